Source: an optimization exercise on an open RTL-to-GDS flow (aim: small area and a short achievable clock period). Production flows keep margins and buffers that such runs may drop. Where RTL was checked, it was by simulation tests only, not by an equivalence proof against the original. Runs are listed by start time; runs that overlapped did not see each other's results, and the first one shown may already differ from the original design. The series may have gaps, and a smaller design here may also do less where the tests do not look. Only the layout flow was run in runs 2, 3, 7, 8, 17, 22, 24 and 25; the RTL was not checked for function there. No driver is modelled on the clock port, so clock power and skew are understated where the tree is cut down; a real chip needs a root buffer or a tree.

==> flow/design.v <==
`timescale 1ns/1ps
module sync_fifo #(
    parameter WIDTH = 32,
    parameter DEPTH = 8
)(
    input wire clk,
    input wire rst,
    input wire wr_en,
    input wire rd_en,
    input wire [WIDTH-1:0] din,
    output reg [WIDTH-1:0] dout,
    output reg full,
    output reg empty
);
    reg [WIDTH-1:0] mem [0:DEPTH-1];
    reg [$clog2(DEPTH)-1:0] wptr, rptr;
    reg [$clog2(DEPTH):0] count;
    always @(posedge clk or posedge rst) begin
        if (rst) begin
            wptr  <= 0;
            rptr  <= 0;
            count <= 0;
            full  <= 0;
            empty <= 1;
            dout  <= 0;
        end else begin
            if (rd_en && !empty) begin
                dout <= mem[rptr];
                rptr <= (rptr + 1) % DEPTH;
            end
            if (wr_en && !full) begin
                mem[wptr] <= din;
                wptr <= (wptr + 1) % DEPTH;
            end
            case ({wr_en && !full, rd_en && !empty})
                2'b10: count <= count + 1;    
                2'b01: count <= count - 1;    
                default: count <= count;      
            endcase
            full  <= (count == DEPTH-1) && (wr_en && !full) && !(rd_en && !empty)
                   ? 1'b1 : (count == DEPTH) && !(rd_en && !empty) ? 1'b1 : 1'b0;
            empty <= (count == 1) && (rd_en && !empty) && !(wr_en && !full)
                   ? 1'b1 : (count == 0) && !(wr_en && !full) ? 1'b1 : 1'b0;
        end
    end
endmodule
==> flow/run.sh <==
#!/bin/bash
# synth_recipe.tcl (not shown) runs the flow's synth.tcl, then flattens the netlist and writes it again
# the make line also repeats each setting of config.mk as NAME=value (left out here)
make -C /OpenROAD-flow-scripts/flow DESIGN_CONFIG=/design/flow/config.mk WORK_HOME=/design/flow/orfs CLKGATE_MAP_FILE= SYNTH_SCRIPT=/design/flow/synth_recipe.tcl finish
==> flow/config.mk <==
export PLATFORM = sky130hd
export DESIGN_NAME = sync_fifo
export DESIGN_NICKNAME = sync_fifo
export VERILOG_FILES = /design/flow/design.v
export SDC_FILE = /design/flow/constraint.sdc
export NUM_CORES = 4
export LEC_CHECK = 0
export CAP_MARGIN = 20
export CORE_MARGIN = 2
export CORE_UTILIZATION = 40
export SLEW_MARGIN = 20
==> flow/constraint.sdc <==
create_clock -name core_clock -period 3.0 [get_ports {clk}]
set_input_delay 0.6000 -clock core_clock [delete_from_list [all_inputs] [get_ports {clk}]]
set_output_delay 0.6000 -clock core_clock [all_outputs]
set_load 0.01 [all_outputs]
==> run notes, run 1 <==
status complete, no violations; Die H 175 um; Post-Route Setup TNS 0 ns; CP Buf/Inv Count 2; GR Overflow Total 0; layout net count 805; most frequent cells after synthesis edfxtp_1, dfrtp_1, nand2_1, o21ai_0; count of flip-flops with a built-in enable after synthesis 256; #FFs+latches synth 300; Die Wd 175 um; slowest CP cell dfrtp_2; YS warnings 2; Layout area overhead 19.5%; cell depth of the worst hold path 1; largest stage delay on the critical path 0.74 ns; Pre-antenna DRT Iters 5; largest net degree at the start of global routing 38; WP data arrival 2.85 ns; fin crit share 0.806; GP Congestion 0.736; worst min path class flop to flop; Synth cell types 40; core area 0.0288 sq mm; vias in the first global route 6632; synth top area cells edfxtp_1, dfrtp_1, a221oi_2; DRC 0; final hold violations 0; worst-case clock buffer depth 3; RSZ-0062 raised after global routing false; placed insts 1104; initial antenna violation count 0; clk slew on worst S/H paths 0.06 ns; FF-to-FF End dout[20]$_DFFE_PP0P_; DPL Wire Length 14000 um; Hold Buf Count CTS 0; Hold Crit Start count[2]$_DFFE_PP0P_; Worst-Skew Late Latency 0.55 ns; ant diodes 0; final setup margin 0.582 ns; Avg WL per Cell 21.5 um; crit-path max FO 19; io pins 70; H-tree depth 1; DIE AREA 0.0307 sq mm; Critical Path Start Type flop; area leader, netlist edfxtp_1; row count 62; Slew Limit Fails 0; pre-CTS setup slack 0.526 ns; CP Cell Sequence inv_2 -> ha_1 -> nor4_2 -> nand2_2 -> buf_12 -> o21a_1 -> a22o_1; Data required, critical path 3.44 ns; GRT Total Usage 0.163; routed vias 6270; post-CTS resize count 0; ANT nets after route 0; Initial DRC Count 451; top-count cell post-synth edfxtp_1; Post-Syn Instances 671; Worst setup EP type flop; r2r startpoint rptr[2]$_DFFE_PP0P_; Top delay family on crit path flip-flops; Fin Clk Skew 0.0108 ns; Max Cap Violations 0; Least-Margin Pin Slew 0.683 ns; ys async rst share 0.147; sequential area share after synthesis 0.750; CTS sink count 300; layout cells sized above 1 0.183; first-pass GRT wire length 38500 um; Avg Inst Size Synth 17.5 sq um; FMAX 414 MHz; TritonCTS Buffers 30; Crit Path Category flop to flop; Finished Layout Cells 1160; PortBufs 69; Synth Flop Type edfxtp_1; fin crit period 2.42 ns; max_slew headroom 0.545; CTS Root Cell clkbuf_16; CTS tree built; Via density 5.41; Total Wirelength 24900 um; worst hold endpoint empty$_DFF_PP1_; post-synth top area share 0.656; # setup viols final 0; post-CTS setup buffers 0; FF-to-FF setup slack 0.58 ns; Mapped Area 0.0117 sq mm; starting density of the core 0.407; R2R depth 7
[cell type report]
cell class / instances / area [sq um]
well taps: 384 / 480
multi-input cells: 314 / 2650
clock buffers: 39 / 866
flip-flops and latches: 300 / 8790
repair buffers: 94 / 978
fillers: 2352 / 14800
clock inverters: 17 / 196
inverters: 12 / 45.0
[flip-flops by register name, summed over array words and instances (netlist names)]
name and cells:
count 4, dout 32, empty 1, full 1, mem 256, rptr 3, wptr 3
[metrics by stage]
| step | hold WS [ns] | util | instance area [sq um] |
|---|---|---|---|
| 3_5_place_dp | 0.420 | 0.450 | 12900 |
| 6_report | 0.432 | 0.487 | 14000 |
| 5_1_grt | 0.446 | 0.487 | 14000 |
| 2_1_floorplan | 0.396 | - | 11700 |
| 3_3_place_gp | 0.410 | 0.450 | 12900 |
| 4_1_cts | 0.429 | 0.487 | 14000 |
[cell families after synthesis]
group,synth area share
compound gates,0.140
buf+inv,0.0249
flops,0.750
xor+xnor,0.00448
simple gates,0.0235
fa+ha+maj,0.0181
mux,0.0396
[how the worst max path moves through the flow]
stage / from / endpoint / slack [ns] / cells after the start
global placement: wr_en / count[3]$_DFFE_PP0P_ / 0.52 / 6
finish: rptr[2]$_DFFE_PP0P_ / dout[20]$_DFFE_PP0P_ / 0.58 / 7
global route: rptr[2]$_DFFE_PP0P_ / dout[20]$_DFFE_PP0P_ / 0.41 / 7
CTS: rptr[2]$_DFFE_PP0P_ / dout[20]$_DFFE_PP0P_ / 0.57 / 7
detailed placement: wr_en / mem[6][5]$_DFFE_PP_ / 0.53 / 5
floorplan: wr_en / mem[4][0]$_DFFE_PP_ / 0.74 / 4
[placed cells by master, fill, tap and decap left out, types with 5 or more instances in the layout]
cell type	instances
a221oi_1	8
a221oi_2	25
a22o_1	32
a22oi_1	32
and2_1	5
buf_12	8
buf_4	17
clkbuf_16	31
clkbuf_8	6
clkdlybuf4s50_1	69
clkinv_2	7
dfrtp_1	42
edfxtp_1	256
ha_1	16
inv_1	10
mux2_2	7
mux2_4	25
nand2_1	37
o211a_1	31
o21ai_0	36
o21ai_1	30
xnor2_1	5
[per-layer routing]
layer | GRT usage | vias up | routed length, um
li1 | - | 2836 | -
met1 | 0.213 | 3227 | 10700
met2 | 0.281 | 171 | 12300
met3 | 0.0250 | 36 | 1380
met4 | 0.0486 | 0 | 495
met5 | 0 | - | 0
Power of run 1 is not shown: the default activity estimate is doubtful for this run.
==> run 2, diff against run 1 <==
==> flow/design.v (replaced) <==
`timescale 1ns/1ps
module sync_fifo #(
    parameter WIDTH = 32,
    parameter DEPTH = 8
)(
    input wire clk,
    input wire rst,
    input wire wr_en,
    input wire rd_en,
    input wire [WIDTH-1:0] din,
    output reg [WIDTH-1:0] dout,
    output reg full,
    output reg empty
);
    reg [WIDTH-1:0] mem [0:7];
    reg [2:0] wptr, rptr;
    reg full_i, empty_i;
    wire wr_acc = wr_en & ~full_i;
    wire rd_acc = rd_en & ~empty_i;
    wire [2:0] wptr_inc = wptr + 3'd1;
    wire [2:0] rptr_inc = rptr + 3'd1;
    wire [7:0] wen, rs;
    sync_fifo_dec8 u_wdec (.en(~full_i), .a(wptr), .y(wen));
    sync_fifo_dec8 u_rdec (.en(rd_acc), .a(rptr), .y(rs));
    wire [8:0] sel = {~rd_acc, rs};
    wire [WIDTH-1:0] rdata;
    genvar b, w;
    generate
        for (b = 0; b < WIDTH; b = b + 1) begin : g_rd
            sync_fifo_rdbit u_rd (
                .sel(sel),
                .d({dout[b], mem[7][b], mem[6][b], mem[5][b], mem[4][b],
                    mem[3][b], mem[2][b], mem[1][b], mem[0][b]}),
                .y(rdata[b])
            );
        end
        for (w = 0; w < 8; w = w + 1) begin : g_wr
            always @(posedge clk) begin
                if (wen[w])
                    mem[w] <= din;
            end
        end
    endgenerate
    always @(posedge clk or posedge rst) begin
        if (rst) begin
            wptr    <= 3'd0;
            rptr    <= 3'd0;
            full_i  <= 1'b0;
            empty_i <= 1'b1;
            full    <= 1'b0;
            empty   <= 1'b1;
            dout    <= {WIDTH{1'b0}};
        end else begin
            dout <= rdata;
            if (wr_acc) wptr <= wptr_inc;
            if (rd_acc) rptr <= rptr_inc;
            full_i  <= (full_i & ~rd_acc) | (wr_acc & ~rd_acc & (wptr_inc == rptr));
            empty_i <= (empty_i & ~wr_acc) | (rd_acc & ~wr_acc & (rptr_inc == wptr));
            full    <= ~rd_acc & (full_i | (wr_acc & (wptr_inc == rptr)));
            empty   <= ~wr_acc & (empty_i | (rd_acc & (rptr_inc == wptr)));
        end
    end
endmodule
module sync_fifo_dec8 (
    input wire en,
    input wire [2:0] a,
    output wire [7:0] y
);
    assign y = {7'd0, en} << a;
endmodule
module sync_fifo_rdbit (
    input wire [8:0] sel,
    input wire [8:0] d,
    output wire y
);
    wire [2:0] n;
    sync_fifo_aoi222 u_a (.s(sel[2:0]), .d(d[2:0]), .y(n[0]));
    sync_fifo_aoi222 u_b (.s(sel[5:3]), .d(d[5:3]), .y(n[1]));
    sync_fifo_aoi222 u_c (.s(sel[8:6]), .d(d[8:6]), .y(n[2]));
    sync_fifo_nand3 u_n (.a(n), .y(y));
endmodule
module sync_fifo_aoi222 (
    input wire [2:0] s,
    input wire [2:0] d,
    output wire y
);
    assign y = ~|(s & d);
endmodule
module sync_fifo_nand3 (
    input wire [2:0] a,
    output wire y
);
    assign y = ~&a;
endmodule
==> flow/flow/run.sh (new file) <==
#!/bin/bash
# Own layout flow: the standard ORFS flow (standard synthesis unchanged),
# with the port buffers made as buf_2 cells instead of the default delay
# buffers, and clock tree synthesis without dummy loads.
set -euo pipefail
cd "$(dirname "$0")/.."
bash standard.sh \
  "BUFFER_PORTS_ARGS=-buffer_cell sky130_fd_sc_hd__buf_2" \
  "CTS_ARGS=-sink_clustering_enable -repair_clock_nets -dont_use_dummy_load -sink_clustering_size 30 -sink_clustering_max_diameter 150" \
  finish > make_finish.log 2>&1
==> flow/standard.sh (new file) <==
#!/bin/bash
# synth_recipe.tcl (not shown) runs the flow's synth.tcl, then flattens the netlist and writes it again
# the make line also repeats each setting of config.mk as NAME=value (left out here)
make -C /OpenROAD-flow-scripts/flow DESIGN_CONFIG=/design/flow/config.mk WORK_HOME=/design/flow/orfs CLKGATE_MAP_FILE= SYNTH_SCRIPT=/design/flow/synth_recipe.tcl "${@:-finish}"
--- a/flow/config.mk
+++ b/flow/config.mk
@@ -10,2 +10,3 @@
 export CORE_UTILIZATION = 40
 export SLEW_MARGIN = 20
+export SYNTH_HIERARCHICAL = 1
removed: flow/run.sh
==> run 2 against run 1 <==
Compared with the run above: synthesized cell count is 30% lower; global-route usage is 1.7 points higher; count of clock-buffer cells in the layout is 26 lower; non-clock buffer count down 6; die area down 12%.
==> run notes, run 2 <==
status complete, no violations; Worst setup EP type flop; FMAX 469 MHz; routed vias 5497; Synth Flop Type edfxtp_1; commonest non-fill, non-tap cell in the layout edfxtp_1; Top delay family on crit path simple AND/OR/NAND/NOR gates; largest registers mem x256, dout x32; Post-Syn Instances 472; post-CTS setup buffers 0; Largest register FFs 256; area leader, netlist edfxtp_1; row count 58; Pre-antenna DRT Iters 7; crit-path max FO 21; CTS tree built; YS warnings 8; sequential area share after synthesis 0.851; layout net count 613; slowest CP cell dfstp_2; most frequent cells after synthesis edfxtp_1, a222oi_1, dfrtp_1, nand3_1, xnor2_1; CP Cell Sequence nand2b_4 -> inv_1 -> and4b_2 -> buf_12 -> a222oi_1 -> nand3_1; PortBufs 69; WP data arrival 2.49 ns; Via density 6.08; final hold violations 0; layout cells sized above 1 0.215; worst min path class input port to async pin; Initial DRC Count 932; metal2 WL 11400 um; worst-case clock buffer depth 3; max_slew headroom 0.562; Mapped Area 0.0103 sq mm; CP Buf/Inv Count 2; highest metal used met5; first-pass GRT wire length 35200 um; count of flip-flops with a built-in enable after synthesis 256; # setup viols final 0; ANT nets after route 0; io pins 70; Crit Path Category flop to flop; top-count cell post-synth edfxtp_1; synth top area cells edfxtp_1, dfrtp_1, a222oi_1; Met3 Wirelength 2250 um; post-synth top area share 0.748; DRC 0; Data required, critical path 3.35 ns; Total Wirelength 24000 um; starting density of the core 0.408; core area 0.0252 sq mm; GR Overflow Total 0; CTS sink count 298; largest stage delay on the critical path 0.55 ns; DIE AREA 0.0270 sq mm; Slew Limit Fails 0; clk slew on worst S/H paths 0.11 ns; Hold Buf Count CTS 0; largest net degree at the start of global routing 36; Least-Margin Pin Slew 0.656 ns; Fin Clk Skew 0.0179 ns; #FFs+latches synth 298; vias in the first global route 5529; Die Wd 164 um; met1 wire length 10000 um; CTS Root Cell clkbuf_16; Synth cell types 21; GRT Total Usage 0.180; Layout area overhead 12.5%; Max Cap Violations 0; initial antenna violation count 3; ys async rst share 0.141; Die H 164 um; DPL Wire Length 12000 um; fin crit share 0.711; Avg WL per Cell 26.5 um; Biggest register mem; Avg Inst Size Synth 21.8 sq um; TritonCTS Buffers 13; r2r startpoint empty_i$_DFF_PP1_; Critical Path Start Type flop; Worst-Skew Late Latency 0.49 ns; GP Congestion 0.727; critical path startpoint empty_i$_DFF_PP1_; RSZ-0062 raised after global routing false; H-tree depth 1; fin crit period 2.13 ns; leading cell types in the layout, fill and taps excluded edfxtp_1, a222oi_1, buf_2, dfrtp_1, nand3_1; Post-Route Setup TNS 0 ns; post-CTS resize count 0
==> run 2: changes by cell type after synthesis, moves of 18 or more <==
cell / previous run / this run
o211a_1: 31 / 0
o21ai_1: 30 / 2
mux2_4: 25 / 0
o21ai_0: 36 / 0
a222oi_1: 0 / 96
a22oi_1: 32 / 0
a22o_1: 32 / 0
nand2_1: 37 / 5
clkbuf_1: 21 / 0
buf_2: 18 / 0
nand3_1: 1 / 33
a221oi_2: 25 / 0
==> run 2: metrics by stage <==
step | cell area [sq um] | instances | hold WS [ns] | setup slack, ns | util
final | 11600 | 904 | 0.189 | 0.866 | 0.459
after global routing | 11600 | 903 | 0.206 | 0.762 | 0.459
after CTS | 11600 | 903 | 0.188 | 0.864 | 0.459
after detailed placement | 11200 | 890 | 0.460 | 0.750 | 0.446
after global placement | 11200 | 890 | 0.451 | 0.832 | 0.446
after floorplan | 10300 | 472 | 0.447 | 0.141 | -
==> run 2: worst register-to-register path, delay by kind of cell (launching register included) <==
| kind | cells | cell delay, ns |
|---|---|---|
| buffers and inverters | 2 | 0.36 |
| flip-flops | 1 | 0.55 |
| AO/OA/AOI/OAI | 1 | 0.44 |
| AND/OR/NAND/NOR | 3 | 0.64 |
==> run 2: cells by family after synthesis <==
group / Yosys count / synth area share
DFF: 298 / 0.851
AOI/OAI and AO/OA: 100 / 0.0957
and+or+nand+nor: 58 / 0.0398
xor gates and xnor gates: 10 / 0.00925
buffers and inverters: 3 / 0.00110
adders and majority gates: 2 / 0.00243
muxes: 1 / 0.00110
==> run 2: per-module statistics from Yosys, one instance, submodules excluded, a selection <==
module	times used	flip-flops and latches	cell area [sq um]
sync_fifo_aoi222	96	0	10.0
sync_fifo_nand3	32	0	5.00
sync_fifo	1	298	8960
sync_fifo_dec8	2	0	96.3
==> run 2: layout make-up <==
cell class              count  area, sq um
diodes                      1         2.50
clock buffers              13          325
fillers                  2086        13600
inverters                   3         11.3
multi-input cells         171         1540
flip-flops and latches    298         8740
well taps                 330          413
repair buffers             88          526
==> run 2: worst paths after layout <==
path	slack, ns	to	depth (start not counted)
worst max-delay path	0.87	dout[28]$_DFF_PP0_	6
worst max register to register	0.87	dout[28]$_DFF_PP0_	6
max in group asynchronous	2.10	empty_i$_DFF_PP1_	3
min in group core_clock	0.38	mem[3][4]$_DFFE_PP_	1
worst min-delay path	0.19	dout[27]$_DFF_PP0_	2
worst min register to register	0.48	dout[13]$_DFF_PP0_	2
==> run 2: routing by layer <==
layer / GRT usage / up-vias
li1: - / 2350
met1: 0.262 / 2846
met2: 0.289 / 266
met3: 0.0303 / 31
met4: 0.0339 / 4
met5: 0 / -
Power of run 2 is not shown: the default activity estimate is doubtful for this run.
==> run 3, diff against run 2 <==
--- a/flow/flow/run.sh
+++ b/flow/flow/run.sh
@@ -7,4 +7,4 @@
 bash standard.sh \
   "BUFFER_PORTS_ARGS=-buffer_cell sky130_fd_sc_hd__buf_2" \
-  "CTS_ARGS=-sink_clustering_enable -repair_clock_nets -dont_use_dummy_load -sink_clustering_size 30 -sink_clustering_max_diameter 150" \
+  "CTS_ARGS=-sink_clustering_enable -repair_clock_nets -dont_use_dummy_load" \
   finish > make_finish.log 2>&1
==> run 3 against run 2 <==
Compared with the run above: sequential share of layout area is 2.7 points lower; utilization rose by 1.7 points; via count is 2.0% higher; die area unchanged; synthesized area is the same; first-iteration DRC count fell by 11%; global-route usage increased by 0.11 points; still clean; largest cell class unchanged.
==> run notes, run 3 <==
layout net count 630; Crit Path Category flop to flop; Largest register FFs 256; H-tree depth 1; pre-CTS setup slack 0.750 ns; # setup viols final 0; CTS sink count 298; Finished Layout Cells 921; leading cell types in the layout, fill and taps excluded edfxtp_1, a222oi_1, buf_2, dfrtp_1, nand3_1; sequential area share after synthesis 0.851; synth top area cells edfxtp_1, dfrtp_1, a222oi_1; FMAX 478 MHz; most frequent cells after synthesis edfxtp_1, a222oi_1, dfrtp_1, nand3_1, xnor2_1; final setup margin 0.906 ns; YS warnings 8; Data required, critical path 3.41 ns; Synth Flop Type edfxtp_1; row count 58; status complete, no violations; initial antenna violation count 3; clk slew on worst S/H paths 0.06 ns; layout cells sized above 1 0.237; Hold WS 0.147 ns; Layout area overhead 16.6%; routed vias 5608; Post-Route Setup TNS 0 ns; commonest non-fill, non-tap cell in the layout edfxtp_1; Pre-antenna DRT Iters 6; core area 0.0252 sq mm; Avg WL per Cell 26.4 um; Fin Clk Skew 0.0481 ns; CTS Root Cell clkbuf_16; worst min path class input port to async pin; count of flip-flops with a built-in enable after synthesis 256; fill count 2035; fin crit period 2.09 ns; Max Cap Violations 0; fin crit share 0.698; Biggest register mem; Synth cell types 21; TritonCTS Buffers 30; crit-path max FO 21; worst-case clock buffer depth 3; Worst setup EP type flop; DIE AREA 0.0270 sq mm; final hold violations 0; largest net degree at the start of global routing 36; Avg Inst Size Synth 21.8 sq um; post-CTS setup buffers 0; Slew Limit Fails 0; #FFs+latches synth 298; post-CTS resize count 0; GRT Total Usage 0.181; Critical Path Start Type flop; largest registers mem x256, dout x32; GR Overflow Total 0; Total Wirelength 24300 um; Mapped Area 0.0103 sq mm; DRC 0; Initial DRC Count 829; RSZ-0062 raised after global routing false; post-synth top area share 0.748; starting density of the core 0.408; CTS tree built; Hold Buf Count CTS 0; Die H 164 um; ys async rst share 0.141; WP data arrival 2.51 ns; Worst-Skew Late Latency 0.56 ns; max_slew headroom 0.554; GP Congestion 0.727; ANT nets after route 0; Via density 6.09; placed insts 890; R2R depth 6; first-pass GRT wire length 35400 um; area leader, netlist edfxtp_1; Least-Margin Pin Slew 0.668 ns; io pins 70; vias in the first global route 5661; PortBufs 69; Post-Syn Instances 472; top-count cell post-synth edfxtp_1; Die Wd 164 um; DPL Wire Length 12000 um
## run 3: logic make-up (layout without fill, tap and decap cells)
kind of cell,count (synthesis),after routing,synth area share
muxes,1,1,0.00110
AOI/OAI and AO/OA,100,100,0.0957
adders and majority gates,2,2,0.00243
and+or+nand+nor,58,58,0.0398
buffers and inverters,3,121,0.00110
xor gates and xnor gates,10,10,0.00925
other,0,1,0
DFF,298,298,0.851
## run 3: modules after synthesis (local to each module, per instance), excerpt
module | times used | cells inside
sync_fifo | 1 | 328
sync_fifo_aoi222 | 96 | 1
sync_fifo_nand3 | 32 | 1
sync_fifo_dec8 | 2 | 8
## run 3: cell type report
| cell class | instances | area, sq um | area share |
|---|---|---|---|
| inverters | 3 | 11.3 | 0.000940 |
| well taps | 330 | 413 | 0.0345 |
| clock buffers | 30 | 751 | 0.0626 |
| multi-input cells | 171 | 1540 | 0.129 |
| repair buffers | 88 | 526 | 0.0438 |
| diodes | 1 | 2.50 | 0.000209 |
| flip-flops and latches | 298 | 8740 | 0.729 |
## run 3: critical path: stages, from the launching register on
cell and delay, ns:
dfstp_2 0.53, nand2b_4 0.12, inv_1 0.14, and4b_2 0.40
buf_12 0.23, a222oi_1 0.42, nand3_1 0.13
## run 3: per-layer routing
metal / wire, um / global-route usage / part of all wire
met5: 20 / 0 / 0.00082
met4: 585 / 0.0415 / 0.024
met3: 1910 / 0.0328 / 0.078
met2: 11600 / 0.295 / 0.48
met1: 10200 / 0.255 / 0.42
## run 3: worst paths after layout
kind / slack, ns / start / end
min in group core_clock: 0.31 / din[24] / mem[3][24]$_DFFE_PP_
min: 0.15 / rst / dout[3]$_DFF_PP0_
min reg2reg: 0.46 / mem[1][25]$_DFFE_PP_ / dout[25]$_DFF_PP0_
max reg2reg: 0.91 / empty_i$_DFF_PP1_ / dout[28]$_DFF_PP0_
max: 0.91 / empty_i$_DFF_PP1_ / dout[28]$_DFF_PP0_
max in group asynchronous: 2.10 / rst / empty_i$_DFF_PP1_
## run 3: through the flow
step                      area [sq um]   util
after CTS                        12000  0.476
after detailed placement         11200  0.446
after global placement           11200  0.446
after global routing             12000  0.476
final                            12000  0.476
after floorplan                  10300      -
Power of run 3 is not shown: the default activity estimate is doubtful for this run.
==> run 4, diff against run 3 <==
--- a/flow/design.v
+++ b/flow/design.v
@@ -14,14 +14,14 @@
 );
     reg [WIDTH-1:0] mem [0:7];
-    reg [2:0] wptr, rptr;
-    reg full_i, empty_i;
+    reg [2:0] wptr;
+    reg [7:0] rsel;
+    reg full_i, nempty_i;
     wire wr_acc = wr_en & ~full_i;
-    wire rd_acc = rd_en & ~empty_i;
-    wire [2:0] wptr_inc = wptr + 3'd1;
-    wire [2:0] rptr_inc = rptr + 3'd1;
-    wire [7:0] wen, rs;
+    wire rd_acc = rd_en & nempty_i;
+    wire [7:0] wen;
     sync_fifo_dec8 u_wdec (.en(~full_i), .a(wptr), .y(wen));
-    sync_fifo_dec8 u_rdec (.en(rd_acc), .a(rptr), .y(rs));
-    wire [8:0] sel = {~rd_acc, rs};
+    wire n7 = |(wen & {rsel[0], rsel[7:1]});
+    wire n1 = |(rsel & {wen[0], wen[7:1]});
+    wire [8:0] sel = {~rd_acc, rsel & {8{rd_acc}}};
     wire [WIDTH-1:0] rdata;
     genvar b, w;
@@ -44,19 +44,19 @@
     always @(posedge clk or posedge rst) begin
         if (rst) begin
-            wptr    <= 3'd0;
-            rptr    <= 3'd0;
-            full_i  <= 1'b0;
-            empty_i <= 1'b1;
-            full    <= 1'b0;
-            empty   <= 1'b1;
-            dout    <= {WIDTH{1'b0}};
+            wptr     <= 3'd0;
+            rsel     <= 8'd1;
+            full_i   <= 1'b0;
+            nempty_i <= 1'b0;
+            full     <= 1'b0;
+            empty    <= 1'b1;
+            dout     <= {WIDTH{1'b0}};
         end else begin
             dout <= rdata;
-            if (wr_acc) wptr <= wptr_inc;
-            if (rd_acc) rptr <= rptr_inc;
-            full_i  <= (full_i & ~rd_acc) | (wr_acc & ~rd_acc & (wptr_inc == rptr));
-            empty_i <= (empty_i & ~wr_acc) | (rd_acc & ~wr_acc & (rptr_inc == wptr));
-            full    <= ~rd_acc & (full_i | (wr_acc & (wptr_inc == rptr)));
-            empty   <= ~wr_acc & (empty_i | (rd_acc & (rptr_inc == wptr)));
+            if (wr_acc) wptr <= wptr + 3'd1;
+            if (rd_acc) rsel <= {rsel[6:0], rsel[7]};
+            full_i   <= (full_i & ~rd_acc) | (wr_acc & ~rd_acc & n7);
+            nempty_i <= (nempty_i | wr_acc) & ~(rd_acc & ~wr_acc & n1);
+            full     <= ~rd_acc & (full_i | (wr_acc & n7));
+            empty    <= ~wr_acc & (~nempty_i | (rd_acc & n1));
         end
     end
--- a/flow/flow/run.sh
+++ b/flow/flow/run.sh
@@ -7,4 +7,4 @@
 bash standard.sh \
   "BUFFER_PORTS_ARGS=-buffer_cell sky130_fd_sc_hd__buf_2" \
-  "CTS_ARGS=-sink_clustering_enable -repair_clock_nets -dont_use_dummy_load" \
+  "CTS_ARGS=-sink_clustering_enable -repair_clock_nets -dont_use_dummy_load -sink_clustering_size 30 -sink_clustering_max_diameter 150" \
   finish > make_finish.log 2>&1
==> run 4 against run 3 <==
Compared with the run above: register-to-register slack got worse by 0.09 ns; critical path type unchanged; highest routed layer unchanged; flip-flop and latch count increased by 5; synthesized cell count increased by 2.5%; fmax decreased by 4.0%; die area increased by 1.2%; global-route usage decreased by 0.14 points; via count increased by 0.55%; cell area decreased by 1.6%; wire length decreased by 0.11%; count of clock-buffer cells in the layout decreased by 16; critical path depth decreased by 3; first-iteration DRC count increased by 9.9%.
==> run notes, run 4 <==
Mapped Area 0.0104 sq mm; Total Wirelength 24300 um; DPL Wire Length 14200 um; Critical Path Start Type flop; Post-Route Setup TNS 0 ns; synth top area cells edfxtp_1, dfrtp_1, a222oi_1; layout cells sized above 1 0.213; Avg WL per Cell 26.2 um; Hold Buf Count CTS 0; post-CTS resize count 0; Data required, critical path 3.09 ns; Via density 6.07; CP Buf/Inv Count 2; layout net count 631; Least-Margin Pin Slew 0.943 ns; routed vias 5639; fin crit share 0.727; vias in the first global route 5825; Pre-antenna DRT Iters 5; PortBufs 69; fin crit period 2.18 ns; CP Cell Sequence inv_1 -> and4b_2 -> buf_4; leading cell types in the layout, fill and taps excluded edfxtp_1, a222oi_1, buf_2, dfrtp_1, nand3_1; clk slew on worst S/H paths 0.11 ns; post-CTS setup buffers 0; Worst-Skew Late Latency 0.49 ns; WP data arrival 2.27 ns; Post-Syn Instances 484; sequential area share after synthesis 0.852; CTS sink count 303; CTS Root Cell clkbuf_16; core area 0.0258 sq mm; Avg Inst Size Synth 21.5 sq um; RSZ-0062 raised after global routing false; final hold violations 0; Slew Limit Fails 0; largest stage delay on the critical path 0.70 ns; ANT nets after route 0; io pins 70; # setup viols final 0; Top delay family on crit path simple AND/OR/NAND/NOR gates; starting density of the core 0.404; TritonCTS Buffers 14; post-synth top area share 0.739; H-tree depth 1; count of flip-flops with a built-in enable after synthesis 256; Synth Flop Type edfxtp_1; YS warnings 8; Max Cap Violations 0; Synth cell types 29; #FFs+latches synth 303; slowest CP cell and4b_2; area leader, netlist edfxtp_1; worst-case clock buffer depth 3; GP Congestion 0.750; GR Overflow Total 0; GRT Total Usage 0.179; DIE AREA 0.0273 sq mm; initial antenna violation count 3; Biggest register mem; status complete, no violations; Fin Clk Skew 0.0664 ns; Crit Path Category flop to flop; Largest register FFs 256; ys async rst share 0.155; most frequent cells after synthesis edfxtp_1, a222oi_1, dfrtp_1, nand3_1; Die H 165 um; top-count cell post-synth edfxtp_1; worst min path class input port to async pin; Worst setup EP type flop; Initial DRC Count 911; row count 59; Layout area overhead 13.4%; first-pass GRT wire length 35900 um; FMAX 459 MHz; largest registers mem x256, dout x32, rsel x8; Die Wd 165 um; DRC 0; largest net degree at the start of global routing 48; commonest non-fill, non-tap cell in the layout edfxtp_1; CTS tree built; crit-path max FO 19; max_slew headroom 0.371
-- run 4: cell count changes after synthesis, sizes merged, moves of 2 or more --
cell	change
xnor2	-8
buf	+2
nand2b	-2
a21o	+8
dfrtp	+5
and4b	-3
o22ai	-2
and3	+8
and4bb	-3
a22oi	+8
-- run 4: layer usage --
layer	track usage	part of all wire
met1	0.236	0.40
met2	0.316	0.51
met3	0.0270	0.073
met4	0.0419	0.017
met5	0	0.00053
-- run 4: worst paths after layout --
kind | from | endpoint | slack [ns] | depth (start not counted)
worst min register to register | mem[4][11]$_DFFE_PP_ | dout[11]$_DFF_PP0_ | 0.40 | 2
min in group core_clock | din[11] | mem[6][11]$_DFFE_PP_ | 0.38 | 1
worst max-delay path | full_i$_DFF_PP0_ | mem[6][8]$_DFFE_PP_ | 0.82 | 3
worst min-delay path | rst | dout[12]$_DFF_PP0_ | 0.31 | 3
worst max register to register | full_i$_DFF_PP0_ | mem[6][8]$_DFFE_PP_ | 0.82 | 3
max in group asynchronous | rst | dout[23]$_DFF_PP0_ | 2.17 | 3
-- run 4: final cells by class --
type	count	area (sq um)
fill	2147	14000
sequential	303	8870
timing repair buffer	96	623
multi-input combinational	177	1520
inverter	2	7.51
antenna	2	5.00
clock buffer	14	350
tap	335	419
-- run 4: kinds of logic after synthesis --
family	Yosys count	share of synthesized area
buffers and inverters	4	0.00229
AO/OA/AOI/OAI	116	0.106
AND/OR/NAND/NOR	57	0.0350
flip-flops	303	0.852
adder cells (fa/ha/maj)	1	0.00120
XOR/XNOR	2	0.00168
multiplexers	1	0.00108
-- run 4: per-stage QoR --
stage	util	std cells	area (sq um)	worst slack, ns	hold WS (ns)
6_report	0.458	929	11800	0.820	0.313
5_1_grt	0.457	927	11800	0.721	0.356
4_1_cts	0.457	927	11800	0.806	0.341
3_5_place_dp	0.444	913	11400	0.754	0.458
3_3_place_gp	0.444	913	11400	0.792	0.451
2_1_floorplan	-	484	10400	0.668	0.447
-- run 4: worst min-delay path: cells and delay by family --
family,cells,cell delay (ns)
buffers and inverters,3,0.71
-- run 4: Yosys stat by module (local to each module, per instance), a selection --
module / cells / flops+latches
sync_fifo: 348 / 303
sync_fifo_nand3: 1 / 0
sync_fifo_dec8: 8 / 0
sync_fifo_aoi222: 1 / 0
Power of run 4 is not shown: the default activity estimate is doubtful for this run.
==> run 5, diff against run 4 <==
--- a/flow/config.mk
+++ b/flow/config.mk
@@ -9,4 +9,5 @@
 export CORE_MARGIN = 2
 export CORE_UTILIZATION = 40
+export SETUP_SLACK_MARGIN = 1.4
 export SLEW_MARGIN = 20
 export SYNTH_HIERARCHICAL = 1
==> run 5 against run 4 <==
Compared with the run above: still clean on timing, DRC and antenna; wire length increased by 24%; critical endpoint is now empty; utilization increased by 3.0 points; synthesized area unchanged; count of clock-buffer cells in the layout unchanged; clock skew increased by 0.023 ns; worst hold slack improved by 0.037 ns; critical path depth decreased by 2; global-route usage increased by 2.6 points.
==> run notes, run 5 <==
routed vias 6279; first-pass GRT wire length 40000 um; Initial DRC Count 1148; layout net count 697; Die H 165 um; worst-case clock buffer depth 3; DIE AREA 0.0273 sq mm; largest stage delay on the critical path 0.54 ns; sequential area share after synthesis 0.852; Worst-Skew Late Latency 0.50 ns; worst min path class input port to async pin; layout cells sized above 1 0.313; Worst setup EP type output pin; slowest CP cell dfstp_2; Die Wd 165 um; Avg Inst Size Synth 21.5 sq um; H-tree depth 1; Post-Syn Instances 484; crit-path max FO 1; GRT Total Usage 0.205; largest net degree at the start of global routing 48; initial antenna violation count 3; fin crit share 0.581; FMAX 574 MHz; Worst path depth 1; #FFs+latches synth 303; top-count cell post-synth edfxtp_1; Via density 6.31; Data required, critical path 2.40 ns; CTS Root Cell clkbuf_16; most frequent cells after synthesis edfxtp_1, a222oi_1, dfrtp_1, nand3_1; fill count 2120; Biggest register mem; CTS tree built; post-synth top area share 0.739; Post-Route Setup TNS 0 ns; WP data arrival 1.14 ns; DRC 0; ys async rst share 0.155; Hold Buf Count CTS 0; Hold WS 0.350 ns; row count 59; Mapped Area 0.0104 sq mm; synth top area cells edfxtp_1, dfrtp_1, a222oi_1; core area 0.0258 sq mm; Synth Flop Type edfxtp_1; area leader, netlist edfxtp_1; count of flip-flops with a built-in enable after synthesis 256; final hold violations 0; # setup viols final 0; fin crit period 1.74 ns; leading cell types in the layout, fill and taps excluded edfxtp_1, a222oi_1, buf_2, buf_4, dfrtp_1; starting density of the core 0.404; Total Wirelength 30200 um; GP Congestion 0.708; GR Overflow Total 0; CTS sink count 303; Least-Margin Pin Slew 0.819 ns; Avg WL per Cell 30.4 um; Max Cap Violations 0; Top delay family on crit path flip-flops; YS warnings 8; Pre-antenna DRT Iters 6; Crit Path Category flop to output pin; R2R depth 2; DPL Wire Length 13000 um; Critical Path Start Type flop; vias in the first global route 6230; max_slew headroom 0.454; status complete, no violations; CP Buf/Inv Count 1; Largest register FFs 256; TritonCTS Buffers 14; Slew Limit Fails 0; largest registers mem x256, dout x32, rsel x8; CP Cell Sequence buf_6; Layout area overhead 20.9%; clk slew on worst S/H paths 0.11 ns; PortBufs 69; Synth cell types 29; ANT nets after route 0; Fin Clk Skew 0.0899 ns; RSZ-0062 raised after global routing true; io pins 70; commonest non-fill, non-tap cell in the layout edfxtp_1
run 5: layout make-up:
type                    count  area, sq um  area share
diodes                      2         5.00    0.000398
repair buffers            138         1070      0.0851
inverters                   2         16.3     0.00129
well taps                 335          419      0.0333
flip-flops and latches    303         8870       0.706
clock buffers              14          350      0.0279
multi-input cells         201         1840       0.146
run 5: cell families (layout without fill, tap and decap cells):
kind of cell | after synthesis | in the layout | synth area share
multiplexers | 1 | 1 | 0.00108
adder cells (fa/ha/maj) | 1 | 1 | 0.00120
AND/OR/NAND/NOR | 57 | 81 | 0.0350
other | 0 | 2 | 0
AO/OA/AOI/OAI | 116 | 116 | 0.106
XOR/XNOR | 2 | 2 | 0.00168
buffers and inverters | 4 | 154 | 0.00229
flip-flops | 303 | 303 | 0.852
run 5: metrics by stage:
stage / area, sq um / std cells / utilization / worst slack [ns]
finish: 12600 / 995 / 0.488 / 1.26
global route: 12600 / 993 / 0.488 / 1.23
CTS: 12200 / 964 / 0.473 / 1.24
detailed placement: 11400 / 901 / 0.441 / 0.991
global placement: 11400 / 901 / 0.441 / 1.02
floorplan: 10500 / 484 / - / 0.782
run 5: path summary, 6_finish.rpt:
| kind | startpoint | to | slack, ns |
|---|---|---|---|
| max | empty$_DFF_PP1_ | empty | 1.26 |
| min | rst | dout[13]$_DFF_PP0_ | 0.35 |
| max reg2reg | wptr[0]$_DFFE_PP0P_ | mem[2][0]$_DFFE_PP_ | 1.42 |
| min reg2reg | mem[7][16]$_DFFE_PP_ | dout[16]$_DFF_PP0_ | 0.40 |
| max in group asynchronous | rst | wptr[1]$_DFFE_PP0P_ | 2.09 |
| min in group core_clock | din[9] | mem[6][9]$_DFFE_PP_ | 0.36 |
run 5: metal layers:
layer | global-route usage | up-vias | routed length (um) | part of all wire
met1 | 0.266 | 3219 | 11100 | 0.37
li1 | - | 2604 | - | -
met3 | 0.0350 | 65 | 3390 | 0.11
met4 | 0.0613 | 4 | 967 | 0.032
met2 | 0.355 | 387 | 14700 | 0.49
met5 | 0 | - | 28 | 0.00093
run 5: timing repair:
action                     CTS  global route
resized for setup           25            32
buffers inserted            38            13
cloned                      11            16
pin swaps                   11            23
setup endpoints to repair  299            99
run 5: modules after synthesis (local to each module, per instance), a selection:
module,cells inside,times used
sync_fifo_dec8,8,1
sync_fifo_nand3,1,32
sync_fifo_aoi222,1,96
sync_fifo,348,1
Power of run 5 is not shown: the default activity estimate is doubtful for this run.
==> run 6, diff against run 5 <==
--- a/flow/config.mk
+++ b/flow/config.mk
@@ -9,5 +9,5 @@
 export CORE_MARGIN = 2
 export CORE_UTILIZATION = 40
-export SETUP_SLACK_MARGIN = 1.4
+export SETUP_SLACK_MARGIN = 1.2
 export SLEW_MARGIN = 20
 export SYNTH_HIERARCHICAL = 1
==> run 6 against run 5 <==
Compared with the run above: still clean on timing, DRC and antenna; register-to-register slack got worse by 0.15 ns; wire length fell by 17%; clock skew is 0.027 ns lower; via count fell by 8.5%; global-route usage is 2.0 points lower; critical path depth increased by 1; critical path type is now flop to flop; highest routed layer unchanged.
==> run notes, run 6 <==
ANT nets after route 0; RSZ-0062 raised after global routing true; Data required, critical path 3.18 ns; io pins 70; Initial DRC Count 877; Via density 6.17; worst-case clock buffer depth 3; max_slew headroom 0.690; layout cells sized above 1 0.235; area leader, netlist edfxtp_1; crit-path max FO 17; Pre-antenna DRT Iters 6; worst min path class input port to async pin; first-pass GRT wire length 37200 um; #FFs+latches synth 303; Mapped Area 0.0104 sq mm; Layout area overhead 14.3%; Die H 165 um; GP Congestion 0.712; fin crit period 1.73 ns; Post-Route Setup TNS 0 ns; status complete, no violations; routed vias 5746; Biggest register mem; FMAX 577 MHz; ys async rst share 0.155; ant diodes 0; Total Wirelength 25000 um; Synth Flop Type edfxtp_1; row count 59; starting density of the core 0.404; Critical Path Start Type flop; Fin Clk Skew 0.0628 ns; GR Overflow Total 0; leading cell types in the layout, fill and taps excluded edfxtp_1, a222oi_1, buf_2, dfrtp_1, nand3_1; Post-Syn Instances 484; fill count 2171; Crit Path Category flop to flop; Avg WL per Cell 26.9 um; Worst setup EP type flop; layout net count 635; largest registers mem x256, dout x32, rsel x8; GRT Total Usage 0.186; post-synthesis mux area share 0.00108; DIE AREA 0.0273 sq mm; Synth cell types 29; CTS tree built; # setup viols final 0; initial antenna violation count 1; top-count cell post-synth edfxtp_1; clk slew on worst S/H paths 0.11 ns; largest net degree at the start of global routing 38; adder-cell share of the synthesized area 0.00120; most frequent cells after synthesis edfxtp_1, a222oi_1, dfrtp_1, nand3_1; CTS Root Cell clkbuf_16; Slew Limit Fails 0; Hold WS 0.0765 ns; largest family of logic cells by synthesized area compound AO/OA/AOI/OAI gates; Worst-Skew Late Latency 0.48 ns; sequential area share after synthesis 0.852; final hold violations 0; count of flip-flops with a built-in enable after synthesis 256; YS warnings 8; Max Cap Violations 0; synth top area cells edfxtp_1, dfrtp_1, a222oi_1; commonest non-fill, non-tap cell in the layout edfxtp_1; Avg Inst Size Synth 21.5 sq um; post-synth top area share 0.739; DPL Wire Length 14200 um; XOR/XNOR share of the synthesized area 0.00168; core area 0.0258 sq mm; Die Wd 165 um; vias in the first global route 5939; Synth Area in Simple Gates 0.0350; WP data arrival 1.91 ns; CTS sink count 303; Largest register FFs 256; post-synthesis compound-gate area fraction 0.106; PortBufs 69; DRC 0; Least-Margin Pin Slew 0.465 ns; TritonCTS Buffers 14; H-tree depth 1; fin crit share 0.578
[run 6: logic make-up (layout without fill, tap and decap cells)]
| group | after synthesis | count (layout) |
|---|---|---|
| simple gates | 57 | 57 |
| compound gates | 116 | 116 |
| xor+xnor | 2 | 2 |
| buf+inv | 4 | 116 |
| flops | 303 | 303 |
| mux | 1 | 1 |
| fa+ha+maj | 1 | 1 |
[run 6: layout make-up]
class                           instances  area (sq um)  area share
Multi-Input combinational cell        177          1560       0.131
Clock buffer                           14           350      0.0295
Tap cell                              335           419      0.0353
Timing Repair Buffer                  100           681      0.0573
Inverter                                2          7.51    0.000632
Sequential cell                       303          8870       0.746
[run 6: final timing paths]
kind / startpoint / endpoint / slack, ns / cells past startpoint
worst min register to register: mem[4][20]$_DFFE_PP_ / dout[20]$_DFF_PP0_ / 0.41 / 2
max in group asynchronous: rst / rsel[0]$_DFFE_PP1P_ / 2.30 / 3
worst max-delay path: wptr[2]$_DFFE_PP0P_ / mem[3][24]$_DFFE_PP_ / 1.27 / 2
worst min-delay path: rst / dout[5]$_DFF_PP0_ / 0.08 / 2
min in group core_clock: din[14] / mem[3][14]$_DFFE_PP_ / 0.38 / 1
worst max register to register: wptr[2]$_DFFE_PP0P_ / mem[3][24]$_DFFE_PP_ / 1.27 / 2
[run 6: what timing repair did]
action,in CTS,in global routing
pin swaps,0,1
setup buffers,0,4
resized for setup,11,9
setup endpoints to repair,128,56
hold buffers,0,0
[run 6: per-module statistics from Yosys, one instance, submodules excluded, excerpt]
module / cells inside / times used
sync_fifo_dec8: 8 / 1
sync_fifo_aoi222: 1 / 96
sync_fifo_nand3: 1 / 32
sync_fifo: 348 / 1
[run 6: metal layers]
layer / part of all wire / wire length (um) / global-route usage
met4: 0.019 / 474 / 0.0470
met5: 0.00044 / 11 / 0
met2: 0.48 / 12100 / 0.302
met1: 0.42 / 10400 / 0.267
met3: 0.082 / 2050 / 0.0247
[run 6: worst max-delay path: stages, from the launching register on]
cell     delay [ns]
dfrtp_2        0.50
and4b_4        0.61
buf_4          0.31
[run 6: through the flow]
stage / area [sq um] / utilization / std cells / worst slack (ns)
finish: 11900 / 0.461 / 931 / 1.27
global route: 11900 / 0.461 / 931 / 1.19
CTS: 11800 / 0.459 / 927 / 1.20
detailed placement: 11500 / 0.445 / 913 / 0.806
global placement: 11500 / 0.445 / 913 / 0.830
floorplan: 10400 / - / 484 / 0.782
Power of run 6 is not shown: the default activity estimate is doubtful for this run.
==> run 7, diff against run 6 <==
--- a/flow/design.v
+++ b/flow/design.v
@@ -11,10 +11,11 @@
     output reg [WIDTH-1:0] dout,
     output reg full,
-    output reg empty
+    output wire empty
 );
     reg [WIDTH-1:0] mem [0:7];
     reg [2:0] wptr;
     reg [7:0] rsel;
-    reg full_i, nempty_i;
+    reg full_i, nempty_i, nempty_o;
+    assign empty = ~nempty_o;
     wire wr_acc = wr_en & ~full_i;
     wire rd_acc = rd_en & nempty_i;
@@ -49,5 +50,5 @@
             nempty_i <= 1'b0;
             full     <= 1'b0;
-            empty    <= 1'b1;
+            nempty_o <= 1'b0;
             dout     <= {WIDTH{1'b0}};
         end else begin
@@ -58,5 +59,5 @@
             nempty_i <= (nempty_i | wr_acc) & ~(rd_acc & ~wr_acc & n1);
             full     <= ~rd_acc & (full_i | (wr_acc & n7));
-            empty    <= ~wr_acc & (~nempty_i | (rd_acc & n1));
+            nempty_o <= wr_acc | (nempty_i & ~(rd_acc & n1));
         end
     end
==> run 7 against run 6 <==
Compared with the run above: critical path depth is 1 higher; count of clock-buffer cells in the layout is the same; die area about the same; still clean on timing, DRC and antenna; non-clock buffer count rose by 2.
==> run notes, run 7 <==
largest family of logic cells by synthesized area compound AO/OA/AOI/OAI gates; Met3 Wirelength 1760 um; Top delay family on crit path buffers and inverters; Pre-antenna DRT Iters 7; layout cells sized above 1 0.240; Crit Path Category flop to flop; commonest non-fill, non-tap cell in the layout edfxtp_1; Worst-Skew Late Latency 0.50 ns; XOR/XNOR share of the synthesized area 0.00168; worst-case clock buffer depth 3; DRC 0; Avg Inst Size Synth 21.5 sq um; Hold Buf Count CTS 0; PortBufs 69; GP Congestion 0.744; fill count 2236; Mapped Area 0.0104 sq mm; adder-cell share of the synthesized area 0.00120; Least-Margin Pin Slew 0.629 ns; slowest CP cell dfrtp_1; io pins 70; row count 59; most frequent cells after synthesis edfxtp_1, a222oi_1, dfrtp_1, nand3_1; core area 0.0258 sq mm; post-synthesis mux area share 0.00108; fin crit period 1.74 ns; CP Cell Sequence inv_2 -> and4b_4 -> buf_8; metal2 WL 11800 um; ANT nets after route 0; DIE AREA 0.0273 sq mm; GRT Total Usage 0.175; layout net count 639; first-pass GRT wire length 35300 um; sequential cell area 0.00887 sq mm; final setup margin 1.26 ns; Post-Syn Instances 485; clk slew on worst S/H paths 0.11 ns; Fin Clk Skew 0.0709 ns; Data required, critical path 3.16 ns; Die H 165 um; largest net degree at the start of global routing 34; YS warnings 8; ys async rst share 0.155; worst min path class input port to async pin; Post-Place Cell Area 0.0114 sq mm; status complete, no violations; H-tree depth 1; Max Cap Violations 0; DPL Wire Length 13900 um; starting density of the core 0.403; # setup viols final 0; TritonCTS Buffers 14; Critical Path Start Type flop; leading cell types in the layout, fill and taps excluded edfxtp_1, a222oi_1, buf_2, dfrtp_1, nand3_1; sequential area share after synthesis 0.852; Total Wirelength 24100 um; CP Buf/Inv Count 2; placed insts 915; Synth cell types 27; Via density 6.07; post-synthesis compound-gate area fraction 0.106; initial antenna violation count 2; final hold violations 0; Finished Layout Cells 936; Avg WL per Cell 25.8 um; largest registers mem x256, dout x32, rsel x8; Synth Area in Simple Gates 0.0355; max_slew headroom 0.580; area leader, netlist edfxtp_1; synth top area cells edfxtp_1, dfrtp_1, a222oi_1; design area 0.0119 sq mm; post-synth top area share 0.738; RSZ-0062 raised after global routing false; GR Overflow Total 0; multi-input logic area 0.00158 sq mm; CTS tree built; Die Wd 165 um; CTS Root Cell clkbuf_16; largest stage delay on the critical path 0.46 ns; Biggest register mem; routed vias 5684; pre-CTS setup slack 0.898 ns; crit-path max FO 26; highest metal used met5; Slew Limit Fails 0; vias in the first global route 5678; #FFs+latches synth 303; Worst setup EP type flop; Initial DRC Count 839; top-count cell post-synth edfxtp_1; fin crit share 0.581; CTS sink count 303; Layout area overhead 14.5%; Synth Flop Type edfxtp_1; Largest register FFs 256; FMAX 574 MHz; Post-Route Setup TNS 0 ns; WP data arrival 1.91 ns; met1 wire length 10100 um; count of flip-flops with a built-in enable after synthesis 256
==> run 7: changes by cell type in the layout (fill, tap and decap cells not counted), moves of 2 or more <==
cell and delta:
and3_1 -2, and3_4 +3, buf_4 +5, buf_6 -3
inv_1 +2
==> run 7: per-layer routing <==
layer	up-vias	GRT usage
li1	2429	-
met1	2970	0.234
met2	247	0.301
met3	34	0.0292
met4	4	0.0458
met5	-	0
==> run 7: cell families (layout without fill, tap and decap cells) <==
| kind of cell | Yosys count | in the layout |
|---|---|---|
| xor+xnor | 2 | 2 |
| mux | 1 | 1 |
| flops | 303 | 303 |
| buf+inv | 6 | 120 |
| fa+ha+maj | 1 | 1 |
| compound gates | 116 | 116 |
| other cells | 0 | 1 |
| simple gates | 56 | 57 |
==> run 7: path summary, 6_finish.rpt <==
kind	from	endpoint	slack [ns]	depth (start not counted)
worst max-delay path	full_i$_DFF_PP0_	mem[6][5]$_DFFE_PP_	1.26	3
worst min-delay path	rst	rsel[5]$_DFFE_PP0P_	0.17	2
worst max register to register	full_i$_DFF_PP0_	mem[6][5]$_DFFE_PP_	1.26	3
worst min register to register	mem[7][30]$_DFFE_PP_	dout[30]$_DFF_PP0_	0.40	2
max in group asynchronous	rst	dout[2]$_DFF_PP0_	2.23	3
min in group core_clock	din[7]	mem[6][7]$_DFFE_PP_	0.36	1
==> run 7: area by class of cell <==
type	instances	share of cell area
clock buffers	14	0.0294
flip-flops and latches	303	0.744
diodes	1	0.000210
well taps	335	0.0352
repair buffers	102	0.0570
inverters	4	0.00126
multi-input cells	177	0.133
==> run 7: worst reg2reg max path, stage by stage (launching register included) <==
cell and delay [ns]:
dfrtp_1 0.46, inv_2 0.20, and4b_4 0.41, buf_8 0.32
==> run 7: stage by stage <==
stage	util	hold slack, ns
6_report	0.461	0.165
4_1_cts	0.458	0.191
2_1_floorplan	-	0.447
3_5_place_dp	0.443	0.457
5_1_grt	0.461	0.195
3_3_place_gp	0.443	0.454
==> run 7: what timing repair did <==
action                                 4_1_cts  5_1_grt
pin swaps                                    0        1
setup endpoints to repair                  144       74
gates resized for setup                     12        9
buffers inserted                             0        5
cloned                                       0        1
endpoints found under the hold margin        0        0
==> run 7: per-module statistics from Yosys, one instance, submodules excluded, a selection <==
| module | flip-flops and latches | times used | cells inside | area (sq um) |
|---|---|---|---|---|
| sync_fifo | 303 | 1 | 349 | 9190 |
| sync_fifo_dec8 | 0 | 1 | 8 | 96.3 |
| sync_fifo_aoi222 | 0 | 96 | 1 | 10.0 |
| sync_fifo_nand3 | 0 | 32 | 1 | 5.00 |
Power of run 7 is not shown: the default activity estimate is doubtful for this run.
==> run 8, diff against run 7 <==
==> flow/flow/run.sh (replaced) <==
#!/bin/bash
# Own layout flow: the standard ORFS flow (standard synthesis unchanged),
# with the port buffers made as buf_1 cells instead of the default delay
# buffers, and clock tree synthesis without dummy loads.
set -euo pipefail
cd "$(dirname "$0")/.."
bash standard.sh \
  "BUFFER_PORTS_ARGS=-buffer_cell sky130_fd_sc_hd__buf_1" \
  "CTS_ARGS=-sink_clustering_enable -repair_clock_nets -dont_use_dummy_load -sink_clustering_size 30 -sink_clustering_max_diameter 150" \
  finish > make_finish.log 2>&1
==> run 8 against run 7 <==
Compared with the run above: setup slack lost 0.012 ns; fmax shrank 0.67%; synthesized area stayed put.
==> run notes, run 8 <==
status complete, no violations; multi-input logic area 0.00156 sq mm; sequential cell area 0.00887 sq mm; io pins 70; worst-case clock buffer depth 3; #FFs+latches synth 303; Hold Buf Count CTS 0; RSZ-0062 raised after global routing true; Via density 6.12; PortBufs 69; area leader, netlist edfxtp_1; Pre-antenna DRT Iters 6; CTS sink count 303; Least-Margin Pin Slew 0.636 ns; max_slew headroom 0.576; largest registers mem x256, dout x32, rsel x8; Worst setup EP type flop; commonest non-fill, non-tap cell in the layout edfxtp_1; most frequent cells after synthesis edfxtp_1, a222oi_1, dfrtp_1, nand3_1; largest net degree at the start of global routing 34; Post-Syn Instances 485; starting density of the core 0.403; pre-CTS setup slack 0.774 ns; FF-to-FF End mem[4][1]$_DFFE_PP_; M2 GR Usage 0.313; DRC 0; core area 0.0258 sq mm; Top Usage Layer GRT met2; met1 Track Usage GR 0.240; FF-to-FF setup slack 1.24 ns; Synth cell types 27; Post-Route Setup TNS 0 ns; CTS tree built; DIE AREA 0.0273 sq mm; Critical Path Start Type flop; crit-path max FO 16; fill count 2189; Hold WS 0.155 ns; top-count cell post-synth edfxtp_1; DPL Wire Length 14000 um; layout net count 642; GRT Total Usage 0.179; fin crit period 1.76 ns; FMAX 570 MHz; Mapped Area 0.0104 sq mm; Die H 165 um; # setup viols final 0; GP Congestion 0.758; Max Cap Violations 0; count of flip-flops with a built-in enable after synthesis 256; synth top area cells edfxtp_1, dfrtp_1, a222oi_1; ys async rst share 0.155; R2R depth 2; vias in the first global route 5746; clk slew on worst S/H paths 0.11 ns; Largest register FFs 256; leading cell types in the layout, fill and taps excluded edfxtp_1, a222oi_1, buf_1, dfrtp_1, nand3_1; Avg Inst Size Synth 21.5 sq um; row count 59; final hold violations 0; H-tree depth 1; Total Wirelength 24300 um; Data required, critical path 3.17 ns; final setup margin 1.24 ns; ANT nets after route 0; YS warnings 8; post-synth top area share 0.738; GR Overflow Total 0; CTS Root Cell clkbuf_16; initial antenna violation count 0; Synth Flop Type edfxtp_1; TritonCTS Buffers 14; fin crit share 0.585; ant diodes 0; Worst-Skew Late Latency 0.49 ns; M3 GR Usage 0.0255; WP data arrival 1.92 ns; Slew Limit Fails 0; Fin Clk Skew 0.0652 ns; layout cells sized above 1 0.124; first-pass GRT wire length 35700 um; Crit Path Category flop to flop; Biggest register mem; Avg WL per Cell 25.9 um; Initial DRC Count 774; r2r startpoint wptr[0]$_DFFE_PP0P_; routed vias 5738; sequential area share after synthesis 0.852; worst min path class input port to async pin; Layout area overhead 14.1%; Die Wd 165 um
==> run 8: area by class of cell <==
class                      count  area share
clock buffer                  14      0.0295
multi-input combinational    176       0.132
tap                          335      0.0353
timing repair buffer         106      0.0560
sequential                   303       0.746
inverter                       4     0.00126
==> run 8: worst max path at each step <==
stage | from | endpoint | slack (ns) | cells past startpoint
6_report | wptr[0]$_DFFE_PP0P_ | mem[4][1]$_DFFE_PP_ | 1.24 | 2
5_1_grt | nempty_i$_DFF_PP0_ | dout[4]$_DFF_PP0_ | 1.18 | 4
4_1_cts | full_i$_DFF_PP0_ | mem[6][19]$_DFFE_PP_ | 1.18 | 3
3_5_place_dp | rd_en | dout[24]$_DFF_PP0_ | 0.77 | 5
3_3_place_gp | rd_en | dout[24]$_DFF_PP0_ | 0.82 | 5
2_1_floorplan | wptr[2]$_DFFE_PP0P_ | full$_DFF_PP0_ | 0.78 | 4
==> run 8: repair_timing <==
action                                  CTS  global route
hold endpoints to repair                  0             0
endpoints found under the setup margin  124            89
resized for setup                        10             3
pin swaps                                 0             1
setup buffers                             3            10
==> run 8: kinds of logic (layout without fill, tap and decap cells) <==
group           Yosys count  in the layout  synth area share
simple gates             56             56            0.0355
xor+xnor                  2              2           0.00168
compound gates          116            116             0.106
buf+inv                   6            124           0.00300
flops                   303            303             0.852
mux                       1              1           0.00108
fa+ha+maj                 1              1           0.00120
==> run 8: layer usage <==
metal | up-vias | wire, um
met2 | 236 | 12300
met5 | - | 0
met4 | 0 | 370
met1 | 3034 | 10000
li1 | 2438 | -
met3 | 30 | 1650
==> run 8: worst max-delay path, cell delays in order (launching register included) <==
cell and delay (ns):
dfrtp_1 0.52, and4bb_4 0.56, buf_4 0.35
==> run 8: Yosys stat by module, one instance, submodules excluded, excerpt <==
| module | copies in the design | flops+latches | cells |
|---|---|---|---|
| sync_fifo | 1 | 303 | 349 |
| sync_fifo_aoi222 | 96 | 0 | 1 |
| sync_fifo_dec8 | 1 | 0 | 8 |
| sync_fifo_nand3 | 32 | 0 | 1 |
==> run 8: through the flow <==
step	cells	cell area, sq um	utilization
floorplan	485	10400	-
global placement	911	11400	0.441
detailed placement	911	11400	0.441
CTS	928	11800	0.456
global route	938	11900	0.460
finish	938	11900	0.460
Power of run 8 is not shown: the default activity estimate is doubtful for this run.
==> run 9, diff against run 8 <==
--- a/flow/design.v
+++ b/flow/design.v
@@ -14,5 +14,5 @@
 );
     reg [WIDTH-1:0] mem [0:7];
-    reg [2:0] wptr;
+    reg [7:0] wen;      
     reg [7:0] rsel;
     reg full_i, nempty_i, nempty_o;
@@ -20,8 +20,7 @@
     wire wr_acc = wr_en & ~full_i;
     wire rd_acc = rd_en & nempty_i;
-    wire [7:0] wen;
-    sync_fifo_dec8 u_wdec (.en(~full_i), .a(wptr), .y(wen));
     wire n7 = |(wen & {rsel[0], rsel[7:1]});
     wire n1 = |(rsel & {wen[0], wen[7:1]});
+    wire full_nx = (full_i & ~rd_acc) | (wr_acc & ~rd_acc & n7);
     wire [8:0] sel = {~rd_acc, rsel & {8{rd_acc}}};
     wire [WIDTH-1:0] rdata;
@@ -45,5 +44,5 @@
     always @(posedge clk or posedge rst) begin
         if (rst) begin
-            wptr     <= 3'd0;
+            wen      <= 8'd1;
             rsel     <= 8'd1;
             full_i   <= 1'b0;
@@ -54,7 +53,8 @@
         end else begin
             dout <= rdata;
-            if (wr_acc) wptr <= wptr + 3'd1;
+            wen <= {8{~full_nx}} &
+                   ({8{full_i}} & rsel | (wr_acc ? {wen[6:0], wen[7]} : wen));
             if (rd_acc) rsel <= {rsel[6:0], rsel[7]};
-            full_i   <= (full_i & ~rd_acc) | (wr_acc & ~rd_acc & n7);
+            full_i   <= full_nx;
             nempty_i <= (nempty_i | wr_acc) & ~(rd_acc & ~wr_acc & n1);
             full     <= ~rd_acc & (full_i | (wr_acc & n7));
@@ -62,11 +62,4 @@
         end
     end
-endmodule
-module sync_fifo_dec8 (
-    input wire en,
-    input wire [2:0] a,
-    output wire [7:0] y
-);
-    assign y = {7'd0, en} << a;
 endmodule
 module sync_fifo_rdbit (
==> flow/flow/run.sh (replaced) <==
#!/bin/bash
# Own layout flow: the standard ORFS flow (standard synthesis unchanged),
# with
#  - the port buffers made as buf_1 cells instead of the default delay buffers;
#  - clock tree synthesis without dummy loads, in clusters of up to 30 sinks;
#  - after CTS, the branch level of the clock tree removed (collapse_clock.tcl),
#    so every register sees the root buffer and one leaf buffer.
# make's output goes to make_finish.log; each step's own log is under orfs/logs.
set -euo pipefail
cd "$(dirname "$0")/.."
here=$(pwd)
bash standard.sh \
  "BUFFER_PORTS_ARGS=-buffer_cell sky130_fd_sc_hd__buf_1" \
  "CTS_ARGS=-sink_clustering_enable -repair_clock_nets -dont_use_dummy_load -sink_clustering_size 30 -sink_clustering_max_diameter 150" \
  "POST_CTS_TCL=$here/flow/collapse_clock.tcl" \
  finish > make_finish.log 2>&1
==> flow/flow/collapse_clock.tcl (new file) <==
# POST_CTS hook: collapse the clock tree to two buffer levels. Every clock
# buffer that the root buffer drives and that drives only other clock
# buffers is removed, and its loads are moved onto the root buffer's net.
# All registers keep the same number of buffers (two) between them and the
# clock port, so the tree stays balanced; only the insertion delay drops.
proc my_collapse_clock_tree {} {
  set block [ord::get_db_block]
  set removed 0
  set port [$block findBTerm clk]
  set clknet [$port getNet]
  foreach rit [$clknet getITerms] {
    set root [$rit getInst]
    set rootout ""
    foreach it [$root getITerms] { if {[$it isOutputSignal]} { set rootout [$it getNet] } }
    if {$rootout eq ""} { continue }
    foreach it [$rootout getITerms] {
      set mid [$it getInst]
      if {$mid eq $root} { continue }
      if {![string match "*clkbuf*" [[$mid getMaster] getName]]} { continue }
      set midout ""
      foreach mit [$mid getITerms] { if {[$mit isOutputSignal]} { set midout $mit } }
      if {$midout eq ""} { continue }
      set onet [$midout getNet]
      set all_bufs 1
      foreach lit [$onet getITerms] {
        if {$lit eq $midout} { continue }
        if {![string match "*clkbuf*" [[[$lit getInst] getMaster] getName]]} { set all_bufs 0 }
      }
      if {!$all_bufs} { continue }
      foreach lit [$onet getITerms] {
        if {$lit eq $midout} { continue }
        $lit disconnect
        $lit connect $rootout
      }
      $midout disconnect
      $it disconnect
      odb::dbInst_destroy $mid
      odb::dbNet_destroy $onet
      incr removed
    }
  }
  puts "my_collapse_clock_tree: removed $removed clock buffers"
}
my_collapse_clock_tree
estimate_parasitics -placement
report_clock_latency -clock [all_clocks]
--- a/flow/config.mk
+++ b/flow/config.mk
@@ -8,6 +8,6 @@
 export CAP_MARGIN = 20
 export CORE_MARGIN = 2
-export CORE_UTILIZATION = 40
-export SETUP_SLACK_MARGIN = 1.2
+export CORE_UTILIZATION = 60
+export SETUP_SLACK_MARGIN = 1.3
 export SLEW_MARGIN = 20
 export SYNTH_HIERARCHICAL = 1
==> run 9 against run 8 <==
Compared with the run above: still clean on timing, DRC and antenna; die area shrank 31%; clock skew fell by 0.012 ns; critical path depth up 2; global-route usage rose by 9.6 points; synthesized area increased by 2.2%; utilization rose by 22 points; flip-flop and latch count rose by 5; sequential share of layout area is 1.8 points higher; wire length is 3.2% higher; cell area down 0.75%; cell count shrank 11%; critical path type unchanged.
==> run notes, run 9 <==
fin crit share 0.565; CP Buf/Inv Count 1; # setup viols final 0; vias in the first global route 5945; GRT Total Usage 0.275; Slew Limit Fails 0; slowest CP cell dfrtp_2; post-synth top area share 0.722; ANT nets after route 0; Critical Path Start Type flop; synth top area cells edfxtp_1, dfrtp_1, a222oi_1; Crit Path Category flop to flop; Avg WL per Cell 30.0 um; first-pass GRT wire length 36100 um; initial antenna violation count 0; ant diodes 0; Avg Inst Size Synth 20.7 sq um; commonest non-fill, non-tap cell in the layout edfxtp_1; Synth Flop Type edfxtp_1; CTS sink count 308; final hold violations 0; crit-path max FO 33; largest net degree at the start of global routing 34; FMAX 590 MHz; max_slew headroom 0.557; Top delay family on crit path simple AND/OR/NAND/NOR gates; pre-CTS setup slack 0.551 ns; YS warnings 8; GP Congestion 0.758; GR Overflow Total 0; Die H 137 um; sequential area share after synthesis 0.845; Post-Route Setup TNS 0 ns; layout net count 651; Synth cell types 24; largest stage delay on the critical path 0.46 ns; Top Usage Layer GRT met2; Mapped Area 0.0106 sq mm; Layout area overhead 10.8%; Worst-Skew Late Latency 0.44 ns; layout cells sized above 1 0.103; top-count cell post-synth edfxtp_1; clk slew on worst S/H paths 0.11 ns; M3 GR Usage 0.0673; most frequent cells after synthesis edfxtp_1, a222oi_1, dfrtp_1, nand3_1; CP Cell Sequence buf_4 -> and3_4 -> a222oi_1 -> nand3_1; core area 0.0173 sq mm; starting density of the core 0.615; PortBufs 69; count of flip-flops with a built-in enable after synthesis 256; Data required, critical path 3.30 ns; io pins 70; Final Util 0.682; Pre-antenna DRT Iters 6; Total Wirelength 25100 um; row count 48; DRC 0; Via density 7.20; Initial DRC Count 871; Worst setup EP type flop; routed vias 6031; status complete, no violations; met1 Track Usage GR 0.391; fin crit period 1.70 ns; Hold WS 0.216 ns; Least-Margin Pin Slew 0.665 ns; DIE AREA 0.0188 sq mm; RSZ-0062 raised after global routing true; DPL Wire Length 13200 um; leading cell types in the layout, fill and taps excluded edfxtp_1, a222oi_1, buf_1, dfrtp_1, nand3_1; Largest register FFs 256; #FFs+latches synth 308; Max Cap Violations 0; WP data arrival 2.00 ns; largest registers mem x256, dout x32; Post-Syn Instances 514; worst min path class input port to async pin; ys async rst share 0.169; area leader, netlist edfxtp_1; Die Wd 137 um; M2 GR Usage 0.431; Biggest register mem; final setup margin 1.30 ns; Fin Clk Skew 0.0531 ns
==> run 9: per-layer routing <==
layer  up-vias  share of wire
li1       2508              -
met1      3164           0.40
met2       331           0.49
met3        28          0.094
met4         0          0.014
met5         -              0
==> run 9: cell type report <==
class / count / area, sq um
flip-flops and latches: 308 / 9010
inverters: 4 / 21.3
well taps: 225 / 282
multi-input cells: 194 / 1640
repair buffers: 95 / 537
fillers: 1150 / 5510
clock buffers: 12 / 300
==> run 9: Yosys stat by module, one instance, submodules excluded, a selection <==
module	flip-flops and latches	copies in the design	cells inside	cell area [sq um]
sync_fifo_aoi222	0	96	1	10.0
sync_fifo	308	1	386	9520
sync_fifo_nand3	0	32	1	5.00
==> run 9: kinds of logic after synthesis <==
family	share of synthesized area
flip-flops	0.845
AO/OA/AOI/OAI	0.120
AND/OR/NAND/NOR	0.0288
buffers and inverters	0.00588
==> run 9: worst paths after layout <==
path / start / endpoint / slack, ns / cells past startpoint
setup / recovery: nempty_i$_DFF_PP0_ / dout[25]$_DFF_PP0_ / 1.30 / 4
hold / removal: rst / full$_DFF_PP0_ / 0.22 / 2
setup reg to reg: nempty_i$_DFF_PP0_ / dout[25]$_DFF_PP0_ / 1.30 / 4
hold reg to reg: mem[4][1]$_DFFE_PP_ / dout[1]$_DFF_PP0_ / 0.44 / 2
max in group asynchronous: rst / rsel[6]$_DFFE_PP0P_ / 2.06 / 3
min in group core_clock: mem[4][1]$_DFFE_PP_ / dout[1]$_DFF_PP0_ / 0.44 / 2
==> run 9: stage by stage <==
step           instances  cell area [sq um]
6_report             838              11800
5_1_grt              838              11800
3_5_place_dp         819              11300
3_3_place_gp         819              11300
2_1_floorplan        514              10700
==> run 9: worst reg2reg max path: stages (launching register included) <==
cell and delay, ns:
dfrtp_2 0.46, buf_4 0.17, and3_4 0.35, a222oi_1 0.46, nand3_1 0.13
Power of run 9 is not shown: the default activity estimate is doubtful for this run.
==> run 10, diff against run 9 <==
--- a/flow/design.v
+++ b/flow/design.v
@@ -14,6 +14,8 @@
 );
     reg [WIDTH-1:0] mem [0:7];
-    reg [7:0] wen;      
-    reg [7:0] rsel;
+    reg [7:0] wen_q;    
+    wire [7:0] wen = wen_q ^ 8'd1;
+    reg [7:0] rsel_q;   
+    wire [7:0] rsel = rsel_q ^ 8'd1;
     reg full_i, nempty_i, nempty_o;
     assign empty = ~nempty_o;
@@ -44,6 +46,6 @@
     always @(posedge clk or posedge rst) begin
         if (rst) begin
-            wen      <= 8'd1;
-            rsel     <= 8'd1;
+            wen_q    <= 8'd0;
+            rsel_q   <= 8'd0;
             full_i   <= 1'b0;
             nempty_i <= 1'b0;
@@ -53,7 +55,7 @@
         end else begin
             dout <= rdata;
-            wen <= {8{~full_nx}} &
-                   ({8{full_i}} & rsel | (wr_acc ? {wen[6:0], wen[7]} : wen));
-            if (rd_acc) rsel <= {rsel[6:0], rsel[7]};
+            wen_q <= ({8{~full_nx}} &
+                     ({8{full_i}} & rsel | (wr_acc ? {wen[6:0], wen[7]} : wen))) ^ 8'd1;
+            if (rd_acc) rsel_q <= {rsel[6:0], rsel[7]} ^ 8'd1;
             full_i   <= full_nx;
             nempty_i <= (nempty_i | wr_acc) & ~(rd_acc & ~wr_acc & n1);
--- a/flow/config.mk
+++ b/flow/config.mk
@@ -8,6 +8,6 @@
 export CAP_MARGIN = 20
 export CORE_MARGIN = 2
-export CORE_UTILIZATION = 60
-export SETUP_SLACK_MARGIN = 1.3
+export CORE_UTILIZATION = 40
+export SETUP_SLACK_MARGIN = 1.4
 export SLEW_MARGIN = 20
 export SYNTH_HIERARCHICAL = 1
==> run 10 against run 9 <==
Compared with the run above: clock skew up 0.0028 ns; global-route usage down 7.6 points; wire length up 11%; sequential share of layout area down 4.4 points; count of clock-buffer cells in the layout unchanged; critical path depth down 3; largest cell class unchanged; highest routed layer unchanged.
==> run notes, run 10 <==
Post-Route Setup TNS 0 ns; Largest register FFs 256; # setup viols final 0; area leader, netlist edfxtp_1; Final Util 0.480; core area 0.0261 sq mm; routed vias 6156; RSZ-0062 raised after global routing true; Crit Path Category flop to output pin; Post-Syn Instances 513; DPL Wire Length 14200 um; io pins 70; Max Cap Violations 0; Synth Flop Type edfxtp_1; ys async rst share 0.169; fin crit period 1.63 ns; final hold violations 0; commonest non-fill, non-tap cell in the layout edfxtp_1; GRT Total Usage 0.199; CP Buf/Inv Count 1; clk slew on worst S/H paths 0.11 ns; worst min path class input port to async pin; layout cells sized above 1 0.213; sequential area share after synthesis 0.845; row count 59; slowest CP cell dfrtp_1; Top delay family on crit path flip-flops; Die H 167 um; Worst-Skew Late Latency 0.45 ns; YS warnings 8; crit-path max FO 2; largest registers mem x256, dout x32; status complete, no violations; Least-Margin Pin Slew 0.801 ns; #FFs+latches synth 308; Die Wd 167 um; vias in the first global route 6344; Synth cell types 25; GP Congestion 0.818; max_slew headroom 0.466; largest stage delay on the critical path 0.43 ns; Avg Inst Size Synth 20.7 sq um; fin crit share 0.542; placed insts 933; top-count cell post-synth edfxtp_1; Fin Clk Skew 0.0558 ns; DIE AREA 0.0279 sq mm; WP data arrival 1.03 ns; PortBufs 69; largest net degree at the start of global routing 36; Finished Layout Cells 989; Pre-antenna DRT Iters 8; Slew Limit Fails 0; ant diodes 0; DRC 0; ANT nets after route 0; layout net count 692; Total Wirelength 27900 um; Initial DRC Count 950; synth top area cells edfxtp_1, dfrtp_1, a222oi_1; CP Cell Sequence buf_2; Data required, critical path 2.40 ns; Mapped Area 0.0106 sq mm; GR Overflow Total 0; initial antenna violation count 0; starting density of the core 0.408; count of flip-flops with a built-in enable after synthesis 256; first-pass GRT wire length 40400 um; Via density 6.22; fill count 2173; Layout area overhead 17.6%; CTS sink count 308; Worst setup EP type output pin; Biggest register mem; Avg WL per Cell 28.3 um; FMAX 615 MHz; most frequent cells after synthesis edfxtp_1, a222oi_1, dfrtp_1, nand3_1, a211oi_1; leading cell types in the layout, fill and taps excluded edfxtp_1, a222oi_1, dfrtp_1, buf_4, buf_1; post-synth top area share 0.723; Critical Path Start Type flop
## run 10: cell types whose count changed in the layout (fill, tap and decap cells not counted), moves of 3 or more
| cell | before | now |
|---|---|---|
| clkbuf_2 | 1 | 17 |
| buf_2 | 0 | 12 |
| buf_4 | 18 | 39 |
| buf_1 | 68 | 35 |
| buf_12 | 3 | 9 |
| a211oi_1 | 8 | 12 |
| a211oi_2 | 0 | 3 |
| buf_6 | 1 | 15 |
| a22oi_1 | 5 | 0 |
| a221oi_1 | 8 | 1 |
## run 10: stage by stage
step / hold WS, ns / instance area [sq um] / setup WS, ns
2_1_floorplan: 0.447 / 10700 / 1.26
3_5_place_dp: 0.461 / 11500 / 0.616
3_3_place_gp: 0.449 / 11500 / 0.672
6_report: 0.260 / 12500 / 1.37
5_1_grt: 0.290 / 12500 / 1.34
## run 10: logic make-up (layout without fill, tap and decap cells)
kind of cell           after synthesis  after routing  share of synthesized area
and+or+nand+nor                     53             53                     0.0262
buffers and inverters               12            152                    0.00518
AOI/OAI and AO/OA                  140            141                      0.123
DFF                                308            308                      0.845
## run 10: layout make-up
cell class,count,area (sq um),share of cell area
Clock buffer,12,300,0.0240
Inverter,7,46.3,0.00370
Multi-Input combinational cell,194,1670,0.134
Sequential cell,308,9020,0.721
Tap cell,335,419,0.0335
Timing Repair Buffer,132,1040,0.0834
Timing Repair inverter,1,8.76,0.000700
## run 10: final timing paths
check                                startpoint               endpoint  slack [ns]  cells after the start
setup / recovery             dout[25]$_DFF_PP0_               dout[25]        1.37                      1
hold / removal                              rst      dout[1]$_DFF_PP0_        0.26                      2
setup reg to reg             wen_q[5]$_DFF_PP0_     wen_q[0]$_DFF_PP0_        1.41                      4
hold reg to reg            mem[1][13]$_DFFE_PP_     dout[13]$_DFF_PP0_        0.43                      2
max in group asynchronous                   rst  rsel_q[4]$_DFFE_PP0P_        2.06                      3
min in group core_clock    mem[1][13]$_DFFE_PP_     dout[13]$_DFF_PP0_        0.43                      2
## run 10: Yosys stat by module, one instance, submodules excluded, excerpt
module            times used  flops+latches  cells
sync_fifo_nand3           32              0      1
sync_fifo_aoi222          96              0      1
sync_fifo                  1            308    385
## run 10: metal layers
| metal | up-vias | share of wire | GRT usage |
|---|---|---|---|
| met1 | 3218 | 0.40 | 0.271 |
| li1 | 2592 | - | - |
| met3 | 35 | 0.084 | 0.0385 |
| met5 | - | 0 | 0 |
| met4 | 0 | 0.015 | 0.0607 |
| met2 | 311 | 0.50 | 0.327 |
Power of run 10 is not shown: the default activity estimate is doubtful for this run.
==> run 11, diff against run 10 <==
--- a/flow/config.mk
+++ b/flow/config.mk
@@ -9,5 +9,5 @@
 export CORE_MARGIN = 2
 export CORE_UTILIZATION = 40
-export SETUP_SLACK_MARGIN = 1.4
+export SETUP_SLACK_MARGIN = 1.5
 export SLEW_MARGIN = 20
 export SYNTH_HIERARCHICAL = 1
==> run 11 against run 10 <==
Compared with the run above: worst hold slack got worse by 0.027 ns; setup slack worse by 0.044 ns; still clean on timing, DRC and antenna; die area did not move; via count grew 2.2%; non-clock buffer count up 21; critical endpoint is now dout[12]$_DFF_PP0_.
==> run notes, run 11 <==
Slew Limit Fails 0; routed vias 6291; final hold violations 0; GP Congestion 0.772; Critical Path Start Type flop; vias in the first global route 6373; Initial DRC Count 1091; clk slew on worst S/H paths 0.12 ns; Hold WS 0.232 ns; # setup viols final 0; placed insts 935; Worst setup EP type flop; DPL Wire Length 14000 um; io pins 70; ys async rst share 0.169; sequential area share after synthesis 0.845; Least-Margin Pin Slew 0.794 ns; design area 0.0129 sq mm; fin crit share 0.556; Largest register FFs 256; max_slew headroom 0.471; Die Wd 167 um; core area 0.0261 sq mm; DIE AREA 0.0279 sq mm; leading cell types in the layout, fill and taps excluded edfxtp_1, a222oi_1, buf_4, dfrtp_1, buf_1; Post-Route Setup TNS 0 ns; Synth cell types 25; Layout area overhead 21.2%; Synth Flop Type edfxtp_1; first-pass GRT wire length 40800 um; Fin Clk Skew 0.0628 ns; worst min path class input port to async pin; Total Wirelength 27700 um; sequential cell area 0.00901 sq mm; most frequent cells after synthesis edfxtp_1, a222oi_1, dfrtp_1, nand3_1, a211oi_1; PortBufs 69; row count 59; Crit Path Category flop to flop; ANT nets after route 0; CTS sink count 308; highest metal used met4; YS warnings 8; Met3 Wirelength 3130 um; GRT Total Usage 0.201; status complete, no violations; fill count 2097; Via density 6.22; layout cells sized above 1 0.244; count of flip-flops with a built-in enable after synthesis 256; met1 wire length 11000 um; initial antenna violation count 2; commonest non-fill, non-tap cell in the layout edfxtp_1; largest registers mem x256, dout x32; layout net count 713; top-count cell post-synth edfxtp_1; FMAX 599 MHz; starting density of the core 0.408; GR Overflow Total 0; Finished Layout Cells 1012; DRC 0; Avg WL per Cell 27.4 um; Biggest register mem; Post-Syn Instances 513; WP data arrival 1.98 ns; RSZ-0062 raised after global routing true; multi-input logic area 0.00171 sq mm; largest net degree at the start of global routing 33; crit-path max FO 8; #FFs+latches synth 308; post-synth top area share 0.723; area leader, netlist edfxtp_1; Pre-antenna DRT Iters 7; fin crit period 1.67 ns; Data required, critical path 3.31 ns; Post-Place Cell Area 0.0115 sq mm; Die H 167 um; Worst-Skew Late Latency 0.44 ns; metal2 WL 13000 um; Avg Inst Size Synth 20.7 sq um; Mapped Area 0.0106 sq mm; synth top area cells edfxtp_1, dfrtp_1, a222oi_1; Max Cap Violations 0
[run 11: area by class of cell]
type,count,area share
Sequential cell,308,0.699
Multi-Input combinational cell,194,0.132
Timing Repair Buffer,153,0.108
Tap cell,335,0.0325
Clock buffer,12,0.0233
Inverter,7,0.00359
Timing Repair inverter,1,0.000679
Antenna cell,2,0.000388
[run 11: worst paths after layout]
path                                           start                     to  slack, ns  cells past startpoint
worst max register to register    nempty_i$_DFF_PP0_     dout[12]$_DFF_PP0_       1.33                      6
max in group asynchronous                        rst  rsel_q[5]$_DFFE_PP0P_       2.04                      3
min in group core_clock         mem[7][29]$_DFFE_PP_     dout[29]$_DFF_PP0_       0.48                      2
worst min register to register  mem[7][29]$_DFFE_PP_     dout[29]$_DFF_PP0_       0.48                      2
worst max-delay path              nempty_i$_DFF_PP0_     dout[12]$_DFF_PP0_       1.33                      6
worst min-delay path                             rst     nempty_o$_DFF_PP0_       0.23                      2
[run 11: cells by family after synthesis]
group | count (synthesis) | synth area share
flip-flops | 308 | 0.845
buffers and inverters | 12 | 0.00518
AO/OA/AOI/OAI | 140 | 0.123
AND/OR/NAND/NOR | 53 | 0.0262
[run 11: stage by stage]
stage | setup slack (ns) | util
final | 1.33 | 0.495
after global routing | 1.28 | 0.495
after detailed placement | 0.661 | 0.442
after global placement | 0.698 | 0.442
after floorplan | 1.26 | -
[run 11: layer usage]
layer,vias up,global-route usage
met5,-,0
met4,0,0.0705
met3,43,0.0542
met2,392,0.306
met1,3214,0.282
li1,2642,-
[run 11: worst max-delay path, cell delays in order (launching register included)]
cell and delay, ns:
dfrtp_2 0.43, and2_4 0.20, clkinv_8 0.08, nor2_4 0.44, buf_12 0.21, a222oi_1 0.09, nand3_1 0.08
[run 11: Yosys stat by module (local to each module, per instance), excerpt]
module / flops+latches / cells / copies in the design
sync_fifo: 308 / 385 / 1
sync_fifo_aoi222: 0 / 1 / 96
sync_fifo_nand3: 0 / 1 / 32
Power of run 11 is not shown: the default activity estimate is doubtful for this run.
==> run 12, diff against run 11 <==
--- a/flow/config.mk
+++ b/flow/config.mk
@@ -9,5 +9,5 @@
 export CORE_MARGIN = 2
 export CORE_UTILIZATION = 40
-export SETUP_SLACK_MARGIN = 1.5
+export SETUP_SLACK_MARGIN = 1.33
 export SLEW_MARGIN = 20
 export SYNTH_HIERARCHICAL = 1
==> run 12 against run 11 <==
Compared with the run above: register-to-register slack better by 0.02 ns; count of clock-buffer cells in the layout stayed put; setup slack better by 0.019 ns; critical path type unchanged; critical endpoint is now dout[7]$_DFF_PP0_; largest cell class unchanged.
==> run notes, run 12 <==
R2R depth 5; Initial DRC Count 1068; CP Cell Sequence buf_1 -> and3_1 -> buf_4 -> a222oi_1 -> nand3_1; GR Overflow Total 0; Synth cell types 25; post-synth top area share 0.723; status complete, no violations; GP Congestion 0.811; Avg WL per Cell 26.3 um; DIE AREA 0.0279 sq mm; # setup viols final 0; DPL Wire Length 14100 um; Post-Route Setup TNS 0 ns; fin crit period 1.65 ns; crit-path max FO 15; Crit Path Category flop to flop; fin crit share 0.550; area leader, netlist edfxtp_1; Critical Path Start Type flop; Synth Flop Type edfxtp_1; Mapped Area 0.0106 sq mm; PortBufs 69; Least-Margin Pin Slew 0.785 ns; clk slew on worst S/H paths 0.12 ns; commonest non-fill, non-tap cell in the layout edfxtp_1; M3 GR Usage 0.0387; top-count cell post-synth edfxtp_1; CTS sink count 308; ys async rst share 0.169; Top Usage Layer GRT met2; largest registers mem x256, dout x32; layout cells sized above 1 0.133; Die H 167 um; Max Cap Violations 0; Via density 6.11; ant diodes 0; first-pass GRT wire length 37200 um; starting density of the core 0.408; Total Wirelength 25500 um; Worst setup EP type flop; io pins 70; largest stage delay on the critical path 0.45 ns; #FFs+latches synth 308; Fin Clk Skew 0.0625 ns; most frequent cells after synthesis edfxtp_1, a222oi_1, dfrtp_1, nand3_1, a211oi_1; Largest register FFs 256; sequential area share after synthesis 0.845; vias in the first global route 5928; initial antenna violation count 0; RSZ-0062 raised after global routing true; pre-CTS setup slack 0.508 ns; Biggest register mem; worst min path class input port to async pin; leading cell types in the layout, fill and taps excluded edfxtp_1, a222oi_1, buf_1, dfrtp_1, buf_4; Slew Limit Fails 0; Pre-antenna DRT Iters 8; count of flip-flops with a built-in enable after synthesis 256; M2 GR Usage 0.302; FF-to-FF setup slack 1.35 ns; Post-Syn Instances 513; Worst path depth 5; Data required, critical path 3.25 ns; final setup margin 1.35 ns; FMAX 606 MHz; WP data arrival 1.90 ns; met1 Track Usage GR 0.248; layout net count 675; core area 0.0261 sq mm; GRT Total Usage 0.182; max_slew headroom 0.477; YS warnings 8; CP Buf/Inv Count 2; largest net degree at the start of global routing 31; row count 59; routed vias 5938; final hold violations 0; Die Wd 167 um; synth top area cells edfxtp_1, dfrtp_1, a222oi_1; Avg Inst Size Synth 20.7 sq um; Layout area overhead 13.7%; slowest CP cell dfrtp_2; Top delay family on crit path flip-flops; Worst-Skew Late Latency 0.45 ns; DRC 0; ANT nets after route 0
==> run 12: cell counts after synthesis <==
No cell type changed its count.
==> run 12: cell families after synthesis <==
kind of cell | Yosys count | synth area share
flops | 308 | 0.845
buf+inv | 12 | 0.00518
compound gates | 140 | 0.123
simple gates | 53 | 0.0262
==> run 12: final cells by class <==
class / count / area (sq um)
clock buffer: 12 / 300
fill: 2187 / 14000
inverter: 7 / 46.3
multi-input combinational: 193 / 1610
sequential: 308 / 9010
tap: 335 / 419
timing repair buffer: 116 / 692
timing repair inverter: 1 / 8.76
==> run 12: per-stage QoR <==
step	util	instances	hold slack, ns	instance area (sq um)
after floorplan	-	513	0.447	10700
after global placement	0.441	937	0.449	11500
after detailed placement	0.442	938	0.463	11500
after global routing	0.464	972	0.279	12100
final	0.464	972	0.250	12100
==> run 12: path summary, 6_finish.rpt <==
kind                                       to                start
setup / recovery            dout[7]$_DFF_PP0_   nempty_i$_DFF_PP0_
hold / removal                 full$_DFF_PP0_                  rst
setup reg to reg            dout[7]$_DFF_PP0_   nempty_i$_DFF_PP0_
hold reg to reg             dout[6]$_DFF_PP0_  mem[1][6]$_DFFE_PP_
max in group asynchronous  dout[15]$_DFF_PP0_                  rst
min in group core_clock     dout[6]$_DFF_PP0_  mem[1][6]$_DFFE_PP_
==> run 12: layer usage <==
layer / wire length [um] / part of all wire
met5: 0 / 0
met1: 10400 / 0.41
met3: 2220 / 0.087
met2: 12700 / 0.50
met4: 246 / 0.0096
==> run 12: modules after synthesis, one instance, submodules excluded, a selection <==
module            cells  area, sq um
sync_fifo_nand3       1         5.00
sync_fifo           385         9510
sync_fifo_aoi222      1         10.0
Power of run 12 is not shown: the default activity estimate is doubtful for this run.
==> run 13, diff against run 12 <==
--- a/flow/config.mk
+++ b/flow/config.mk
@@ -9,5 +9,5 @@
 export CORE_MARGIN = 2
 export CORE_UTILIZATION = 40
-export SETUP_SLACK_MARGIN = 1.33
+export SETUP_SLACK_MARGIN = 1.36
 export SLEW_MARGIN = 20
 export SYNTH_HIERARCHICAL = 1
==> run 13 against run 12 <==
Compared with the run above: worst hold slack better by 0.018 ns; count of clock-buffer cells in the layout unchanged; fmax increased by 0.98%; non-clock buffer count up 2; clock skew down 0.0062 ns; register-to-register slack gained 0.03 ns.
==> run notes, run 13 <==
Synth cell types 25; Total Wirelength 27200 um; Final Util 0.471; count of flip-flops with a built-in enable after synthesis 256; RSZ-0062 raised after global routing true; initial antenna violation count 0; fill count 2197; final setup margin 1.37 ns; Worst-Skew Late Latency 0.45 ns; vias in the first global route 6278; Mapped Area 0.0106 sq mm; Largest register FFs 256; fin crit period 1.63 ns; CP Buf/Inv Count 1; FMAX 612 MHz; GR Overflow Total 0; first-pass GRT wire length 39800 um; starting density of the core 0.408; Data required, critical path 2.40 ns; DIE AREA 0.0279 sq mm; largest stage delay on the critical path 0.43 ns; most frequent cells after synthesis edfxtp_1, a222oi_1, dfrtp_1, nand3_1, a211oi_1; area leader, netlist edfxtp_1; row count 59; CTS sink count 308; Fin Clk Skew 0.0564 ns; Die H 167 um; ant diodes 0; WP data arrival 1.03 ns; leading cell types in the layout, fill and taps excluded edfxtp_1, a222oi_1, dfrtp_1, buf_1, nand3_1; GRT Total Usage 0.196; core area 0.0261 sq mm; io pins 70; Slew Limit Fails 0; Post-Syn Instances 513; Avg Inst Size Synth 20.7 sq um; Worst setup EP type output pin; top-count cell post-synth edfxtp_1; ys async rst share 0.169; clk slew on worst S/H paths 0.11 ns; layout net count 678; Initial DRC Count 1006; Top delay family on crit path flip-flops; DRC 0; # setup viols final 0; layout cells sized above 1 0.172; slowest CP cell dfrtp_1; ANT nets after route 0; post-synth top area share 0.723; Synth Flop Type edfxtp_1; Avg WL per Cell 27.9 um; Post-Route Setup TNS 0 ns; Die Wd 167 um; final hold violations 0; GP Congestion 0.818; YS warnings 8; Biggest register mem; synth top area cells edfxtp_1, dfrtp_1, a222oi_1; status complete, no violations; commonest non-fill, non-tap cell in the layout edfxtp_1; Max Cap Violations 0; PortBufs 69; Critical Path Start Type flop; Pre-antenna DRT Iters 6; Via density 6.21; Layout area overhead 15.3%; sequential area share after synthesis 0.845; max_slew headroom 0.437; crit-path max FO 2; largest net degree at the start of global routing 36; #FFs+latches synth 308; CP Cell Sequence buf_2; Crit Path Category flop to output pin; pre-CTS setup slack 0.616 ns; routed vias 6054; fin crit share 0.545; worst min path class input port to async pin; largest registers mem x256, dout x32; DPL Wire Length 14200 um; Least-Margin Pin Slew 0.845 ns
## run 13: cell counts after synthesis
Identical to the previous run, type by type.
## run 13: layout make-up
cell class | instances | area (sq um) | share of cell area
Sequential cell | 308 | 9010 | 0.735
Timing Repair Buffer | 118 | 825 | 0.0672
Inverter | 7 | 42.5 | 0.00347
Tap cell | 335 | 419 | 0.0342
Clock buffer | 12 | 300 | 0.0245
Multi-Input combinational cell | 194 | 1660 | 0.135
Timing Repair inverter | 1 | 8.76 | 0.000714
## run 13: final timing paths
kind / slack, ns / depth (start not counted) / startpoint / to
max: 1.37 / 1 / dout[25]$_DFF_PP0_ / dout[25]
min: 0.27 / 2 / rst / dout[27]$_DFF_PP0_
max reg2reg: 1.38 / 3 / wen_q[6]$_DFF_PP0_ / wen_q[0]$_DFF_PP0_
min reg2reg: 0.43 / 2 / mem[1][13]$_DFFE_PP_ / dout[13]$_DFF_PP0_
max in group asynchronous: 2.05 / 3 / rst / rsel_q[4]$_DFFE_PP0P_
min in group core_clock: 0.43 / 2 / mem[1][13]$_DFFE_PP_ / dout[13]$_DFF_PP0_
## run 13: modules after synthesis, one instance, submodules excluded, a selection
module | copies in the design | cell area [sq um] | flops+latches
sync_fifo | 1 | 9510 | 308
sync_fifo_aoi222 | 96 | 10.0 | 0
sync_fifo_nand3 | 32 | 5.00 | 0
## run 13: stage by stage
stage	cell area, sq um	hold WS, ns	cells
after global placement	11500	0.449	933
final	12300	0.268	975
after detailed placement	11500	0.461	933
after global routing	12300	0.289	975
after floorplan	10700	0.447	513
## run 13: cells by family after synthesis
kind of cell,synth area share
DFF,0.845
and+or+nand+nor,0.0262
buffers and inverters,0.00518
AOI/OAI and AO/OA,0.123
## run 13: per-layer routing
metal  wire length (um)  vias up  GRT usage
met5                  0        -          0
met4                485        0     0.0536
met3               2300       42     0.0378
met2              13700      322      0.329
met1              10700     3128      0.265
li1                   -     2562          -
Power of run 13 is not shown: the default activity estimate is doubtful for this run.
==> run 14, diff against run 13 <==
--- a/flow/design.v
+++ b/flow/design.v
@@ -14,8 +14,6 @@
 );
     reg [WIDTH-1:0] mem [0:7];
-    reg [7:0] wen_q;    
-    wire [7:0] wen = wen_q ^ 8'd1;
-    reg [7:0] rsel_q;   
-    wire [7:0] rsel = rsel_q ^ 8'd1;
+    reg [7:0] wen;      
+    reg [7:0] rsel;
     reg full_i, nempty_i, nempty_o;
     assign empty = ~nempty_o;
@@ -46,6 +44,6 @@
     always @(posedge clk or posedge rst) begin
         if (rst) begin
-            wen_q    <= 8'd0;
-            rsel_q   <= 8'd0;
+            wen      <= 8'd1;
+            rsel     <= 8'd1;
             full_i   <= 1'b0;
             nempty_i <= 1'b0;
@@ -55,7 +53,7 @@
         end else begin
             dout <= rdata;
-            wen_q <= ({8{~full_nx}} &
-                     ({8{full_i}} & rsel | (wr_acc ? {wen[6:0], wen[7]} : wen))) ^ 8'd1;
-            if (rd_acc) rsel_q <= {rsel[6:0], rsel[7]} ^ 8'd1;
+            wen <= {8{~full_nx}} &
+                   ({8{full_i}} & rsel | (wr_acc ? {wen[6:0], wen[7]} : wen));
+            if (rd_acc) rsel <= {rsel[6:0], rsel[7]};
             full_i   <= full_nx;
             nempty_i <= (nempty_i | wr_acc) & ~(rd_acc & ~wr_acc & n1);
--- a/flow/config.mk
+++ b/flow/config.mk
@@ -9,5 +9,5 @@
 export CORE_MARGIN = 2
 export CORE_UTILIZATION = 40
-export SETUP_SLACK_MARGIN = 1.36
+export SETUP_SLACK_MARGIN = 1.3
 export SLEW_MARGIN = 20
 export SYNTH_HIERARCHICAL = 1
==> run 14 against run 13 <==
Compared with the run above: synthesized area is essentially flat; flip-flop and latch count is the same; synthesized cell count grew 0.19%; via count shrank 3.7%; worst hold slack lost 0.028 ns; critical path depth grew 2; non-clock buffer count shrank 29.
==> run notes, run 14 <==
XOR/XNOR share of the synthesized area 0; Post-Route Setup TNS 0 ns; Biggest register mem; FF-to-FF setup slack 1.34 ns; Max Cap Violations 0; Data required, critical path 3.38 ns; DPL Wire Length 13600 um; WP data arrival 2.04 ns; Post-Place Cell Area 0.0115 sq mm; fin crit period 1.66 ns; Mapped Area 0.0106 sq mm; Slew Limit Fails 0; clk slew on worst S/H paths 0.11 ns; most frequent cells after synthesis edfxtp_1, a222oi_1, dfrtp_1, nand3_1; commonest non-fill, non-tap cell in the layout edfxtp_1; ys async rst share 0.169; largest family of logic cells by synthesized area compound AO/OA/AOI/OAI gates; synth top area cells edfxtp_1, dfrtp_1, a222oi_1; max_slew headroom 0.548; Synth Area in Simple Gates 0.0288; Least-Margin Pin Slew 0.677 ns; largest registers mem x256, dout x32; vias in the first global route 5916; Hold WS 0.240 ns; routed vias 5828; #FFs+latches synth 308; Die Wd 167 um; design area 0.0119 sq mm; Synth Flop Type edfxtp_1; GR Overflow Total 0; io pins 70; Post-Syn Instances 514; GP Congestion 0.754; Worst-Skew Late Latency 0.44 ns; Largest register FFs 256; largest net degree at the start of global routing 41; layout net count 645; adder-cell share of the synthesized area 0; Fin Clk Skew 0.0568 ns; starting density of the core 0.408; Avg WL per Cell 26.9 um; ANT nets after route 0; row count 59; worst min path class input port to async pin; DIE AREA 0.0279 sq mm; status complete, no violations; YS warnings 8; Via density 6.19; first-pass GRT wire length 37100 um; Synth cell types 24; core area 0.0261 sq mm; PortBufs 69; Layout area overhead 11.7%; final hold violations 0; Die H 167 um; post-synth top area share 0.722; fill count 2222; initial antenna violation count 1; post-synthesis mux area share 0; FMAX 603 MHz; area leader, netlist edfxtp_1; layout cells sized above 1 0.100; Critical Path Start Type flop; Worst setup EP type flop; GRT Total Usage 0.182; RSZ-0062 raised after global routing true; DRC 0; sequential area share after synthesis 0.845; # setup viols final 0; leading cell types in the layout, fill and taps excluded edfxtp_1, a222oi_1, buf_1, dfrtp_1, nand3_1; Crit Path Category flop to flop; crit-path max FO 33; Total Wirelength 25300 um; count of flip-flops with a built-in enable after synthesis 256; Initial DRC Count 944; Avg Inst Size Synth 20.7 sq um; ant diodes 0; top-count cell post-synth edfxtp_1; post-synthesis compound-gate area fraction 0.120; fin crit share 0.552; CTS sink count 308; Pre-antenna DRT Iters 5
-- run 14: kinds of logic (layout without fill, tap and decap cells) --
| group | count (synthesis) | count (layout) |
|---|---|---|
| AND/OR/NAND/NOR | 55 | 55 |
| flip-flops | 308 | 308 |
| AO/OA/AOI/OAI | 139 | 139 |
| buffers and inverters | 12 | 105 |
-- run 14: path summary, 6_finish.rpt --
check                                      to                  from  cells past startpoint
max                         dout[7]$_DFF_PP0_   rsel[0]$_DFFE_PP1P_                      3
min in group core_clock    dout[25]$_DFF_PP0_  mem[4][25]$_DFFE_PP_                      2
max reg2reg                 dout[7]$_DFF_PP0_   rsel[0]$_DFFE_PP1P_                      3
min                          wen[6]$_DFF_PP0_                   rst                      2
min reg2reg                dout[25]$_DFF_PP0_  mem[4][25]$_DFFE_PP_                      2
max in group asynchronous  dout[24]$_DFF_PP0_                   rst                      3
-- run 14: routing by layer --
metal | share of wire | track usage | vias to the layer above
met5 | 0.00043 | 0 | -
met4 | 0.018 | 0.0525 | 2
met3 | 0.084 | 0.0409 | 36
met2 | 0.50 | 0.307 | 266
met1 | 0.40 | 0.237 | 3024
li1 | - | - | 2500
-- run 14: per-module statistics from Yosys, one instance, submodules excluded, a selection --
module	flip-flops and latches	cells
sync_fifo_nand3	0	1
sync_fifo_aoi222	0	1
sync_fifo	308	386
-- run 14: critical path: stages, from the launching register on --
cell,delay [ns]
dfstp_2,0.61
and3_4,0.58
a222oi_1,0.26
nand3_1,0.13
-- run 14: final cells by class --
cell class / instances / area, sq um / area share
multi-input combinational: 194 / 1650 / 0.139
sequential: 308 / 9020 / 0.759
inverter: 4 / 23.8 / 0.00200
timing repair buffer: 89 / 469 / 0.0395
tap: 335 / 419 / 0.0353
clock buffer: 12 / 300 / 0.0253
-- run 14: through the flow --
step           instances  setup WS [ns]   util
2_1_floorplan        514           1.31      -
3_3_place_gp         926          0.640  0.440
3_5_place_dp         926          0.509  0.440
5_1_grt              942           1.28  0.456
6_report             942           1.34  0.456
Power of run 14 is not shown: the default activity estimate is doubtful for this run.
==> run 15, diff against run 14 <==
--- a/flow/design.v
+++ b/flow/design.v
@@ -14,6 +14,8 @@
 );
     reg [WIDTH-1:0] mem [0:7];
-    reg [7:0] wen;      
-    reg [7:0] rsel;
+    reg [7:0] wen_q;    
+    wire [7:0] wen = wen_q ^ 8'd1;
+    reg [7:0] rsel_q;   
+    wire [7:0] rsel = rsel_q ^ 8'd1;
     reg full_i, nempty_i, nempty_o;
     assign empty = ~nempty_o;
@@ -44,6 +46,6 @@
     always @(posedge clk or posedge rst) begin
         if (rst) begin
-            wen      <= 8'd1;
-            rsel     <= 8'd1;
+            wen_q    <= 8'd0;
+            rsel_q   <= 8'd0;
             full_i   <= 1'b0;
             nempty_i <= 1'b0;
@@ -53,7 +55,7 @@
         end else begin
             dout <= rdata;
-            wen <= {8{~full_nx}} &
-                   ({8{full_i}} & rsel | (wr_acc ? {wen[6:0], wen[7]} : wen));
-            if (rd_acc) rsel <= {rsel[6:0], rsel[7]};
+            wen_q <= ({8{~full_nx}} &
+                     ({8{full_i}} & rsel | (wr_acc ? {wen[6:0], wen[7]} : wen))) ^ 8'd1;
+            if (rd_acc) rsel_q <= {rsel[6:0], rsel[7]} ^ 8'd1;
             full_i   <= full_nx;
             nempty_i <= (nempty_i | wr_acc) & ~(rd_acc & ~wr_acc & n1);
--- a/flow/flow/run.sh
+++ b/flow/flow/run.sh
@@ -5,5 +5,6 @@
 #  - clock tree synthesis without dummy loads, in clusters of up to 30 sinks;
 #  - after CTS, the branch level of the clock tree removed (collapse_clock.tcl),
-#    so every register sees the root buffer and one leaf buffer.
+#    so every register sees the root buffer and one leaf buffer; the CTS
+#    step's timing repair then runs on the collapsed tree.
 # make's output goes to make_finish.log; each step's own log is under orfs/logs.
 set -euo pipefail
@@ -14,3 +15,4 @@
   "CTS_ARGS=-sink_clustering_enable -repair_clock_nets -dont_use_dummy_load -sink_clustering_size 30 -sink_clustering_max_diameter 150" \
   "POST_CTS_TCL=$here/flow/collapse_clock.tcl" \
+  "SKIP_CTS_REPAIR_TIMING=1" \
   finish > make_finish.log 2>&1
--- a/flow/flow/collapse_clock.tcl
+++ b/flow/flow/collapse_clock.tcl
@@ -1,3 +1,3 @@
-# POST_CTS hook: collapse the clock tree to two buffer levels. Every clock
+# POST_CTS hook (with SKIP_CTS_REPAIR_TIMING=1): collapse the clock tree to two buffer levels. Every clock
 # buffer that the root buffer drives and that drives only other clock
 # buffers is removed, and its loads are moved onto the root buffer's net.
@@ -45,2 +45,11 @@
 estimate_parasitics -placement
 report_clock_latency -clock [all_clocks]
+
+# The CTS step's own timing repair is skipped (SKIP_CTS_REPAIR_TIMING=1) so
+# that it runs here, on the collapsed tree, as cts.tcl would run it.
+repair_timing_helper
+set result [catch { detailed_placement } msg]
+if { $result != 0 } {
+  error "Detailed placement failed after the clock tree collapse: $msg"
+}
+check_placement -verbose
--- a/flow/config.mk
+++ b/flow/config.mk
@@ -9,5 +9,5 @@
 export CORE_MARGIN = 2
 export CORE_UTILIZATION = 40
-export SETUP_SLACK_MARGIN = 1.3
+export SETUP_SLACK_MARGIN = 1.33
 export SLEW_MARGIN = 20
 export SYNTH_HIERARCHICAL = 1
==> run 15 against run 14 <==
Compared with the run above: count of clock-buffer cells in the layout unchanged; critical path type is now flop to output pin; synthesized cell count fell by 0.19%; cell area up 1.5%; die area barely moved; register-to-register slack better by 0.05 ns; fmax up 1.8%; wire length is 1.7% higher; flip-flop and latch count unchanged.
==> run notes, run 15 <==
fill count 2190; ys async rst share 0.169; Slew Limit Fails 0; Synth Flop Type edfxtp_1; # setup viols final 0; initial antenna violation count 0; commonest non-fill, non-tap cell in the layout edfxtp_1; Total Wirelength 25800 um; Die Wd 167 um; Mapped Area 0.0106 sq mm; area leader, netlist edfxtp_1; Worst setup EP type output pin; Worst path depth 1; starting density of the core 0.408; clk slew on worst S/H paths 0.12 ns; largest net degree at the start of global routing 31; routed vias 5954; Initial DRC Count 1092; CTS sink count 308; FMAX 615 MHz; CP Cell Sequence buf_1; ANT nets after route 0; Critical Path Start Type flop; Post-Syn Instances 513; Biggest register mem; Avg Inst Size Synth 20.7 sq um; ant diodes 0; DIE AREA 0.0279 sq mm; DRC 0; Synth cell types 25; final hold violations 0; worst min path class input port to async pin; layout cells sized above 1 0.122; status complete, no violations; most frequent cells after synthesis edfxtp_1, a222oi_1, dfrtp_1, nand3_1, a211oi_1; layout net count 671; RSZ-0062 raised after global routing true; final setup margin 1.37 ns; top-count cell post-synth edfxtp_1; crit-path max FO 2; largest registers mem x256, dout x32; GR Overflow Total 0; WP data arrival 1.03 ns; Top delay family on crit path flip-flops; YS warnings 8; row count 59; first-pass GRT wire length 37100 um; post-synth top area share 0.723; DPL Wire Length 14100 um; slowest CP cell dfrtp_1; Max Cap Violations 0; Layout area overhead 13.4%; Fin Clk Skew 0.0615 ns; Data required, critical path 2.40 ns; vias in the first global route 5888; io pins 70; Worst-Skew Late Latency 0.45 ns; pre-CTS setup slack 0.508 ns; Least-Margin Pin Slew 0.791 ns; Crit Path Category flop to output pin; fin crit share 0.542; synth top area cells edfxtp_1, dfrtp_1, a222oi_1; leading cell types in the layout, fill and taps excluded edfxtp_1, a222oi_1, buf_1, dfrtp_1, nand3_1; Pre-antenna DRT Iters 8; Die H 167 um; Largest register FFs 256; fin crit period 1.63 ns; GP Congestion 0.811; #FFs+latches synth 308; largest stage delay on the critical path 0.42 ns; core area 0.0261 sq mm; Post-Route Setup TNS 0 ns; Via density 6.15; PortBufs 69; count of flip-flops with a built-in enable after synthesis 256; Avg WL per Cell 26.6 um; CP Buf/Inv Count 1; R2R depth 5; sequential area share after synthesis 0.845; max_slew headroom 0.472; GRT Total Usage 0.182
## run 15: logic make-up (layout without fill, tap and decap cells)
family                 after synthesis  in the layout  synth area share
AND/OR/NAND/NOR                     53             53            0.0262
AO/OA/AOI/OAI                      140            140             0.123
buffers and inverters               12            132           0.00518
flip-flops                         308            308             0.845
## run 15: stage by stage
| stage | std cells | hold WS (ns) | cell area, sq um | util |
|---|---|---|---|---|
| 6_report | 968 | 0.255 | 12100 | 0.463 |
| 5_1_grt | 968 | 0.279 | 12100 | 0.463 |
| 3_5_place_dp | 938 | 0.463 | 11500 | 0.442 |
| 3_3_place_gp | 937 | 0.449 | 11500 | 0.441 |
| 2_1_floorplan | 513 | 0.447 | 10700 | - |
## run 15: routing by layer
metal  wire [um]  up-vias  GRT usage
met5           0        -          0
met2       12700      274      0.299
met4         274        0     0.0435
li1            -     2547          -
met3        1960       22     0.0380
met1       10800     3111      0.250
## run 15: cell type report
class | count | area [sq um] | share of cell area
timing repair inverter | 1 | 8.76 | 0.000726
sequential | 308 | 9010 | 0.747
clock buffer | 12 | 300 | 0.0249
tap | 335 | 419 | 0.0348
multi-input combinational | 193 | 1610 | 0.133
inverter | 7 | 46.3 | 0.00384
timing repair buffer | 112 | 668 | 0.0554
## run 15: path summary, 6_finish.rpt
| path | from | endpoint | slack [ns] |
|---|---|---|---|
| max | dout[23]$_DFF_PP0_ | dout[23] | 1.37 |
| min | rst | nempty_o$_DFF_PP0_ | 0.25 |
| max reg2reg | nempty_i$_DFF_PP0_ | dout[7]$_DFF_PP0_ | 1.39 |
| min reg2reg | mem[1][6]$_DFFE_PP_ | dout[6]$_DFF_PP0_ | 0.44 |
| max in group asynchronous | rst | dout[4]$_DFF_PP0_ | 2.01 |
| min in group core_clock | mem[1][6]$_DFFE_PP_ | dout[6]$_DFF_PP0_ | 0.44 |
## run 15: modules after synthesis, one instance, submodules excluded, excerpt
module,flops+latches,area (sq um),cells inside
sync_fifo_nand3,0,5.00,1
sync_fifo_aoi222,0,10.0,1
sync_fifo,308,9510,385
Power of run 15 is not shown: the default activity estimate is doubtful for this run.
==> run 16, diff against run 15 <==
--- a/flow/config.mk
+++ b/flow/config.mk
@@ -8,5 +8,5 @@
 export CAP_MARGIN = 20
 export CORE_MARGIN = 2
-export CORE_UTILIZATION = 40
+export CORE_UTILIZATION = 55
 export SETUP_SLACK_MARGIN = 1.33
 export SLEW_MARGIN = 20
==> run 16 against run 15 <==
Compared with the run above: still clean on timing, DRC and antenna; sequential share of layout area decreased by 0.41 points; count of clock-buffer cells in the layout unchanged; synthesized area unchanged; worst hold slack lost 0.15 ns; non-clock buffer count up 5; critical endpoint is now dout[4]$_DFF_PP0_; highest routed layer unchanged.
==> run notes, run 16 <==
status complete, no violations; Data required, critical path 3.31 ns; Critical Path Start Type flop; Slew Limit Fails 0; Synth Flop Type edfxtp_1; GP Congestion 0.835; row count 50; max_slew headroom 0.456; initial antenna violation count 0; RSZ-0062 raised after global routing true; Fin Clk Skew 0.0608 ns; CP Cell Sequence buf_6 -> and3_4 -> clkbuf_16 -> a222oi_1 -> nand3_1; Least-Margin Pin Slew 0.816 ns; WP data arrival 1.97 ns; Biggest register mem; sequential area share after synthesis 0.845; Max Cap Violations 0; io pins 70; ys async rst share 0.169; FMAX 601 MHz; post-synth top area share 0.723; YS warnings 8; Worst-Skew Late Latency 0.44 ns; Initial DRC Count 916; Synth cell types 25; Via density 6.69; core area 0.0188 sq mm; fill count 1330; Pre-antenna DRT Iters 6; ant diodes 0; commonest non-fill, non-tap cell in the layout edfxtp_1; synth top area cells edfxtp_1, dfrtp_1, a222oi_1; layout cells sized above 1 0.130; routed vias 6018; Layout area overhead 14.0%; top-count cell post-synth edfxtp_1; clk slew on worst S/H paths 0.11 ns; Post-Route Setup TNS 0 ns; Post-Syn Instances 513; Total Wirelength 25400 um; DIE AREA 0.0205 sq mm; DPL Wire Length 13500 um; DRC 0; fin crit period 1.66 ns; largest registers mem x256, dout x32; largest net degree at the start of global routing 44; #FFs+latches synth 308; area leader, netlist edfxtp_1; GR Overflow Total 0; Largest register FFs 256; Crit Path Category flop to flop; layout net count 677; count of flip-flops with a built-in enable after synthesis 256; # setup viols final 0; largest stage delay on the critical path 0.46 ns; Avg Inst Size Synth 20.7 sq um; vias in the first global route 5811; worst min path class input port to async pin; Mapped Area 0.0106 sq mm; most frequent cells after synthesis edfxtp_1, a222oi_1, dfrtp_1, nand3_1, a211oi_1; fin crit share 0.554; slowest CP cell dfrtp_2; crit-path max FO 11; final hold violations 0; starting density of the core 0.565; leading cell types in the layout, fill and taps excluded edfxtp_1, a222oi_1, buf_1, dfrtp_1, nand3_1; multi-input logic area 0.00163 sq mm; Avg WL per Cell 28.3 um; Die Wd 143 um; first-pass GRT wire length 36400 um; ANT nets after route 0; CTS sink count 308; Die H 143 um; PortBufs 69; Worst setup EP type flop; GRT Total Usage 0.254; sequential cell area 0.00901 sq mm
-- run 16: modules after synthesis (local to each module, per instance), a selection --
module            cells  area, sq um
sync_fifo           385         9510
sync_fifo_aoi222      1         10.0
sync_fifo_nand3       1         5.00
-- run 16: kinds of logic after synthesis --
logic type,count (synthesis),share of synthesized area
AOI/OAI and AO/OA,140,0.123
buffers and inverters,12,0.00518
DFF,308,0.845
and+or+nand+nor,53,0.0262
-- run 16: cell type report --
type                       count  share of cell area
tap                          260              0.0268
timing repair inverter         1            0.000516
inverter                       7             0.00382
clock buffer                  12              0.0248
sequential                   308               0.743
multi-input combinational    194               0.134
timing repair buffer         117              0.0667
-- run 16: stage by stage --
step	instances	hold slack, ns	util	instance area (sq um)	setup slack, ns
after floorplan	513	0.447	-	10700	1.26
after global placement	860	0.451	0.608	11400	0.542
after detailed placement	860	0.463	0.608	11400	0.407
after global routing	899	0.114	0.644	12100	1.26
final	899	0.107	0.644	12100	1.34
-- run 16: path summary, 6_finish.rpt --
kind	endpoint	cells after the start	from	slack, ns
min in group core_clock	dout[12]$_DFF_PP0_	2	mem[7][12]$_DFFE_PP_	0.42
setup / recovery	dout[4]$_DFF_PP0_	5	nempty_i$_DFF_PP0_	1.34
hold reg to reg	dout[12]$_DFF_PP0_	2	mem[7][12]$_DFFE_PP_	0.42
max in group asynchronous	wen_q[5]$_DFF_PP0_	3	rst	2.31
setup reg to reg	dout[4]$_DFF_PP0_	5	nempty_i$_DFF_PP0_	1.34
hold / removal	dout[12]$_DFF_PP0_	2	rst	0.11
-- run 16: routing by layer --
metal  GRT usage  vias to the layer above  part of all wire
li1            -                     2565                 -
met1       0.361                     3121              0.41
met2       0.409                      308              0.49
met3      0.0402                       24             0.084
met4      0.0803                        0             0.014
met5           0                        -                 0
-- run 16: critical path: cells and delay by family, from the launching register on --
| family | cells | cell delay, ns |
|---|---|---|
| compound gates | 1 | 0.38 |
| flops | 1 | 0.46 |
| buf+inv | 2 | 0.35 |
| simple gates | 2 | 0.34 |
Power of run 16 is not shown: the default activity estimate is doubtful for this run.
==> run 17, diff against run 16 <==
--- a/flow/design.v
+++ b/flow/design.v
@@ -14,16 +14,18 @@
 );
     reg [WIDTH-1:0] mem [0:7];
-    reg [7:0] wen_q;    
-    wire [7:0] wen = wen_q ^ 8'd1;
-    reg [7:0] rsel_q;   
-    wire [7:0] rsel = rsel_q ^ 8'd1;
+    reg [3:0] wj, rj;             
     reg full_i, nempty_i, nempty_o;
     assign empty = ~nempty_o;
     wire wr_acc = wr_en & ~full_i;
     wire rd_acc = rd_en & nempty_i;
-    wire n7 = |(wen & {rsel[0], rsel[7:1]});
-    wire n1 = |(rsel & {wen[0], wen[7:1]});
-    wire full_nx = (full_i & ~rd_acc) | (wr_acc & ~rd_acc & n7);
-    wire [8:0] sel = {~rd_acc, rsel & {8{rd_acc}}};
+    wire [3:0] wj_inc = {wj[2:0], ~wj[3]};
+    wire [3:0] rj_inc = {rj[2:0], ~rj[3]};
+    wire n7 = (wj_inc == rj);
+    wire n1 = (rj_inc == wj);
+    wire [7:0] wdec, rdec;
+    sync_fifo_jdec u_wdec (.j(wj), .y(wdec));
+    sync_fifo_jdec u_rdec (.j(rj), .y(rdec));
+    wire [7:0] wen = wdec & {8{~full_i}};
+    wire [8:0] sel = {~rd_acc, rdec & {8{rd_acc}}};
     wire [WIDTH-1:0] rdata;
     genvar b, w;
@@ -46,6 +48,6 @@
     always @(posedge clk or posedge rst) begin
         if (rst) begin
-            wen_q    <= 8'd0;
-            rsel_q   <= 8'd0;
+            wj       <= 4'd0;
+            rj       <= 4'd0;
             full_i   <= 1'b0;
             nempty_i <= 1'b0;
@@ -55,8 +57,7 @@
         end else begin
             dout <= rdata;
-            wen_q <= ({8{~full_nx}} &
-                     ({8{full_i}} & rsel | (wr_acc ? {wen[6:0], wen[7]} : wen))) ^ 8'd1;
-            if (rd_acc) rsel_q <= {rsel[6:0], rsel[7]} ^ 8'd1;
-            full_i   <= full_nx;
+            if (wr_acc) wj <= wj_inc;
+            if (rd_acc) rj <= rj_inc;
+            full_i   <= (full_i & ~rd_acc) | (wr_acc & ~rd_acc & n7);
             nempty_i <= (nempty_i | wr_acc) & ~(rd_acc & ~wr_acc & n1);
             full     <= ~rd_acc & (full_i | (wr_acc & n7));
@@ -64,4 +65,17 @@
         end
     end
+endmodule
+module sync_fifo_jdec (
+    input wire [3:0] j,
+    output wire [7:0] y
+);
+    assign y[0] = ~j[3] & ~j[0];
+    assign y[1] =  j[0] & ~j[1];
+    assign y[2] =  j[1] & ~j[2];
+    assign y[3] =  j[2] & ~j[3];
+    assign y[4] =  j[3] &  j[0];
+    assign y[5] = ~j[0] &  j[1];
+    assign y[6] = ~j[1] &  j[2];
+    assign y[7] = ~j[2] &  j[3];
 endmodule
 module sync_fifo_rdbit (
--- a/flow/config.mk
+++ b/flow/config.mk
@@ -8,5 +8,5 @@
 export CAP_MARGIN = 20
 export CORE_MARGIN = 2
-export CORE_UTILIZATION = 55
+export CORE_UTILIZATION = 40
 export SETUP_SLACK_MARGIN = 1.33
 export SLEW_MARGIN = 20
==> run 17 against run 16 <==
Compared with the run above: still clean on timing, DRC and antenna; clock skew decreased by 0.049 ns; cell area increased by 0.17%; largest cell class unchanged; register-to-register slack got worse by 0.12 ns; synthesized area decreased by 2.2%.
==> run notes, run 17 <==
GRT Total Usage 0.194; Initial DRC Count 1067; WP data arrival 1.84 ns; largest stage delay on the critical path 0.61 ns; slowest CP cell and2b_1; largest registers mem x256, dout x32; Synth Flop Type edfxtp_1; ant diodes 0; row count 59; count of flip-flops with a built-in enable after synthesis 256; top-count cell post-synth edfxtp_1; final hold violations 0; Biggest register mem; # setup viols final 0; vias in the first global route 5723; Least-Margin Pin Slew 0.739 ns; Worst setup EP type flop; Avg Inst Size Synth 21.1 sq um; GR Overflow Total 0; final setup margin 1.22 ns; worst min path class input port to async pin; fin crit share 0.593; DIE AREA 0.0273 sq mm; Critical Path Start Type flop; PortBufs 69; Data required, critical path 3.06 ns; Post-Route Setup TNS 0 ns; crit-path max FO 10; core area 0.0258 sq mm; FMAX 562 MHz; DPL Wire Length 12900 um; CP Cell Sequence nor2b_1 -> and2b_1; Via density 6.13; io pins 70; most frequent cells after synthesis edfxtp_1, a222oi_1, dfrtp_1, nand3_1; sequential area share after synthesis 0.845; Mapped Area 0.0104 sq mm; commonest non-fill, non-tap cell in the layout edfxtp_1; clk slew on worst S/H paths 0.11 ns; largest net degree at the start of global routing 45; Pre-antenna DRT Iters 7; Avg WL per Cell 29.0 um; fin crit period 1.78 ns; #FFs+latches synth 300; first-pass GRT wire length 37100 um; routed vias 5927; Largest register FFs 256; YS warnings 8; GP Congestion 0.706; CTS sink count 300; leading cell types in the layout, fill and taps excluded edfxtp_1, a222oi_1, buf_1, dfrtp_1, nand3_1; pre-CTS setup slack 0.810 ns; DRC 0; max_slew headroom 0.507; post-synth top area share 0.739; Worst-Skew Late Latency 0.42 ns; Layout area overhead 16.7%; status complete, no violations; Hold WS 0.344 ns; area leader, netlist edfxtp_1; ANT nets after route 0; Post-Syn Instances 492; Crit Path Category flop to flop; Die Wd 165 um; layout net count 670; synth top area cells edfxtp_1, dfrtp_1, a222oi_1; Max Cap Violations 0; layout cells sized above 1 0.180; Die H 165 um; Fin Clk Skew 0.0122 ns; Slew Limit Fails 0; starting density of the core 0.404; RSZ-0062 raised after global routing true; ys async rst share 0.147; Total Wirelength 28100 um; Synth cell types 25; initial antenna violation count 1
[run 17: changes by cell type in the layout (fill, tap and decap cells not counted), sizes merged, moves of 3 or more]
cell	change
a21o	-9
xnor2	+4
mux2	+6
xor2	+4
dfrtp	-8
and3	+7
inv	-3
and2b	+15
o21ai	-7
a211oi	-15
[run 17: cells by family (layout without fill, tap and decap cells)]
kind of cell	after synthesis	in the layout	share of synthesized area
multiplexers	6	6	0.00758
AO/OA/AOI/OAI	102	102	0.0967
buffers and inverters	4	134	0.00216
AND/OR/NAND/NOR	72	82	0.0421
flip-flops	300	300	0.845
XOR/XNOR	8	8	0.00673
[run 17: metal layers]
metal / vias up / global-route usage / wire, um
met5: - / 0 / 16
met4: 2 / 0.0577 / 308
met3: 21 / 0.0492 / 3330
met2: 359 / 0.310 / 13300
met1: 3053 / 0.263 / 11100
li1: 2492 / - / -
[run 17: worst paths after layout]
check	startpoint	end	slack [ns]	cells after the start
max in group asynchronous	rst	nempty_i$_DFF_PP0_	2.11	3
min in group core_clock	wr_en	full_i$_DFF_PP0_	0.44	3
worst max-delay path	wj[1]$_DFFE_PP0P_	mem[5][5]$_DFFE_PP_	1.22	2
worst min register to register	mem[4][18]$_DFFE_PP_	dout[18]$_DFF_PP0_	0.48	2
worst max register to register	wj[1]$_DFFE_PP0P_	mem[5][5]$_DFFE_PP_	1.22	2
worst min-delay path	rst	dout[0]$_DFF_PP0_	0.34	3
[run 17: worst max-delay path, delay by kind of cell, from the launching register on]
| family | cells | cell delay (ns) |
|---|---|---|
| AND/OR/NAND/NOR | 2 | 0.90 |
| flip-flops | 1 | 0.52 |
[run 17: modules after synthesis (local to each module, per instance), excerpt]
module / cells / flops+latches
sync_fifo_jdec: 8 / 0
sync_fifo_nand3: 1 / 0
sync_fifo: 348 / 300
sync_fifo_aoi222: 1 / 0
[run 17: area by class of cell]
cell class | count | area (sq um)
inverter | 2 | 7.51
fill | 2153 | 13600
tap | 335 | 419
multi-input combinational | 198 | 1750
sequential | 300 | 8800
timing repair buffer | 121 | 888
clock buffer | 11 | 275
[run 17: stage by stage]
stage | cells | util | cell area (sq um)
final | 967 | 0.471 | 12100
after global routing | 967 | 0.471 | 12100
after detailed placement | 913 | 0.436 | 11200
after global placement | 913 | 0.436 | 11200
after floorplan | 492 | - | 10400
Power of run 17 is not shown: the default activity estimate is doubtful for this run.
==> run 18, diff against run 17 <==
--- a/flow/design.v
+++ b/flow/design.v
@@ -14,18 +14,16 @@
 );
     reg [WIDTH-1:0] mem [0:7];
-    reg [3:0] wj, rj;             
+    reg [7:0] wen_q;    
+    wire [7:0] wen = wen_q ^ 8'd1;
+    reg [7:0] rsel_q;   
+    wire [7:0] rsel = rsel_q ^ 8'd1;
     reg full_i, nempty_i, nempty_o;
     assign empty = ~nempty_o;
     wire wr_acc = wr_en & ~full_i;
     wire rd_acc = rd_en & nempty_i;
-    wire [3:0] wj_inc = {wj[2:0], ~wj[3]};
-    wire [3:0] rj_inc = {rj[2:0], ~rj[3]};
-    wire n7 = (wj_inc == rj);
-    wire n1 = (rj_inc == wj);
-    wire [7:0] wdec, rdec;
-    sync_fifo_jdec u_wdec (.j(wj), .y(wdec));
-    sync_fifo_jdec u_rdec (.j(rj), .y(rdec));
-    wire [7:0] wen = wdec & {8{~full_i}};
-    wire [8:0] sel = {~rd_acc, rdec & {8{rd_acc}}};
+    wire n7 = |(wen & {rsel[0], rsel[7:1]});
+    wire n1 = |(rsel & {wen[0], wen[7:1]});
+    wire full_nx = (full_i & ~rd_acc) | (wr_acc & ~rd_acc & n7);
+    wire [8:0] sel = {~rd_acc, rsel & {8{rd_acc}}};
     wire [WIDTH-1:0] rdata;
     genvar b, w;
@@ -48,6 +46,6 @@
     always @(posedge clk or posedge rst) begin
         if (rst) begin
-            wj       <= 4'd0;
-            rj       <= 4'd0;
+            wen_q    <= 8'd0;
+            rsel_q   <= 8'd0;
             full_i   <= 1'b0;
             nempty_i <= 1'b0;
@@ -57,7 +55,8 @@
         end else begin
             dout <= rdata;
-            if (wr_acc) wj <= wj_inc;
-            if (rd_acc) rj <= rj_inc;
-            full_i   <= (full_i & ~rd_acc) | (wr_acc & ~rd_acc & n7);
+            wen_q <= ({8{~full_nx}} &
+                     ({8{full_i}} & rsel | (wr_acc ? {wen[6:0], wen[7]} : wen))) ^ 8'd1;
+            if (rd_acc) rsel_q <= {rsel[6:0], rsel[7]} ^ 8'd1;
+            full_i   <= full_nx;
             nempty_i <= (nempty_i | wr_acc) & ~(rd_acc & ~wr_acc & n1);
             full     <= ~rd_acc & (full_i | (wr_acc & n7));
@@ -65,17 +64,4 @@
         end
     end
-endmodule
-module sync_fifo_jdec (
-    input wire [3:0] j,
-    output wire [7:0] y
-);
-    assign y[0] = ~j[3] & ~j[0];
-    assign y[1] =  j[0] & ~j[1];
-    assign y[2] =  j[1] & ~j[2];
-    assign y[3] =  j[2] & ~j[3];
-    assign y[4] =  j[3] &  j[0];
-    assign y[5] = ~j[0] &  j[1];
-    assign y[6] = ~j[1] &  j[2];
-    assign y[7] = ~j[2] &  j[3];
 endmodule
 module sync_fifo_rdbit (
--- a/flow/config.mk
+++ b/flow/config.mk
@@ -9,5 +9,6 @@
 export CORE_MARGIN = 2
 export CORE_UTILIZATION = 40
-export SETUP_SLACK_MARGIN = 1.33
+export SETUP_SLACK_MARGIN = 1.36
 export SLEW_MARGIN = 20
 export SYNTH_HIERARCHICAL = 1
+export TNS_END_PERCENT = 0
==> run 18 against run 17 <==
Compared with the run above: still clean on timing, DRC and antenna; global-route usage decreased by 0.52 points; wire length decreased by 6.7%; sequential share of layout area increased by 1.9 points; via count increased by 2.1%; utilization decreased by 0.73 points; non-clock buffer count decreased by 5; cell count increased by 0.41%; fmax increased by 7.9%; first-iteration DRC count increased by 0.28%; synthesized cell count increased by 4.3%.
==> run notes, run 18 <==
Die H 167 um; DRC 0; sequential area share after synthesis 0.845; row count 59; vias in the first global route 6113; largest registers mem x256, dout x32; Layout area overhead 13.7%; Data required, critical path 3.30 ns; Mapped Area 0.0106 sq mm; worst min path class input port to async pin; Fin Clk Skew 0.0627 ns; DPL Wire Length 14900 um; post-synthesis compound-gate area fraction 0.123; layout net count 674; Worst-Skew Late Latency 0.44 ns; sequential cell area 0.00899 sq mm; WP data arrival 1.95 ns; pre-CTS setup slack 0.694 ns; DIE AREA 0.0279 sq mm; post-synthesis mux area share 0; crit-path max FO 13; area leader, netlist edfxtp_1; Largest register FFs 256; fin crit share 0.550; ANT nets after route 0; clk slew on worst S/H paths 0.11 ns; CTS sink count 308; max_slew headroom 0.575; Slew Limit Fails 0; Max Cap Violations 0; layout cells sized above 1 0.126; Die Wd 167 um; Synth Area in Simple Gates 0.0262; Final Util 0.464; GRT Total Usage 0.188; adder-cell share of the synthesized area 0; Avg WL per Cell 27.0 um; post-synth top area share 0.723; most frequent cells after synthesis edfxtp_1, a222oi_1, dfrtp_1, nand3_1, a211oi_1; Pre-antenna DRT Iters 6; Via density 6.23; final setup margin 1.35 ns; core area 0.0261 sq mm; Crit Path Category flop to flop; Initial DRC Count 1070; Biggest register mem; GP Congestion 0.856; ys async rst share 0.169; starting density of the core 0.408; initial antenna violation count 1; GR Overflow Total 0; Critical Path Start Type flop; RSZ-0062 raised after global routing true; final hold violations 0; synth top area cells edfxtp_1, dfrtp_1, a222oi_1; Synth Flop Type edfxtp_1; PortBufs 69; fin crit period 1.65 ns; FMAX 606 MHz; largest net degree at the start of global routing 37; multi-input logic area 0.00164 sq mm; Avg Inst Size Synth 20.7 sq um; io pins 70; # setup viols final 0; top-count cell post-synth edfxtp_1; Least-Margin Pin Slew 0.638 ns; largest family of logic cells by synthesized area compound AO/OA/AOI/OAI gates; XOR/XNOR share of the synthesized area 0; Worst setup EP type flop; Post-Syn Instances 513; Total Wirelength 26200 um; #FFs+latches synth 308; first-pass GRT wire length 38500 um; count of flip-flops with a built-in enable after synthesis 256; leading cell types in the layout, fill and taps excluded edfxtp_1, a222oi_1, buf_1, dfrtp_1, buf_4; routed vias 6049; status complete, no violations; commonest non-fill, non-tap cell in the layout edfxtp_1; fill count 2164; ant diodes 0; Post-Route Setup TNS 0 ns; Synth cell types 25; YS warnings 8
[run 18: cell count changes after synthesis, sizes merged, moves of 4 or more]
cell / change
o21ai: +7
and2b: -12
xor2: -4
xnor2: -4
inv: +4
a211oi: +15
a21o: +9
dfrtp: +8
mux2: -6
[run 18: worst max-delay path, stage by stage (launching register included)]
cell      delay, ns
dfrtp_2        0.48
buf_6          0.15
and3_4         0.18
buf_4          0.21
a222oi_1       0.34
nand3_1        0.14
[run 18: per-module statistics from Yosys, one instance, submodules excluded, excerpt]
module | times used | cells inside | area [sq um] | flip-flops and latches
sync_fifo_aoi222 | 96 | 1 | 10.0 | 0
sync_fifo_nand3 | 32 | 1 | 5.00 | 0
sync_fifo | 1 | 385 | 9510 | 308
[run 18: layer usage]
metal  wire [um]  GRT usage
met5          16          0
met4         371     0.0495
met3        2320     0.0442
met2       13200      0.315
met1       10300      0.250
[run 18: area by class of cell]
type	count	share of cell area
Clock buffer	12	0.0248
Inverter	7	0.00290
Multi-Input combinational cell	193	0.135
Sequential cell	308	0.744
Tap cell	335	0.0347
Timing Repair Buffer	116	0.0586
[run 18: worst paths after layout]
check / start / to / slack, ns / depth (start not counted)
max: nempty_i$_DFF_PP0_ / dout[17]$_DFF_PP0_ / 1.35 / 5
min: rst / dout[28]$_DFF_PP0_ / 0.21 / 2
max reg2reg: nempty_i$_DFF_PP0_ / dout[17]$_DFF_PP0_ / 1.35 / 5
min reg2reg: mem[4][19]$_DFFE_PP_ / dout[19]$_DFF_PP0_ / 0.41 / 2
max in group asynchronous: rst / wen_q[7]$_DFF_PP0_ / 2.08 / 3
min in group core_clock: mem[4][19]$_DFFE_PP_ / dout[19]$_DFF_PP0_ / 0.41 / 2
[run 18: stage by stage]
stage / area (sq um) / instances / hold slack [ns]
2_1_floorplan: 10600 / 513 / 0.447
3_3_place_gp: 11600 / 944 / 0.453
3_5_place_dp: 11600 / 944 / 0.463
5_1_grt: 12100 / 971 / 0.237
6_report: 12100 / 971 / 0.211
[run 18: cells by family (layout without fill, tap and decap cells)]
group,Yosys count,count (layout)
AOI/OAI and AO/OA,140,140
buffers and inverters,12,135
and+or+nand+nor,53,53
DFF,308,308
Power of run 18 is not shown: the default activity estimate is doubtful for this run.
==> run 19, diff against run 18 <==
--- a/flow/config.mk
+++ b/flow/config.mk
@@ -12,3 +12,3 @@
 export SLEW_MARGIN = 20
 export SYNTH_HIERARCHICAL = 1
-export TNS_END_PERCENT = 0
+export TNS_END_PERCENT = 25
==> run 19 against run 18 <==
Compared with the run above: critical path type is now flop to output pin; via count is 0.23% higher; still clean on timing, DRC and antenna; global-route usage up 0.32 points; highest routed layer is now met4; critical path depth shrank 4.
==> run notes, run 19 <==
Fin Clk Skew 0.0588 ns; Die H 167 um; Crit Path Category flop to output pin; fin crit share 0.548; Largest register FFs 256; sequential area share after synthesis 0.845; post-synth top area share 0.723; layout net count 674; row count 59; WP data arrival 1.04 ns; Worst-Skew Late Latency 0.44 ns; layout cells sized above 1 0.134; Synth cell types 25; ANT nets after route 0; largest net degree at the start of global routing 37; most frequent cells after synthesis edfxtp_1, a222oi_1, dfrtp_1, nand3_1, a211oi_1; Data required, critical path 2.40 ns; Via density 6.24; largest registers mem x256, dout x32; first-pass GRT wire length 39100 um; Total Wirelength 26800 um; vias in the first global route 6106; io pins 70; DRC 0; Initial DRC Count 1027; GP Congestion 0.822; count of flip-flops with a built-in enable after synthesis 256; fin crit period 1.64 ns; RSZ-0062 raised after global routing true; DIE AREA 0.0279 sq mm; Die Wd 167 um; leading cell types in the layout, fill and taps excluded edfxtp_1, a222oi_1, buf_1, dfrtp_1, nand3_1; Post-Route Setup TNS 0 ns; initial antenna violation count 0; # setup viols final 0; core area 0.0261 sq mm; Synth Flop Type edfxtp_1; top-count cell post-synth edfxtp_1; #FFs+latches synth 308; Worst setup EP type output pin; ys async rst share 0.169; area leader, netlist edfxtp_1; routed vias 6063; Layout area overhead 15.3%; Biggest register mem; final hold violations 0; PortBufs 69; FMAX 608 MHz; Top delay family on crit path flip-flops; status complete, no violations; commonest non-fill, non-tap cell in the layout edfxtp_1; worst min path class input port to async pin; Least-Margin Pin Slew 0.891 ns; Avg WL per Cell 27.6 um; Mapped Area 0.0106 sq mm; clk slew on worst S/H paths 0.11 ns; DPL Wire Length 14000 um; Pre-antenna DRT Iters 9; Critical Path Start Type flop; GRT Total Usage 0.192; ant diodes 0; Avg Inst Size Synth 20.7 sq um; CP Cell Sequence buf_1; max_slew headroom 0.405; synth top area cells edfxtp_1, dfrtp_1, a222oi_1; Post-Syn Instances 513; starting density of the core 0.408; slowest CP cell dfrtp_1; CP Buf/Inv Count 1; Slew Limit Fails 0; CTS sink count 308; largest stage delay on the critical path 0.43 ns; GR Overflow Total 0; crit-path max FO 2; Max Cap Violations 0; YS warnings 8
run 19: worst paths after layout:
kind                                 startpoint                  to  slack (ns)  cells past startpoint
min                                         rst  dout[19]$_DFF_PP0_        0.31                      2
min reg2reg                mem[7][12]$_DFFE_PP_  dout[12]$_DFF_PP0_        0.43                      2
max reg2reg                  nempty_i$_DFF_PP0_   dout[7]$_DFF_PP0_        1.40                      5
min in group core_clock    mem[7][12]$_DFFE_PP_  dout[12]$_DFF_PP0_        0.43                      2
max                          dout[29]$_DFF_PP0_            dout[29]        1.36                      1
max in group asynchronous                   rst   dout[5]$_DFF_PP0_        1.99                      3
run 19: cells by family after synthesis:
family          share of synthesized area
flops                               0.845
compound gates                      0.123
simple gates                       0.0262
buf+inv                           0.00518
run 19: per-stage QoR:
stage,area (sq um),hold slack [ns],utilization,setup slack [ns],instances
after floorplan,10700,0.447,-,1.12,513
after global placement,11500,0.450,0.442,0.649,933
after detailed placement,11500,0.460,0.442,0.584,933
after global routing,12300,0.382,0.471,1.32,971
final,12300,0.313,0.471,1.36,971
run 19: metal layers:
metal,up-vias,global-route usage,wire [um]
li1,2550,-,-
met1,3148,0.263,11000
met2,329,0.310,13000
met3,36,0.0402,2360
met4,0,0.0581,519
met5,-,0,0
run 19: final cells by class:
cell class	count	area, sq um
tap	335	419
clock buffer	12	300
fill	2192	13800
timing repair inverter	2	32.5
inverter	7	60.1
multi-input combinational	193	1650
timing repair buffer	114	801
sequential	308	9000
run 19: modules after synthesis (local to each module, per instance), excerpt:
module | cell area [sq um] | cells | times used
sync_fifo_nand3 | 5.00 | 1 | 32
sync_fifo_aoi222 | 10.0 | 1 | 96
sync_fifo | 9510 | 385 | 1
Power of run 19 is not shown: the default activity estimate is doubtful for this run.
==> run 20, diff against run 19 <==
--- a/flow/config.mk
+++ b/flow/config.mk
@@ -9,6 +9,6 @@
 export CORE_MARGIN = 2
 export CORE_UTILIZATION = 40
-export SETUP_SLACK_MARGIN = 1.36
+export PLACE_DENSITY = 0.85
+export SETUP_SLACK_MARGIN = 1.33
 export SLEW_MARGIN = 20
 export SYNTH_HIERARCHICAL = 1
-export TNS_END_PERCENT = 25
==> run 20 against run 19 <==
Compared with the run above: register-to-register slack got worse by 0.10 ns; largest cell class unchanged; synthesized area is the same; first-iteration DRC count grew 18%; worst hold slack got worse by 0.26 ns; die area did not move; still clean on timing, DRC and antenna; non-clock buffer count did not move; critical path depth rose by 2; fmax decreased by 3.2%; sequential share of layout area rose by 0.48 points; cell area is 0.57% lower; utilization is 0.27 points lower; count of clock-buffer cells in the layout unchanged.
==> run notes, run 20 <==
status complete, no violations; WP data arrival 2.03 ns; vias in the first global route 6091; Synth Area in Simple Gates 0.0262; Final Util 0.468; Top delay family on crit path compound AO/OA/AOI/OAI gates; worst min path class input port to async pin; Crit Path Category flop to flop; layout net count 674; GRT Total Usage 0.178; # setup viols final 0; post-synthesis mux area share 0; final hold violations 0; Worst-Skew Late Latency 0.43 ns; sequential area share after synthesis 0.845; Max Cap Violations 0; DIE AREA 0.0279 sq mm; DPL Wire Length 14000 um; area leader, netlist edfxtp_1; Data required, critical path 3.33 ns; fin crit period 1.70 ns; PortBufs 69; first-pass GRT wire length 36900 um; synth top area cells edfxtp_1, dfrtp_1, a222oi_1; largest registers mem x256, dout x32; Pre-antenna DRT Iters 6; largest stage delay on the critical path 0.67 ns; post-synthesis compound-gate area fraction 0.123; ANT nets after route 0; initial antenna violation count 2; routed vias 6144; Mapped Area 0.0106 sq mm; CP Cell Sequence a221oi_4 -> a31oi_4 -> a211o_1; Layout area overhead 14.7%; GR Overflow Total 0; io pins 70; core area 0.0261 sq mm; Post-Syn Instances 513; max_slew headroom 0.543; YS warnings 8; CP Buf/Inv Count 0; Initial DRC Count 1213; leading cell types in the layout, fill and taps excluded edfxtp_1, a222oi_1, buf_1, dfrtp_1, nand3_1; ys async rst share 0.169; row count 59; CTS sink count 308; largest net degree at the start of global routing 34; Critical Path Start Type flop; XOR/XNOR share of the synthesized area 0; adder-cell share of the synthesized area 0; Biggest register mem; slowest CP cell dfrtp_4; count of flip-flops with a built-in enable after synthesis 256; FMAX 588 MHz; largest family of logic cells by synthesized area compound AO/OA/AOI/OAI gates; DRC 0; layout cells sized above 1 0.127; fin crit share 0.567; top-count cell post-synth edfxtp_1; #FFs+latches synth 308; starting density of the core 0.408; commonest non-fill, non-tap cell in the layout edfxtp_1; Total Wirelength 26400 um; Synth cell types 25; Post-Route Setup TNS 0 ns; Synth Flop Type edfxtp_1; Via density 6.32; post-synth top area share 0.723; most frequent cells after synthesis edfxtp_1, a222oi_1, dfrtp_1, nand3_1, a211oi_1; GP Congestion 0.814; Worst setup EP type flop; Slew Limit Fails 0; clk slew on worst S/H paths 0.11 ns; Least-Margin Pin Slew 0.686 ns; Die H 167 um; Avg Inst Size Synth 20.7 sq um; Largest register FFs 256; Avg WL per Cell 27.2 um; Fin Clk Skew 0.0559 ns; RSZ-0062 raised after global routing true; Die Wd 167 um; crit-path max FO 20
[run 20: cell count changes in the layout (fill, tap and decap cells not counted), sizes merged]
cell,delta
buf,-2
clkbuf,+2
clkinv,-1
clkinvlp,+1
diode,+1
[run 20: metrics by stage]
| step | setup WS (ns) | hold WS [ns] | cells | area [sq um] |
|---|---|---|---|---|
| 6_report | 1.30 | 0.0514 | 972 | 12200 |
| 5_1_grt | 1.24 | 0.0547 | 972 | 12200 |
| 3_5_place_dp | 0.350 | 0.461 | 936 | 11500 |
| 3_3_place_gp | 0.531 | 0.451 | 936 | 11500 |
| 2_1_floorplan | 1.26 | 0.447 | 513 | 10700 |
[run 20: cell type report]
class | instances | area, sq um
Clock buffer | 12 | 300
Multi-Input combinational cell | 193 | 1620
Fill cell | 2099 | 13900
Timing Repair Buffer | 114 | 778
Tap cell | 335 | 419
Inverter | 7 | 46.3
Antenna cell | 1 | 2.50
Timing Repair inverter | 2 | 13.8
Sequential cell | 308 | 9010
[run 20: modules after synthesis (local to each module, per instance), a selection]
module | cells | times used | flip-flops and latches | cell area [sq um]
sync_fifo | 385 | 1 | 308 | 9510
sync_fifo_aoi222 | 1 | 96 | 0 | 10.0
sync_fifo_nand3 | 1 | 32 | 0 | 5.00
[run 20: final timing paths]
check,from,end,slack [ns],cells after the start
max,wen_q[1]$_DFF_PP0_,wen_q[0]$_DFF_PP0_,1.30,3
min,rst,nempty_o$_DFF_PP0_,0.05,2
max reg2reg,wen_q[1]$_DFF_PP0_,wen_q[0]$_DFF_PP0_,1.30,3
min reg2reg,mem[4][4]$_DFFE_PP_,dout[4]$_DFF_PP0_,0.43,2
max in group asynchronous,rst,wen_q[6]$_DFF_PP0_,2.32,3
min in group core_clock,mem[4][4]$_DFFE_PP_,dout[4]$_DFF_PP0_,0.43,2
[run 20: layer usage]
metal,up-vias,wire [um],global-route usage
met2,470,13200,0.295
met5,-,13,0
met1,3046,9230,0.221
li1,2555,-,-
met3,71,3300,0.0473
met4,2,739,0.0742
[run 20: logic make-up after synthesis]
group	Yosys count
flip-flops	308
AO/OA/AOI/OAI	140
AND/OR/NAND/NOR	53
buffers and inverters	12
Power of run 20 is not shown: the default activity estimate is doubtful for this run.
==> run 21, diff against run 20 <==
--- a/flow/config.mk
+++ b/flow/config.mk
@@ -9,5 +9,5 @@
 export CORE_MARGIN = 2
 export CORE_UTILIZATION = 40
-export PLACE_DENSITY = 0.85
+export PLACE_DENSITY = 0.45
 export SETUP_SLACK_MARGIN = 1.33
 export SLEW_MARGIN = 20
==> run 21 against run 20 <==
Compared with the run above: critical path type unchanged; setup slack improved by 0.077 ns; fmax up 4.8%; cell count is 0.41% lower; critical path depth up 3; utilization down 0.053 points; synthesized area unchanged; still clean; synthesized cell count did not move.
==> run notes, run 21 <==
r2r startpoint nempty_i$_DFF_PP0_; R2R depth 6; DIE AREA 0.0279 sq mm; layout cells sized above 1 0.125; io pins 70; layout net count 670; max_slew headroom 0.557; FMAX 616 MHz; leading cell types in the layout, fill and taps excluded edfxtp_1, a222oi_1, buf_1, dfrtp_1, nand3_1; row count 59; FF-to-FF End dout[28]$_DFF_PP0_; Pre-antenna DRT Iters 6; count of flip-flops with a built-in enable after synthesis 256; RSZ-0062 raised after global routing true; GR Overflow Total 0; multi-input logic area 0.00163 sq mm; ys async rst share 0.169; top-count cell post-synth edfxtp_1; Die Wd 167 um; Layout area overhead 14.5%; Least-Margin Pin Slew 0.665 ns; fin crit share 0.541; synth top area cells edfxtp_1, dfrtp_1, a222oi_1; PortBufs 69; Slew Limit Fails 0; Avg WL per Cell 28.1 um; status complete, no violations; Post-Place Cell Area 0.0116 sq mm; routed vias 5915; GP Congestion 0.725; largest stage delay on the critical path 0.47 ns; CTS sink count 308; fin crit period 1.62 ns; Die H 167 um; Max Cap Violations 0; Synth Flop Type edfxtp_1; Post-Syn Instances 513; #FFs+latches synth 308; sequential cell area 0.00901 sq mm; Worst-Skew Late Latency 0.44 ns; final hold violations 0; post-synth top area share 0.723; Synth cell types 25; first-pass GRT wire length 40000 um; ANT nets after route 0; Biggest register mem; Post-Route Setup TNS 0 ns; Initial DRC Count 788; Via density 6.11; Top delay family on crit path flip-flops; starting density of the core 0.408; worst min path class input port to async pin; Avg Inst Size Synth 20.7 sq um; Total Wirelength 27200 um; vias in the first global route 6053; DRC 0; CP Buf/Inv Count 2; # setup viols final 0; CP Cell Sequence and2_4 -> clkinv_8 -> nor2_4 -> buf_12 -> a222oi_1 -> nand3_1; area leader, netlist edfxtp_1; largest registers mem x256, dout x32; YS warnings 8; slowest CP cell dfrtp_2; fill count 2218; commonest non-fill, non-tap cell in the layout edfxtp_1; FF-to-FF setup slack 1.38 ns; clk slew on worst S/H paths 0.11 ns; Worst setup EP type flop; DPL Wire Length 14700 um; largest net degree at the start of global routing 36; crit-path max FO 9; initial antenna violation count 1; sequential area share after synthesis 0.845; design area 0.0122 sq mm; WP data arrival 1.92 ns; Critical Path Start Type flop; pre-CTS setup slack 0.521 ns; Mapped Area 0.0106 sq mm; Fin Clk Skew 0.0538 ns; final setup margin 1.38 ns; Largest register FFs 256; Data required, critical path 3.30 ns; GRT Total Usage 0.200; most frequent cells after synthesis edfxtp_1, a222oi_1, dfrtp_1, nand3_1, a211oi_1; core area 0.0261 sq mm; Crit Path Category flop to flop
## run 21: logic make-up (layout without fill, tap and decap cells)
logic type	count (synthesis)	count (layout)	share of synthesized area
DFF	308	308	0.845
AOI/OAI and AO/OA	140	140	0.123
and+or+nand+nor	53	53	0.0262
buffers and inverters	12	131	0.00518
other	0	1	0
## run 21: metal layers
layer	GRT usage	wire length, um
met5	0	0
met4	0.0603	420
met3	0.0444	1780
met2	0.329	13500
met1	0.267	11500
## run 21: Yosys stat by module, one instance, submodules excluded, a selection
module | copies in the design | flops+latches | cells | cell area [sq um]
sync_fifo | 1 | 308 | 385 | 9510
sync_fifo_aoi222 | 96 | 0 | 1 | 10.0
sync_fifo_nand3 | 32 | 0 | 1 | 5.00
## run 21: per-stage QoR
step / hold WS [ns] / util / std cells
after floorplan: 0.447 / - / 513
after global placement: 0.455 / 0.443 / 938
after detailed placement: 0.459 / 0.443 / 938
after global routing: 0.188 / 0.467 / 967
final: 0.167 / 0.467 / 968
## run 21: cell type report
| type | instances | area share |
|---|---|---|
| Inverter | 7 | 0.00349 |
| Clock buffer | 12 | 0.0247 |
| Sequential cell | 308 | 0.740 |
| Timing Repair inverter | 1 | 0.000719 |
| Multi-Input combinational cell | 193 | 0.134 |
| Tap cell | 335 | 0.0344 |
| Antenna cell | 1 | 0.000205 |
| Timing Repair Buffer | 111 | 0.0629 |
## run 21: worst max path at each step
stage | startpoint | slack (ns) | end | depth (start not counted)
floorplan | wen_q[0]$_DFF_PP0_ | 1.26 | wen_q[1]$_DFF_PP0_ | 4
global placement | rd_en | 0.60 | dout[4]$_DFF_PP0_ | 6
detailed placement | rd_en | 0.52 | dout[4]$_DFF_PP0_ | 6
global route | nempty_i$_DFF_PP0_ | 1.29 | dout[1]$_DFF_PP0_ | 6
finish | nempty_i$_DFF_PP0_ | 1.38 | dout[28]$_DFF_PP0_ | 6
Power of run 21 is not shown: the default activity estimate is doubtful for this run.
==> run 22, diff against run 21 <==
--- a/flow/design.v
+++ b/flow/design.v
@@ -16,6 +16,7 @@
     reg [7:0] wen_q;    
     wire [7:0] wen = wen_q ^ 8'd1;
-    reg [7:0] rsel_q;   
-    wire [7:0] rsel = rsel_q ^ 8'd1;
+    reg [3:0] rj;       
+    wire [7:0] rsel;    
+    sync_fifo_jdec u_rdec (.j(rj), .y(rsel));
     reg full_i, nempty_i, nempty_o;
     assign empty = ~nempty_o;
@@ -47,5 +48,5 @@
         if (rst) begin
             wen_q    <= 8'd0;
-            rsel_q   <= 8'd0;
+            rj       <= 4'd0;
             full_i   <= 1'b0;
             nempty_i <= 1'b0;
@@ -57,5 +58,5 @@
             wen_q <= ({8{~full_nx}} &
                      ({8{full_i}} & rsel | (wr_acc ? {wen[6:0], wen[7]} : wen))) ^ 8'd1;
-            if (rd_acc) rsel_q <= {rsel[6:0], rsel[7]} ^ 8'd1;
+            if (rd_acc) rj <= {rj[2:0], ~rj[3]};
             full_i   <= full_nx;
             nempty_i <= (nempty_i | wr_acc) & ~(rd_acc & ~wr_acc & n1);
@@ -64,4 +65,17 @@
         end
     end
+endmodule
+module sync_fifo_jdec (
+    input wire [3:0] j,
+    output wire [7:0] y
+);
+    assign y[0] = ~j[3] & ~j[0];
+    assign y[1] =  j[0] & ~j[1];
+    assign y[2] =  j[1] & ~j[2];
+    assign y[3] =  j[2] & ~j[3];
+    assign y[4] =  j[3] &  j[0];
+    assign y[5] = ~j[0] &  j[1];
+    assign y[6] = ~j[1] &  j[2];
+    assign y[7] = ~j[2] &  j[3];
 endmodule
 module sync_fifo_rdbit (
--- a/flow/config.mk
+++ b/flow/config.mk
@@ -9,5 +9,4 @@
 export CORE_MARGIN = 2
 export CORE_UTILIZATION = 40
-export PLACE_DENSITY = 0.45
 export SETUP_SLACK_MARGIN = 1.33
 export SLEW_MARGIN = 20
==> run 22 against run 21 <==
Compared with the run above: synthesized cell count up 0.97%; global-route usage fell by 0.84 points; die area fell by 0.77%; via count rose by 2.4%; flip-flop and latch count down 4; cell area shrank 0.52%; synthesized area is 0.79% lower; cell count grew 0.31%; utilization shrank 0.11 points; clock skew up 0.016 ns; register-to-register slack got worse by 0.13 ns; largest cell class unchanged.
==> run notes, run 22 <==
crit-path max FO 10; Avg WL per Cell 28.3 um; GP Congestion 0.832; CP Cell Sequence and2b_2 -> a22o_1 -> a221oi_2 -> a311oi_4 -> buf_12 -> a211o_1; commonest non-fill, non-tap cell in the layout edfxtp_1; layout cells sized above 1 0.145; # setup viols final 0; Worst-Skew Late Latency 0.44 ns; Avg Inst Size Synth 20.4 sq um; top-count cell post-synth edfxtp_1; Largest register FFs 256; ys async rst share 0.158; DRC 0; Mapped Area 0.0106 sq mm; YS warnings 8; Synth Flop Type edfxtp_1; WP data arrival 2.09 ns; clk slew on worst S/H paths 0.11 ns; synth top area cells edfxtp_1, dfrtp_1, a222oi_1; Total Wirelength 27400 um; starting density of the core 0.406; FMAX 571 MHz; layout net count 673; post-synth top area share 0.729; initial antenna violation count 2; Initial DRC Count 1215; GR Overflow Total 0; r2r startpoint rj[2]$_DFFE_PP0P_; most frequent cells after synthesis edfxtp_1, a222oi_1, dfrtp_1, nand3_1, a211oi_1; Die Wd 166 um; fin crit share 0.584; slowest CP cell dfrtp_1; largest stage delay on the critical path 0.44 ns; #FFs+latches synth 304; Layout area overhead 14.8%; vias in the first global route 6162; pre-CTS setup slack 0.338 ns; Post-Syn Instances 518; leading cell types in the layout, fill and taps excluded edfxtp_1, a222oi_1, buf_1, dfrtp_1, nand3_1; Post-Route Setup TNS 0 ns; R2R depth 6; status complete, no violations; final hold violations 0; RSZ-0062 raised after global routing true; Max Cap Violations 0; io pins 70; worst min path class input port to async pin; Crit Path Category flop to flop; Met3 Wirelength 2640 um; FF-to-FF setup slack 1.25 ns; Least-Margin Pin Slew 0.794 ns; first-pass GRT wire length 38700 um; ANT nets after route 0; highest metal used met5; final setup margin 1.25 ns; Worst setup EP type flop; area leader, netlist edfxtp_1; FF-to-FF End wen_q[0]$_DFF_PP0_; Fin Clk Skew 0.0694 ns; Biggest register mem; Synth cell types 24; max_slew headroom 0.470; CTS sink count 304; largest net degree at the start of global routing 40; DPL Wire Length 13300 um; Die H 166 um; Pre-antenna DRT Iters 7; Critical Path Start Type flop; PortBufs 69; count of flip-flops with a built-in enable after synthesis 256; routed vias 6056; largest registers mem x256, dout x32, wen_q x8; DIE AREA 0.0277 sq mm; GRT Total Usage 0.191; metal2 WL 13100 um; met1 wire length 11300 um; core area 0.0260 sq mm; fin crit period 1.75 ns; Slew Limit Fails 0; Via density 6.24; row count 59; Data required, critical path 3.34 ns; sequential area share after synthesis 0.843
==> run 22: modules after synthesis (local to each module, per instance), excerpt <==
module,flip-flops and latches,times used
sync_fifo_aoi222,0,96
sync_fifo_nand3,0,32
sync_fifo,304,1
sync_fifo_jdec,0,1
==> run 22: cell type report <==
class	count	area (sq um)
repair buffers	104	661
fillers	2179	13900
flip-flops and latches	304	8910
diodes	1	2.50
inverters	6	42.5
multi-input cells	209	1780
clock buffers	12	300
well taps	335	419
==> run 22: worst max path at each step <==
stage / to / slack [ns] / from / cells past startpoint
3_3_place_gp: dout[16]$_DFF_PP0_ / 0.48 / rd_en / 5
6_report: wen_q[0]$_DFF_PP0_ / 1.25 / rj[2]$_DFFE_PP0P_ / 6
2_1_floorplan: wen_q[0]$_DFF_PP0_ / 1.29 / wen_q[0]$_DFF_PP0_ / 4
3_5_place_dp: dout[12]$_DFF_PP0_ / 0.34 / rd_en / 5
5_1_grt: wen_q[0]$_DFF_PP0_ / 1.19 / rj[2]$_DFFE_PP0P_ / 6
==> run 22: cell families after synthesis <==
| group | share of synthesized area |
|---|---|
| AOI/OAI and AO/OA | 0.119 |
| DFF | 0.843 |
| buffers and inverters | 0.00427 |
| and+or+nand+nor | 0.0345 |
==> run 22: metrics by stage <==
stage,instance area [sq um],utilization,std cells,hold slack (ns)
after global routing,12100,0.466,970,0.298
after detailed placement,11400,0.439,930,0.461
after global placement,11400,0.439,930,0.454
after floorplan,10600,-,518,0.447
final,12100,0.466,971,0.266
==> run 22: critical path: cells and delay by family (launching register included) <==
| kind | cells | cell delay (ns) |
|---|---|---|
| compound gates | 4 | 0.80 |
| flops | 1 | 0.44 |
| simple gates | 1 | 0.25 |
| buf+inv | 1 | 0.17 |
==> run 22: layer usage <==
| layer | vias to the layer above | GRT usage |
|---|---|---|
| li1 | 2566 | - |
| met1 | 3163 | 0.268 |
| met2 | 296 | 0.306 |
| met3 | 29 | 0.0448 |
| met4 | 2 | 0.0442 |
| met5 | - | 0 |
Power of run 22 is not shown: the default activity estimate is doubtful for this run.
==> run 23, diff against run 22 <==
--- a/flow/design.v
+++ b/flow/design.v
@@ -16,7 +16,6 @@
     reg [7:0] wen_q;    
     wire [7:0] wen = wen_q ^ 8'd1;
-    reg [3:0] rj;       
-    wire [7:0] rsel;    
-    sync_fifo_jdec u_rdec (.j(rj), .y(rsel));
+    reg [7:0] rsel_q;   
+    wire [7:0] rsel = rsel_q ^ 8'd1;
     reg full_i, nempty_i, nempty_o;
     assign empty = ~nempty_o;
@@ -48,5 +47,5 @@
         if (rst) begin
             wen_q    <= 8'd0;
-            rj       <= 4'd0;
+            rsel_q   <= 8'd0;
             full_i   <= 1'b0;
             nempty_i <= 1'b0;
@@ -58,5 +57,5 @@
             wen_q <= ({8{~full_nx}} &
                      ({8{full_i}} & rsel | (wr_acc ? {wen[6:0], wen[7]} : wen))) ^ 8'd1;
-            if (rd_acc) rj <= {rj[2:0], ~rj[3]};
+            if (rd_acc) rsel_q <= {rsel[6:0], rsel[7]} ^ 8'd1;
             full_i   <= full_nx;
             nempty_i <= (nempty_i | wr_acc) & ~(rd_acc & ~wr_acc & n1);
@@ -65,17 +64,4 @@
         end
     end
-endmodule
-module sync_fifo_jdec (
-    input wire [3:0] j,
-    output wire [7:0] y
-);
-    assign y[0] = ~j[3] & ~j[0];
-    assign y[1] =  j[0] & ~j[1];
-    assign y[2] =  j[1] & ~j[2];
-    assign y[3] =  j[2] & ~j[3];
-    assign y[4] =  j[3] &  j[0];
-    assign y[5] = ~j[0] &  j[1];
-    assign y[6] = ~j[1] &  j[2];
-    assign y[7] = ~j[2] &  j[3];
 endmodule
 module sync_fifo_rdbit (
--- a/flow/flow/run.sh
+++ b/flow/flow/run.sh
@@ -6,5 +6,7 @@
 #  - after CTS, the branch level of the clock tree removed (collapse_clock.tcl),
 #    so every register sees the root buffer and one leaf buffer; the CTS
-#    step's timing repair then runs on the collapsed tree.
+#    step's timing repair then runs on the collapsed tree;
+#  - at floorplan, synthesis buffers removed instead of a timing repair on
+#    the unplaced netlist.
 # make's output goes to make_finish.log; each step's own log is under orfs/logs.
 set -euo pipefail
@@ -16,3 +18,4 @@
   "POST_CTS_TCL=$here/flow/collapse_clock.tcl" \
   "SKIP_CTS_REPAIR_TIMING=1" \
+  "REMOVE_ABC_BUFFERS=1" \
   finish > make_finish.log 2>&1
==> run 23 against run 22 <==
Compared with the run above: non-clock buffer count up 2; first-iteration DRC count down 12%; synthesized cell count fell by 0.97%; utilization fell by 0.39 points; flip-flop and latch count is 4 higher; count of clock-buffer cells in the layout did not move.
==> run notes, run 23 <==
status complete, no violations; ys async rst share 0.169; ant diodes 0; Least-Margin Pin Slew 0.818 ns; CP Buf/Inv Count 1; Worst setup EP type output pin; Mapped Area 0.0106 sq mm; DPL Wire Length 14600 um; ANT nets after route 0; Largest register FFs 256; Layout area overhead 13.3%; Synth Flop Type edfxtp_1; max_slew headroom 0.455; Synth cell types 25; initial antenna violation count 0; Via density 6.13; FMAX 611 MHz; row count 59; multi-input logic area 0.00165 sq mm; top-count cell post-synth edfxtp_1; area leader, netlist edfxtp_1; core area 0.0261 sq mm; io pins 70; GP Congestion 0.781; GR Overflow Total 0; Die Wd 167 um; Worst path depth 1; post-synth top area share 0.723; Max Cap Violations 0; Pre-antenna DRT Iters 8; DRC 0; largest net degree at the start of global routing 37; fin crit period 1.64 ns; starting density of the core 0.408; fill count 2190; Avg WL per Cell 26.6 um; fin crit share 0.546; most frequent cells after synthesis edfxtp_1, a222oi_1, dfrtp_1, nand3_1, a211oi_1; CTS sink count 308; WP data arrival 1.04 ns; Biggest register mem; Initial DRC Count 1075; GRT Total Usage 0.186; leading cell types in the layout, fill and taps excluded edfxtp_1, a222oi_1, buf_1, dfrtp_1, nand3_1; sequential area share after synthesis 0.845; Crit Path Category flop to output pin; Die H 167 um; vias in the first global route 5989; Critical Path Start Type flop; DIE AREA 0.0279 sq mm; # setup viols final 0; Top delay family on crit path flip-flops; Total Wirelength 25600 um; first-pass GRT wire length 37900 um; clk slew on worst S/H paths 0.11 ns; #FFs+latches synth 308; YS warnings 8; Data required, critical path 2.40 ns; Post-Syn Instances 513; slowest CP cell dfrtp_1; Hold WS 0.187 ns; largest registers mem x256, dout x32; Post-Route Setup TNS 0 ns; commonest non-fill, non-tap cell in the layout edfxtp_1; layout cells sized above 1 0.116; RSZ-0062 raised after global routing true; Worst-Skew Late Latency 0.44 ns; Avg Inst Size Synth 20.7 sq um; R2R depth 3; Slew Limit Fails 0; worst min path class input port to async pin; layout net count 665; sequential cell area 0.00900 sq mm; Fin Clk Skew 0.0535 ns; PortBufs 69; count of flip-flops with a built-in enable after synthesis 256; synth top area cells edfxtp_1, dfrtp_1, a222oi_1; CP Cell Sequence buf_2; largest stage delay on the critical path 0.44 ns; final hold violations 0; crit-path max FO 2; routed vias 5893
==> run 23: cell count changes in the layout (fill, tap and decap cells not counted), moves of 3 or more <==
cell,delta
nand2_1,-9
and3_4,-10
a21o_1,+7
a211oi_1,+3
buf_2,+3
buf_6,+3
dfrtp_1,+8
buf_12,-6
a211oi_2,-3
==> run 23: per-module statistics from Yosys (local to each module, per instance), excerpt <==
module | flip-flops and latches | times used | area, sq um
sync_fifo_nand3 | 0 | 32 | 5.00
sync_fifo_aoi222 | 0 | 96 | 10.0
sync_fifo | 308 | 1 | 9510
==> run 23: routing by layer <==
| metal | up-vias | routed length, um | GRT usage |
|---|---|---|---|
| met4 | 0 | 680 | 0.0626 |
| met1 | 3073 | 10200 | 0.236 |
| met2 | 244 | 12800 | 0.313 |
| met5 | - | 0 | 0 |
| li1 | 2539 | - | - |
| met3 | 37 | 1920 | 0.0456 |
==> run 23: area by class of cell <==
class                   instances  area share
clock buffers                  12      0.0249
inverters                       7     0.00312
multi-input cells             194       0.137
flip-flops and latches        308       0.747
well taps                     335      0.0348
repair buffers                106      0.0532
==> run 23: final timing paths <==
| kind | from | to | slack, ns |
|---|---|---|---|
| max in group asynchronous | rst | wen_q[1]$_DFF_PP0_ | 2.04 |
| min reg2reg | mem[1][27]$_DFFE_PP_ | dout[27]$_DFF_PP0_ | 0.44 |
| max reg2reg | wen_q[1]$_DFF_PP0_ | wen_q[4]$_DFF_PP0_ | 1.38 |
| max | dout[0]$_DFF_PP0_ | dout[0] | 1.36 |
| min in group core_clock | mem[1][27]$_DFFE_PP_ | dout[27]$_DFF_PP0_ | 0.44 |
| min | rst | dout[23]$_DFF_PP0_ | 0.19 |
==> run 23: logic make-up (layout without fill, tap and decap cells) <==
family,after synthesis,after routing,synth area share
AO/OA/AOI/OAI,140,141,0.123
buffers and inverters,12,125,0.00518
flip-flops,308,308,0.845
AND/OR/NAND/NOR,53,53,0.0262
==> run 23: per-stage QoR <==
step,std cells,area [sq um],worst slack (ns),utilization
floorplan,508,10600,0.215,-
global placement,942,11500,0.710,0.442
detailed placement,942,11500,0.665,0.442
global route,962,12000,1.30,0.462
finish,962,12000,1.36,0.462
Power of run 23 is not shown: the default activity estimate is doubtful for this run.
==> run 24, diff against run 23 <==
--- a/flow/design.v
+++ b/flow/design.v
@@ -14,9 +14,11 @@
 );
     reg [WIDTH-1:0] mem [0:7];
-    reg [7:0] wen_q;    
-    wire [7:0] wen = wen_q ^ 8'd1;
+    reg [3:0] wj;       
     reg [7:0] rsel_q;   
+    reg full_i, nempty_i, nempty_o;
     wire [7:0] rsel = rsel_q ^ 8'd1;
-    reg full_i, nempty_i, nempty_o;
+    wire [7:0] wdec;
+    sync_fifo_jdec u_wdec (.j(wj), .y(wdec));
+    wire [7:0] wen = wdec & {8{~full_i}};
     assign empty = ~nempty_o;
     wire wr_acc = wr_en & ~full_i;
@@ -46,5 +48,5 @@
     always @(posedge clk or posedge rst) begin
         if (rst) begin
-            wen_q    <= 8'd0;
+            wj       <= 4'd0;
             rsel_q   <= 8'd0;
             full_i   <= 1'b0;
@@ -55,6 +57,5 @@
         end else begin
             dout <= rdata;
-            wen_q <= ({8{~full_nx}} &
-                     ({8{full_i}} & rsel | (wr_acc ? {wen[6:0], wen[7]} : wen))) ^ 8'd1;
+            if (wr_acc) wj <= {wj[2:0], ~wj[3]};
             if (rd_acc) rsel_q <= {rsel[6:0], rsel[7]} ^ 8'd1;
             full_i   <= full_nx;
@@ -64,4 +65,17 @@
         end
     end
+endmodule
+module sync_fifo_jdec (
+    input wire [3:0] j,
+    output wire [7:0] y
+);
+    assign y[0] = ~j[3] & ~j[0];
+    assign y[1] =  j[0] & ~j[1];
+    assign y[2] =  j[1] & ~j[2];
+    assign y[3] =  j[2] & ~j[3];
+    assign y[4] =  j[3] &  j[0];
+    assign y[5] = ~j[0] &  j[1];
+    assign y[6] = ~j[1] &  j[2];
+    assign y[7] = ~j[2] &  j[3];
 endmodule
 module sync_fifo_rdbit (
==> run 24 against run 23 <==
Compared with the run above: synthesized area down 1.8%; cell count fell by 0.94%; first-iteration DRC count is 6.4% lower; non-clock buffer count rose by 3; cell area increased by 0.38%; fmax decreased by 1.9%; register-to-register slack got worse by 0.05 ns; flip-flop and latch count down 4.
==> run notes, run 24 <==
CTS sink count 304; Mapped Area 0.0104 sq mm; clk slew on worst S/H paths 0.11 ns; fin crit period 1.67 ns; Finished Layout Cells 953; Max Cap Violations 0; GRT Total Usage 0.188; commonest non-fill, non-tap cell in the layout edfxtp_1; worst min path class input port to async pin; PortBufs 69; XOR/XNOR share of the synthesized area 0; DIE AREA 0.0274 sq mm; fin crit share 0.556; status complete, no violations; adder-cell share of the synthesized area 0; crit-path max FO 33; Critical Path Start Type flop; max_slew headroom 0.572; ys async rst share 0.158; leading cell types in the layout, fill and taps excluded edfxtp_1, a222oi_1, buf_1, dfrtp_1, nand3_1; Pre-antenna DRT Iters 8; final hold violations 0; # setup viols final 0; Post-Route Setup TNS 0 ns; Slew Limit Fails 0; Total Wirelength 25800 um; ANT nets after route 0; row count 59; Synth cell types 26; vias in the first global route 5805; layout cells sized above 1 0.141; WP data arrival 1.97 ns; GP Congestion 0.774; Post-Syn Instances 496; Worst-Skew Late Latency 0.44 ns; #FFs+latches synth 304; largest family of logic cells by synthesized area compound AO/OA/AOI/OAI gates; synth top area cells edfxtp_1, dfrtp_1, a222oi_1; starting density of the core 0.404; core area 0.0258 sq mm; Via density 6.08; DPL Wire Length 13200 um; RSZ-0062 raised after global routing true; largest net degree at the start of global routing 34; Crit Path Category flop to flop; Die H 166 um; most frequent cells after synthesis edfxtp_1, a222oi_1, dfrtp_1, nand3_1, nor2b_1; Data required, critical path 3.31 ns; initial antenna violation count 2; Synth Area in Simple Gates 0.0324; routed vias 5790; DRC 0; first-pass GRT wire length 36300 um; post-synthesis mux area share 0.00324; layout net count 655; GR Overflow Total 0; Layout area overhead 15.8%; largest registers mem x256, dout x32, rsel_q x8; io pins 70; R2R depth 5; Biggest register mem; sequential area share after synthesis 0.851; count of flip-flops with a built-in enable after synthesis 256; Avg WL per Cell 27.1 um; top-count cell post-synth edfxtp_1; Die Wd 166 um; YS warnings 8; placed insts 917; post-synth top area share 0.736; Synth Flop Type edfxtp_1; area leader, netlist edfxtp_1; Least-Margin Pin Slew 0.642 ns; Largest register FFs 256; Avg Inst Size Synth 21.1 sq um; Initial DRC Count 1006; post-synthesis compound-gate area fraction 0.109; Fin Clk Skew 0.0670 ns; FMAX 599 MHz; Worst setup EP type flop
run 24: cell count changes after synthesis, sizes merged, moves of 3 or more:
cell    change
mux2        +3
a21oi       +3
nor2b       +4
dfrtp       -4
a211oi     -15
o21ai       -6
run 24: metrics by stage:
stage,utilization,area [sq um],setup slack [ns],hold WS (ns)
after global placement,0.441,11400,0.807,0.456
after global routing,0.468,12100,1.29,0.238
after detailed placement,0.441,11400,0.734,0.463
final,0.468,12100,1.33,0.208
after floorplan,-,10400,0.217,0.447
run 24: critical path, stage by stage (launching register included):
cell and delay (ns):
dfrtp_2 0.47, buf_12 0.15, and3_2 0.19, buf_12 0.19, a222oi_1 0.41, nand3_1 0.13
run 24: cell type report:
type,instances,area (sq um)
Antenna cell,1,2.50
Timing Repair Buffer,109,830
Sequential cell,304,8890
Clock buffer,12,300
Tap cell,335,419
Fill cell,2177,13700
Inverter,5,18.8
Multi-Input combinational cell,187,1630
run 24: per-layer routing:
| layer | wire length, um | GRT usage | up-vias |
|---|---|---|---|
| met3 | 1950 | 0.0425 | 27 |
| met2 | 12700 | 0.306 | 253 |
| met5 | 11 | 0 | - |
| li1 | - | - | 2472 |
| met1 | 10800 | 0.254 | 3036 |
| met4 | 400 | 0.0545 | 2 |
run 24: cells by family (layout without fill, tap and decap cells):
| logic type | count (synthesis) | count (layout) |
|---|---|---|
| DFF | 304 | 304 |
| AOI/OAI and AO/OA | 120 | 120 |
| and+or+nand+nor | 61 | 64 |
| buffers and inverters | 8 | 126 |
| muxes | 3 | 3 |
| other | 0 | 1 |
run 24: Yosys stat by module (local to each module, per instance), excerpt:
module,flip-flops and latches,cell area [sq um],cells inside
sync_fifo,304,9270,360
sync_fifo_jdec,0,52.6,8
sync_fifo_aoi222,0,10.0,1
sync_fifo_nand3,0,5.00,1
run 24: path summary, 6_finish.rpt:
kind / start / to / slack [ns]
max: nempty_i$_DFF_PP0_ / dout[10]$_DFF_PP0_ / 1.33
max reg2reg: nempty_i$_DFF_PP0_ / dout[10]$_DFF_PP0_ / 1.33
min reg2reg: mem[4][26]$_DFFE_PN_ / dout[26]$_DFF_PP0_ / 0.41
min in group core_clock: mem[4][26]$_DFFE_PN_ / dout[26]$_DFF_PP0_ / 0.41
min: rst / dout[29]$_DFF_PP0_ / 0.21
max in group asynchronous: rst / dout[10]$_DFF_PP0_ / 2.18
Power of run 24 is not shown: the default activity estimate is doubtful for this run.
==> run 25, diff against run 24 <==
--- a/flow/flow/run.sh
+++ b/flow/flow/run.sh
@@ -6,7 +6,5 @@
 #  - after CTS, the branch level of the clock tree removed (collapse_clock.tcl),
 #    so every register sees the root buffer and one leaf buffer; the CTS
-#    step's timing repair then runs on the collapsed tree;
-#  - at floorplan, synthesis buffers removed instead of a timing repair on
-#    the unplaced netlist.
+#    step's timing repair then runs on the collapsed tree.
 # make's output goes to make_finish.log; each step's own log is under orfs/logs.
 set -euo pipefail
@@ -18,4 +16,3 @@
   "POST_CTS_TCL=$here/flow/collapse_clock.tcl" \
   "SKIP_CTS_REPAIR_TIMING=1" \
-  "REMOVE_ABC_BUFFERS=1" \
   finish > make_finish.log 2>&1
==> run 25 against run 24 <==
Compared with the run above: still clean on timing, DRC and antenna; first-iteration DRC count is 7.6% lower; synthesized area stayed put; critical path type unchanged; global-route usage is 0.18 points lower; synthesized cell count stayed put; critical path depth is 1 lower; via count is 1.8% lower.
==> run notes, run 25 <==
status complete, no violations; Largest register FFs 256; r2r startpoint nempty_i$_DFF_PP0_; vias in the first global route 5702; count of flip-flops with a built-in enable after synthesis 256; # setup viols final 0; placed insts 921; CTS sink count 304; critical path startpoint nempty_i$_DFF_PP0_; PortBufs 69; most frequent cells after synthesis edfxtp_1, a222oi_1, dfrtp_1, nand3_1, nor2b_1; layout net count 648; core area 0.0258 sq mm; largest stage delay on the critical path 0.50 ns; FF-to-FF setup slack 1.36 ns; Synth cell types 26; sequential area share after synthesis 0.851; Die H 166 um; largest registers mem x256, dout x32, rsel_q x8; CP Buf/Inv Count 1; Final Util 0.461; Least-Margin Pin Slew 0.774 ns; post-synth top area share 0.736; Pre-antenna DRT Iters 6; ANT nets after route 0; Crit Path Category flop to flop; Avg Inst Size Synth 21.1 sq um; Hold WS 0.373 ns; Initial DRC Count 930; largest net degree at the start of global routing 49; fin crit period 1.64 ns; clk slew on worst S/H paths 0.11 ns; final hold violations 0; leading cell types in the layout, fill and taps excluded edfxtp_1, a222oi_1, buf_1, dfrtp_1, nand3_1; Synth Flop Type edfxtp_1; starting density of the core 0.404; row count 59; Top delay family on crit path flip-flops; Avg WL per Cell 25.7 um; Layout area overhead 14.0%; DIE AREA 0.0274 sq mm; Via density 6.01; top-count cell post-synth edfxtp_1; Post-Route Setup TNS 0 ns; YS warnings 8; Critical Path Start Type flop; GRT Total Usage 0.186; synth top area cells edfxtp_1, dfrtp_1, a222oi_1; first-pass GRT wire length 36100 um; Die Wd 166 um; commonest non-fill, non-tap cell in the layout edfxtp_1; Worst-Skew Late Latency 0.43 ns; Total Wirelength 24300 um; layout cells sized above 1 0.125; Data required, critical path 3.29 ns; Biggest register mem; area leader, netlist edfxtp_1; Worst setup EP type flop; routed vias 5687; max_slew headroom 0.484; Finished Layout Cells 946; DRC 0; R2R depth 4; slowest CP cell dfrtp_2; #FFs+latches synth 304; RSZ-0062 raised after global routing true; io pins 70; crit-path max FO 17; Slew Limit Fails 0; initial antenna violation count 1; Mapped Area 0.0104 sq mm; WP data arrival 1.94 ns; FF-to-FF End dout[22]$_DFF_PP0_; worst min path class input port to async pin; ys async rst share 0.158; DPL Wire Length 13500 um; fin crit share 0.547; Post-Syn Instances 496; Fin Clk Skew 0.0680 ns; FMAX 610 MHz; Max Cap Violations 0; CP Cell Sequence and3_4 -> buf_4 -> a222oi_1 -> nand3_1; GP Congestion 0.825; GR Overflow Total 0
## run 25: kinds of logic after synthesis
kind of cell,count (synthesis),synth area share
buffers and inverters,8,0.00395
AO/OA/AOI/OAI,120,0.109
flip-flops,304,0.851
AND/OR/NAND/NOR,61,0.0324
multiplexers,3,0.00324
## run 25: Yosys stat by module, one instance, submodules excluded, a selection
module | times used | cells inside | flip-flops and latches
sync_fifo_nand3 | 32 | 1 | 0
sync_fifo_jdec | 1 | 8 | 0
sync_fifo_aoi222 | 96 | 1 | 0
sync_fifo | 1 | 360 | 304
## run 25: worst max-delay path by stage
stage | to | cells after the start
global route | dout[15]$_DFF_PP0_ | 5
detailed placement | dout[20]$_DFF_PP0_ | 5
global placement | dout[18]$_DFF_PP0_ | 5
finish | dout[22]$_DFF_PP0_ | 4
floorplan | mem[6][0]$_DFFE_PN_ | 2
## run 25: worst min-delay path: stages
cell,delay (ns)
buf_1,0.10
clkinvlp_4,0.06
buf_4,0.58
## run 25: final cells by class
class | count | area, sq um
multi-input cells | 184 | 1610
inverters | 5 | 22.5
fillers | 2203 | 13900
flip-flops and latches | 304 | 8890
repair buffers | 105 | 659
well taps | 335 | 419
clock buffers | 12 | 300
diodes | 1 | 2.50
## run 25: per-layer routing
layer	track usage	up-vias	part of all wire
li1	-	2441	-
met1	0.263	2979	0.42
met2	0.294	246	0.48
met3	0.0427	21	0.082
met4	0.0451	0	0.012
met5	0	-	0
## run 25: stage by stage
stage / setup slack [ns] / area [sq um]
after floorplan: 1.06 / 10500
after global placement: 0.845 / 11400
after detailed placement: 0.782 / 11400
after global routing: 1.30 / 11900
final: 1.36 / 11900
Power of run 25 is not shown: the default activity estimate is doubtful for this run.

## afterwards: timing with drivers on the ports
No port has a modelled driver above. Below, the same layouts with a new extraction and two added sets of constraints.
Step 1 assumes that a clkbuf_16 drives the clock port and a buf_2 every other input.
Step 2 moves the port delays by t, midway between the first and last clock arrival at a register: inputs arrive t later, outputs are due t later. That takes back most of the time a late clock gives input paths.
Slacks: ideal / step 1 / step 2; pairs: ideal / step 1.
run | t (ns) | slack for setup (ns) | cell pins on the clock port's net
run 1 | 0.593 | 0.582 / 0.582 / 0.517 | 1
run 2 | 0.525 | 0.866 / 0.866 / 0.745 | 1
run 3 | 0.579 | 0.906 / 0.906 / 0.730 | 1
run 4 | 0.500 | 0.820 / 0.820 / 0.745 | 1
run 5 | 0.506 | 1.258 / 1.212 / 1.032 | 1
run 6 | 0.497 | 1.267 / 1.221 / 0.989 | 1
run 7 | 0.508 | 1.257 / 1.257 / 1.021 | 1
run 8 | 0.510 | 1.245 / 1.239 / 0.911 | 1
run 9 | 0.455 | 1.305 / 1.305 / 0.980 | 1
run 10 | 0.464 | 1.375 / 1.330 / 1.037 | 1
run 11 | 0.457 | 1.331 / 1.309 / 0.976 | 1
run 12 | 0.457 | 1.350 / 1.327 / 0.994 | 1
run 13 | 0.463 | 1.366 / 1.322 / 1.007 | 1
run 14 | 0.456 | 1.343 / 1.325 / 1.056 | 1
run 15 | 0.457 | 1.373 / 1.331 / 1.006 | 1
run 16 | 0.456 | 1.337 / 1.335 / 0.971 | 1
run 17 | 0.463 | 1.221 / 1.221 / 0.958 | 1
run 18 | 0.461 | 1.351 / 1.316 / 0.972 | 1
run 19 | 0.459 | 1.356 / 1.311 / 1.029 | 1
run 20 | 0.443 | 1.300 / 1.300 / 1.021 | 1
run 21 | 0.461 | 1.378 / 1.336 / 1.031 | 1
run 22 | 0.448 | 1.248 / 1.248 / 0.922 | 1
run 23 | 0.456 | 1.362 / 1.316 / 1.008 | 1
run 24 | 0.453 | 1.331 / 1.323 / 0.972 | 1
run 25 | 0.442 | 1.360 / 1.318 / 1.054 | 1
After both steps setup and hold are still met in every run listed. For run 18, which loses most, drivers alone change the setup slack by -0.035 ns; drivers and shift together by -0.379 ns.
